This design comes from an exercise in tuning for small area and a short achievable clock period on the open sky130 flow, not from production work.
At most, simulation tests tie the RTL to the original design; equivalence was not proved.
The runs stand in the order in which they began. Some may have run side by side, so a run need not build on the results above it, and the first need not be the original design.
The series may have gaps, and a smaller design here may also do less where the tests do not look.
For run 5, only the layout was checked, not whether the RTL still works.

**design/flow/run.sh**
```bash
#!/bin/bash
# synth_recipe.tcl (not shown) runs the flow's synth.tcl, then flattens the netlist and writes it again
# the make line also repeats each setting of config.mk as NAME=value (left out here)
make -C /OpenROAD-flow-scripts/flow DESIGN_CONFIG=/design/flow/config.mk WORK_HOME=/design/flow/orfs CLKGATE_MAP_FILE= SYNTH_SCRIPT=/design/flow/synth_recipe.tcl finish
```
**design/flow/config.mk**
```make
export PLATFORM = sky130hd
export DESIGN_NAME = fft
export DESIGN_NICKNAME = fft
export VERILOG_FILES = /design/flow/design.v
export SDC_FILE = /design/flow/constraint.sdc
export NUM_CORES = 4
export LEC_CHECK = 0
export CAP_MARGIN = 20
export CORE_MARGIN = 2
export CORE_UTILIZATION = 40
export SLEW_MARGIN = 20
```
**design/flow/constraint.sdc**
```tcl
create_clock -name core_clock -period 10.0 [get_ports {clk}]
set_input_delay 2.0000 -clock core_clock [delete_from_list [all_inputs] [get_ports {clk}]]
set_output_delay 2.0000 -clock core_clock [all_outputs]
set_load 0.01 [all_outputs]
```
**design/flow/design.v**
```verilog
`timescale 1ns / 1ps
module ROM16 (
    input [3:0]     rom_16_counter,
    output reg signed [8:0] w_r,  
    output reg signed [8:0] w_i   
);
        localparam signed [8:0] cos_q1_0 = 9'sd128; localparam signed [8:0] sin_q1_0 = 9'sd0;
        localparam signed [8:0] cos_q1_1 = 9'sd125; localparam signed [8:0] sin_q1_1 = 9'sd24;
        localparam signed [8:0] cos_q1_2 = 9'sd118; localparam signed [8:0] sin_q1_2 = 9'sd48;
        localparam signed [8:0] cos_q1_3 = 9'sd106; localparam signed [8:0] sin_q1_3 = 9'sd71;
        localparam signed [8:0] cos_q1_4 = 9'sd90;  localparam signed [8:0] sin_q1_4 = 9'sd90;
        localparam signed [8:0] cos_q1_5 = 9'sd71;  localparam signed [8:0] sin_q1_5 = 9'sd106;
        localparam signed [8:0] cos_q1_6 = 9'sd48;  localparam signed [8:0] sin_q1_6 = 9'sd118;
        localparam signed [8:0] cos_q1_7 = 9'sd24;  localparam signed [8:0] sin_q1_7 = 9'sd125;
    always @(rom_16_counter) begin
        case (rom_16_counter)
            4'd0: begin
                w_r = cos_q1_0;
                w_i = -sin_q1_0;
            end
            4'd1: begin
                w_r = cos_q1_1;
                w_i = -sin_q1_1;
            end
            4'd2: begin
                w_r = cos_q1_2;
                w_i = -sin_q1_2;
            end
            4'd3: begin
                w_r = cos_q1_3;
                w_i = -sin_q1_3;
            end
            4'd4: begin
                w_r = cos_q1_4;
                w_i = -sin_q1_4;
            end
            4'd5: begin
                w_r = cos_q1_5;
                w_i = -sin_q1_5;
            end
            4'd6: begin
                w_r = cos_q1_6;
                w_i = -sin_q1_6;
            end
            4'd7: begin
                w_r = cos_q1_7;
                w_i = -sin_q1_7;
            end
            4'd8: begin
                w_r = -sin_q1_0;
                w_i = -cos_q1_0;
            end
            4'd9: begin
                w_r = -sin_q1_1;
                w_i = -cos_q1_1;
            end
            4'd10: begin
                w_r = -sin_q1_2;
                w_i = -cos_q1_2;
            end
            4'd11: begin
                w_r = -sin_q1_3;
                w_i = -cos_q1_3;
            end
            4'd12: begin
                w_r = -sin_q1_4;
                w_i = -cos_q1_4;
            end
            4'd13: begin
                w_r = -sin_q1_5;
                w_i = -cos_q1_5;
            end
            4'd14: begin
                w_r = -sin_q1_6;
                w_i = -cos_q1_6;
            end
            4'd15: begin
                w_r = -sin_q1_7;
                w_i = -cos_q1_7;
            end
            default: begin
                w_r = 0;
                w_i = 0;
            end
        endcase
    end
endmodule
`timescale 1ns / 1ps
module ROM8 (
    input [2:0] rom_8_counter,
    output reg signed [8:0] w_r, 
    output reg signed [8:0] w_i
);
        localparam signed [8:0] cos_q1_0 = 9'sd128; localparam signed [8:0] sin_q1_0 = 9'sd0;
        localparam signed [8:0] cos_q1_1 = 9'sd118; localparam signed [8:0] sin_q1_1 = 9'sd48;
        localparam signed [8:0] cos_q1_2 = 9'sd90;  localparam signed [8:0] sin_q1_2 = 9'sd90;
        localparam signed [8:0] cos_q1_3 = 9'sd48;  localparam signed [8:0] sin_q1_3 = 9'sd118;
    always @(rom_8_counter) begin
        case (rom_8_counter)
            4'd0: begin
                w_r = cos_q1_0;
                w_i = -sin_q1_0;
            end
            4'd1: begin
                w_r = cos_q1_1;
                w_i = -sin_q1_1;
            end
            4'd2: begin
                w_r = cos_q1_2;
                w_i = -sin_q1_2;
            end
            4'd3: begin
                w_r = cos_q1_3;
                w_i = -sin_q1_3;
            end
            4'd4: begin
                w_r = -sin_q1_0;
                w_i = -cos_q1_0;
            end
            4'd5: begin
                w_r = -sin_q1_1;
                w_i = -cos_q1_1;
            end
            4'd6: begin
                w_r = -sin_q1_2;
                w_i = -cos_q1_2;
            end
            4'd7: begin
                w_r = -sin_q1_3;
                w_i = -cos_q1_3;
            end
            default: begin
                w_r = 0;
                w_i = 0;
            end
        endcase
    end
endmodule
`timescale 1ns / 1ps
module ROM4 (
    input [1:0] rom_4_counter,
    output reg signed [8:0] w_r, 
    output reg signed [8:0] w_i
);
        localparam signed [8:0] cos_q1_0 = 9'sd128; localparam signed [8:0] sin_q1_0 = 9'sd0;
        localparam signed [8:0] cos_q1_1 = 9'sd90;  localparam signed [8:0] sin_q1_1 = 9'sd90;
    always @(rom_4_counter) begin
        case (rom_4_counter)
            4'd0: begin
                w_r = cos_q1_0;
                w_i = -sin_q1_0;
            end
            4'd1: begin
                w_r = cos_q1_1;
                w_i = -sin_q1_1;
            end
            4'd2: begin
                w_r = -sin_q1_0;
                w_i = -cos_q1_0;
            end
            4'd3: begin
                w_r = -sin_q1_1;
                w_i = -cos_q1_1;
            end
            default: begin
                w_r = 0;
                w_i = 0;
            end
        endcase
    end
endmodule
`timescale 1ns / 1ps
module ROM2 (
    input rom_2_counter,
    output reg signed [8:0] w_r, 
    output reg signed [8:0] w_i
);
        localparam signed [8:0] cos_q1 = 9'sd128; localparam signed [8:0] sin_q1 = 9'sd0;
    always @(rom_2_counter) begin
        case (rom_2_counter)
            4'd0: begin
                w_r = cos_q1;
                w_i = -sin_q1;
            end
            4'd1: begin
                w_r = -sin_q1;
                w_i = -cos_q1;
            end
            default: begin
                w_r = 0;
                w_i = 0;
            end
        endcase
    end
endmodule
`timescale 1ns / 1ps
module shift #(
    parameter   DEPTH = 16,
    parameter   WIDTH = 9
)(
    input               clk,       
    input               rst_n,     
    input   [WIDTH-1:0] di_re,     
    input   [WIDTH-1:0] di_im,     
    output  [WIDTH-1:0] do_re,     
    output  [WIDTH-1:0] do_im      
);
reg [WIDTH-1:0] buf_re[0:DEPTH-1];
reg [WIDTH-1:0] buf_im[0:DEPTH-1];
integer n;
always @(posedge clk or negedge rst_n) begin
    if (!rst_n) begin
        for (n = 0; n < DEPTH; n = n + 1) begin
            buf_re[n] <= 0;
            buf_im[n] <= 0;
        end
    end else begin
        for (n = DEPTH-1; n > 0; n = n - 1) begin
            buf_re[n] <= buf_re[n-1];
            buf_im[n] <= buf_im[n-1];
        end
        buf_re[0] <= di_re;
        buf_im[0] <= di_im;
    end
end
assign do_re = buf_re[DEPTH-1];
assign do_im = buf_im[DEPTH-1];
endmodule
`timescale 1ns / 1ps
module butterfly #(
    parameter WIDTH = 10
)(
    input  wire                  butter_mode,      
    input  wire signed [WIDTH-2:0] x0_re,
    input  wire signed [WIDTH-2:0] x0_im,
    input  wire signed [WIDTH-2:0] x1_re,
    input  wire signed [WIDTH-2:0] x1_im,
    output reg  signed [WIDTH-1:0] y0_re,
    output reg  signed [WIDTH-1:0] y0_im,
    output reg  signed [WIDTH-1:0] y1_re,
    output reg  signed [WIDTH-1:0] y1_im
);
always @(x0_re or x0_im or x1_re or x1_im) begin
    if (!butter_mode) begin   
        y0_re = x0_re + x1_re;
        y0_im = x0_im + x1_im;
        y1_re = x0_re - x1_re;
        y1_im = x0_im - x1_im;
    end else begin   
        y0_re = x0_re;
        y0_im = x0_im;
        y1_re = x1_re;
        y1_im = x1_im;
    end
end
endmodule
`timescale 1ns / 1ps
module multiply #(
    parameter   WIDTH = 10
)(
    input   wire                mul_mode,       
    input   signed  [WIDTH-1:0] x0_re,
    input   signed  [WIDTH-1:0] x0_im,
    input   signed  [WIDTH-2:0] rom_re,
    input   signed  [WIDTH-2:0] rom_im,
    output  reg  signed [2*WIDTH-2:0] m_re,
    output  reg  signed [2*WIDTH-2:0] m_im
);
    wire signed [2*WIDTH-4:0] arbr, arbi, aibr, aibi;
    assign arbr  = x0_re * rom_re;
    assign arbi  = x0_re * rom_im;
    assign aibr  = x0_im * rom_re;
    assign aibi  = x0_im * rom_im;
    always @(arbr or arbi or aibr or aibi) begin
        if (!mul_mode) begin
            m_re = arbr - aibi;
            m_im = arbi + aibr;
        end else begin
            m_re = x0_re;
            m_im = x0_im;
        end
    end
endmodule
`timescale 1ns / 1ps
module commutator_state1 #(
    parameter WIDTH = 9
)(
    input  wire [4:0]            state_com_mode,      
    input  wire [6:0]            com_mask,  
    input  wire signed [WIDTH-1:0] inLI_re,
    input  wire signed [WIDTH-1:0] inLI_im,
    output wire  signed [WIDTH-1:0] Up_out_re,
    output wire  signed [WIDTH-1:0] Up_out_im,
    output wire  signed [WIDTH-1:0] Low_out_re,
    output wire  signed [WIDTH-1:0] Low_out_im
);
    assign Up_out_re  = (state_com_mode[0] && !com_mask[0]) ? inLI_re : 0;
    assign Up_out_im  = (state_com_mode[0] && !com_mask[0]) ? inLI_im : 0;
    assign Low_out_re = (state_com_mode[0] &&  com_mask[0]) ? inLI_re : 0;
    assign Low_out_im = (state_com_mode[0] &&  com_mask[0]) ? inLI_im : 0;
endmodule
`timescale 1ns / 1ps
module commutator_state2 #(
    parameter WIDTH = 9
)(
    input  wire [4:0]              state_com_mode,   
    input  wire [6:0]              com_mask,         
    input  wire signed [WIDTH-1:0] inUI_re,
    input  wire signed [WIDTH-1:0] inUI_im,
    input  wire signed [WIDTH-1:0] inLI_re,
    input  wire signed [WIDTH-1:0] inLI_im,
    output wire signed [WIDTH-1:0] Up_out_re,
    output wire signed [WIDTH-1:0] Up_out_im,
    output wire signed [WIDTH-1:0] Low_out_re,
    output wire signed [WIDTH-1:0] Low_out_im
);
    wire is_switch_mode = ~state_com_mode[1];
    assign Up_out_re  = is_switch_mode ?
                        (com_mask[1] ? inUI_re :
                         com_mask[2] ? inLI_re :
                         0) : 0;
    assign Up_out_im  = is_switch_mode ?
                        (com_mask[1] ? inUI_im :
                         com_mask[2] ? inLI_im :
                         0) : 0;
    assign Low_out_re = is_switch_mode ?
                        (com_mask[2] ? inUI_re :
                         com_mask[3] ? inLI_re :
                         0) : 0;
    assign Low_out_im = is_switch_mode ?
                        (com_mask[2] ? inUI_im :
                         com_mask[3] ? inLI_im :
                         0) : 0;
endmodule
`timescale 1ns / 1ps
module commutator_state3 #(
    parameter WIDTH = 9
)(
    input  wire [4:0]              state_com_mode,   
    input  wire [6:0]              com_mask,         
    input  wire signed [WIDTH-1:0] inUI_re,
    input  wire signed [WIDTH-1:0] inUI_im,
    input  wire signed [WIDTH-1:0] inLI_re,
    input  wire signed [WIDTH-1:0] inLI_im,
    output wire signed [WIDTH-1:0] Up_out_re,
    output wire signed [WIDTH-1:0] Up_out_im,
    output wire signed [WIDTH-1:0] Low_out_re,
    output wire signed [WIDTH-1:0] Low_out_im
);
    wire is_switch_mode = ~state_com_mode[2];
    assign Up_out_re = is_switch_mode ?
                        (com_mask[4] ? inUI_re :
                         com_mask[5] ? inLI_re :
                         0) : 0;
    assign Up_out_im = is_switch_mode ?
                        (com_mask[4] ? inUI_im :
                         com_mask[5] ? inLI_im :
                         0) : 0;
    assign Low_out_re = is_switch_mode ?
                        (com_mask[4] ? inLI_re :
                         com_mask[5] ? inUI_re :
                         com_mask[6] ? inLI_re :
                         0) : 0;
    assign Low_out_im = is_switch_mode ?
                        (com_mask[4] ? inLI_im :
                         com_mask[5] ? inUI_im :
                         com_mask[6] ? inLI_im :
                         0) : 0;
endmodule
`timescale 1ns / 1ps
module commutator_state4 #(
    parameter WIDTH = 9
)(
    input  wire [4:0]              state_com_mode,    
    input  wire                    state4_com_flag,
    input  wire signed [WIDTH-1:0] inUI_re,
    input  wire signed [WIDTH-1:0] inUI_im,
    input  wire signed [WIDTH-1:0] inLI_re,
    input  wire signed [WIDTH-1:0] inLI_im,
    output wire signed [WIDTH-1:0] Up_out_re,
    output wire signed [WIDTH-1:0] Up_out_im,
    output wire signed [WIDTH-1:0] Low_out_re,
    output wire signed [WIDTH-1:0] Low_out_im
);
    wire is_switch_mode = ~state_com_mode[3];
    assign Up_out_re   = is_switch_mode ? (state4_com_flag ? inUI_re : inLI_re) : 0;
    assign Up_out_im   = is_switch_mode ? (state4_com_flag ? inUI_im : inLI_im) : 0;
    assign Low_out_re  = is_switch_mode ? (state4_com_flag ? inLI_re : inUI_re) : 0;
    assign Low_out_im  = is_switch_mode ? (state4_com_flag ? inLI_im : inUI_im) : 0;
endmodule
`timescale 1ns / 1ps
module commutator_state5 #(
    parameter WIDTH = 9
)(
    input  wire [4:0]              state_com_mode,   
    input  wire                    state5_com_flag,
    input  wire signed [WIDTH-1:0] inUI_re,
    input  wire signed [WIDTH-1:0] inUI_im,
    input  wire signed [WIDTH-1:0] inLI_re,
    input  wire signed [WIDTH-1:0] inLI_im,
    output wire signed [WIDTH-1:0] Up_out_re,
    output wire signed [WIDTH-1:0] Up_out_im,
    output wire signed [WIDTH-1:0] Low_out_re,
    output wire signed [WIDTH-1:0] Low_out_im
);
    wire is_switch_mode = ~state_com_mode[4];
    assign Up_out_re   = is_switch_mode ? (state5_com_flag ? inUI_re : inLI_re) : 0;
    assign Up_out_im   = is_switch_mode ? (state5_com_flag ? inUI_im : inLI_im) : 0;
    assign Low_out_re  = is_switch_mode ? (state5_com_flag ? inLI_re : inUI_re) : 0;
    assign Low_out_im  = is_switch_mode ? (state5_com_flag ? inLI_im : inUI_im) : 0;
endmodule
`timescale 1ns / 1ps
module fft_state1 #(
    parameter WIDTH = 9
) (
    input clk,
    input rst_n,
    input [4:0] state_com_mode,
    input       butter_mode,
    input       mul_mode,
    input [6:0] state_code,
    input [3:0] rom_16_counter,
    input signed [WIDTH-1:0] state1_inLI_re,
    input signed [WIDTH-1:0] state1_inLI_im,
    output signed [WIDTH-1:0] state1_outUp_re,
    output signed [WIDTH-1:0] state1_outUp_im,
    output signed [WIDTH-1:0] state1_outL_re,
    output signed [WIDTH-1:0] state1_outL_im
);
    wire signed [8:0] state1_comUp_re;
    wire signed [8:0] state1_comUp_im;
    wire signed [8:0] state1_comL_re;
    wire signed [8:0] state1_comL_im;
    wire signed [8:0] state1_shift_re;
    wire signed [8:0] state1_shift_im;
    wire signed [9:0] state1_butter_up_re;
    wire signed [9:0] state1_butter_up_im;
    wire signed [9:0] state1_butter_l_re;
    wire signed [9:0] state1_butter_l_im;
    wire signed [8:0] rom16_re;
    wire signed [8:0] rom16_im;
    wire signed [18:0] state1_mul_l_re;
    wire signed [18:0] state1_mul_l_im;
    commutator_state1#(9) state1_com (state_com_mode, 
                            state_code,
                            state1_inLI_re, 
                            state1_inLI_im, 
                            state1_comUp_re, 
                            state1_comUp_im, 
                            state1_comL_re, 
                            state1_comL_im
    );
    shift#(16, 9) state1_shift_1(clk, 
                                rst_n, 
                                state1_comUp_re, 
                                state1_comUp_im, 
                                state1_shift_re, 
                                state1_shift_im
    );
    butterfly#(10) state1_butter(butter_mode, 
                                state1_shift_re, 
                                state1_shift_im, 
                                state1_comL_re, 
                                state1_comL_im, 
                                state1_butter_up_re, 
                                state1_butter_up_im, 
                                state1_butter_l_re, 
                                state1_butter_l_im
    );
    ROM16 rom_16(rom_16_counter, 
                rom16_re, 
                rom16_im
    );
    multiply#(10) state1_mul(mul_mode, 
                            state1_butter_l_re, 
                            state1_butter_l_im, 
                            rom16_re, rom16_im, 
                            state1_mul_l_re, 
                            state1_mul_l_im
    );
    assign state1_outUp_re = state1_butter_up_re[8:0];
    assign state1_outUp_im = state1_butter_up_im[8:0];
    assign state1_outL_re = state1_mul_l_re[15:7];
    assign state1_outL_im = state1_mul_l_im[15:7];
endmodule
`timescale 1ns / 1ps
module fft_state2 #(
    parameter WIDTH = 9
) (
    input clk,
    input rst_n,
    input [4:0] state_com_mode,
    input       butter_mode,
    input       mul_mode,
    input [6:0] state_code,
    input [2:0] rom_8_counter,
    input signed [WIDTH-1:0] state1_outUp_re,
    input signed [WIDTH-1:0] state1_outUp_im,
    input signed [WIDTH-1:0] state1_outL_re,
    input signed [WIDTH-1:0] state1_outL_im,
    output signed [WIDTH-1:0] state2_outUp_re,
    output signed [WIDTH-1:0] state2_outUp_im,
    output signed [WIDTH-1:0] state2_outL_re,
    output signed [WIDTH-1:0] state2_outL_im
);
    wire signed [8:0] state2_shift1_re;
    wire signed [8:0] state2_shift1_im;
    wire signed [8:0] state2_comUp_re;
    wire signed [8:0] state2_comUp_im;
    wire signed [8:0] state2_comL_re;
    wire signed [8:0] state2_comL_im;
    wire signed [8:0] state2_shift2_re;
    wire signed [8:0] state2_shift2_im;
    wire signed [9:0] state2_butter_up_re;
    wire signed [9:0] state2_butter_up_im;
    wire signed [9:0] state2_butter_l_re;
    wire signed [9:0] state2_butter_l_im;
    wire signed [8:0] rom8_re;
    wire signed [8:0] rom8_im;
    wire signed [18:0] state2_mul_l_re;
    wire signed [18:0] state2_mul_l_im;
    shift#(8, 9) state2_shift_1(clk, 
                                rst_n, 
                                state1_outL_re,
                                state1_outL_im, 
                                state2_shift1_re, 
                                state2_shift1_im
    );
    commutator_state2#(9) state2_com(state_com_mode, 
                            state_code,
                            state1_outUp_re, 
                            state1_outUp_im, 
                            state2_shift1_re, 
                            state2_shift1_im, 
                            state2_comUp_re, 
                            state2_comUp_im, 
                            state2_comL_re, 
                            state2_comL_im
    );
    shift#(8, 9) state2_shift_2(clk, 
                                rst_n, 
                                state2_comUp_re, 
                                state2_comUp_im, 
                                state2_shift2_re, 
                                state2_shift2_im
    );
    butterfly#(10) state2_butter(butter_mode, 
                                state2_shift2_re, 
                                state2_shift2_im, 
                                state2_comL_re, 
                                state2_comL_im, 
                                state2_butter_up_re, 
                                state2_butter_up_im, 
                                state2_butter_l_re, 
                                state2_butter_l_im
    );
    ROM8 rom_8(rom_8_counter, 
            rom8_re, 
            rom8_im);
    multiply#(10) state2_mul(mul_mode, 
                            state2_butter_l_re, 
                            state2_butter_l_im, 
                            rom8_re, rom8_im, 
                            state2_mul_l_re, 
                            state2_mul_l_im
    );
    assign state2_outUp_re = state2_butter_up_re[8:0];
    assign state2_outUp_im = state2_butter_up_im[8:0];
    assign state2_outL_re = state2_mul_l_re[15:7];
    assign state2_outL_im = state2_mul_l_im[15:7];
endmodule
`timescale 1ns / 1ps
module fft_state3 #(
    parameter WIDTH = 9
) (
    input clk,
    input rst_n,
    input [4:0] state_com_mode,
    input       butter_mode,
    input       mul_mode,
    input [6:0] state_code,
    input [1:0] rom_4_counter,
    input signed [WIDTH-1:0] state2_outUp_re,
    input signed [WIDTH-1:0] state2_outUp_im,
    input signed [WIDTH-1:0] state2_outL_re,
    input signed [WIDTH-1:0] state2_outL_im,
    output signed [WIDTH-1:0] state3_outUp_re,
    output signed [WIDTH-1:0] state3_outUp_im,
    output signed [WIDTH-1:0] state3_outL_re,
    output signed [WIDTH-1:0] state3_outL_im
);
    wire signed [8:0] state3_shift1_re;
    wire signed [8:0] state3_shift1_im;
    wire signed [8:0] state3_comUp_re;
    wire signed [8:0] state3_comUp_im;
    wire signed [8:0] state3_comL_re;
    wire signed [8:0] state3_comL_im;
    wire signed [8:0] state3_shift2_re;
    wire signed [8:0] state3_shift2_im;
    wire signed [9:0] state3_butter_up_re;
    wire signed [9:0] state3_butter_up_im;
    wire signed [9:0] state3_butter_l_re;
    wire signed [9:0] state3_butter_l_im;
    wire signed [8:0] rom4_re;
    wire signed [8:0] rom4_im;
    wire signed [18:0] state3_mul_l_re;
    wire signed [18:0] state3_mul_l_im;
    shift#(4, 9) state3_shift_1(clk, 
                                rst_n, 
                                state2_outL_re, 
                                state2_outL_im, 
                                state3_shift1_re, 
                                state3_shift1_im
    );
    commutator_state3#(9) state3_com(state_com_mode,
                            state_code,
                            state2_outUp_re,
                            state2_outUp_im,
                            state3_shift1_re,
                            state3_shift1_im,
                            state3_comUp_re,
                            state3_comUp_im,
                            state3_comL_re,
                            state3_comL_im
    );
    shift#(4, 9) state3_shift_2(clk, 
                                rst_n, 
                                state3_comUp_re, 
                                state3_comUp_im, 
                                state3_shift2_re, 
                                state3_shift2_im
    );
    butterfly#(10) state3_butter(butter_mode, 
                                state3_shift2_re, 
                                state3_shift2_im, 
                                state3_comL_re, 
                                state3_comL_im, 
                                state3_butter_up_re, 
                                state3_butter_up_im, 
                                state3_butter_l_re, 
                                state3_butter_l_im
    );
    ROM4 rom_4(rom_4_counter, 
            rom4_re, 
            rom4_im);
    multiply#(10) state3_mul(mul_mode, 
                            state3_butter_l_re, 
                            state3_butter_l_im, 
                            rom4_re, rom4_im, 
                            state3_mul_l_re, 
                            state3_mul_l_im
    );
    assign state3_outUp_re = state3_butter_up_re[8:0];
    assign state3_outUp_im = state3_butter_up_im[8:0];
    assign state3_outL_re = state3_mul_l_re[15:7];
    assign state3_outL_im = state3_mul_l_im[15:7];
endmodule
`timescale 1ns / 1ps
module fft_state4 #(
    parameter WIDTH = 9
) (
    input clk,
    input rst_n,
    input [4:0] state_com_mode,
    input butter_mode,
    input mul_mode,
    input state4_com_flag,
    input rom_2_counter,
    input signed [WIDTH-1:0] state3_outUp_re,
    input signed [WIDTH-1:0] state3_outUp_im,
    input signed [WIDTH-1:0] state3_outL_re,
    input signed [WIDTH-1:0] state3_outL_im,
    output signed [WIDTH-1:0] state4_outUp_re,
    output signed [WIDTH-1:0] state4_outUp_im,
    output signed [WIDTH-1:0] state4_outL_re,
    output signed [WIDTH-1:0] state4_outL_im
);
    wire signed [8:0] state4_shift1_re;
    wire signed [8:0] state4_shift1_im;
    wire signed [8:0] state4_comUp_re;
    wire signed [8:0] state4_comUp_im;
    wire signed [8:0] state4_comL_re;
    wire signed [8:0] state4_comL_im;
    wire signed [8:0] state4_shift2_re;
    wire signed [8:0] state4_shift2_im;
    wire signed [9:0] state4_butter_up_re;
    wire signed [9:0] state4_butter_up_im;
    wire signed [9:0] state4_butter_l_re;
    wire signed [9:0] state4_butter_l_im;
    wire signed [8:0] rom2_re;
    wire signed [8:0] rom2_im;
    wire signed [18:0] state4_mul_l_re;
    wire signed [18:0] state4_mul_l_im;
    shift#(2, 9) state4_shift_1(clk, 
                                rst_n, 
                                state3_outL_re, 
                                state3_outL_im, 
                                state4_shift1_re, 
                                state4_shift1_im
    );
    commutator_state4#(9) state4_com(state_com_mode,
                            state4_com_flag,
                            state3_outUp_re,
                            state3_outUp_im,
                            state4_shift1_re,
                            state4_shift1_im,
                            state4_comUp_re,
                            state4_comUp_im,
                            state4_comL_re,
                            state4_comL_im
    );
    shift#(2, 9) state4_shift_2(clk, 
                                rst_n, 
                                state4_comUp_re, 
                                state4_comUp_im, 
                                state4_shift2_re, 
                                state4_shift2_im
    );
    butterfly#(10) state4_butter(butter_mode, 
                                state4_shift2_re, 
                                state4_shift2_im, 
                                state4_comL_re, 
                                state4_comL_im, 
                                state4_butter_up_re, 
                                state4_butter_up_im, 
                                state4_butter_l_re, 
                                state4_butter_l_im
    );
    ROM2 rom_2(rom_2_counter, 
            rom2_re, 
            rom2_im);
    multiply#(10) state4_mul(mul_mode, 
                            state4_butter_l_re, 
                            state4_butter_l_im, 
                            rom2_re, rom2_im, 
                            state4_mul_l_re, 
                            state4_mul_l_im
    );
    assign state4_outUp_re = state4_butter_up_re[8:0];
    assign state4_outUp_im = state4_butter_up_im[8:0];
    assign state4_outL_re = state4_mul_l_re[15:7];
    assign state4_outL_im = state4_mul_l_im[15:7];
endmodule
`timescale 1ns / 1ps
module fft_state5 #(
    parameter WIDTH = 9
) (
    input clk,
    input rst_n,
    input [4:0] state_com_mode,
    input butter_mode,
    input state5_com_flag,
    input signed [WIDTH-1:0] state4_outUp_re,
    input signed [WIDTH-1:0] state4_outUp_im,
    input signed [WIDTH-1:0] state4_outL_re,
    input signed [WIDTH-1:0] state4_outL_im,
    output signed [WIDTH-1:0] state5_outUp_re,
    output signed [WIDTH-1:0] state5_outUp_im,
    output signed [WIDTH-1:0] state5_outL_re,
    output signed [WIDTH-1:0] state5_outL_im
);
    wire signed [8:0] state5_shift1_re;
    wire signed [8:0] state5_shift1_im;
    wire signed [8:0] state5_comUp_re;
    wire signed [8:0] state5_comUp_im;
    wire signed [8:0] state5_comL_re;
    wire signed [8:0] state5_comL_im;
    wire signed [8:0] state5_shift2_re;
    wire signed [8:0] state5_shift2_im;
    wire signed [9:0] state5_butter_up_re;
    wire signed [9:0] state5_butter_up_im;
    wire signed [9:0] state5_butter_l_re;
    wire signed [9:0] state5_butter_l_im;
    shift#(1, 9) state5_shift_1(clk, 
                                rst_n, 
                                state4_outL_re, 
                                state4_outL_im, 
                                state5_shift1_re, 
                                state5_shift1_im
    );
    commutator_state5#(9) state5_com(state_com_mode,
                            state5_com_flag,
                            state4_outUp_re,
                            state4_outUp_im,
                            state5_shift1_re,
                            state5_shift1_im,
                            state5_comUp_re,
                            state5_comUp_im,
                            state5_comL_re,
                            state5_comL_im
    );
    shift#(1, 9) state5_shift_2(clk, 
                                rst_n, 
                                state5_comUp_re, 
                                state5_comUp_im, 
                                state5_shift2_re, 
                                state5_shift2_im
    );
    butterfly#(10) state4_butter(butter_mode, 
                                state5_shift2_re, 
                                state5_shift2_im, 
                                state5_comL_re, 
                                state5_comL_im, 
                                state5_butter_up_re, 
                                state5_butter_up_im, 
                                state5_butter_l_re, 
                                state5_butter_l_im
    );
    assign state5_outUp_re = state5_butter_up_re[8:0];
    assign state5_outUp_im = state5_butter_up_im[8:0];
    assign state5_outL_re = state5_butter_l_re[8:0];
    assign state5_outL_im = state5_butter_l_im[8:0];
endmodule
`timescale 1ns / 1ps
module controller (
    input clk,
    input rst_n,
    input valid_in,
    output reg [4:0] state_com_mode,
    output           butter_mode,
    output           mul_mode,
    output reg [3:0] rom_16_counter,
    output reg [2:0] rom_8_counter,
    output reg [1:0] rom_4_counter,
    output reg       rom_2_counter,
    output reg  [6:0]  com_mask,
    output reg state4_com_flag,
    output reg state5_com_flag,
    output     valid_ping_pong_in
);
    reg [4:0] counter;
    always @(posedge clk or negedge rst_n) begin
        if (!rst_n) begin
            counter <= 0;
        end else if (valid_in) begin
            counter <= counter + 1;
        end else begin
            counter <= counter;
        end 
    end
    reg [4:0] res_counter;
    reg res_count_enable;
    always @(posedge clk or negedge rst_n) begin
        if (!rst_n) begin
            res_count_enable <= 0;
        end else if (counter == 30) begin
            res_count_enable <= 1;
        end else if (res_counter == 16) begin
            res_count_enable <= 0;
        end
    end
    always @(posedge clk or negedge rst_n) begin
        if (!rst_n) begin
            res_counter <= 0;
        end else if (res_count_enable) begin
            if (res_counter == 16) begin
                res_counter <= 0;
            end else begin
                res_counter <= res_counter + 1;
            end
        end else begin
            res_counter <= 0;
        end
    end
    always @(posedge clk or negedge rst_n) begin
        if (!rst_n) begin
            state_com_mode <= 0;
        end else begin
            state_com_mode[0] <= (counter >= 0);                                             
            state_com_mode[1] <= !((counter > 15 && counter < 32) || (res_counter < 9));     
            state_com_mode[2] <= !((counter > 23 && counter < 32) || (res_counter < 13));     
            state_com_mode[3] <= !((counter > 28 && counter < 32) || (res_counter < 15));     
            state_com_mode[4] <= !((counter < 30 && counter < 32) || (res_counter < 16));     
        end
    end
    assign butter_mode = ((counter >= 0) || (res_counter < 16)) ? 0 : 1;
    assign mul_mode = ((counter >= 0) || (res_counter < 15)) ? 0 : 1;
    always @(posedge clk or negedge rst_n) begin
        if (!rst_n) begin
            com_mask <= 6'b0;
        end else begin
            com_mask[0] <= (counter > 15 && counter < 32);   
            com_mask[1] <= (counter > 15 && counter < 24);   
            com_mask[2] <= (counter > 23 && counter < 32);   
            com_mask[3] <= (res_counter > 0 && res_counter < 9);   
            com_mask[4] <= (counter > 23 && counter < 28) || (res_counter > 0 && res_counter < 5);  
            com_mask[5] <= (counter > 27 && counter < 32) || (res_counter > 4 && res_counter < 9);  
            com_mask[6] <= (res_counter > 8 && res_counter < 13);   
        end
    end
    reg [1:0] pulse_cnt;
    always @(posedge clk or negedge rst_n) begin
        if (!rst_n) begin
            state4_com_flag <= 0;
            pulse_cnt  <= 0;
        end else begin
            if ((counter > 26 && counter < 32) || (res_counter < 15 && res_count_enable)) begin
                if (pulse_cnt == 1) begin
                    state4_com_flag <= ~state4_com_flag;
                    pulse_cnt  <= 0;
                end else begin
                    pulse_cnt <= pulse_cnt + 1;
                end
            end else begin
                state4_com_flag <= 0;
                pulse_cnt  <= 0;
            end
        end
    end
    always @(posedge clk or negedge rst_n) begin
        if (!rst_n) begin
            state5_com_flag  <= 0;
        end else begin
            if ((counter > 27 && counter < 32) || (res_count_enable && res_counter < 16)) begin   
                state5_com_flag <= ~state5_com_flag;  
            end else begin
                state5_com_flag <= 0;
            end
        end
    end
    reg flag_in_rom_16;
    wire valid_in_rom16;
    reg flag_in_tmp_rom16;
    always @(posedge clk or negedge rst_n) begin
        if (!rst_n) begin
            flag_in_tmp_rom16 <= 0;
        end else if (counter == 15) begin
            flag_in_tmp_rom16 <= 1;
        end
    end
    assign valid_in_rom16 = flag_in_tmp_rom16;
    always @(posedge clk or negedge rst_n) begin
        if (!rst_n) begin
            rom_16_counter <= 0;
        end else if (flag_in_rom_16) begin
            rom_16_counter <= rom_16_counter + 1;
        end else begin
            rom_16_counter <= 0;
        end
    end
    always @(posedge clk or negedge rst_n) begin
        if (!rst_n) begin
            flag_in_rom_16 <= 0;
        end else if (valid_in_rom16) begin
            flag_in_rom_16 <= 1;
        end else if (flag_in_rom_16 && rom_16_counter == 15) begin
            flag_in_rom_16 <= 0;
        end else begin
            flag_in_rom_16 <= flag_in_rom_16;
        end
    end
    reg flag_in_rom_8;
    wire valid_in_rom8;
    reg flag_in_tmp_rom8;
    always @(posedge clk or negedge rst_n) begin
        if (!rst_n) begin
            flag_in_tmp_rom8 <= 0;
        end else if (counter == 23) begin
            flag_in_tmp_rom8 <= 1;
        end
    end
    assign valid_in_rom8 = flag_in_tmp_rom8;
    always @(posedge clk or negedge rst_n) begin
        if (!rst_n) begin
            rom_8_counter <= 0;
        end else if (flag_in_rom_8) begin
            rom_8_counter <= rom_8_counter + 1;
        end else begin
            rom_8_counter <= 0;
        end
    end
    always @(posedge clk or negedge rst_n) begin
        if (!rst_n) begin
            flag_in_rom_8 <= 0;
        end else if (valid_in_rom8) begin
            flag_in_rom_8 <= 1;
        end else if (flag_in_rom_8 && rom_8_counter == 7) begin
            flag_in_rom_8 <= 0;
        end else begin
            flag_in_rom_8 <= flag_in_rom_8;
        end
    end
    reg flag_in_rom_4;
    wire valid_in_rom4;
    reg flag_in_tmp_rom4;
    always @(posedge clk or negedge rst_n) begin
        if (!rst_n) begin
            flag_in_tmp_rom4 <= 0;
        end else if (counter == 27) begin
            flag_in_tmp_rom4 <= 1;
        end
    end
    assign valid_in_rom4 = flag_in_tmp_rom4;
    always @(posedge clk or negedge rst_n) begin
        if (!rst_n) begin
            rom_4_counter <= 0;
        end else if (flag_in_rom_4) begin
            rom_4_counter <= rom_4_counter + 1;
        end else begin
            rom_4_counter <= 0;
        end
    end
    always @(posedge clk or negedge rst_n) begin
        if (!rst_n) begin
            flag_in_rom_4 <= 0;
        end else if (valid_in_rom4) begin
            flag_in_rom_4 <= 1;
        end else if (flag_in_rom_4 && rom_4_counter == 3) begin
            flag_in_rom_4 <= 0;
        end else begin
            flag_in_rom_4 <= flag_in_rom_4;
        end
    end
    reg flag_in_rom_2;
    wire valid_in_rom2;
    reg flag_in_tmp_rom2;
    always @(posedge clk or negedge rst_n) begin
        if (!rst_n) begin
            flag_in_tmp_rom2 <= 0;
        end else if (counter == 29) begin
            flag_in_tmp_rom2 <= 1;
        end
    end
    assign valid_in_rom2 = flag_in_tmp_rom2;
    always @(posedge clk or negedge rst_n) begin
        if (!rst_n) begin
            rom_2_counter <= 0;
        end else if (flag_in_rom_2) begin
            rom_2_counter <= rom_2_counter + 1;
        end else begin
            rom_2_counter <= 0;
        end
    end
    always @(posedge clk or negedge rst_n) begin
        if (!rst_n) begin
            flag_in_rom_2 <= 0;
        end else if (valid_in_rom2) begin
            flag_in_rom_2 <= 1;
        end else if (flag_in_rom_2 && rom_2_counter == 1) begin
            flag_in_rom_2 <= 0;
        end else begin
            flag_in_rom_2 <= flag_in_rom_2;
        end
    end
    assign valid_ping_pong_in = (counter == 31);
endmodule
`timescale 1ns / 1ps
module ping_pong (
    input  wire        clk,
    input  wire        rst_n,
    input  wire        valid_ping_pong_in,
    input  wire [8:0] state5_outUp_re,
    input  wire [8:0] state5_outUp_im,
    input  wire [8:0] state5_outL_re,
    input  wire [8:0] state5_outL_im,
    output reg  [8:0] memOut_re,
    output reg  [8:0] memOut_im
);
    reg [8:0] bankA_re [0:31];
    reg [8:0] bankA_im [0:31];
    reg [8:0] bankB_re [0:31];
    reg [8:0] bankB_im [0:31];
    reg [5:0] wr_count;
    reg [4:0] rd_count;
    reg       write_en;
    reg       write_sel;   
    reg       read_en;
    reg       read_sel;    
    wire [4:0] rd_addr = {rd_count[0], rd_count[1], rd_count[2], rd_count[3], rd_count[4]};
    always @(posedge clk or negedge rst_n) begin
        if (!rst_n) begin
            wr_count   <= 0;
            rd_count   <= 0;
            write_en   <= 0;
            write_sel  <= 0;
            read_en    <= 0;
            read_sel   <= 0;
        end else begin
            if (valid_ping_pong_in)
                write_en <= 1;
            if (write_en) begin
                if (wr_count == 6'd30) begin
                    wr_count   <= 0;
                    write_en   <= 0;
                    write_sel  <= ~write_sel;
                    read_en    <= 1;
                    rd_count   <= 0;
                end else begin
                    wr_count <= wr_count + 2;
                end
                if (!write_sel) begin
                    bankA_re[wr_count]     <= state5_outUp_re;
                    bankA_im[wr_count]     <= state5_outUp_im;
                    bankA_re[wr_count + 1] <= state5_outL_re;
                    bankA_im[wr_count + 1] <= state5_outL_im;
                end else begin
                    bankB_re[wr_count]     <= state5_outUp_re;
                    bankB_im[wr_count]     <= state5_outUp_im;
                    bankB_re[wr_count + 1] <= state5_outL_re;
                    bankB_im[wr_count + 1] <= state5_outL_im;
                end
            end
            if (read_en) begin
                if (rd_count == 5'd31) begin
                    read_sel <= ~read_sel;
                end else begin
                    rd_count <= rd_count + 1;
                end
            end
        end
    end
    always @(*) begin
        if (read_en) begin
            if (!read_sel) begin
                memOut_re = bankA_re[rd_addr];
                memOut_im = bankA_im[rd_addr];
            end else begin
                memOut_re = bankB_re[rd_addr];
                memOut_im = bankB_im[rd_addr];
            end
        end else begin
            memOut_re = 9'd0;
            memOut_im = 9'd0;
        end
    end
endmodule
`timescale 1ns / 1ps
module fft (
    input clk,
    input rst_n,
    input                   valid_in,
    input wire signed [8:0] FFTInRe,
    input wire signed [8:0] FFTInIm,
    output wire signed [8:0] MDCOutUpRe,
    output wire signed [8:0] MDCOutUpIm,
    output wire signed [8:0] MDCOutDownRe,
    output wire signed [8:0] MDCOutDownIm,
    output wire signed [8:0] FFTOutRe,
    output wire signed [8:0] FFTOutIm
);
wire [4:0] state_com_mode;
wire butter_mode;
wire mul_mode;
reg signed [8:0] state1_inLI_re;
reg signed [8:0] state1_inLI_im;
wire signed [8:0] state1_outUp_re;
wire signed [8:0] state1_outUp_im;
wire signed [8:0] state1_outL_re;
wire signed [8:0] state1_outL_im;
wire signed [3:0] rom_16_counter;
wire signed [8:0] state2_outUp_re;
wire signed [8:0] state2_outUp_im;
wire signed [8:0] state2_outL_re;
wire signed [8:0] state2_outL_im;
wire signed [2:0] rom_8_counter;
wire signed [8:0] state3_outUp_re;
wire signed [8:0] state3_outUp_im;
wire signed [8:0] state3_outL_re;
wire signed [8:0] state3_outL_im;
wire [1:0] rom_4_counter;
wire signed [8:0] state4_outUp_re;
wire signed [8:0] state4_outUp_im;
wire signed [8:0] state4_outL_re;
wire signed [8:0] state4_outL_im;
wire state4_com_flag;
wire rom_2_counter;
wire signed [8:0] state5_outUp_re;
wire signed [8:0] state5_outUp_im;
wire signed [8:0] state5_outL_re;
wire signed [8:0] state5_outL_im;
wire state5_com_flag;
wire valid_ping_pong_in;
wire [6:0] state_code;
controller controler_1(
    clk, 
    rst_n, 
    valid_in,
    state_com_mode,
    butter_mode,
    mul_mode,
    rom_16_counter, 
    rom_8_counter, 
    rom_4_counter,
    rom_2_counter,
    state_code,
    state4_com_flag,
    state5_com_flag,
    valid_ping_pong_in
);
always @(posedge clk or negedge rst_n) begin
    if (!rst_n) begin
        state1_inLI_re <= 0;
        state1_inLI_im <= 0;
    end else begin
        state1_inLI_re <= FFTInRe;
        state1_inLI_im <= FFTInIm;
    end
end
fft_state1 state1(
    clk,
    rst_n,
    state_com_mode,
    butter_mode,
    mul_mode,
    state_code,
    rom_16_counter,
    state1_inLI_re,
    state1_inLI_im,
    state1_outUp_re,
    state1_outUp_im,
    state1_outL_re,
    state1_outL_im
);
fft_state2#(9) state2(
    clk,
    rst_n,
    state_com_mode,
    butter_mode,
    mul_mode,
    state_code,
    rom_8_counter,
    state1_outUp_re,
    state1_outUp_im,
    state1_outL_re,
    state1_outL_im,
    state2_outUp_re,
    state2_outUp_im,
    state2_outL_re,
    state2_outL_im
);
    reg [8:0] state2_pp_outUp_re, state2_pp_outUp_im;
    reg [8:0] state2_pp_outL_re,  state2_pp_outL_im;
    always @(posedge clk or negedge rst_n) begin
        if (!rst_n) begin
            state2_pp_outUp_re <= 0; state2_pp_outUp_im <= 0;
            state2_pp_outL_re  <= 0; state2_pp_outL_im  <= 0;
        end else begin
            state2_pp_outUp_re <= state2_outUp_re;
            state2_pp_outUp_im <= state2_outUp_im;
            state2_pp_outL_re  <= state2_outL_re;
            state2_pp_outL_im  <= state2_outL_im;
        end
    end
    reg [4:0] state_com_mode_d1;
    reg       butter_mode_d1;
    reg       mul_mode_d1;
    reg [6:0] state_code_d1;
    reg [1:0] rom_4_counter_d1;
    reg       rom_2_counter_d1;
    reg       state4_com_flag_d1;
    reg       state5_com_flag_d1;
    always @(posedge clk or negedge rst_n) begin
        if (!rst_n) begin
            state_com_mode_d1 <= 0;
            butter_mode_d1    <= 0;
            mul_mode_d1       <= 0;
            state_code_d1     <= 0;
            rom_4_counter_d1  <= 0;
            rom_2_counter_d1  <= 0;
            state4_com_flag_d1 <= 0;
            state5_com_flag_d1 <= 0;
        end else begin
            state_com_mode_d1 <= state_com_mode;
            butter_mode_d1    <= butter_mode;
            mul_mode_d1       <= mul_mode;
            state_code_d1     <= state_code;
            rom_4_counter_d1  <= rom_8_counter;
            rom_2_counter_d1  <= rom_4_counter;
            state4_com_flag_d1 <= state4_com_flag;
            state5_com_flag_d1 <= state5_com_flag;
        end
    end
fft_state3#(9) state3(
    clk,
    rst_n,
    state_com_mode_d1,
    butter_mode_d1,
    mul_mode_d1,
    state_code_d1,
    rom_4_counter_d1,
    state2_pp_outUp_re,
    state2_pp_outUp_im,
    state2_pp_outL_re,
    state2_pp_outL_im,
    state3_outUp_re,
    state3_outUp_im,
    state3_outL_re,
    state3_outL_im
);
    reg [8:0] state3_pp_outUp_re, state3_pp_outUp_im;
    reg [8:0] state3_pp_outL_re,  state3_pp_outL_im;
    always @(posedge clk or negedge rst_n) begin
        if (!rst_n) begin
            state3_pp_outUp_re <= 0; state3_pp_outUp_im <= 0;
            state3_pp_outL_re  <= 0; state3_pp_outL_im  <= 0;
        end else begin
            state3_pp_outUp_re <= state3_outUp_re;
            state3_pp_outUp_im <= state3_outUp_im;
            state3_pp_outL_re  <= state3_outL_re;
            state3_pp_outL_im  <= state3_outL_im;
        end
    end
    reg [4:0] state_com_mode_d2;
    reg       butter_mode_d2;
    reg       mul_mode_d2;
    reg [6:0] state_code_d2;
    reg       rom_2_counter_d2;
    reg       state4_com_flag_d2;
    reg       state5_com_flag_d2;
    always @(posedge clk or negedge rst_n) begin
        if (!rst_n) begin
            state_com_mode_d2 <= 0;
            butter_mode_d2    <= 0;
            mul_mode_d2       <= 0;
            state_code_d2     <= 0;
            rom_2_counter_d2  <= 0;
            state4_com_flag_d2 <= 0;
            state5_com_flag_d2 <= 0;
        end else begin
            state_com_mode_d2 <= state_com_mode_d1;
            butter_mode_d2    <= butter_mode_d1;
            mul_mode_d2       <= mul_mode_d1;
            state_code_d2     <= state_code_d1;
            rom_2_counter_d2  <= rom_2_counter_d1;
            state4_com_flag_d2 <= state4_com_flag_d1;
            state5_com_flag_d2 <= state5_com_flag_d1;
        end
    end
fft_state4#(9) state4(
    clk,
    rst_n,
    state_com_mode_d2,
    butter_mode_d2,
    mul_mode_d2,
    state4_com_flag_d2,
    rom_2_counter_d2,
    state3_pp_outUp_re,
    state3_pp_outUp_im,
    state3_pp_outL_re,
    state3_pp_outL_im,
    state4_outUp_re,
    state4_outUp_im,
    state4_outL_re,
    state4_outL_im
);
fft_state5#(9) state5(
    clk,
    rst_n,
    state_com_mode_d2,
    butter_mode_d2,
    state5_com_flag_d2,
    state4_outUp_re,
    state4_outUp_im,
    state4_outL_re,
    state4_outL_im,
    state5_outUp_re,
    state5_outUp_im,
    state5_outL_re,
    state5_outL_im
);
assign MDCOutUpRe = state5_outUp_re;
assign MDCOutUpIm = state5_outUp_im;
assign MDCOutDownRe = state5_outL_re;
assign MDCOutDownIm = state5_outL_im;
    reg valid_ping_pong_in_d;
    reg valid_ping_pong_in_d2;
    always @(posedge clk or negedge rst_n) begin
        if (!rst_n) begin
            valid_ping_pong_in_d <= 0;
            valid_ping_pong_in_d2 <= 0;
        end
        else begin
            valid_ping_pong_in_d <= valid_ping_pong_in;
            valid_ping_pong_in_d2 <= valid_ping_pong_in_d;
        end
    end
ping_pong pp(
    clk,
    rst_n,
    valid_ping_pong_in_d2,
    state5_outUp_re,
    state5_outUp_im,
    state5_outL_re,
    state5_outL_im,
    FFTOutRe,
    FFTOutIm
);
endmodule
```
==> results of run 1 <==
## per-layer routing
metal	global-route usage [%]	wire length [microns]	share of wire (%)	up-vias
met4	13.89	24950	6.6	24
met3	7.131	44780	12	1211
li1	-	-	-	31380
met1	32.62	138700	37	38100
met2	40.59	170700	45	4711
met5	0	164	0.043	-
## logic make-up (layout without fill, tap and decap cells)
| kind of cell | count (synthesis) | count (layout) | synth area share (%) |
|---|---|---|---|
| flip-flops | 2144 | 2144 | 51.74 |
| AND/OR/NAND/NOR | 1932 | 1932 | 7.423 |
| buffers and inverters | 1668 | 2021 | 5.509 |
| adder cells (fa/ha/maj) | 1530 | 1530 | 21.77 |
| AO/OA/AOI/OAI | 1299 | 1299 | 8.166 |
| XOR/XNOR | 557 | 557 | 4.335 |
| multiplexers | 118 | 118 | 1.049 |
| other | 2 | 13 | 0.006540 |
## final cells by class
class	count	area share (%)
sequential	2144	45.90
timing repair buffer	365	2.335
clock buffer	281	4.654
tap	3762	3.636
multi-input combinational	5440	38.64
antenna	9	0.01740
inverter	1254	3.636
clock inverter	121	1.182
## path summary, 6_finish.rpt
check	cells after the start	slack (ns)	to	startpoint
worst min register to register	0	0.25	state4.state4_shift_1.buf_im[0][7]$_DFF_PN0_	state3_pp_outL_im[7]$_DFF_PN0_
worst max register to register	33	0.47	state2_pp_outL_re[8]$_DFF_PN0_	controler_1.state_com_mode[0]$_DFF_PN0_
worst min-delay path	0	0.25	state4.state4_shift_1.buf_im[0][7]$_DFF_PN0_	state3_pp_outL_im[7]$_DFF_PN0_
worst max-delay path	33	0.47	state2_pp_outL_re[8]$_DFF_PN0_	controler_1.state_com_mode[0]$_DFF_PN0_
max in group asynchronous	4	6.20	state2.state2_shift_1.buf_im[7][1]$_DFF_PN0_	rst_n
min in group asynchronous	1	0.96	state2.state2_shift_1.buf_im[4][6]$_DFF_PN0_	rst_n
## metrics by stage
| stage | hold slack, ns | setup slack, ns | instances |
|---|---|---|---|
| final | 0.2538 | 0.4671 | 13380 |
| after CTS | 0.2836 | 0.4307 | 13370 |
| after global routing | 0.2928 | 0.004099 | 13370 |
| after floorplan | 0.3312 | 0.7873 | 9252 |
| after global placement | 0.3311 | 0.4894 | 12960 |
| after detailed placement | 0.3347 | 0.5332 | 12960 |
## cells in the final DEF, fill, tap and decap left out, drive strengths merged, types with 22 or more instances in the layout
cell type,netlist,final
a21oi,305,305
bufinv,0,24
a22oi,37,37
a22o,245,245
a221oi,277,277
xnor2,424,424
clkinv,4,74
nand4,80,80
clkbuf,350,281
dfrtp,992,992
nand2b,89,89
ha,750,750
a21o,66,66
edfxtp,1152,1152
o21bai,58,58
clkdlybuf4s50,0,73
nor3,46,46
nor2b,60,60
buf,64,292
o21a,22,22
or2,52,52
and2,117,117
xor2,129,129
fa,780,780
mux2i,108,108
nor2,823,823
o21ai,167,167
inv,1250,1265
nand2,592,592
o22ai,22,22
## critical path, delay by kind of cell (launching register included)
kind	cells	cell delay, ns
flops	1	0.37
simple gates	7	1.27
fa+ha+maj	11	4.70
compound gates	9	1.82
xor+xnor	3	0.96
buf+inv	3	0.19
## registers in the layout, indices dropped and copies added (netlist names), 144 cells and up
signal,cells
pp.bankA_im,288
pp.bankA_re,288
pp.bankB_im,288
pp.bankB_re,288
state1.state1_shift_1.buf_im,144
state1.state1_shift_1.buf_re,144
## what timing repair did
item / CTS / global route
resized for setup: 0 / 4
setup endpoints to repair: 0 / 1
endpoints found under the hold margin: 0 / 0
hold buffers: 0 / 0
==> out/metrics.cfg, run 1 <==
[status]
status = no timing/DRC/antenna violations

[clock_network]
postCtsSetupRepairBufs = 0
insertion_delay_ns = 1.02
h-tree-depth = 4
clk_pin_slew_ns = 0.06
cts-root-buf = clkbuf_16
cts_sinks = 2144
cts_buffers = 220
cts_tree = built
cts_buffer_depth = 4

[critical_path]
start_kind = register
required_ns = 10.71
critPathMaxStageDelay_ns = 0.58
end_kind = register
cp_max_fo = 8
critPathArrivalTime_ns = 10.25
worstSetupPathType = register to register
cpMaxStageDelayCell = fa_1
cpMostUsedCell = fa_1

[sta]
maxSlewHeadroom_pct = 15.44
fin_crit_sh_pct = 95.33
tns_ns = 0
fin_worst_skew_ns = 0.2044
maxSlewViolCount = 0
tightest_slew_ns = 1.267
rsz0062_at_grt = false
timing.fmax_mhz = 104.9
fin_crit_ns = 9.533
setup_violations = 0
finalHoldViolCount = 0

[route]
routed_wl_mm = 379.3
dr.pass1.iters = 9
wl_per_cell_microns = 28.36
final_antenna_net_count = 0
dr_total_vias = 75420
drc_errors = 0
first_iter_violations = 9845
viasPerCell = 5.639

[global_routing]
grt-ovfl-total = 0
grt_first_pass_wirelength_mm = 545.8
grt_pass1_vias = 77620
antenna_found_initial = 23
grt.total_usage_pct = 25.90
grt_max_degree = 161

[placement]
hpwlAfterDp_mm = 256.9
post_dp_cell_area_sq_um = 121800
io_buffers = 74
routabilityCongestion = 0.9433

[synthesis]
syn_area_sq_um = 114800
synthFlopType = edfxtp_1
ys_seq_elements = 2144
avgSynthCellArea_sq_um = 12.41
synth_top_area_share_pct = 30.12
synth_area_leader_cell = edfxtp_1
synthArstFlopShare_pct = 46.27
syn_inst = 9250
synth_cell_types = 81
ys_warn_count = 28
synth-edff-count = 1152
synth_area_leaders = edfxtp_1 (30%), dfrtp_1 (22%), fa_1 (14%), ha_1 (8.2%), inv_1 (4.1%)
synth.top_cells.by_count = inv_1 (1241), edfxtp_1 (1152), dfrtp_1 (992), nor2_1 (823), fa_1 (780)
yosysMostFrequentCell = inv_1
seq_area_frac_synth_pct = 51.74

[layout]
design_area_sq_um = 129500
seqCellArea_sq_um = 59420
multi_input_area_sq_um = 50030
area_growth_pct = 12.74
final_nets = 10980
drive_gt1_share_pct = 9.308
fin_util_pct = 45.35
nFillCells = 25730

[floorplanning]
num_io_pins = 75
die_area_sq_um = 291400
die_x_microns = 539.8
placementRows = 196
start_util_pct = 40.23
dieHeight_microns = 539.8
core_sq_um = 285500

[worst_hold_path]
hp-class = register to register

[flow_run]
max_cap_viol_count = 0

Power of run 1 is left out: the tool's default activity adds up to more than one toggle a clock period on the data nets, which glitch-free logic cannot reach.
==> run 2: changes to the inputs <==
==> design/flow/design.v (replaced) <==
module fft (
    input clk,
    input rst_n,
    input                   valid_in,
    input wire signed [8:0] FFTInRe,
    input wire signed [8:0] FFTInIm,
    output wire signed [8:0] MDCOutUpRe,
    output wire signed [8:0] MDCOutUpIm,
    output wire signed [8:0] MDCOutDownRe,
    output wire signed [8:0] MDCOutDownIm,
    output wire signed [8:0] FFTOutRe,
    output wire signed [8:0] FFTOutIm
);
    reg  [4:0] ph;
    wire [4:0] ph_n = valid_in ? ph + 5'd1 : ph;    
    always @(posedge clk or negedge rst_n)
        if (!rst_n) ph <= 5'd31;
        else        ph <= ph_n;
    reg ins1, ins2, sel2a, sel3u, sel4u, sel5u, selr_up;
    reg [3:0] rdsel;
    localparam E1 = 2;       
    localparam J2 = 2;       
    wire [4:0] q_ins1 = ph_n + 5'd1 - E1;
    wire [4:0] q_ins2 = ph_n - 5'd24 - J2;
    wire [4:0] q_s4   = ph_n + 5'd1;
    wire [4:0] q_rd   = ph_n;
    always @(posedge clk or negedge rst_n)
        if (!rst_n) begin
            ins1 <= 1'b0; ins2 <= 1'b0; sel2a <= 1'b0; sel3u <= 1'b0;
            sel4u <= 1'b0; sel5u <= 1'b0; selr_up <= 1'b0; rdsel <= 4'd0;
        end else begin
            ins1    <= q_ins1[4];                    
            ins2    <= ~q_ins2[4];                   
            sel2a   <= ph_n[4];                      
            sel3u   <= ph_n[2];
            sel4u   <= ~q_s4[1];
            sel5u   <= ~ph_n[0];
            selr_up <= (ph_n >= 5'd1) && (ph_n <= 5'd16);
            rdsel   <= ph_n[3:0];
        end
    function [17:0] tw32;    
        input [3:0] n;
        reg [7:0] c, s;
        begin
            case (n[2:0])
                3'd0: begin c = 8'd128; s = 8'd0;   end
                3'd1: begin c = 8'd125; s = 8'd24;  end
                3'd2: begin c = 8'd118; s = 8'd48;  end
                3'd3: begin c = 8'd106; s = 8'd71;  end
                3'd4: begin c = 8'd90;  s = 8'd90;  end
                3'd5: begin c = 8'd71;  s = 8'd106; end
                3'd6: begin c = 8'd48;  s = 8'd118; end
                default: begin c = 8'd24; s = 8'd125; end
            endcase
            if (!n[3]) tw32 = {1'b0, c, -{1'b0, s}};
            else       tw32 = {-{1'b0, s}, -{1'b0, c}};
        end
    endfunction
    reg  [17:0] s1 [0:16];
    reg  [8:0]  a_re, a_im;           
    reg  [9:0]  d_re, d_im;           
    wire [8:0]  x0_re = s1[15][17:9], x0_im = s1[15][8:0];
    wire [17:0] b_new;
    integer i;
    always @(posedge clk) begin
        s1[0] <= {FFTInRe, FFTInIm};
        for (i = 1; i < 17; i = i + 1)
            s1[i] <= (ins1 && i == E1) ? b_new : s1[i-1];
        a_re <= x0_re + FFTInRe;
        a_im <= x0_im + FFTInIm;
        d_re <= {x0_re[8], x0_re} - {FFTInRe[8], FFTInRe};
        d_im <= {x0_im[8], x0_im} - {FFTInIm[8], FFTInIm};
    end
    reg signed [17:0] m1_rr, m1_ii, m1_ri, m1_ir;
    wire [17:0] w1 = tw32(ph[3:0]);
    wire signed [9:0] d_re_s = d_re, d_im_s = d_im;
    wire signed [8:0] w1_re = w1[17:9], w1_im = w1[8:0];
    always @(posedge clk) begin
        m1_rr <= d_re_s * w1_re;
        m1_ii <= d_im_s * w1_im;
        m1_ri <= d_re_s * w1_im;
        m1_ir <= d_im_s * w1_re;
    end
    wire [17:0] m1_re = m1_rr - m1_ii;
    wire [17:0] m1_im = m1_ri + m1_ir;
    assign b_new = {m1_re[15:7], m1_im[15:7]};
    reg  [17:0] s2 [0:7];
    wire [17:0] d_new;
    wire [17:0] bf2_x0 = sel2a ? s2[7] : s1[16];
    wire [17:0] bf2_x1 = sel2a ? {a_re, a_im} : s1[8];
    wire [8:0]  u2_re = bf2_x0[17:9] + bf2_x1[17:9];
    wire [8:0]  u2_im = bf2_x0[8:0]  + bf2_x1[8:0];
    reg  [9:0]  d2_re, d2_im;
    reg  [2:0]  d2_k;
    always @(posedge clk) begin
        s2[0] <= {a_re, a_im};
        for (i = 1; i < 8; i = i + 1)
            s2[i] <= (ins2 && i == J2) ? d_new : s2[i-1];
        d2_re <= {bf2_x0[17], bf2_x0[17:9]} - {bf2_x1[17], bf2_x1[17:9]};
        d2_im <= {bf2_x0[8],  bf2_x0[8:0]}  - {bf2_x1[8],  bf2_x1[8:0]};
        d2_k  <= ph[2:0];
    end
    reg signed [17:0] m2_rr, m2_ii, m2_ri, m2_ir;
    wire [17:0] w2 = tw32({d2_k, 1'b0});
    wire signed [9:0] d2_re_s = d2_re, d2_im_s = d2_im;
    wire signed [8:0] w2_re = w2[17:9], w2_im = w2[8:0];
    always @(posedge clk) begin
        m2_rr <= d2_re_s * w2_re;
        m2_ii <= d2_im_s * w2_im;
        m2_ri <= d2_re_s * w2_im;
        m2_ir <= d2_im_s * w2_re;
    end
    wire [17:0] m2_re = m2_rr - m2_ii;
    wire [17:0] m2_im = m2_ri + m2_ir;
    assign d_new = {m2_re[15:7], m2_im[15:7]};
    reg  [17:0] s3 [0:3];
    wire [17:0] bf3_x0 = sel3u ? s3[3] : s2[7];
    wire [17:0] bf3_x1 = sel3u ? {u2_re, u2_im} : s2[3];
    reg  [17:0] u3;
    reg  [9:0]  d3_re, d3_im;
    reg  [1:0]  d3_k;
    always @(posedge clk) begin
        s3[0] <= {u2_re, u2_im};
        for (i = 1; i < 4; i = i + 1) s3[i] <= s3[i-1];
        u3[17:9] <= bf3_x0[17:9] + bf3_x1[17:9];
        u3[8:0]  <= bf3_x0[8:0]  + bf3_x1[8:0];
        d3_re <= {bf3_x0[17], bf3_x0[17:9]} - {bf3_x1[17], bf3_x1[17:9]};
        d3_im <= {bf3_x0[8],  bf3_x0[8:0]}  - {bf3_x1[8],  bf3_x1[8:0]};
        d3_k  <= ph[1:0];
    end
    reg  [10:0] t3_re, t3_im;
    reg         t3_mul;
    wire [10:0] e3_re = {d3_re[9], d3_re}, e3_im = {d3_im[9], d3_im};
    always @(posedge clk) begin
        t3_mul <= d3_k[0];
        case (d3_k)
            2'd0: begin t3_re <= e3_re;          t3_im <= e3_im;          end
            2'd1: begin t3_re <= e3_re + e3_im;  t3_im <= e3_im - e3_re;  end
            2'd2: begin t3_re <= e3_im;          t3_im <= -e3_re;         end
            default: begin t3_re <= e3_im - e3_re; t3_im <= -e3_re - e3_im; end
        endcase
    end
    wire signed [10:0] t3_re_s = t3_re, t3_im_s = t3_im;
    wire signed [17:0] p3_re = t3_re_s * 18'sd90;
    wire signed [17:0] p3_im = t3_im_s * 18'sd90;
    reg  [17:0] v3;
    reg  [17:0] l4 [0:1];
    always @(posedge clk) begin
        v3 <= t3_mul ? {p3_re[15:7], p3_im[15:7]} : {t3_re[8:0], t3_im[8:0]};
        l4[0] <= v3;
        l4[1] <= l4[0];
    end
    reg  [17:0] s4 [0:1];
    reg         k4;
    wire [17:0] bf4_x0 = sel4u ? s4[1] : l4[1];
    wire [17:0] bf4_x1 = sel4u ? u3 : v3;
    wire [8:0]  u4_re = bf4_x0[17:9] + bf4_x1[17:9];
    wire [8:0]  u4_im = bf4_x0[8:0]  + bf4_x1[8:0];
    wire [8:0]  v4_re = k4 ? bf4_x0[8:0] - bf4_x1[8:0]   : bf4_x0[17:9] - bf4_x1[17:9];
    wire [8:0]  v4_im = k4 ? bf4_x1[17:9] - bf4_x0[17:9] : bf4_x0[8:0]  - bf4_x1[8:0];
    always @(posedge clk or negedge rst_n)
        if (!rst_n) k4 <= 1'b0;
        else        k4 <= ~ph_n[0];
    reg  [17:0] s5;
    reg  [17:0] l5 [0:1];
    always @(posedge clk) begin
        s4[0] <= u3;
        s4[1] <= s4[0];
        s5    <= {u4_re, u4_im};
        l5[0] <= {v4_re, v4_im};
        l5[1] <= l5[0];
    end
    wire [17:0] bf5_x0 = sel5u ? s5 : l5[1];
    wire [17:0] bf5_x1 = sel5u ? {u4_re, u4_im} : l5[0];
    reg  [17:0] mu, md;
    always @(posedge clk) begin
        mu[17:9] <= bf5_x0[17:9] + bf5_x1[17:9];
        mu[8:0]  <= bf5_x0[8:0]  + bf5_x1[8:0];
        md[17:9] <= bf5_x0[17:9] - bf5_x1[17:9];
        md[8:0]  <= bf5_x0[8:0]  - bf5_x1[8:0];
    end
    assign MDCOutUpRe   = mu[17:9];
    assign MDCOutUpIm   = mu[8:0];
    assign MDCOutDownRe = md[17:9];
    assign MDCOutDownIm = md[8:0];
    reg  [17:0] dl [0:15];
    reg  [17:0] r  [0:23];
    reg  [17:0] fo;
    always @(posedge clk) begin
        dl[0] <= md;
        for (i = 1; i < 16; i = i + 1) dl[i] <= dl[i-1];
        r[0] <= selr_up ? mu : dl[15];
        for (i = 1; i < 24; i = i + 1) r[i] <= r[i-1];
        case (rdsel)    
            4'd0:  fo <= r[14];
            4'd1:  fo <= r[7];
            4'd2:  fo <= r[12];
            4'd3:  fo <= r[5];
            4'd4:  fo <= r[16];
            4'd5:  fo <= r[9];
            4'd6:  fo <= r[14];
            4'd7:  fo <= r[7];
            4'd8:  fo <= r[21];
            4'd9:  fo <= r[14];
            4'd10: fo <= r[19];
            4'd11: fo <= r[12];
            4'd12: fo <= r[23];
            4'd13: fo <= r[16];
            4'd14: fo <= r[21];
            default: fo <= r[14];
        endcase
    end
    assign FFTOutRe = fo[17:9];
    assign FFTOutIm = fo[8:0];
endmodule
==> out/metrics.cfg, run 2 <==
[sta]
fin_crit_sh_pct = 80.60  ; -15 points
finalHoldViolCount = 0  ; unchanged
fin_worst_skew_ns = 0.06247  ; -0.1419 ns
setup_violations = 0  ; unchanged
rsz0062_at_grt = false
timing.fmax_mhz = 124.1  ; +18%
tns_ns = 0  ; unchanged
maxSlewHeadroom_pct = 26.32  ; +11 points
fin_crit_ns = 8.060  ; -1.473 ns
tightest_slew_ns = 1.105  ; -0.1618 ns
maxSlewViolCount = 0  ; unchanged
fin_ws_ns = 1.940  ; +1.473 ns

[floorplanning]
placementRows = 156  ; -20%
die_area_sq_um = 185400  ; -36%
dieHeight_microns = 430.6  ; -20%
die_x_microns = 430.6  ; -20%
num_io_pins = 75  ; unchanged
start_util_pct = 40.27  ; about the same
core_sq_um = 180700  ; -37%

[clock_network]
cts_buffers = 162  ; -26%
cts_tree = built
insertion_delay_ns = 0.80  ; -0.22 ns
cts_hold_buffers = 0  ; unchanged
cts_sinks = 1693  ; -21%
cts-root-buf = clkbuf_16
cts_buffer_depth = 3  ; -1
cts.repair.resized = 0  ; unchanged
postCtsSetupRepairBufs = 0  ; unchanged
clk_pin_slew_ns = 0.06  ; about the same
h-tree-depth = 4  ; unchanged

[synthesis]
muxShareOfSynthArea_pct = 2.976  ; +1.9 points
synth-edff-count = 0  ; -100%
syn_inst = 6373  ; -31%
ys_warn_count = 9  ; -68%
synthSimpleGateAreaFrac_pct = 7.525  ; +0.10 points
synth.top_cells.by_count = dfxtp_1 (1678), inv_1 (925), ha_1 (631), fa_1 (538), and2_1 (299)
synth_area_leader_cell = dfxtp_1
synthArstFlopShare_pct = 0.8860  ; -45 points
synth_top_family_by_area = adder cells
syn_area_sq_um = 72780  ; -37%
avgSynthCellArea_sq_um = 11.42  ; -8.0%
synthFlopType = dfxtp_1
yosys.area_share.adder_pct = 25.65  ; +3.9 points
seq_area_frac_synth_pct = 46.68  ; -5.1 points
synth_compound_area_share_pct = 6.809  ; -1.4 points
yosysMostFrequentCell = dfxtp_1
ys_seq_elements = 1693  ; -21%
synth-xor-area-share_pct = 4.611  ; +0.28 points
synth_area_leaders = dfxtp_1 (46%), fa_1 (15%), ha_1 (11%), inv_1 (4.8%), xnor2_1 (3.5%)
synth_top_area_share_pct = 46.16  ; +16 points
synth_cell_types = 83  ; +2.5%

[layout]
layout_common_cells = dfxtp_1 (1678), inv_1 (925), ha_1 (631)
nFillCells = 16750  ; -35%
drive_gt1_share_pct = 7.960  ; -1.3 points
largest_register_ff_count = 432
final_nets = 7676  ; -30%
seqCellArea_sq_um = 33980  ; -43%
largestRegisters = r x432, s1 x306, dl x288
top_register = r
area_growth_pct = 12.81  ; about the same
layout_commonest_cell = dfxtp_1
multi_input_area_sq_um = 34630  ; -31%
design_area_sq_um = 82100  ; -37%

[worst_hold_path]
hp-class = register to register
whs_path_depth = 0  ; unchanged

[route]
first_iter_violations = 1988  ; -80%
wl_per_cell_microns = 15.73  ; -45%
viasPerCell = 4.612  ; -18%
routed_wl_mm = 141.5  ; -63%
final_antenna_net_count = 0  ; unchanged
dr_total_vias = 41480  ; -45%
dr.pass1.iters = 8  ; -1
drc_errors = 0  ; unchanged

[flow_run]
max_cap_viol_count = 0  ; unchanged

[global_routing]
antenna_found_initial = 3  ; -87%
grt_first_pass_wirelength_mm = 232.1  ; -57%
grt_pass1_vias = 43520  ; -44%
grt_max_degree = 66  ; -59%
grt.total_usage_pct = 15.65  ; -10 points
grt-ovfl-total = 0  ; unchanged

[placement]
post_dp_cell_area_sq_um = 76220  ; -37%
routabilityCongestion = 0.8226  ; -13%
hpwlAfterDp_mm = 104.5  ; -59%
place_worst_setup_slack_ns = 1.950  ; +1.417 ns
io_buffers = 74  ; unchanged

[critical_path]
cpMaxStageDelayCell = or3_1
worstSetupPathType = register to register
cp-endpoint = m1_rr[15]$_DFF_P_
end_kind = register
reg2reg_setup_slack_ns = 1.94  ; +1.47 ns
required_ns = 10.67  ; -0.04 ns
cpMostUsedCell = inv_1
critPathMaxStageDelay_ns = 0.72  ; +0.14 ns
regToRegStartpoint = ph[1]$_DFF_PN1_
start_kind = register
worstRegToRegCells = 28  ; -15%
cp_max_fo = 20  ; +12
r2r_end = m1_rr[15]$_DFF_P_
critPathArrivalTime_ns = 8.73  ; -1.52 ns
critPathLaunch = ph[1]$_DFF_PN1_

[status]
status = no timing/DRC/antenna violations

[run 2: cell count changes after synthesis, moves of 132 or more]
cell,previous run,this run
fa_1,780,538
a221oi_1,277,27
inv_1,1241,925
nand2_1,592,292
dfxtp_1,0,1678
dfrtp_1,992,10
nor2_1,823,199
and2_1,117,299
a22o_1,245,19
edfxtp_1,1152,0
xnor2_1,423,291
clkbuf_1,349,164
[run 2: layout make-up]
cell class | instances | share of cell area [%]
Sequential cell | 1693 | 41.39
Multi-Input combinational cell | 3572 | 42.18
Clock inverter | 74 | 1.533
Clock buffer | 225 | 5.620
Antenna cell | 3 | 0.009144
Inverter | 926 | 4.234
Timing Repair Buffer | 131 | 1.423
Tap cell | 2370 | 3.612
[run 2: logic make-up after synthesis]
kind of cell	count (synthesis)
buffers and inverters	1108
adder cells (fa/ha/maj)	1169
flip-flops	1693
AO/OA/AOI/OAI	757
XOR/XNOR	380
AND/OR/NAND/NOR	1067
multiplexers	199
[run 2: how the worst min path moves through the flow]
stage	startpoint	endpoint	slack, ns
floorplan	dl[9][0]$_DFF_P_	dl[10][0]$_DFF_P_	0.31
global placement	s1[14][8]$_DFF_P_	s1[15][8]$_DFF_P_	0.31
detailed placement	dl[13][5]$_DFF_P_	dl[14][5]$_DFF_P_	0.31
CTS	s1[6][11]$_DFF_P_	s1[7][11]$_DFF_P_	0.29
global route	s1[5][9]$_DFF_P_	s1[6][9]$_DFF_P_	0.29
finish	s1[6][13]$_DFF_P_	s1[7][13]$_DFF_P_	0.29
[run 2: worst max-delay path, delay by kind of cell, from the launching register on]
kind | cells | cell delay, ns
compound gates | 6 | 1.47
xor+xnor | 1 | 0.15
buf+inv | 7 | 0.56
flops | 1 | 0.67
simple gates | 6 | 1.84
fa+ha+maj | 8 | 3.29
[run 2: layer usage]
layer,track usage [%],up-vias,routed length (microns)
li1,-,20420,-
met1,20.79,20300,66580
met2,26.58,571,67530
met3,2.406,187,4653
met4,4.049,0,2700
met5,0,-,0
[run 2: stage by stage]
step                      hold WS [ns]  utilization (%)  instances
after floorplan                 0.3096                -       6373
after detailed placement        0.3121            42.17       8692
after global routing            0.2897            45.42       8992
after CTS                       0.2850            45.42       8991
final                           0.2948            45.42       8994
after global placement          0.3096            42.17       8692
Power of run 2 is left out for the same reason.
==> run 3: changes to the inputs <==
--- a/design/flow/design.v
+++ b/design/flow/design.v
@@ -1,3 +1,101 @@
+module bmul (
+    input         clk,
+    input  [3:0]  idx,         
+    input  [9:0]  dr,
+    input  [9:0]  di,
+    output [17:0] out          
+);
+    reg [50-1:0] ctl;
+    always @(*) begin
+        case (idx)
+            4'd0: ctl = 50'h1;
+            4'd1: ctl = 50'h10a45c02c10a4;
+            4'd2: ctl = 50'h155a900d01558;
+            4'd3: ctl = 50'h15ba8c48555b8;
+            4'd4: ctl = 50'habae58ab8ab8;
+            4'd5: ctl = 50'h8571595b8854;
+            4'd6: ctl = 50'hd031b9558d00;
+            4'd7: ctl = 50'h2c30350a42c0;
+            4'd8: ctl = 50'h3000000002;
+            4'd9: ctl = 50'h5c30350a45c0;
+            4'd10: ctl = 50'h29031b955a900;
+            4'd11: ctl = 50'h28c71595ba8c4;
+            4'd12: ctl = 50'h2e5ae58abae58;
+            4'd13: ctl = 50'h315a8c4857158;
+            4'd14: ctl = 50'h31ba900d031b8;
+            4'd15: ctl = 50'h30345c02c3034;
+            default: ctl = 50'd0;
+        endcase
+    end
+    wire [10:0] xr = {dr[9], dr};
+    wire [10:0] xi = {di[9], di};
+    function [11:0] brow;
+        input [2:0]  c;      
+        input [10:0] x;
+        reg [10:0] m;
+        begin
+            m = c[0] ? x : c[1] ? {x[9:0], 1'b0} : 11'd0;
+            m = m ^ {11{c[2]}};
+            brow = {c[2], ~m[10], m[9:0]};
+        end
+    endfunction
+    wire [11:0] a0 = brow(ctl[4:2],   xr), a1 = brow(ctl[7:5],   xr),
+                a2 = brow(ctl[10:8],  xr), a3 = brow(ctl[13:11], xr);
+    wire [11:0] b0 = brow(ctl[16:14], xi), b1 = brow(ctl[19:17], xi),
+                b2 = brow(ctl[22:20], xi), b3 = brow(ctl[25:23], xi);
+    wire [11:0] c0 = brow(ctl[28:26], xr), c1 = brow(ctl[31:29], xr),
+                c2 = brow(ctl[34:32], xr), c3 = brow(ctl[37:35], xr);
+    wire [11:0] d0 = brow(ctl[40:38], xi), d1 = brow(ctl[43:41], xi),
+                d2 = brow(ctl[46:44], xi), d3 = brow(ctl[49:47], xi);
+    wire wr128 = ctl[0], nwi128 = ctl[1];
+    wire [15:0] ra0 = {5'b01011, a0[10:0]};
+    wire [15:0] ra1 = {3'b000, a1[10:0], 2'b00};
+    wire [15:0] ra2 = {1'b0, a2[10:0], 4'b0000};
+    wire [15:0] ra3 = {a3[9:0], 1'b0, b2[11], 1'b0, b1[11], 1'b0, b0[11]};
+    wire [15:0] rb0 = {5'b00000, b0[10:0]};
+    wire [15:0] rb1 = {3'b000, b1[10:0], 2'b00};
+    wire [15:0] rb2 = {1'b0, b2[10:0], 4'b0000};
+    wire [15:0] rb3 = {b3[9:0], 1'b0, a2[11], 1'b0, a1[11], 1'b0, a0[11]};
+    wire [15:0] er  = {(wr128 ? dr[8:0] : nwi128 ? di[8:0] : 9'd0), a3[11], 6'd0};
+    wire [15:0] rc0 = {5'b01011, c0[10:0]};
+    wire [15:0] rc1 = {3'b000, c1[10:0], 2'b00};
+    wire [15:0] rc2 = {1'b0, c2[10:0], 4'b0000};
+    wire [15:0] rc3 = {c3[9:0], 1'b0, d2[11], 1'b0, d1[11], 1'b0, d0[11]};
+    wire [15:0] rd0 = {5'b00000, d0[10:0]};
+    wire [15:0] rd1 = {3'b000, d1[10:0], 2'b00};
+    wire [15:0] rd2 = {1'b0, d2[10:0], 4'b0000};
+    wire [15:0] rd3 = {d3[9:0], 1'b0, c2[11], 1'b0, c1[11], 1'b0, c0[11]};
+    wire [15:0] ei  = wr128 ? {di[8:0], 7'd0}
+                            : {8'd0, c3[11] & d3[11], c3[11] ^ d3[11], 6'd0};
+    function [31:0] csa;     
+        input [15:0] x, y, z;
+        begin
+            csa = {((x & y) | (x & z) | (y & z)) << 1, x ^ y ^ z};
+        end
+    endfunction
+    wire [31:0] r1a = csa(ra0, ra1, ra2);
+    wire [31:0] r1b = csa(ra3, rb0, rb1);
+    wire [31:0] r1c = csa(rb2, rb3, er);
+    wire [31:0] r2a = csa(r1a[15:0], r1a[31:16], r1b[15:0]);
+    wire [31:0] r2b = csa(r1b[31:16], r1c[15:0], r1c[31:16]);
+    wire [31:0] r3a = csa(r2a[15:0], r2a[31:16], r2b[15:0]);
+    wire [31:0] r4a = csa(r3a[15:0], r3a[31:16], r2b[31:16]);
+    wire [31:0] i1a = csa(rc0, rc1, rc2);
+    wire [31:0] i1b = csa(rc3, rd0, rd1);
+    wire [31:0] i1c = csa(rd2, rd3, ei);
+    wire [31:0] i2a = csa(i1a[15:0], i1a[31:16], i1b[15:0]);
+    wire [31:0] i2b = csa(i1b[31:16], i1c[15:0], i1c[31:16]);
+    wire [31:0] i3a = csa(i2a[15:0], i2a[31:16], i2b[15:0]);
+    wire [31:0] i4a = csa(i3a[15:0], i3a[31:16], i2b[31:16]);
+    reg [15:0] rs, rc, is_, ic;
+    always @(posedge clk) begin
+        rs <= r4a[15:0]; rc <= r4a[31:16];
+        is_ <= i4a[15:0]; ic <= i4a[31:16];
+    end
+    wire [15:0] re = rs + rc;
+    wire [15:0] im = is_ + ic;
+    assign out = {re[15:7], im[15:7]};
+endmodule
 module fft (
     input clk,
     input rst_n,
@@ -38,24 +136,6 @@
             selr_up <= (ph_n >= 5'd1) && (ph_n <= 5'd16);
             rdsel   <= ph_n[3:0];
         end
-    function [17:0] tw32;    
-        input [3:0] n;
-        reg [7:0] c, s;
-        begin
-            case (n[2:0])
-                3'd0: begin c = 8'd128; s = 8'd0;   end
-                3'd1: begin c = 8'd125; s = 8'd24;  end
-                3'd2: begin c = 8'd118; s = 8'd48;  end
-                3'd3: begin c = 8'd106; s = 8'd71;  end
-                3'd4: begin c = 8'd90;  s = 8'd90;  end
-                3'd5: begin c = 8'd71;  s = 8'd106; end
-                3'd6: begin c = 8'd48;  s = 8'd118; end
-                default: begin c = 8'd24; s = 8'd125; end
-            endcase
-            if (!n[3]) tw32 = {1'b0, c, -{1'b0, s}};
-            else       tw32 = {-{1'b0, s}, -{1'b0, c}};
-        end
-    endfunction
     reg  [17:0] s1 [0:16];
     reg  [8:0]  a_re, a_im;           
     reg  [9:0]  d_re, d_im;           
@@ -71,19 +151,9 @@
         d_re <= {x0_re[8], x0_re} - {FFTInRe[8], FFTInRe};
         d_im <= {x0_im[8], x0_im} - {FFTInIm[8], FFTInIm};
     end
-    reg signed [17:0] m1_rr, m1_ii, m1_ri, m1_ir;
-    wire [17:0] w1 = tw32(ph[3:0]);
-    wire signed [9:0] d_re_s = d_re, d_im_s = d_im;
-    wire signed [8:0] w1_re = w1[17:9], w1_im = w1[8:0];
-    always @(posedge clk) begin
-        m1_rr <= d_re_s * w1_re;
-        m1_ii <= d_im_s * w1_im;
-        m1_ri <= d_re_s * w1_im;
-        m1_ir <= d_im_s * w1_re;
-    end
-    wire [17:0] m1_re = m1_rr - m1_ii;
-    wire [17:0] m1_im = m1_ri + m1_ir;
-    assign b_new = {m1_re[15:7], m1_im[15:7]};
+    reg [3:0] ix1;
+    always @(posedge clk) ix1 <= ph_n[3:0];
+    bmul mul1 (.clk(clk), .idx(ix1), .dr(d_re), .di(d_im), .out(b_new));
     reg  [17:0] s2 [0:7];
     wire [17:0] d_new;
     wire [17:0] bf2_x0 = sel2a ? s2[7] : s1[16];
@@ -100,34 +170,27 @@
         d2_im <= {bf2_x0[8],  bf2_x0[8:0]}  - {bf2_x1[8],  bf2_x1[8:0]};
         d2_k  <= ph[2:0];
     end
-    reg signed [17:0] m2_rr, m2_ii, m2_ri, m2_ir;
-    wire [17:0] w2 = tw32({d2_k, 1'b0});
-    wire signed [9:0] d2_re_s = d2_re, d2_im_s = d2_im;
-    wire signed [8:0] w2_re = w2[17:9], w2_im = w2[8:0];
-    always @(posedge clk) begin
-        m2_rr <= d2_re_s * w2_re;
-        m2_ii <= d2_im_s * w2_im;
-        m2_ri <= d2_re_s * w2_im;
-        m2_ir <= d2_im_s * w2_re;
-    end
-    wire [17:0] m2_re = m2_rr - m2_ii;
-    wire [17:0] m2_im = m2_ri + m2_ir;
-    assign d_new = {m2_re[15:7], m2_im[15:7]};
+    bmul mul2 (.clk(clk), .idx({d2_k, 1'b0}), .dr(d2_re), .di(d2_im), .out(d_new));
     reg  [17:0] s3 [0:3];
     wire [17:0] bf3_x0 = sel3u ? s3[3] : s2[7];
-    wire [17:0] bf3_x1 = sel3u ? {u2_re, u2_im} : s2[3];
+    wire [17:0] bf3_q  = sel3u ? bf2_x0 : s2[3];
+    wire [17:0] bf3_r  = sel3u ? bf2_x1 : 18'd0;
     reg  [17:0] u3;
-    reg  [9:0]  d3_re, d3_im;
+    reg  [17:0] x3;                  
+    reg         x3u;
     reg  [1:0]  d3_k;
     always @(posedge clk) begin
         s3[0] <= {u2_re, u2_im};
         for (i = 1; i < 4; i = i + 1) s3[i] <= s3[i-1];
-        u3[17:9] <= bf3_x0[17:9] + bf3_x1[17:9];
-        u3[8:0]  <= bf3_x0[8:0]  + bf3_x1[8:0];
-        d3_re <= {bf3_x0[17], bf3_x0[17:9]} - {bf3_x1[17], bf3_x1[17:9]};
-        d3_im <= {bf3_x0[8],  bf3_x0[8:0]}  - {bf3_x1[8],  bf3_x1[8:0]};
-        d3_k  <= ph[1:0];
-    end
+        u3[17:9] <= bf3_x0[17:9] + bf3_q[17:9] + bf3_r[17:9];
+        u3[8:0]  <= bf3_x0[8:0]  + bf3_q[8:0]  + bf3_r[8:0];
+        x3  <= bf3_x0;
+        x3u <= sel3u;
+        d3_k <= ph[1:0];
+    end
+    wire [17:0] x3b = x3u ? s3[0] : s2[4];
+    wire [9:0]  d3_re = {x3[17], x3[17:9]} - {x3b[17], x3b[17:9]};
+    wire [9:0]  d3_im = {x3[8],  x3[8:0]}  - {x3b[8],  x3b[8:0]};
     reg  [10:0] t3_re, t3_im;
     reg         t3_mul;
     wire [10:0] e3_re = {d3_re[9], d3_re}, e3_im = {d3_im[9], d3_im};
@@ -170,14 +233,15 @@
         l5[0] <= {v4_re, v4_im};
         l5[1] <= l5[0];
     end
-    wire [17:0] bf5_x0 = sel5u ? s5 : l5[1];
-    wire [17:0] bf5_x1 = sel5u ? {u4_re, u4_im} : l5[0];
+    wire [17:0] bf5_p = sel5u ? s5 : l5[1];
+    wire [17:0] bf5_q = sel5u ? bf4_x0 : l5[0];
+    wire [17:0] bf5_r = sel5u ? bf4_x1 : 18'd0;
     reg  [17:0] mu, md;
     always @(posedge clk) begin
-        mu[17:9] <= bf5_x0[17:9] + bf5_x1[17:9];
-        mu[8:0]  <= bf5_x0[8:0]  + bf5_x1[8:0];
-        md[17:9] <= bf5_x0[17:9] - bf5_x1[17:9];
-        md[8:0]  <= bf5_x0[8:0]  - bf5_x1[8:0];
+        mu[17:9] <= bf5_p[17:9] + bf5_q[17:9] + bf5_r[17:9];
+        mu[8:0]  <= bf5_p[8:0]  + bf5_q[8:0]  + bf5_r[8:0];
+        md[17:9] <= bf5_p[17:9] - bf5_q[17:9] - bf5_r[17:9];
+        md[8:0]  <= bf5_p[8:0]  - bf5_q[8:0]  - bf5_r[8:0];
     end
     assign MDCOutUpRe   = mu[17:9];
     assign MDCOutUpIm   = mu[8:0];
--- a/design/flow/config.mk
+++ b/design/flow/config.mk
@@ -8,4 +8,5 @@
 export CAP_MARGIN = 20
 export CORE_MARGIN = 2
 export CORE_UTILIZATION = 40
+export SETUP_SLACK_MARGIN = 5
 export SLEW_MARGIN = 20
==> out/metrics.cfg, run 3 <==
[status]
status = no timing/DRC/antenna violations

[synthesis]
synth.top_cells.by_count = dfxtp_1 (1708), inv_1 (631), nand2_1 (411), ha_1 (406), fa_1 (362)
avgSynthCellArea_sq_um = 11.51  ; +0.82%
synth_area_leader_cell = dfxtp_1
synthArstFlopShare_pct = 0.8706  ; -0.015 points
synth_top_area_share_pct = 51.74  ; +5.6 points
synth-edff-count = 0  ; unchanged
syn_area_sq_um = 66080  ; -9.2%
syn_inst = 5739  ; -9.9%
yosysMostFrequentCell = dfxtp_1
ys_warn_count = 10  ; +1
seq_area_frac_synth_pct = 52.32  ; +5.6 points
ys_seq_elements = 1723  ; +1.8%
synthFlopType = dfxtp_1
synth_cell_types = 75  ; -9.6%
synth_area_leaders = dfxtp_1 (52%), fa_1 (11%), ha_1 (7.7%), xnor2_1 (4.3%), inv_1 (3.6%)

[sta]
timing.fmax_mhz = 210.8  ; +70%
fin_worst_skew_ns = 0.06337  ; +0.0009015 ns
finalHoldViolCount = 0  ; unchanged
tns_ns = 0  ; unchanged
rsz0062_at_grt = false
fin_crit_sh_pct = 47.43  ; -33 points
maxSlewHeadroom_pct = 22.46  ; -3.9 points
setup_violations = 0  ; unchanged
fin_crit_ns = 4.743  ; -3.317 ns
tightest_slew_ns = 1.162  ; +0.05665 ns
maxSlewViolCount = 0  ; unchanged

[critical_path]
cp_max_fo = 24  ; +20%
critPathMaxStageDelay_ns = 1.05  ; +0.33 ns
worstSetupPathType = register to register
crit_family = adder cells
path_buf_inv = 4  ; -3
cpMostUsedCell = fa_1
end_kind = register
path_cells = buf_4 > inv_1 > nor2_2 > a22oi_1 > xnor2_1 > fa_1 > fa_1 > inv_1 > fa_1 > inv_1 > fa_1
r2r_end = mul2.is_[13]$_DFF_P_
start_kind = register
cpMaxStageDelayCell = nor2_2
worstRegToRegCells = 11  ; -61%
required_ns = 10.65  ; -0.02 ns
regToRegStartpoint = mul2.ctl[45]$_DFF_P_
critPathArrivalTime_ns = 5.40  ; -3.33 ns
reg2reg_setup_slack_ns = 5.26  ; +3.32 ns

[layout]
top_register = r
layout_common_cells = dfxtp_1 (1704), inv_1 (631), nand2_1 (411)
final_nets = 6584  ; -14%
fin_util_pct = 45.51  ; +0.089 points
nFillCells = 15130  ; -9.7%
largestRegisters = r x432, s1 x306, dl x288
area_growth_pct = 13.25
layout_commonest_cell = dfxtp_1
largest_register_ff_count = 432  ; unchanged
drive_gt1_share_pct = 8.366  ; +0.41 points

[placement]
routabilityCongestion = 0.8595  ; +4.5%
io_buffers = 74  ; unchanged
hpwlAfterDp_mm = 98.70  ; -5.6%

[route]
first_iter_violations = 2018  ; +1.5%
wl_per_cell_microns = 16.91  ; +7.5%
routed_wl_mm = 137.3  ; -3.0%
final_antenna_net_count = 0  ; unchanged
dr.pass1.iters = 5  ; -3
dr_total_vias = 37950  ; -8.5%
viasPerCell = 4.674  ; +1.4%
drc_errors = 0  ; unchanged

[global_routing]
grt_pass1_vias = 39050  ; -10%
grt_max_degree = 85  ; +29%
antenna_found_initial = 5  ; +2
grt-ovfl-total = 0  ; unchanged
grt_first_pass_wirelength_mm = 217.6  ; -6.2%
grt.total_usage_pct = 16.49  ; +0.84 points

[floorplanning]
dieHeight_microns = 410.5  ; -4.7%
start_util_pct = 40.19  ; -0.080 points
num_io_pins = 75  ; unchanged
die_area_sq_um = 168500  ; -9.1%
die_x_microns = 410.5  ; -4.7%
placementRows = 149  ; -4.5%
core_sq_um = 164400  ; -9.0%

[clock_network]
insertion_delay_ns = 0.83  ; +0.03 ns
postCtsSetupRepairBufs = 0  ; unchanged
h-tree-depth = 4  ; unchanged
cts_sinks = 1723  ; +1.8%
clk_pin_slew_ns = 0.07  ; about the same
cts_hold_buffers = 0  ; unchanged
cts_tree = built
cts-root-buf = clkbuf_16
cts_buffer_depth = 3  ; unchanged
cts.repair.resized = 0  ; unchanged
cts_buffers = 161  ; -0.62%

[worst_hold_path]
hp-class = register to register
hold_start = s3[2][12]$_DFF_P_
min_to = s3[3][12]$_DFF_P_
whs_path_depth = 0  ; unchanged

[flow_run]
max_cap_viol_count = 0  ; unchanged

## run 3: final cells by class
type / count / area (sq um) / area share, %
clock inverters: 81 / 1222 / 1.633
multi-input cells: 3154 / 28250 / 37.75
diodes: 1 / 2.502 / 0.003344
inverters: 638 / 2395 / 3.200
repair buffers: 117 / 1067 / 1.426
clock buffers: 216 / 4578 / 6.117
well taps: 2189 / 2739 / 3.660
flip-flops and latches: 1723 / 34590 / 46.21
## run 3: logic make-up (layout without fill, tap and decap cells)
kind of cell / after synthesis / in the layout / synth area share [%]
compound gates: 824 / 824 / 7.975
xor+xnor: 485 / 485 / 6.451
fa+ha+maj: 768 / 768 / 18.65
buf+inv: 862 / 1052 / 4.934
flops: 1723 / 1723 / 52.32
mux: 238 / 238 / 3.988
other cells: 0 / 1 / 0
simple gates: 839 / 839 / 5.677
## run 3: through the flow
step | area, sq um | setup WS [ns] | hold WS, ns | instances
final | 74840 | 5.257 | 0.3035 | 8119
after global routing | 74840 | 5.014 | 0.3096 | 8118
after CTS | 74830 | 5.294 | 0.2948 | 8118
after detailed placement | 69030 | 5.331 | 0.3121 | 7821
after global placement | 69030 | 5.327 | 0.3096 | 7821
after floorplan | 66080 | 5.529 | 0.3096 | 5739
## run 3: per-layer routing
metal  track usage (%)  vias to the layer above  part of all wire [%]  wire [microns]
met1             21.46                    18450                    45           62260
met4             5.147                        2                   2.5            3442
li1                  -                    18570                     -               -
met3             2.674                      210                   3.9            5383
met5                 0                        -                0.0087              12
met2             27.98                      717                    48           66180
## run 3: worst max path at each step
stage                    startpoint                    to  slack (ns)  cells past startpoint
2_1_floorplan           x3u$_DFF_P_     t3_im[10]$_DFF_P_        5.53                     18
3_3_place_gp       d2_re[0]$_DFF_P_     t3_im[10]$_DFF_P_        5.33                     18
3_5_place_dp       d2_re[0]$_DFF_P_     t3_im[10]$_DFF_P_        5.33                     18
4_1_cts                 x3u$_DFF_P_     t3_im[10]$_DFF_P_        5.29                     19
5_1_grt                 x3u$_DFF_P_     t3_im[10]$_DFF_P_        5.01                     19
6_report       mul2.ctl[45]$_DFF_P_  mul2.is_[13]$_DFF_P_        5.26                     11
## run 3: worst reg2reg max path: stages (launching register included)
cell,delay (ns)
dfxtp_1,0.30
buf_4,0.29
inv_1,0.49
nor2_2,1.06
a22oi_1,0.20
xnor2_1,0.23
fa_1,0.47
fa_1,0.52
inv_1,0.06
fa_1,0.52
inv_1,0.04
fa_1,0.42
Power of run 3 is left out for the same reason.
==> run 4: changes to the inputs <==
--- a/design/flow/config.mk
+++ b/design/flow/config.mk
@@ -7,6 +7,6 @@
 export LEC_CHECK = 0
 export CAP_MARGIN = 20
 export CORE_MARGIN = 2
-export CORE_UTILIZATION = 40
+export CORE_UTILIZATION = 60
 export SETUP_SLACK_MARGIN = 5
 export SLEW_MARGIN = 20
==> out/metrics.cfg, run 4 <==
[clock_network]
cts_buffer_depth = 3  ; unchanged
cts_buffers = 162  ; +0.62%
clk_pin_slew_ns = 0.06  ; about the same
h-tree-depth = 4  ; unchanged
cts_tree = built
insertion_delay_ns = 0.79  ; -0.04 ns
postCtsSetupRepairBufs = 0  ; unchanged
cts_sinks = 1723  ; unchanged
cts-root-buf = clkbuf_16
cts_hold_buffers = 0  ; unchanged
cts.repair.resized = 0  ; unchanged

[flow_run]
max_cap_viol_count = 0  ; unchanged

[route]
final_antenna_net_count = 0  ; unchanged
viasPerCell = 5.167  ; +11%
dr.pass1.iters = 6  ; +1
routed_wl_mm = 136.8  ; -0.37%
dr_total_vias = 37970  ; +0.040%
first_iter_violations = 1929  ; -4.4%
drc_errors = 0  ; unchanged
wl_per_cell_microns = 18.61  ; +10%

[floorplanning]
die_x_microns = 335.9  ; -18%
core_sq_um = 109000  ; -34%
num_io_pins = 75  ; unchanged
placementRows = 121  ; -19%
dieHeight_microns = 335.9  ; -18%
start_util_pct = 60.62  ; +20 points
die_area_sq_um = 112800  ; -33%

[synthesis]
synth-edff-count = 0  ; unchanged
synth_cell_types = 75  ; unchanged
syn_inst = 5739  ; unchanged
synth_top_family_by_area = adder cells
ys_warn_count = 10  ; unchanged
synth_area_leader_cell = dfxtp_1
yosys.area_share.adder_pct = 18.65  ; unchanged
avgSynthCellArea_sq_um = 11.51  ; unchanged
yosysMostFrequentCell = dfxtp_1
synthSimpleGateAreaFrac_pct = 5.677  ; unchanged
synth_area_leaders = dfxtp_1 (52%), fa_1 (11%), ha_1 (7.7%), xnor2_1 (4.3%), inv_1 (3.6%)
synthArstFlopShare_pct = 0.8706  ; unchanged
synthFlopType = dfxtp_1
synth-xor-area-share_pct = 6.451  ; unchanged
syn_area_sq_um = 66080  ; unchanged
seq_area_frac_synth_pct = 52.32  ; unchanged
synth_compound_area_share_pct = 7.975  ; unchanged
synth_top_area_share_pct = 51.74  ; unchanged
ys_seq_elements = 1723  ; unchanged
muxShareOfSynthArea_pct = 3.988  ; unchanged
synth.top_cells.by_count = dfxtp_1 (1708), inv_1 (631), nand2_1 (411), ha_1 (406), fa_1 (362)

[placement]
routabilityCongestion = 0.8581  ; -0.16%
place_worst_setup_slack_ns = 5.356  ; +0.02528 ns
io_buffers = 74  ; unchanged
hpwlAfterDp_mm = 98.19  ; -0.52%

[global_routing]
grt.total_usage_pct = 24.91  ; +8.4 points
grt-ovfl-total = 0  ; unchanged
grt_pass1_vias = 38860  ; -0.47%
antenna_found_initial = 1  ; -4
grt_first_pass_wirelength_mm = 216.7  ; -0.41%
grt_max_degree = 77  ; -9.4%

[critical_path]
path_cells = buf_4 > inv_1 > nor2_2 > a22oi_1 > xnor2_1 > fa_1 > inv_1 > fa_1 > inv_1 > fa_1 > fa_1
start_kind = register
end_kind = register
crit_family = adder cells
cp_max_fo = 24  ; unchanged
required_ns = 10.60  ; -0.05 ns
critPathMaxStageDelay_ns = 1.02  ; -0.03 ns
critPathArrivalTime_ns = 5.32  ; -0.08 ns
cpMaxStageDelayCell = nor2_2
cpMostUsedCell = fa_1
worstSetupPathType = register to register
path_buf_inv = 4  ; unchanged

[sta]
fin_ws_ns = 5.280  ; +0.02308 ns
hold_slack_ns = 0.2872  ; -0.01632 ns
rsz0062_at_grt = false
maxSlewHeadroom_pct = 24.62  ; +2.2 points
finalHoldViolCount = 0  ; unchanged
fin_worst_skew_ns = 0.06476  ; +0.001389 ns
timing.fmax_mhz = 211.9  ; +0.49%
tns_ns = 0  ; unchanged
setup_violations = 0  ; unchanged
tightest_slew_ns = 1.130  ; -0.03230 ns
fin_crit_ns = 4.720  ; -0.02308 ns
fin_crit_sh_pct = 47.20  ; -0.23 points
maxSlewViolCount = 0  ; unchanged

[layout]
nFillCells = 8240  ; -46%
largest_register_ff_count = 432  ; unchanged
area_growth_pct = 11.64
final_nets = 6583  ; -0.015%
largestRegisters = r x432, s1 x306, dl x288
layout_commonest_cell = dfxtp_1
layout_common_cells = dfxtp_1 (1705), inv_1 (631), nand2_1 (411)
seqCellArea_sq_um = 34590  ; about the same
drive_gt1_share_pct = 8.208  ; -0.16 points
top_register = r
multi_input_area_sq_um = 28250  ; unchanged

[status]
status = no timing/DRC/antenna violations

[worst_hold_path]
hp-class = register to register

[run 4: final timing paths]
path | start | endpoint | cells past startpoint | slack, ns
worst max-delay path | mul2.ctl[45]$_DFF_P_ | mul2.is_[7]$_DFF_P_ | 11 | 5.28
worst min-delay path | s3[0][1]$_DFF_P_ | s3[1][1]$_DFF_P_ | 0 | 0.29
worst max register to register | mul2.ctl[45]$_DFF_P_ | mul2.is_[7]$_DFF_P_ | 11 | 5.28
worst min register to register | s3[0][1]$_DFF_P_ | s3[1][1]$_DFF_P_ | 0 | 0.29
max in group asynchronous | rst_n | k4$_DFF_PN0_ | 1 | 7.69
min in group asynchronous | rst_n | rdsel[1]$_DFF_PN0_ | 1 | 1.71
[run 4: final cells by class]
class,instances,share of cell area (%)
inverters,638,3.246
clock inverters,73,1.425
well taps,1414,2.398
clock buffers,230,6.335
repair buffers,115,1.421
flip-flops and latches,1723,46.88
multi-input cells,3154,38.29
diodes,1,0.003392
[run 4: through the flow]
| step | std cells | instance area [sq um] | utilization [%] |
|---|---|---|---|
| 2_1_floorplan | 5739 | 66080 | - |
| 3_3_place_gp | 7044 | 68040 | 62.42 |
| 3_5_place_dp | 7044 | 68040 | 62.42 |
| 4_1_cts | 7347 | 73770 | 67.67 |
| 5_1_grt | 7347 | 73770 | 67.68 |
| 6_report | 7348 | 73770 | 67.68 |
[run 4: cells by family after synthesis]
logic type | Yosys count
compound gates | 824
xor+xnor | 485
mux | 238
flops | 1723
buf+inv | 862
fa+ha+maj | 768
simple gates | 839
[run 4: per-layer routing]
metal	track usage (%)	part of all wire, %	vias to the layer above
li1	-	-	18570
met1	31.95	44	18450
met2	43.43	50	724
met3	3.570	3.7	227
met4	7.938	2.7	0
met5	0	0	-
Power of run 4 is left out for the same reason.
==> run 5: changes to the inputs <==
--- a/design/flow/design.v
+++ b/design/flow/design.v
@@ -111,37 +111,61 @@
 );
     reg  [4:0] ph;
     wire [4:0] ph_n = valid_in ? ph + 5'd1 : ph;    
+    wire [4:0] ph_1 = ph + 5'd1;                     
     always @(posedge clk or negedge rst_n)
         if (!rst_n) ph <= 5'd31;
         else        ph <= ph_n;
-    reg ins1, ins2, sel2a, sel3u, sel4u, sel5u, selr_up;
-    reg [3:0] rdsel;
     localparam E1 = 2;       
     localparam J2 = 2;       
-    wire [4:0] q_ins1 = ph_n + 5'd1 - E1;
-    wire [4:0] q_ins2 = ph_n - 5'd24 - J2;
-    wire [4:0] q_s4   = ph_n + 5'd1;
-    wire [4:0] q_rd   = ph_n;
+    wire [4:0] q_ins1 = ph_1 + 5'd1 - E1;
+    wire [4:0] q_ins2 = ph_1 - 5'd24 - J2;
+    wire [4:0] q_s4   = ph_1 + 5'd1;
+    wire [4:0] q_s4n  = ph_n + 5'd1;
+    wire [1:0] k3n    = ph_1[1:0] - 2'd1;           
+    reg ins1, ins2, selr_up;
+    reg sel2a_r, sel2a_i, sel3u_r, sel3u_i, sel4u_r, sel4u_i, sel5u_r, sel5u_i;
+    reg k4_r, k4_i;
+    reg [3:0] rdsel;
+    reg [3:0] ix1;
+    reg [1:0] rsa, rsb, isa, isb;    
+    reg       t3m;
     always @(posedge clk or negedge rst_n)
         if (!rst_n) begin
-            ins1 <= 1'b0; ins2 <= 1'b0; sel2a <= 1'b0; sel3u <= 1'b0;
-            sel4u <= 1'b0; sel5u <= 1'b0; selr_up <= 1'b0; rdsel <= 4'd0;
+            ins1 <= 1'b0; ins2 <= 1'b0; selr_up <= 1'b0;
+            sel2a_r <= 1'b0; sel2a_i <= 1'b0; sel3u_r <= 1'b0; sel3u_i <= 1'b0;
+            sel4u_r <= 1'b0; sel4u_i <= 1'b0; sel5u_r <= 1'b0; sel5u_i <= 1'b0;
+            k4_r <= 1'b0; k4_i <= 1'b0;
+            rdsel <= 4'd0;
+            rsa <= 2'd0; rsb <= 2'd0; isa <= 2'd0; isb <= 2'd0; t3m <= 1'b0;
         end else begin
             ins1    <= q_ins1[4];                    
             ins2    <= ~q_ins2[4];                   
-            sel2a   <= ph_n[4];                      
-            sel3u   <= ph_n[2];
-            sel4u   <= ~q_s4[1];
-            sel5u   <= ~ph_n[0];
-            selr_up <= (ph_n >= 5'd1) && (ph_n <= 5'd16);
-            rdsel   <= ph_n[3:0];
+            selr_up <= (ph_1 >= 5'd1) && (ph_1 <= 5'd16);
+            sel2a_r <= ph_1[4];                      
+            sel2a_i <= ph_n[4];
+            sel3u_r <= ph_1[2];                      
+            sel3u_i <= ph_n[2];
+            sel4u_r <= ~q_s4[1];
+            sel4u_i <= ~q_s4n[1];
+            sel5u_r <= ~ph_1[0];
+            sel5u_i <= ~ph_n[0];
+            k4_r    <= ~ph_1[0];
+            k4_i    <= ~ph_n[0];
+            rdsel   <= ph_1[3:0];
+            t3m <= k3n[0];
+            case (k3n)
+                2'd0: begin rsa <= 2'b10; rsb <= 2'b00; isa <= 2'b00; isb <= 2'b10; end
+                2'd1: begin rsa <= 2'b10; rsb <= 2'b10; isa <= 2'b01; isb <= 2'b10; end
+                2'd2: begin rsa <= 2'b00; rsb <= 2'b10; isa <= 2'b01; isb <= 2'b00; end
+                default: begin rsa <= 2'b01; rsb <= 2'b10; isa <= 2'b01; isb <= 2'b01; end
+            endcase
         end
+    integer i;
     reg  [17:0] s1 [0:16];
     reg  [8:0]  a_re, a_im;           
     reg  [9:0]  d_re, d_im;           
     wire [8:0]  x0_re = s1[15][17:9], x0_im = s1[15][8:0];
     wire [17:0] b_new;
-    integer i;
     always @(posedge clk) begin
         s1[0] <= {FFTInRe, FFTInIm};
         for (i = 1; i < 17; i = i + 1)
@@ -151,57 +175,67 @@
         d_re <= {x0_re[8], x0_re} - {FFTInRe[8], FFTInRe};
         d_im <= {x0_im[8], x0_im} - {FFTInIm[8], FFTInIm};
     end
-    reg [3:0] ix1;
-    always @(posedge clk) ix1 <= ph_n[3:0];
+    always @(posedge clk) ix1 <= ph_1[3:0];
     bmul mul1 (.clk(clk), .idx(ix1), .dr(d_re), .di(d_im), .out(b_new));
     reg  [17:0] s2 [0:7];
     wire [17:0] d_new;
-    wire [17:0] bf2_x0 = sel2a ? s2[7] : s1[16];
-    wire [17:0] bf2_x1 = sel2a ? {a_re, a_im} : s1[8];
-    wire [8:0]  u2_re = bf2_x0[17:9] + bf2_x1[17:9];
-    wire [8:0]  u2_im = bf2_x0[8:0]  + bf2_x1[8:0];
+    wire [8:0]  bf2_x0_re = sel2a_r ? s2[7][17:9] : s1[16][17:9];
+    wire [8:0]  bf2_x1_re = sel2a_r ? a_re : s1[8][17:9];
+    wire [8:0]  bf2_x0_im = sel2a_i ? s2[7][8:0] : s1[16][8:0];
+    wire [8:0]  bf2_x1_im = sel2a_i ? a_im : s1[8][8:0];
+    wire [8:0]  u2_re = bf2_x0_re + bf2_x1_re;
+    wire [8:0]  u2_im = bf2_x0_im + bf2_x1_im;
     reg  [9:0]  d2_re, d2_im;
     reg  [2:0]  d2_k;
     always @(posedge clk) begin
         s2[0] <= {a_re, a_im};
         for (i = 1; i < 8; i = i + 1)
             s2[i] <= (ins2 && i == J2) ? d_new : s2[i-1];
-        d2_re <= {bf2_x0[17], bf2_x0[17:9]} - {bf2_x1[17], bf2_x1[17:9]};
-        d2_im <= {bf2_x0[8],  bf2_x0[8:0]}  - {bf2_x1[8],  bf2_x1[8:0]};
+        d2_re <= {bf2_x0_re[8], bf2_x0_re} - {bf2_x1_re[8], bf2_x1_re};
+        d2_im <= {bf2_x0_im[8], bf2_x0_im} - {bf2_x1_im[8], bf2_x1_im};
         d2_k  <= ph[2:0];
     end
     bmul mul2 (.clk(clk), .idx({d2_k, 1'b0}), .dr(d2_re), .di(d2_im), .out(d_new));
     reg  [17:0] s3 [0:3];
-    wire [17:0] bf3_x0 = sel3u ? s3[3] : s2[7];
-    wire [17:0] bf3_q  = sel3u ? bf2_x0 : s2[3];
-    wire [17:0] bf3_r  = sel3u ? bf2_x1 : 18'd0;
+    wire [8:0]  bf3_p_re = sel3u_r ? s3[3][17:9] : s2[7][17:9];
+    wire [8:0]  bf3_q_re = sel3u_r ? bf2_x0_re : s2[3][17:9];
+    wire [8:0]  bf3_r_re = sel3u_r ? bf2_x1_re : 9'd0;
+    wire [8:0]  bf3_p_im = sel3u_i ? s3[3][8:0] : s2[7][8:0];
+    wire [8:0]  bf3_q_im = sel3u_i ? bf2_x0_im : s2[3][8:0];
+    wire [8:0]  bf3_r_im = sel3u_i ? bf2_x1_im : 9'd0;
+    wire [8:0]  bf3_x1_re = sel3u_r ? u2_re : s2[3][17:9];
+    wire [8:0]  bf3_x1_im = sel3u_i ? u2_im : s2[3][8:0];
     reg  [17:0] u3;
-    reg  [17:0] x3;                  
-    reg         x3u;
-    reg  [1:0]  d3_k;
+    reg  [17:0] x3, x3b;             
     always @(posedge clk) begin
         s3[0] <= {u2_re, u2_im};
         for (i = 1; i < 4; i = i + 1) s3[i] <= s3[i-1];
-        u3[17:9] <= bf3_x0[17:9] + bf3_q[17:9] + bf3_r[17:9];
-        u3[8:0]  <= bf3_x0[8:0]  + bf3_q[8:0]  + bf3_r[8:0];
-        x3  <= bf3_x0;
-        x3u <= sel3u;
-        d3_k <= ph[1:0];
-    end
-    wire [17:0] x3b = x3u ? s3[0] : s2[4];
-    wire [9:0]  d3_re = {x3[17], x3[17:9]} - {x3b[17], x3b[17:9]};
-    wire [9:0]  d3_im = {x3[8],  x3[8:0]}  - {x3b[8],  x3b[8:0]};
+        u3[17:9] <= bf3_p_re + bf3_q_re + bf3_r_re;
+        u3[8:0]  <= bf3_p_im + bf3_q_im + bf3_r_im;
+        x3  <= {bf3_p_re, bf3_p_im};
+        x3b <= {bf3_x1_re, bf3_x1_im};
+    end
+    wire [10:0] e_r  = {{2{x3[17]}},  x3[17:9]},  e_i  = {{2{x3[8]}},  x3[8:0]};
+    wire [10:0] e_br = {{2{x3b[17]}}, x3b[17:9]}, e_bi = {{2{x3b[8]}}, x3b[8:0]};
+    function [10:0] sgn;     
+        input [1:0] s;
+        input [10:0] v;
+        begin
+            sgn = s[1] ? v : s[0] ? ~v : 11'd0;
+        end
+    endfunction
+    wire [10:0] t_re = sgn(rsa, e_r) + sgn({rsa[0], rsa[1]}, e_br)
+                     + sgn(rsb, e_i) + sgn({rsb[0], rsb[1]}, e_bi)
+                     + {10'd0, |rsa} + {10'd0, |rsb};
+    wire [10:0] t_im = sgn(isa, e_r) + sgn({isa[0], isa[1]}, e_br)
+                     + sgn(isb, e_i) + sgn({isb[0], isb[1]}, e_bi)
+                     + {10'd0, |isa} + {10'd0, |isb};
     reg  [10:0] t3_re, t3_im;
     reg         t3_mul;
-    wire [10:0] e3_re = {d3_re[9], d3_re}, e3_im = {d3_im[9], d3_im};
-    always @(posedge clk) begin
-        t3_mul <= d3_k[0];
-        case (d3_k)
-            2'd0: begin t3_re <= e3_re;          t3_im <= e3_im;          end
-            2'd1: begin t3_re <= e3_re + e3_im;  t3_im <= e3_im - e3_re;  end
-            2'd2: begin t3_re <= e3_im;          t3_im <= -e3_re;         end
-            default: begin t3_re <= e3_im - e3_re; t3_im <= -e3_re - e3_im; end
-        endcase
+    always @(posedge clk) begin
+        t3_mul <= t3m;
+        t3_re  <= t_re;
+        t3_im  <= t_im;
     end
     wire signed [10:0] t3_re_s = t3_re, t3_im_s = t3_im;
     wire signed [17:0] p3_re = t3_re_s * 18'sd90;
@@ -214,16 +248,14 @@
         l4[1] <= l4[0];
     end
     reg  [17:0] s4 [0:1];
-    reg         k4;
-    wire [17:0] bf4_x0 = sel4u ? s4[1] : l4[1];
-    wire [17:0] bf4_x1 = sel4u ? u3 : v3;
-    wire [8:0]  u4_re = bf4_x0[17:9] + bf4_x1[17:9];
-    wire [8:0]  u4_im = bf4_x0[8:0]  + bf4_x1[8:0];
-    wire [8:0]  v4_re = k4 ? bf4_x0[8:0] - bf4_x1[8:0]   : bf4_x0[17:9] - bf4_x1[17:9];
-    wire [8:0]  v4_im = k4 ? bf4_x1[17:9] - bf4_x0[17:9] : bf4_x0[8:0]  - bf4_x1[8:0];
-    always @(posedge clk or negedge rst_n)
-        if (!rst_n) k4 <= 1'b0;
-        else        k4 <= ~ph_n[0];
+    wire [8:0]  bf4_x0_re = sel4u_r ? s4[1][17:9] : l4[1][17:9];
+    wire [8:0]  bf4_x1_re = sel4u_r ? u3[17:9] : v3[17:9];
+    wire [8:0]  bf4_x0_im = sel4u_i ? s4[1][8:0] : l4[1][8:0];
+    wire [8:0]  bf4_x1_im = sel4u_i ? u3[8:0] : v3[8:0];
+    wire [8:0]  u4_re = bf4_x0_re + bf4_x1_re;
+    wire [8:0]  u4_im = bf4_x0_im + bf4_x1_im;
+    wire [8:0]  v4_re = k4_r ? bf4_x0_im - bf4_x1_im : bf4_x0_re - bf4_x1_re;
+    wire [8:0]  v4_im = k4_i ? bf4_x1_re - bf4_x0_re : bf4_x0_im - bf4_x1_im;
     reg  [17:0] s5;
     reg  [17:0] l5 [0:1];
     always @(posedge clk) begin
@@ -233,15 +265,18 @@
         l5[0] <= {v4_re, v4_im};
         l5[1] <= l5[0];
     end
-    wire [17:0] bf5_p = sel5u ? s5 : l5[1];
-    wire [17:0] bf5_q = sel5u ? bf4_x0 : l5[0];
-    wire [17:0] bf5_r = sel5u ? bf4_x1 : 18'd0;
+    wire [8:0]  bf5_p_re = sel5u_r ? s5[17:9] : l5[1][17:9];
+    wire [8:0]  bf5_q_re = sel5u_r ? bf4_x0_re : l5[0][17:9];
+    wire [8:0]  bf5_r_re = sel5u_r ? bf4_x1_re : 9'd0;
+    wire [8:0]  bf5_p_im = sel5u_i ? s5[8:0] : l5[1][8:0];
+    wire [8:0]  bf5_q_im = sel5u_i ? bf4_x0_im : l5[0][8:0];
+    wire [8:0]  bf5_r_im = sel5u_i ? bf4_x1_im : 9'd0;
     reg  [17:0] mu, md;
     always @(posedge clk) begin
-        mu[17:9] <= bf5_p[17:9] + bf5_q[17:9] + bf5_r[17:9];
-        mu[8:0]  <= bf5_p[8:0]  + bf5_q[8:0]  + bf5_r[8:0];
-        md[17:9] <= bf5_p[17:9] - bf5_q[17:9] - bf5_r[17:9];
-        md[8:0]  <= bf5_p[8:0]  - bf5_q[8:0]  - bf5_r[8:0];
+        mu[17:9] <= bf5_p_re + bf5_q_re + bf5_r_re;
+        mu[8:0]  <= bf5_p_im + bf5_q_im + bf5_r_im;
+        md[17:9] <= bf5_p_re - bf5_q_re - bf5_r_re;
+        md[8:0]  <= bf5_p_im - bf5_q_im - bf5_r_im;
     end
     assign MDCOutUpRe   = mu[17:9];
     assign MDCOutUpIm   = mu[8:0];
==> design/flow/flow/run.sh (new file) <==
#!/bin/bash
# Standard ORFS layout (standard.sh, standard synthesis), with
# timing repair aimed past the 10 ns clock: repair_timing works until each
# path has SETUP_SLACK_MARGIN ns of slack.
set -euo pipefail
bash standard.sh SETUP_SLACK_MARGIN=6.5 finish > orfs_make.log 2>&1
==> design/flow/standard.sh (new file) <==
#!/bin/bash
# synth_recipe.tcl (not shown) runs the flow's synth.tcl, then flattens the netlist and writes it again
# the make line also repeats each setting of config.mk as NAME=value (left out here)
make -C /OpenROAD-flow-scripts/flow DESIGN_CONFIG=/design/flow/config.mk WORK_HOME=/design/flow/orfs CLKGATE_MAP_FILE= SYNTH_SCRIPT=/design/flow/synth_recipe.tcl "${@:-finish}"
--- a/design/flow/config.mk
+++ b/design/flow/config.mk
@@ -7,6 +7,5 @@
 export LEC_CHECK = 0
 export CAP_MARGIN = 20
 export CORE_MARGIN = 2
-export CORE_UTILIZATION = 60
-export SETUP_SLACK_MARGIN = 5
+export CORE_UTILIZATION = 40
 export SLEW_MARGIN = 20
removed: design/flow/run.sh
==> out/metrics.cfg, run 5 <==
[critical_path]
reg2reg_setup_slack_ns = 6.18  ; +0.90 ns
regToRegStartpoint = isb[1]$_DFF_PN0_
path_cells = nand2b_4 > nor2_4 > a21oi_2 > fa_1 > inv_1 > fa_1 > ha_2 > fa_2 > a21o_1 > a21oi_2 > o21ai_2 > or4_4 > a2111o_1 > o211a_1
worstRegToRegCells = 14  ; +3
crit_family = adder cells
cp_max_fo = 4  ; -83%
start_kind = register
worstSetupPathType = register to register
r2r_end = t3_re[10]$_DFF_P_
critPathArrivalTime_ns = 4.50  ; -0.82 ns
cpMaxStageDelayCell = dfrtp_4
path_buf_inv = 1  ; -3
critPathMaxStageDelay_ns = 0.50  ; -0.52 ns
end_kind = register
required_ns = 10.69  ; +0.09 ns

[route]
dr_total_vias = 39570  ; +4.2%
final_antenna_net_count = 0  ; unchanged
drc_errors = 0  ; unchanged
routed_wl_mm = 141.5  ; +3.4%
dr.pass1.iters = 5  ; -1
wl_per_cell_microns = 16.92  ; -9.1%
first_iter_violations = 2231  ; +16%
viasPerCell = 4.733  ; -8.4%

[synthesis]
syn_area_sq_um = 66970  ; +1.3%
synth.top_cells.by_count = dfxtp_1 (1726), inv_1 (636), nand2_1 (453), fa_1 (396), ha_1 (375)
synth-edff-count = 0  ; unchanged
synthArstFlopShare_pct = 1.259  ; +0.39 points
yosysMostFrequentCell = dfxtp_1
synth_area_leaders = dfxtp_1 (52%), fa_1 (12%), ha_1 (7.0%), xnor2_1 (4.3%), inv_1 (3.6%)
synth_top_area_share_pct = 51.60  ; -0.15 points
synthFlopType = dfxtp_1
ys_warn_count = 10  ; unchanged
ys_seq_elements = 1748  ; +1.5%
synth_area_leader_cell = dfxtp_1
syn_inst = 5902  ; +2.8%
seq_area_frac_synth_pct = 52.43  ; +0.11 points
synth_cell_types = 77  ; +2.7%
avgSynthCellArea_sq_um = 11.35  ; -1.5%

[sta]
rsz0062_at_grt = true
tns_ns = 0  ; unchanged
fin_crit_sh_pct = 38.17  ; -9.0 points
finalHoldViolCount = 0  ; unchanged
maxSlewViolCount = 0  ; unchanged
timing.fmax_mhz = 262.0  ; +24%
fin_worst_skew_ns = 0.05516  ; -0.009599 ns
setup_violations = 0  ; unchanged
maxSlewHeadroom_pct = 49.89  ; +25 points
tightest_slew_ns = 0.7308  ; -0.3987 ns
fin_crit_ns = 3.817  ; -0.9030 ns

[layout]
layout_common_cells = dfxtp_1 (1648), inv_1 (626), nand2_1 (450)
top_register = r
largestRegisters = r x432, s1 x306, dl x288
nFillCells = 15290  ; +86%
area_growth_pct = 15.01
final_nets = 6806  ; +3.4%
drive_gt1_share_pct = 11.72  ; +3.5 points
layout_commonest_cell = dfxtp_1
largest_register_ff_count = 432  ; unchanged

[floorplanning]
start_util_pct = 40.18  ; -20 points
num_io_pins = 75  ; unchanged
dieHeight_microns = 413.2  ; +23%
die_x_microns = 413.2  ; +23%
die_area_sq_um = 170700  ; +51%
core_sq_um = 166700  ; +53%
placementRows = 150  ; +24%

[clock_network]
cts_buffers = 165  ; +1.9%
cts_sinks = 1748  ; +1.5%
cts-root-buf = clkbuf_16
cts_buffer_depth = 3  ; unchanged
h-tree-depth = 4  ; unchanged
insertion_delay_ns = 0.81  ; +0.02 ns
cts_hold_buffers = 0  ; unchanged
cts_tree = built
clk_pin_slew_ns = 0.06  ; about the same

[worst_hold_path]
hp-class = register to register
min_to = s2[7][5]$_DFF_P_
whs_path_depth = 0  ; unchanged
hold_start = s2[6][5]$_DFF_P_

[placement]
hpwlAfterDp_mm = 101.4  ; +3.2%
routabilityCongestion = 0.8674  ; +1.1%
io_buffers = 74  ; unchanged

[global_routing]
antenna_found_initial = 2  ; +1
grt_max_degree = 61  ; -21%
grt_pass1_vias = 40020  ; +3.0%
grt_first_pass_wirelength_mm = 222.1  ; +2.5%
grt.total_usage_pct = 16.68  ; -8.2 points
grt-ovfl-total = 0  ; unchanged

[status]
status = no timing/DRC/antenna violations

[flow_run]
max_cap_viol_count = 0  ; unchanged

-- run 5: cell types whose count changed in the layout (fill, tap and decap cells not counted), moves of 39 or more --
| cell | delta |
|---|---|
| xor2_1 | -41 |
| ha_1 | -49 |
| dfxtp_1 | -57 |
| buf_4 | +42 |
| dfxtp_2 | +57 |
| nor2_1 | +79 |
| nand2_1 | +39 |
| clkdlybuf4s50_1 | -54 |
-- run 5: cell families after synthesis --
logic type / Yosys count / share of synthesized area [%]
AO/OA/AOI/OAI: 852 / 8.197
multiplexers: 184 / 2.954
adder cells (fa/ha/maj): 771 / 18.84
AND/OR/NAND/NOR: 1029 / 6.859
XOR/XNOR: 440 / 5.777
buffers and inverters: 878 / 4.940
flip-flops: 1748 / 52.43
-- run 5: worst register-to-register path, delay by kind of cell, from the launching register on --
kind                       cells  cell delay (ns)
buffers and inverters          1             0.05
AOI/OAI and AO/OA              6             0.97
and+or+nand+nor                3             0.71
adders and majority gates      4             1.48
DFF                            1             0.50
-- run 5: cell type report --
cell class,instances,area [sq um],area share (%)
repair buffers,174,1549,2.011
inverters,647,2460,3.194
clock buffers,218,4599,5.972
repair inverters,2,12.51,0.01625
clock inverters,89,1256,1.631
flip-flops and latches,1748,35280,45.80
well taps,2204,2758,3.580
multi-input cells,3276,29100,37.79
diodes,2,5.005,0.006498
-- run 5: how the worst max path moves through the flow --
stage                                    to        startpoint  depth (start not counted)
after floorplan           t3_re[10]$_DFF_P_  isb[1]$_DFF_PN0_                         15
after global placement    t3_re[10]$_DFF_P_  isb[0]$_DFF_PN0_                         14
after detailed placement  t3_re[10]$_DFF_P_  isb[0]$_DFF_PN0_                         14
after CTS                 t3_re[10]$_DFF_P_  isb[1]$_DFF_PN0_                         14
after global routing      t3_im[10]$_DFF_P_  isb[0]$_DFF_PN0_                         14
final                     t3_re[10]$_DFF_P_  isb[1]$_DFF_PN0_                         14
-- run 5: per-stage QoR --
step	cell area, sq um	utilization, %	worst slack [ns]	hold slack (ns)	instances
after floorplan	67020	-	6.268	0.3096	5902
after global placement	69940	41.97	5.374	0.3096	7993
after detailed placement	69950	41.97	5.296	0.3121	7993
after CTS	76490	45.89	6.127	0.2818	8331
after global routing	77010	46.21	6.062	0.2888	8358
final	77020	46.21	6.183	0.2864	8360
-- run 5: what timing repair did --
item,in CTS,in global routing
gates resized for setup,258,114
pin swaps,21,22
gates cloned,1,1
buffers inserted,30,26
endpoints found under the setup margin,199,112
-- run 5: routing by layer --
metal	track usage, %	part of all wire, %	vias to the layer above
li1	-	-	19240
met1	21.22	44	19230
met2	28.67	49	848
met3	2.756	4.1	250
met4	5.524	2.8	2
met5	0	0.0078	-
Power of run 5 is left out for the same reason.
==> run 6: changes to the inputs <==
--- a/design/flow/design.v
+++ b/design/flow/design.v
@@ -203,20 +203,21 @@
     wire [8:0]  bf3_p_im = sel3u_i ? s3[3][8:0] : s2[7][8:0];
     wire [8:0]  bf3_q_im = sel3u_i ? bf2_x0_im : s2[3][8:0];
     wire [8:0]  bf3_r_im = sel3u_i ? bf2_x1_im : 9'd0;
-    wire [8:0]  bf3_x1_re = sel3u_r ? u2_re : s2[3][17:9];
-    wire [8:0]  bf3_x1_im = sel3u_i ? u2_im : s2[3][8:0];
+    wire ov2_re = sel3u_r & (bf2_x0_re[8] ~^ bf2_x1_re[8]) & (u2_re[8] ^ bf2_x0_re[8]);
+    wire ov2_im = sel3u_i & (bf2_x0_im[8] ~^ bf2_x1_im[8]) & (u2_im[8] ^ bf2_x0_im[8]);
+    wire [9:0]  dd3_re = {bf3_p_re[8], bf3_p_re} - {bf3_q_re[8], bf3_q_re} - {bf3_r_re[8], bf3_r_re};
+    wire [9:0]  dd3_im = {bf3_p_im[8], bf3_p_im} - {bf3_q_im[8], bf3_q_im} - {bf3_r_im[8], bf3_r_im};
     reg  [17:0] u3;
-    reg  [17:0] x3, x3b;             
+    reg  [9:0]  d3_re, d3_im;
     always @(posedge clk) begin
         s3[0] <= {u2_re, u2_im};
         for (i = 1; i < 4; i = i + 1) s3[i] <= s3[i-1];
         u3[17:9] <= bf3_p_re + bf3_q_re + bf3_r_re;
         u3[8:0]  <= bf3_p_im + bf3_q_im + bf3_r_im;
-        x3  <= {bf3_p_re, bf3_p_im};
-        x3b <= {bf3_x1_re, bf3_x1_im};
+        d3_re <= dd3_re ^ {ov2_re, 9'd0};
+        d3_im <= dd3_im ^ {ov2_im, 9'd0};
     end
-    wire [10:0] e_r  = {{2{x3[17]}},  x3[17:9]},  e_i  = {{2{x3[8]}},  x3[8:0]};
-    wire [10:0] e_br = {{2{x3b[17]}}, x3b[17:9]}, e_bi = {{2{x3b[8]}}, x3b[8:0]};
+    wire [10:0] e_r = {d3_re[9], d3_re}, e_i = {d3_im[9], d3_im};
     function [10:0] sgn;     
         input [1:0] s;
         input [10:0] v;
@@ -224,12 +225,8 @@
             sgn = s[1] ? v : s[0] ? ~v : 11'd0;
         end
     endfunction
-    wire [10:0] t_re = sgn(rsa, e_r) + sgn({rsa[0], rsa[1]}, e_br)
-                     + sgn(rsb, e_i) + sgn({rsb[0], rsb[1]}, e_bi)
-                     + {10'd0, |rsa} + {10'd0, |rsb};
-    wire [10:0] t_im = sgn(isa, e_r) + sgn({isa[0], isa[1]}, e_br)
-                     + sgn(isb, e_i) + sgn({isb[0], isb[1]}, e_bi)
-                     + {10'd0, |isa} + {10'd0, |isb};
+    wire [10:0] t_re = sgn(rsa, e_r) + sgn(rsb, e_i) + {10'd0, rsa[0]} + {10'd0, rsb[0]};
+    wire [10:0] t_im = sgn(isa, e_r) + sgn(isb, e_i) + {10'd0, isa[0]} + {10'd0, isb[0]};
     reg  [10:0] t3_re, t3_im;
     reg         t3_mul;
     always @(posedge clk) begin
@@ -237,9 +234,9 @@
         t3_re  <= t_re;
         t3_im  <= t_im;
     end
-    wire signed [10:0] t3_re_s = t3_re, t3_im_s = t3_im;
-    wire signed [17:0] p3_re = t3_re_s * 18'sd90;
-    wire signed [17:0] p3_im = t3_im_s * 18'sd90;
+    wire [15:0] w3_re = {{5{t3_re[10]}}, t3_re}, w3_im = {{5{t3_im[10]}}, t3_im};
+    wire [15:0] p3_re = (w3_re << 6) + (w3_re << 4) + (w3_re << 3) + (w3_re << 1);
+    wire [15:0] p3_im = (w3_im << 6) + (w3_im << 4) + (w3_im << 3) + (w3_im << 1);
     reg  [17:0] v3;
     reg  [17:0] l4 [0:1];
     always @(posedge clk) begin
==> design/flow/flow/run.sh (replaced) <==
#!/bin/bash
# Standard ORFS layout through standard.sh (standard synthesis and
# steps), with timing repair aimed past the 10 ns clock: repair_timing keeps
# working until each path has SETUP_SLACK_MARGIN ns of slack.  make's full
# output goes to orfs_make.log here; each ORFS step also logs under orfs/logs.
set -euo pipefail
bash standard.sh SETUP_SLACK_MARGIN=6.6 finish > orfs_make.log 2>&1
==> out/metrics.cfg, run 6 <==
[placement]
place_worst_setup_slack_ns = 5.647  ; +0.3515 ns
io_buffers = 74  ; unchanged
post_dp_cell_area_sq_um = 68500  ; -2.1%
routabilityCongestion = 0.8984  ; +3.6%
hpwlAfterDp_mm = 96.65  ; -4.7%

[sta]
tns_ns = 0  ; unchanged
tightest_slew_ns = 0.7767  ; +0.04591 ns
rsz0062_at_grt = true
setup_violations = 0  ; unchanged
maxSlewHeadroom_pct = 48.15  ; -1.7 points
fin_worst_skew_ns = 0.02491  ; -0.03025 ns
maxSlewViolCount = 0  ; unchanged
timing.fmax_mhz = 299.9  ; +14%
fin_crit_ns = 3.334  ; -0.4827 ns
fin_ws_ns = 6.666  ; +0.4827 ns
fin_crit_sh_pct = 33.34  ; -4.8 points
finalHoldViolCount = 0  ; unchanged

[critical_path]
start_kind = register
critPathMaxStageDelay_ns = 0.51  ; about the same
path_buf_inv = 5  ; +4
regToRegStartpoint = sel2a_i$_DFF_PN0_
reg2reg_setup_slack_ns = 6.67  ; +0.48 ns
worstRegToRegCells = 12  ; -2
cp-endpoint = d3_im[8]$_DFF_P_
worstSetupPathType = register to register
end_kind = register
r2r_end = d3_im[8]$_DFF_P_
critPathLaunch = sel2a_i$_DFF_PN0_
required_ns = 10.68  ; about the same
cp_max_fo = 7  ; +3
path_cells = buf_12 > buf_4 > buf_4 > mux2i_2 > inv_1 > nand2_1 > inv_1 > fa_1 > ha_1 > a21oi_1 > o21ai_0 > xnor2_1
crit_family = adder cells
cpMaxStageDelayCell = fa_1
critPathArrivalTime_ns = 4.01  ; -0.49 ns
cp.depth = 12  ; -2

[layout]
final_nets = 6624  ; -2.7%
layout_common_cells = dfxtp_1 (1624), inv_1 (670), nand2_1 (427)
area_growth_pct = 15.39
largest_register_ff_count = 432  ; unchanged
layout_commonest_cell = dfxtp_1
drive_gt1_share_pct = 12.13  ; +0.41 points
largestRegisters = r x432, s1 x306, dl x288
design_area_sq_um = 75640  ; -1.8%
top_register = r

[global_routing]
grt.total_usage_pct = 16.26  ; -0.42 points
grt_max_degree = 61  ; unchanged
grt_pass1_vias = 39000  ; -2.5%
antenna_found_initial = 1  ; -1
grt-ovfl-total = 0  ; unchanged
grt_first_pass_wirelength_mm = 213.3  ; -4.0%

[synthesis]
synth-edff-count = 0  ; unchanged
synth_area_leaders = dfxtp_1 (52%), fa_1 (12%), ha_1 (7.0%), xnor2_1 (4.7%), inv_1 (3.9%)
seq_area_frac_synth_pct = 53.02  ; +0.59 points
ys_seq_elements = 1730  ; -1.0%
syn_inst = 5730  ; -2.9%
yosysMostFrequentCell = dfxtp_1
synth.top_cells.by_count = dfxtp_1 (1708), inv_1 (677), nand2_1 (427), fa_1 (377), ha_1 (365)
synthArstFlopShare_pct = 1.272  ; +0.013 points
avgSynthCellArea_sq_um = 11.44  ; +0.82%
synth_top_area_share_pct = 52.17  ; +0.57 points
syn_area_sq_um = 65550  ; -2.1%
ys_warn_count = 10  ; unchanged
synth_area_leader_cell = dfxtp_1
synthFlopType = dfxtp_1
synth_cell_types = 72  ; -6.5%

[route]
wl_per_cell_microns = 16.76  ; -0.97%
first_iter_violations = 2334  ; +4.6%
dr_total_vias = 38010  ; -3.9%
final_antenna_net_count = 0  ; unchanged
dr.pass1.iters = 6  ; +1
routed_wl_mm = 137.0  ; -3.2%
drc_errors = 0  ; unchanged
viasPerCell = 4.650  ; -1.8%

[floorplanning]
placementRows = 148  ; -1.3%
num_io_pins = 75  ; unchanged
die_x_microns = 408.8  ; -1.1%
core_sq_um = 162800  ; -2.3%
start_util_pct = 40.27  ; +0.088 points
dieHeight_microns = 408.8  ; -1.1%
die_area_sq_um = 167100  ; -2.1%

[clock_network]
cts-root-buf = clkbuf_16
h-tree-depth = 4  ; unchanged
cts_buffer_depth = 3  ; unchanged
cts_sinks = 1730  ; -1.0%
clk_pin_slew_ns = 0.07  ; about the same
cts_tree = built
cts_buffers = 169  ; +2.4%
insertion_delay_ns = 0.80  ; about the same

[flow_run]
max_cap_viol_count = 0  ; unchanged

[worst_hold_path]
whs_path_depth = 0  ; unchanged
hold_start = dl[0][6]$_DFF_P_
hp-class = register to register

[status]
status = no timing/DRC/antenna violations

run 6: changes by cell type in the layout (fill, tap and decap cells not counted), sizes merged, moves of 29 or more:
cell,delta
xnor2,+30
inv,+46
nor2,-99
buf,+40
nor3,-29
mux2,-30
run 6: timing repair:
| action | CTS | global route |
|---|---|---|
| gates cloned | 4 | 4 |
| resized for setup | 349 | 143 |
| buffers inserted | 21 | 38 |
| hold buffers | 0 | 0 |
| endpoints found under the hold margin | 0 | 0 |
| setup endpoints to repair | 202 | 105 |
| pin swaps | 4 | 41 |
run 6: final cells by class:
type,count,area [sq um]
inverters,687,2603
fillers,14710,87130
clock inverters,81,1099
flip-flops and latches,1730,34960
repair buffers,182,1689
well taps,2175,2721
diodes,3,7.507
clock buffers,224,4696
multi-input cells,3091,27860
run 6: worst min-delay path by stage:
stage | end | slack, ns
2_1_floorplan | dl[10][0]$_DFF_P_ | 0.31
3_5_place_dp | dl[9][1]$_DFF_P_ | 0.31
4_1_cts | s3[1][11]$_DFF_P_ | 0.31
6_report | dl[1][6]$_DFF_P_ | 0.31
3_3_place_gp | s1[11][6]$_DFF_P_ | 0.31
5_1_grt | s3[1][11]$_DFF_P_ | 0.32
run 6: logic make-up (layout without fill, tap and decap cells):
group                      Yosys count  after routing  share of synthesized area (%)
AOI/OAI and AO/OA                  878            878                          8.527
adders and majority gates          742            742                          18.48
xor gates and xnor gates           465            465                          6.213
and+or+nand+nor                    827            828                          5.583
muxes                              178            178                          2.911
DFF                               1730           1730                          53.02
other                                0              3                              0
buffers and inverters              910           1174                          5.268
run 6: per-layer routing:
| metal | track usage (%) | share of wire (%) | vias up |
|---|---|---|---|
| li1 | - | - | 18570 |
| met1 | 20.28 | 44 | 18260 |
| met2 | 27.29 | 47 | 868 |
| met3 | 2.940 | 4.6 | 309 |
| met4 | 7.456 | 4.4 | 2 |
| met5 | 0 | 0.010 | - |
run 6: per-stage QoR:
step | utilization [%] | std cells | hold slack, ns
3_3_place_gp | 42.08 | 7798 | 0.3097
2_1_floorplan | - | 5730 | 0.3096
3_5_place_dp | 42.08 | 7798 | 0.3121
6_report | 46.47 | 8173 | 0.3118
5_1_grt | 46.46 | 8170 | 0.3155
4_1_cts | 45.94 | 8128 | 0.3136
Power of run 6 is left out for the same reason.
==> run 7: changes to the inputs <==
--- a/design/flow/design.v
+++ b/design/flow/design.v
@@ -79,21 +79,21 @@
     wire [31:0] r2a = csa(r1a[15:0], r1a[31:16], r1b[15:0]);
     wire [31:0] r2b = csa(r1b[31:16], r1c[15:0], r1c[31:16]);
     wire [31:0] r3a = csa(r2a[15:0], r2a[31:16], r2b[15:0]);
-    wire [31:0] r4a = csa(r3a[15:0], r3a[31:16], r2b[31:16]);
     wire [31:0] i1a = csa(rc0, rc1, rc2);
     wire [31:0] i1b = csa(rc3, rd0, rd1);
     wire [31:0] i1c = csa(rd2, rd3, ei);
     wire [31:0] i2a = csa(i1a[15:0], i1a[31:16], i1b[15:0]);
     wire [31:0] i2b = csa(i1b[31:16], i1c[15:0], i1c[31:16]);
     wire [31:0] i3a = csa(i2a[15:0], i2a[31:16], i2b[15:0]);
-    wire [31:0] i4a = csa(i3a[15:0], i3a[31:16], i2b[31:16]);
-    reg [15:0] rs, rc, is_, ic;
+    reg [15:0] ra, rb, rcc, ia, ib, icc;
     always @(posedge clk) begin
-        rs <= r4a[15:0]; rc <= r4a[31:16];
-        is_ <= i4a[15:0]; ic <= i4a[31:16];
+        ra <= r3a[15:0]; rb <= r3a[31:16]; rcc <= r2b[31:16];
+        ia <= i3a[15:0]; ib <= i3a[31:16]; icc <= i2b[31:16];
     end
-    wire [15:0] re = rs + rc;
-    wire [15:0] im = is_ + ic;
+    wire [31:0] r4a = csa(ra, rb, rcc);
+    wire [31:0] i4a = csa(ia, ib, icc);
+    wire [15:0] re = r4a[15:0] + r4a[31:16];
+    wire [15:0] im = i4a[15:0] + i4a[31:16];
     assign out = {re[15:7], im[15:7]};
 endmodule
 module fft (
==> design/flow/flow/run.sh (replaced) <==
#!/bin/bash
# Standard ORFS layout through standard.sh (standard synthesis and
# steps) with these changes to how it is optimised:
#  - timing repair aims past the 10 ns clock: repair_timing keeps working
#    until each path has SETUP_SLACK_MARGIN ns of slack, and may resize cells
#    to any footprint (MATCH_CELL_FOOTPRINT=0);
#  - the port buffers are buf_4 rather than the default delay-type buffer;
#  - clock tree sinks are clustered in larger groups (fewer leaf buffers).
# make's full output goes to orfs_make.log here; each ORFS step also writes
# its own log under orfs/logs.
set -euo pipefail
bash standard.sh SETUP_SLACK_MARGIN=6.7 MATCH_CELL_FOOTPRINT=0 \
  "BUFFER_PORTS_ARGS=-buffer_cell sky130_fd_sc_hd__buf_4" \
  CTS_CLUSTER_SIZE=30 CTS_CLUSTER_DIAMETER=100 \
  finish > orfs_make.log 2>&1
==> out/metrics.cfg, run 7 <==
[synthesis]
synth_area_leaders = dfxtp_1 (53%), fa_1 (11%), ha_1 (6.9%), xnor2_1 (4.7%), inv_1 (3.6%)
avgSynthCellArea_sq_um = 11.67  ; +2.0%
synth_area_leader_cell = dfxtp_1
seq_area_frac_synth_pct = 54.03  ; +1.0 points
syn_area_sq_um = 66240  ; +1.1%
synthFlopType = dfxtp_1
synth_cell_types = 71  ; -1.4%
synth-edff-count = 0  ; unchanged
synth.top_cells.by_count = dfxtp_1 (1760), inv_1 (642), fa_1 (377), nand2_1 (377), ha_1 (365)
ys_seq_elements = 1782  ; +3.0%
synth_top_area_share_pct = 53.19  ; +1.0 points
ys_warn_count = 10  ; unchanged
yosysMostFrequentCell = dfxtp_1
synthArstFlopShare_pct = 1.235  ; -0.037 points
syn_inst = 5676  ; -0.94%

[floorplanning]
num_io_pins = 75  ; unchanged
placementRows = 149  ; +0.68%
start_util_pct = 40.19  ; -0.076 points
core_sq_um = 164800  ; +1.2%
die_area_sq_um = 168900  ; +1.0%
dieHeight_microns = 410.9  ; +0.52%
die_x_microns = 410.9  ; +0.52%

[sta]
tns_ns = 0  ; unchanged
finalHoldViolCount = 0  ; unchanged
fin_crit_sh_pct = 32.93  ; -0.41 points
setup_violations = 0  ; unchanged
tightest_slew_ns = 0.9506  ; +0.1739 ns
maxSlewViolCount = 0  ; unchanged
rsz0062_at_grt = true
timing.fmax_mhz = 303.7  ; +1.2%
hold_slack_ns = 0.3184  ; +0.006626 ns
fin_worst_skew_ns = 0.03978  ; +0.01486 ns
fin_crit_ns = 3.293  ; -0.04083 ns
maxSlewHeadroom_pct = 36.39  ; -12 points

[global_routing]
met2_usage_pct = 26.19  ; -1.1 points
grt.total_usage_pct = 15.64  ; -0.62 points
antenna_found_initial = 3  ; +2
gr-max-usage-layer = met2
grt_pass1_vias = 37650  ; -3.5%
grt-ovfl-total = 0  ; unchanged
met3_usage_pct = 2.619  ; -0.32 points
grt_max_degree = 61  ; unchanged
use_met1_pct = 20.66  ; +0.38 points
grt_first_pass_wirelength_mm = 208.4  ; -2.3%

[placement]
routabilityCongestion = 0.8626  ; -4.0%
hpwlAfterDp_mm = 95.20  ; -1.5%
placed_cells = 7759  ; -0.50%
io_buffers = 74  ; unchanged

[route]
first_iter_violations = 2006  ; -14%
dr.pass1.iters = 6  ; unchanged
final_antenna_net_count = 0  ; unchanged
routed_wl_mm = 132.4  ; -3.3%
wl_per_cell_microns = 16.68  ; -0.46%
viasPerCell = 4.641  ; -0.19%
drc_errors = 0  ; unchanged
dr_total_vias = 36840  ; -3.1%

[critical_path]
start_kind = register
regToRegStartpoint = t3_im[2]$_DFF_P_
critPathArrivalTime_ns = 3.90  ; -0.11 ns
cp_max_fo = 4  ; -3
worstSetupPathType = register to register
worstRegToRegCells = 14  ; +2
required_ns = 10.61  ; -0.07 ns
critPathLaunch = t3_im[2]$_DFF_P_
end_kind = register

[clock_network]
cts_hold_buffers = 0  ; unchanged
cts_buffers = 73  ; -57%
clk_pin_slew_ns = 0.11  ; +0.04 ns
h-tree-depth = 3  ; -1
cts-root-buf = clkbuf_16
insertion_delay_ns = 0.74  ; -0.06 ns
cts_buffer_depth = 3  ; unchanged
cts_tree = built
cts_sinks = 1782  ; +3.0%

[layout]
largest_register_ff_count = 432  ; unchanged
layout_commonest_cell = dfxtp_1
final_nets = 6483  ; -2.1%
largestRegisters = r x432, s1 x306, dl x288
fin_util_pct = 44.21  ; -2.3 points
layout_common_cells = dfxtp_1 (1707), inv_1 (629), nand2_1 (375)
area_growth_pct = 9.985
drive_gt1_share_pct = 10.04  ; -2.1 points
final_cells = 7937  ; -2.9%
top_register = r

[worst_hold_path]
hp-class = register to register
whs_path_depth = 0  ; unchanged
hold_start = dl[13][0]$_DFF_P_

[flow_run]
max_cap_viol_count = 0  ; unchanged

[status]
status = no timing/DRC/antenna violations

## run 7: stage by stage
| stage | instance area, sq um | setup WS (ns) |
|---|---|---|
| floorplan | 66350 | 6.490 |
| global placement | 69090 | 6.169 |
| detailed placement | 69090 | 6.129 |
| CTS | 71860 | 6.540 |
| global route | 72850 | 6.504 |
| finish | 72850 | 6.707 |
## run 7: area by class of cell
| cell class | instances | area [sq um] |
|---|---|---|
| tap | 2189 | 2739 |
| clock buffer | 82 | 1891 |
| timing repair buffer | 187 | 1687 |
| inverter | 649 | 2456 |
| clock inverter | 19 | 346.6 |
| sequential | 1782 | 35910 |
| fill | 15260 | 91950 |
| antenna | 2 | 5.005 |
| multi-input combinational | 3027 | 27820 |
## run 7: what timing repair did
| action | in CTS | in global routing |
|---|---|---|
| cloned | 1 | 4 |
| pin swaps | 16 | 33 |
| gates resized for setup | 127 | 128 |
| setup buffers | 21 | 49 |
| endpoints found under the setup margin | 154 | 85 |
## run 7: worst max-delay path, cell delays in order, from the launching register on
cell	delay, ns
dfxtp_2	0.37
inv_4	0.06
fa_1	0.54
inv_1	0.06
fa_1	0.43
ha_1	0.30
a41oi_2	0.18
o21bai_2	0.11
a21oi_2	0.18
nor2b_2	0.08
a311oi_2	0.37
a21oi_2	0.12
a21oi_2	0.15
xnor2_1	0.13
mux2i_1	0.09
## run 7: path summary, 6_finish.rpt
check	slack (ns)	endpoint
max	6.71	v3[8]$_DFF_P_
min	0.32	dl[14][0]$_DFF_P_
max reg2reg	6.71	v3[8]$_DFF_P_
min reg2reg	0.32	dl[14][0]$_DFF_P_
max in group asynchronous	8.46	isb[1]$_DFF_PN0_
min in group asynchronous	1.19	ins2$_DFF_PN0_
## run 7: cells by family (layout without fill, tap and decap cells)
family / Yosys count / after routing / share of synthesized area [%]
DFF: 1782 / 1782 / 54.03
AOI/OAI and AO/OA: 834 / 834 / 8.209
and+or+nand+nor: 798 / 799 / 5.342
xor gates and xnor gates: 466 / 466 / 6.162
muxes: 186 / 186 / 3.007
buffers and inverters: 868 / 937 / 4.960
other: 0 / 2 / 0
adders and majority gates: 742 / 742 / 18.29
## run 7: routing by layer
metal / wire (microns) / share of wire, %
met1: 60060 / 45
met2: 62530 / 47
met3: 5584 / 4.2
met4: 4186 / 3.2
met5: 39 / 0.029
Power of run 7 is left out for the same reason.
==> run 8: changes to the inputs <==
--- a/design/flow/flow/run.sh
+++ b/design/flow/flow/run.sh
@@ -11,5 +11,5 @@
 set -euo pipefail
 bash standard.sh SETUP_SLACK_MARGIN=6.7 MATCH_CELL_FOOTPRINT=0 \
   "BUFFER_PORTS_ARGS=-buffer_cell sky130_fd_sc_hd__buf_4" \
-  CTS_CLUSTER_SIZE=30 CTS_CLUSTER_DIAMETER=100 \
+  CTS_CLUSTER_SIZE=25 CTS_CLUSTER_DIAMETER=80 \
   finish > orfs_make.log 2>&1
==> out/metrics.cfg, run 8 <==
[status]
status = no timing/DRC/antenna violations

[route]
dr.pass1.iters = 6  ; unchanged
final_antenna_net_count = 0  ; unchanged
first_iter_violations = 2000  ; -0.30%
dr_wl_met3_mm = 6.121  ; +9.6%
viasPerCell = 4.641  ; about the same
routed_wl_mm = 133.0  ; +0.48%
dr_total_vias = 37030  ; +0.52%
wl_met1_mm = 60.22  ; +0.27%
wl_per_cell_microns = 16.68  ; about the same
met2_length_mm = 62.31  ; -0.35%
drc_errors = 0  ; unchanged
top_layer = met5

[layout]
multi_input_area_sq_um = 27820  ; unchanged
final_nets = 6503  ; +0.31%
seqCellArea_sq_um = 35930  ; about the same
nFillCells = 15140  ; -0.79%
area_growth_pct = 11.51
largest_register_ff_count = 432  ; unchanged
top_register = r
layout_common_cells = dfxtp_1 (1699), inv_1 (628), nand2_1 (375)
layout_commonest_cell = dfxtp_1
largestRegisters = r x432, s1 x306, dl x288
drive_gt1_share_pct = 10.89  ; +0.85 points

[clock_network]
cts_buffer_depth = 3  ; unchanged
cts_sinks = 1782  ; unchanged
h-tree-depth = 3  ; unchanged
cts_hold_buffers = 0  ; unchanged
insertion_delay_ns = 0.77  ; +0.03 ns
cts-root-buf = clkbuf_16
clk_pin_slew_ns = 0.10  ; about the same
cts_buffers = 95  ; +30%
cts_tree = built

[synthesis]
avgSynthCellArea_sq_um = 11.67  ; unchanged
ys_seq_elements = 1782  ; unchanged
synth_area_leader_cell = dfxtp_1
ys_warn_count = 10  ; unchanged
seq_area_frac_synth_pct = 54.03  ; unchanged
synthArstFlopShare_pct = 1.235  ; unchanged
synthFlopType = dfxtp_1
synth-edff-count = 0  ; unchanged
yosysMostFrequentCell = dfxtp_1
synth_top_area_share_pct = 53.19  ; unchanged
syn_inst = 5676  ; unchanged
syn_area_sq_um = 66240  ; unchanged
synth_cell_types = 71  ; unchanged
synth_area_leaders = dfxtp_1 (53%), fa_1 (11%), ha_1 (6.9%), xnor2_1 (4.7%), inv_1 (3.6%)
synth.top_cells.by_count = dfxtp_1 (1760), inv_1 (642), fa_1 (377), nand2_1 (377), ha_1 (365)

[critical_path]
cpMostUsedCell = a21oi_2
required_ns = 10.64  ; +0.03 ns
path_buf_inv = 2  ; unchanged
start_kind = register
cpMaxStageDelayCell = fa_1
critPathMaxStageDelay_ns = 0.52  ; -0.02 ns
worstSetupPathType = register to register
critPathArrivalTime_ns = 3.93  ; +0.03 ns
cp_max_fo = 3  ; -1
crit_family = adder cells
path_cells = inv_4 > fa_1 > inv_1 > fa_1 > ha_1 > a41oi_2 > o21bai_2 > a21oi_2 > nor2b_2 > a311oi_2 > a21oi_2 > a21oi_2 > xnor2_1 > mux2i_1
end_kind = register

[sta]
maxSlewHeadroom_pct = 38.27  ; +1.9 points
rsz0062_at_grt = true
finalHoldViolCount = 0  ; unchanged
maxSlewViolCount = 0  ; unchanged
fin_crit_sh_pct = 32.85  ; -0.080 points
fin_worst_skew_ns = 0.04153  ; +0.001757 ns
tns_ns = 0  ; unchanged
fin_crit_ns = 3.285  ; -0.008040 ns
timing.fmax_mhz = 304.4  ; +0.24%
tightest_slew_ns = 0.9246  ; -0.02598 ns
setup_violations = 0  ; unchanged

[floorplanning]
die_area_sq_um = 168900  ; unchanged
dieHeight_microns = 410.9  ; unchanged
die_x_microns = 410.9  ; unchanged
start_util_pct = 40.19  ; unchanged
core_sq_um = 164800  ; unchanged
placementRows = 149  ; unchanged
num_io_pins = 75  ; unchanged

[worst_hold_path]
hp-class = register to register

[placement]
routabilityCongestion = 0.8626  ; unchanged
hpwlAfterDp_mm = 95.20  ; unchanged
io_buffers = 74  ; unchanged

[global_routing]
grt-ovfl-total = 0  ; unchanged
antenna_found_initial = 3  ; unchanged
grt_first_pass_wirelength_mm = 209.9  ; +0.70%
grt_max_degree = 61  ; unchanged
grt_pass1_vias = 37880  ; +0.60%
grt.total_usage_pct = 15.76  ; +0.12 points

[flow_run]
max_cap_viol_count = 0  ; unchanged

## run 8: cell counts after synthesis
No cell type changed its count.
## run 8: stage by stage
stage	hold WS, ns	cells	cell area [sq um]	setup WS [ns]	utilization (%)
floorplan	0.3096	5676	66350	6.490	-
global placement	0.3095	7759	69090	6.169	41.92
detailed placement	0.3121	7759	69090	6.129	41.92
CTS	0.3137	7926	72940	6.500	44.26
global route	0.3075	7975	73860	6.507	44.82
finish	0.3106	7978	73860	6.715	44.82
## run 8: final timing paths
| kind | startpoint | endpoint | slack [ns] | cells after the start |
|---|---|---|---|---|
| max | t3_re[2]$_DFF_P_ | v3[17]$_DFF_P_ | 6.71 | 14 |
| min | dl[5][2]$_DFF_P_ | dl[6][2]$_DFF_P_ | 0.31 | 0 |
| max reg2reg | t3_re[2]$_DFF_P_ | v3[17]$_DFF_P_ | 6.71 | 14 |
| min reg2reg | dl[5][2]$_DFF_P_ | dl[6][2]$_DFF_P_ | 0.31 | 0 |
| max in group asynchronous | rst_n | ph[0]$_DFF_PN1_ | 8.48 | 1 |
| min in group asynchronous | rst_n | sel2a_r$_DFF_PN0_ | 1.16 | 1 |
## run 8: what timing repair did
action / CTS / global route
gates resized for setup: 170 / 124
endpoints found under the hold margin: 0 / 0
setup endpoints to repair: 174 / 88
gates cloned: 0 / 5
pin swaps: 17 / 36
buffers inserted: 24 / 44
## run 8: logic make-up (layout without fill, tap and decap cells)
family,after synthesis,after routing,share of synthesized area [%]
buffers and inverters,868,977,4.960
DFF,1782,1782,54.03
and+or+nand+nor,798,799,5.342
AOI/OAI and AO/OA,834,834,8.209
adders and majority gates,742,742,18.29
other,0,3,0
muxes,186,186,3.007
xor gates and xnor gates,466,466,6.162
## run 8: layout make-up
| cell class | instances | share of cell area (%) |
|---|---|---|
| inverters | 649 | 3.330 |
| repair inverters | 1 | 0.006776 |
| multi-input cells | 3027 | 37.66 |
| repair buffers | 184 | 2.343 |
| diodes | 3 | 0.01016 |
| clock inverters | 39 | 0.9842 |
| well taps | 2189 | 3.708 |
| flip-flops and latches | 1782 | 48.64 |
| clock buffers | 104 | 3.318 |
## run 8: worst reg2reg max path: stages (launching register included)
cell      delay [ns]
dfxtp_2         0.37
inv_4           0.05
fa_1            0.52
inv_1           0.05
fa_1            0.45
ha_1            0.31
a41oi_2         0.18
o21bai_2        0.12
a21oi_2         0.19
nor2b_2         0.07
a311oi_2        0.37
a21oi_2         0.13
a21oi_2         0.15
xnor2_1         0.12
mux2i_1         0.08
## run 8: per-layer routing
layer / vias up / track usage (%)
met5: - / 0
met4: 6 / 5.179
met3: 241 / 2.905
met2: 700 / 26.30
met1: 17960 / 20.60
li1: 18120 / -
Power of run 8 is left out for the same reason.
==> run 9: changes to the inputs <==
--- a/design/flow/design.v
+++ b/design/flow/design.v
@@ -123,26 +123,28 @@
     wire [4:0] q_s4n  = ph_n + 5'd1;
     wire [1:0] k3n    = ph_1[1:0] - 2'd1;           
     reg ins1, ins2, selr_up;
-    reg sel2a_r, sel2a_i, sel3u_r, sel3u_i, sel4u_r, sel4u_i, sel5u_r, sel5u_i;
+    reg sel3u_r, sel3u_i, sel4u_r, sel4u_i, sel5u_r, sel5u_i;
     reg k4_r, k4_i;
     reg [3:0] rdsel;
     reg [3:0] ix1;
+    reg sel2a_e, sel3u_e, sel4u_e, sel5u_e;
+    wire [4:0] ph_2 = ph_1 + 5'd1;
+    wire [4:0] ph_3 = ph_1 + 5'd2;
     reg [1:0] rsa, rsb, isa, isb;    
     reg       t3m;
     always @(posedge clk or negedge rst_n)
         if (!rst_n) begin
             ins1 <= 1'b0; ins2 <= 1'b0; selr_up <= 1'b0;
-            sel2a_r <= 1'b0; sel2a_i <= 1'b0; sel3u_r <= 1'b0; sel3u_i <= 1'b0;
+            sel3u_r <= 1'b0; sel3u_i <= 1'b0;
             sel4u_r <= 1'b0; sel4u_i <= 1'b0; sel5u_r <= 1'b0; sel5u_i <= 1'b0;
             k4_r <= 1'b0; k4_i <= 1'b0;
+            sel2a_e <= 1'b0; sel3u_e <= 1'b0; sel4u_e <= 1'b0; sel5u_e <= 1'b0;
             rdsel <= 4'd0;
             rsa <= 2'd0; rsb <= 2'd0; isa <= 2'd0; isb <= 2'd0; t3m <= 1'b0;
         end else begin
             ins1    <= q_ins1[4];                    
             ins2    <= ~q_ins2[4];                   
             selr_up <= (ph_1 >= 5'd1) && (ph_1 <= 5'd16);
-            sel2a_r <= ph_1[4];                      
-            sel2a_i <= ph_n[4];
             sel3u_r <= ph_1[2];                      
             sel3u_i <= ph_n[2];
             sel4u_r <= ~q_s4[1];
@@ -152,6 +154,10 @@
             k4_r    <= ~ph_1[0];
             k4_i    <= ~ph_n[0];
             rdsel   <= ph_1[3:0];
+            sel2a_e <= ph_2[4];                      
+            sel3u_e <= ph_2[2];
+            sel4u_e <= ~ph_3[1];
+            sel5u_e <= ph_1[0];
             t3m <= k3n[0];
             case (k3n)
                 2'd0: begin rsa <= 2'b10; rsb <= 2'b00; isa <= 2'b00; isb <= 2'b10; end
@@ -161,17 +167,19 @@
             endcase
         end
     integer i;
-    reg  [17:0] s1 [0:16];
-    reg  [8:0]  a_re, a_im;           
+    reg  [17:0] s1 [0:15];
+    reg  [17:0] x2a, x2b;
     reg  [9:0]  d_re, d_im;           
     wire [8:0]  x0_re = s1[15][17:9], x0_im = s1[15][8:0];
+    wire [8:0]  a_re = x0_re + FFTInRe;
+    wire [8:0]  a_im = x0_im + FFTInIm;
     wire [17:0] b_new;
     always @(posedge clk) begin
         s1[0] <= {FFTInRe, FFTInIm};
-        for (i = 1; i < 17; i = i + 1)
+        for (i = 1; i < 16; i = i + 1)
             s1[i] <= (ins1 && i == E1) ? b_new : s1[i-1];
-        a_re <= x0_re + FFTInRe;
-        a_im <= x0_im + FFTInIm;
+        x2a <= sel2a_e ? s2[6] : s1[15];
+        x2b <= sel2a_e ? {a_re, a_im} : s1[7];
         d_re <= {x0_re[8], x0_re} - {FFTInRe[8], FFTInRe};
         d_im <= {x0_im[8], x0_im} - {FFTInIm[8], FFTInIm};
     end
@@ -179,16 +187,14 @@
     bmul mul1 (.clk(clk), .idx(ix1), .dr(d_re), .di(d_im), .out(b_new));
     reg  [17:0] s2 [0:7];
     wire [17:0] d_new;
-    wire [8:0]  bf2_x0_re = sel2a_r ? s2[7][17:9] : s1[16][17:9];
-    wire [8:0]  bf2_x1_re = sel2a_r ? a_re : s1[8][17:9];
-    wire [8:0]  bf2_x0_im = sel2a_i ? s2[7][8:0] : s1[16][8:0];
-    wire [8:0]  bf2_x1_im = sel2a_i ? a_im : s1[8][8:0];
+    wire [8:0]  bf2_x0_re = x2a[17:9], bf2_x0_im = x2a[8:0];
+    wire [8:0]  bf2_x1_re = x2b[17:9], bf2_x1_im = x2b[8:0];
     wire [8:0]  u2_re = bf2_x0_re + bf2_x1_re;
     wire [8:0]  u2_im = bf2_x0_im + bf2_x1_im;
     reg  [9:0]  d2_re, d2_im;
     reg  [2:0]  d2_k;
     always @(posedge clk) begin
-        s2[0] <= {a_re, a_im};
+        s2[0] <= x2b;
         for (i = 1; i < 8; i = i + 1)
             s2[i] <= (ins2 && i == J2) ? d_new : s2[i-1];
         d2_re <= {bf2_x0_re[8], bf2_x0_re} - {bf2_x1_re[8], bf2_x1_re};
@@ -196,11 +202,11 @@
         d2_k  <= ph[2:0];
     end
     bmul mul2 (.clk(clk), .idx({d2_k, 1'b0}), .dr(d2_re), .di(d2_im), .out(d_new));
-    reg  [17:0] s3 [0:3];
-    wire [8:0]  bf3_p_re = sel3u_r ? s3[3][17:9] : s2[7][17:9];
+    reg  [17:0] s3 [0:2];
+    reg  [17:0] p3;
+    wire [8:0]  bf3_p_re = p3[17:9], bf3_p_im = p3[8:0];
     wire [8:0]  bf3_q_re = sel3u_r ? bf2_x0_re : s2[3][17:9];
     wire [8:0]  bf3_r_re = sel3u_r ? bf2_x1_re : 9'd0;
-    wire [8:0]  bf3_p_im = sel3u_i ? s3[3][8:0] : s2[7][8:0];
     wire [8:0]  bf3_q_im = sel3u_i ? bf2_x0_im : s2[3][8:0];
     wire [8:0]  bf3_r_im = sel3u_i ? bf2_x1_im : 9'd0;
     wire ov2_re = sel3u_r & (bf2_x0_re[8] ~^ bf2_x1_re[8]) & (u2_re[8] ^ bf2_x0_re[8]);
@@ -211,7 +217,8 @@
     reg  [9:0]  d3_re, d3_im;
     always @(posedge clk) begin
         s3[0] <= {u2_re, u2_im};
-        for (i = 1; i < 4; i = i + 1) s3[i] <= s3[i-1];
+        for (i = 1; i < 3; i = i + 1) s3[i] <= s3[i-1];
+        p3 <= sel3u_e ? s3[2] : s2[6];
         u3[17:9] <= bf3_p_re + bf3_q_re + bf3_r_re;
         u3[8:0]  <= bf3_p_im + bf3_q_im + bf3_r_im;
         d3_re <= dd3_re ^ {ov2_re, 9'd0};
@@ -237,36 +244,30 @@
     wire [15:0] w3_re = {{5{t3_re[10]}}, t3_re}, w3_im = {{5{t3_im[10]}}, t3_im};
     wire [15:0] p3_re = (w3_re << 6) + (w3_re << 4) + (w3_re << 3) + (w3_re << 1);
     wire [15:0] p3_im = (w3_im << 6) + (w3_im << 4) + (w3_im << 3) + (w3_im << 1);
-    reg  [17:0] v3;
-    reg  [17:0] l4 [0:1];
+    reg  [17:0] v3, l4;
     always @(posedge clk) begin
         v3 <= t3_mul ? {p3_re[15:7], p3_im[15:7]} : {t3_re[8:0], t3_im[8:0]};
-        l4[0] <= v3;
-        l4[1] <= l4[0];
+        l4 <= v3;
     end
-    reg  [17:0] s4 [0:1];
-    wire [8:0]  bf4_x0_re = sel4u_r ? s4[1][17:9] : l4[1][17:9];
+    reg  [17:0] s4, p4;
+    wire [8:0]  bf4_x0_re = p4[17:9], bf4_x0_im = p4[8:0];
     wire [8:0]  bf4_x1_re = sel4u_r ? u3[17:9] : v3[17:9];
-    wire [8:0]  bf4_x0_im = sel4u_i ? s4[1][8:0] : l4[1][8:0];
     wire [8:0]  bf4_x1_im = sel4u_i ? u3[8:0] : v3[8:0];
     wire [8:0]  u4_re = bf4_x0_re + bf4_x1_re;
     wire [8:0]  u4_im = bf4_x0_im + bf4_x1_im;
     wire [8:0]  v4_re = k4_r ? bf4_x0_im - bf4_x1_im : bf4_x0_re - bf4_x1_re;
     wire [8:0]  v4_im = k4_i ? bf4_x1_re - bf4_x0_re : bf4_x0_im - bf4_x1_im;
-    reg  [17:0] s5;
-    reg  [17:0] l5 [0:1];
+    reg  [17:0] p5, l5;
     always @(posedge clk) begin
-        s4[0] <= u3;
-        s4[1] <= s4[0];
-        s5    <= {u4_re, u4_im};
-        l5[0] <= {v4_re, v4_im};
-        l5[1] <= l5[0];
+        s4 <= u3;
+        p4 <= sel4u_e ? s4 : l4;
+        p5 <= sel5u_e ? {u4_re, u4_im} : l5;
+        l5 <= {v4_re, v4_im};
     end
-    wire [8:0]  bf5_p_re = sel5u_r ? s5[17:9] : l5[1][17:9];
-    wire [8:0]  bf5_q_re = sel5u_r ? bf4_x0_re : l5[0][17:9];
+    wire [8:0]  bf5_p_re = p5[17:9], bf5_p_im = p5[8:0];
+    wire [8:0]  bf5_q_re = sel5u_r ? bf4_x0_re : l5[17:9];
     wire [8:0]  bf5_r_re = sel5u_r ? bf4_x1_re : 9'd0;
-    wire [8:0]  bf5_p_im = sel5u_i ? s5[8:0] : l5[1][8:0];
-    wire [8:0]  bf5_q_im = sel5u_i ? bf4_x0_im : l5[0][8:0];
+    wire [8:0]  bf5_q_im = sel5u_i ? bf4_x0_im : l5[8:0];
     wire [8:0]  bf5_r_im = sel5u_i ? bf4_x1_im : 9'd0;
     reg  [17:0] mu, md;
     always @(posedge clk) begin
==> out/metrics.cfg, run 9 <==
[global_routing]
grt_first_pass_wirelength_mm = 213.3  ; +1.6%
grt_pass1_vias = 38520  ; +1.7%
grt-ovfl-total = 0  ; unchanged
grt.total_usage_pct = 16.17  ; +0.41 points
grt_max_degree = 61  ; unchanged
antenna_found_initial = 5  ; +2

[synthesis]
synth_area_leader_cell = dfxtp_1
ys_warn_count = 7  ; -3
syn_area_sq_um = 65270  ; -1.5%
synthFlopType = dfxtp_1
yosysMostFrequentCell = dfxtp_1
synth_top_area_share_pct = 52.45  ; -0.74 points
synth_cell_types = 71  ; unchanged
seq_area_frac_synth_pct = 53.30  ; -0.73 points
synth.top_cells.by_count = dfxtp_1 (1710), inv_1 (611), nand2_1 (399), fa_1 (377), ha_1 (375)
syn_inst = 5647  ; -0.51%
synthArstFlopShare_pct = 1.270  ; +0.036 points
ys_seq_elements = 1732  ; -2.8%
synth-edff-count = 0  ; unchanged
synth_area_leaders = dfxtp_1 (52%), fa_1 (12%), ha_1 (7.2%), xnor2_1 (4.7%), inv_1 (3.5%)
avgSynthCellArea_sq_um = 11.56  ; -0.96%

[layout]
final_cells = 7874  ; -1.3%
antenna_cells = 0  ; -3
largestRegisters = r x432, dl x288, s1 x288
multi_input_area_sq_um = 27640  ; -0.64%
largest_register_ff_count = 432  ; unchanged
top_register = r
drive_gt1_share_pct = 9.616  ; -1.3 points
final_nets = 6431  ; -1.1%
area_growth_pct = 10.21
layout_common_cells = dfxtp_1 (1646), inv_1 (602), nand2_1 (399)
nFillCells = 15150  ; +0.059%
seqCellArea_sq_um = 34920  ; -2.8%
layout_commonest_cell = dfxtp_1

[clock_network]
cts-root-buf = clkbuf_16
h-tree-depth = 3  ; unchanged
cts_hold_buffers = 0  ; unchanged
clk_pin_slew_ns = 0.09  ; about the same
cts_tree = built
cts_buffer_depth = 3  ; unchanged
insertion_delay_ns = 0.77  ; about the same
cts_buffers = 92  ; -3.2%
cts_sinks = 1732  ; -2.8%

[placement]
placed_cells = 7713  ; -0.59%
place_worst_setup_slack_ns = 6.012  ; -0.1174 ns
hpwlAfterDp_mm = 97.14  ; +2.0%
routabilityCongestion = 0.8843  ; +2.5%
io_buffers = 74  ; unchanged

[sta]
fin_crit_sh_pct = 32.67  ; -0.18 points
setup_violations = 0  ; unchanged
hold_slack_ns = 0.3017  ; -0.008986 ns
maxSlewViolCount = 0  ; unchanged
tightest_slew_ns = 1.054  ; +0.1290 ns
finalHoldViolCount = 0  ; unchanged
rsz0062_at_grt = true
fin_worst_skew_ns = 0.05819  ; +0.01665 ns
timing.fmax_mhz = 306.1  ; +0.54%
tns_ns = 0  ; unchanged
fin_crit_ns = 3.267  ; -0.01773 ns
maxSlewHeadroom_pct = 29.76  ; -8.5 points
fin_ws_ns = 6.733  ; +0.01773 ns

[floorplanning]
dieHeight_microns = 407.9  ; -0.73%
start_util_pct = 40.19  ; about the same
placementRows = 148  ; -0.67%
die_area_sq_um = 166400  ; -1.5%
die_x_microns = 407.9  ; -0.73%
core_sq_um = 162400  ; -1.5%
num_io_pins = 75  ; unchanged

[route]
viasPerCell = 4.676  ; +0.76%
dr_total_vias = 36820  ; -0.56%
dr.pass1.iters = 5  ; -1
routed_wl_mm = 133.4  ; +0.30%
drc_errors = 0  ; unchanged
final_antenna_net_count = 0  ; unchanged
wl_per_cell_microns = 16.95  ; +1.6%
first_iter_violations = 2132  ; +6.6%

[critical_path]
crit_family = flip-flops
required_ns = 8.00  ; -2.64 ns
cpMaxStageDelayCell = dfxtp_4
end_kind = output pin
cp_max_fo = 2  ; -1
path_buf_inv = 1  ; -1
worstSetupPathType = register to output pin
critPathArrivalTime_ns = 1.27  ; -2.66 ns
path_cells = buf_6
start_kind = register
critPathMaxStageDelay_ns = 0.40  ; -0.12 ns

[status]
status = no timing/DRC/antenna violations

[worst_hold_path]
hp-class = register to register

[flow_run]
max_cap_viol_count = 0  ; unchanged

run 9: changes by cell type after synthesis, sizes merged, moves of 10 or more:
cell | before | now
ha | 365 | 375
inv | 646 | 619
dfxtp | 1760 | 1710
nor2 | 197 | 178
o21ai | 251 | 278
nand2 | 377 | 399
clkbuf | 183 | 193
a21oi | 178 | 199
mux2i | 100 | 60
a21o | 84 | 51
o21bai | 56 | 42
mux2 | 85 | 119
run 9: final timing paths:
path / from / end / slack (ns) / depth (start not counted)
setup / recovery: mu[11]$_DFF_P_ / MDCOutUpRe[2] / 6.73 / 1
setup reg to reg: d_re[3]$_DFF_P_ / mul1.ia[4]$_DFF_P_ / 6.76 / 8
min in group asynchronous: rst_n / ins1$_DFF_PN0_ / 1.16 / 1
hold reg to reg: s3[0][13]$_DFF_P_ / s3[1][13]$_DFF_P_ / 0.30 / 0
hold / removal: s3[0][13]$_DFF_P_ / s3[1][13]$_DFF_P_ / 0.30 / 0
max in group asynchronous: rst_n / ph[0]$_DFF_PN1_ / 8.46 / 1
run 9: logic make-up after synthesis:
family                   Yosys count  synth area share (%)
flip-flops                      1732                 53.30
AND/OR/NAND/NOR                  820                 5.567
XOR/XNOR                         456                 6.119
multiplexers                     180                 3.014
adder cells (fa/ha/maj)          752                 18.75
AO/OA/AOI/OAI                    866                 8.397
buffers and inverters            841                 4.848
run 9: cell type report:
type,instances,area share (%)
Sequential cell,1732,48.55
Tap cell,2175,3.783
Clock buffer,100,3.298
Timing Repair Buffer,136,1.719
Multi-Input combinational cell,3074,38.42
Timing Repair inverter,1,0.01044
Inverter,621,3.263
Clock inverter,35,0.9514
run 9: per-stage QoR:
stage / cell area (sq um) / utilization, %
detailed placement: 68130 / 41.95
CTS: 71630 / 44.11
global route: 71930 / 44.29
global placement: 68130 / 41.95
finish: 71930 / 44.29
floorplan: 65400 / -
run 9: routing by layer:
metal,vias to the layer above,track usage [%],part of all wire [%]
li1,18000,-,-
met1,17930,20.64,44
met2,665,28.25,49
met3,223,2.138,3.5
met4,0,5.128,3.0
met5,-,0,0
run 9: timing repair:
action / in CTS / in global routing
pin swaps: 3 / 14
buffers inserted: 13 / 12
gates resized for setup: 135 / 66
cloned: 0 / 1
setup endpoints to repair: 153 / 114
Power of run 9 is left out for the same reason.
==> run 10: changes to the inputs <==
--- a/design/flow/flow/run.sh
+++ b/design/flow/flow/run.sh
@@ -9,7 +9,7 @@
 # make's full output goes to orfs_make.log here; each ORFS step also writes
 # its own log under orfs/logs.
 set -euo pipefail
-bash standard.sh SETUP_SLACK_MARGIN=6.7 MATCH_CELL_FOOTPRINT=0 \
+bash standard.sh SETUP_SLACK_MARGIN=6.85 MATCH_CELL_FOOTPRINT=0 \
   "BUFFER_PORTS_ARGS=-buffer_cell sky130_fd_sc_hd__buf_4" \
   CTS_CLUSTER_SIZE=25 CTS_CLUSTER_DIAMETER=80 \
   finish > orfs_make.log 2>&1
==> out/metrics.cfg, run 10 <==
[status]
status = no timing/DRC/antenna violations

[critical_path]
path_cells = buf_6
end_kind = output pin
worstRegToRegCells = 14  ; +6
critPathMaxStageDelay_ns = 0.37  ; -0.03 ns
crit_family = flip-flops
cp_max_fo = 1  ; -1
required_ns = 8.00  ; about the same
cp.depth = 1  ; unchanged
critPathArrivalTime_ns = 1.24  ; -0.03 ns
path_buf_inv = 1  ; unchanged
cpMaxStageDelayCell = dfxtp_4
worstSetupPathType = register to output pin
start_kind = register

[layout]
largest_register_ff_count = 432  ; unchanged
largestRegisters = r x432, dl x288, s1 x288
top_register = r
drive_gt1_share_pct = 11.49  ; +1.9 points
final_nets = 6467  ; +0.56%
nFillCells = 15100  ; -0.32%
area_growth_pct = 11.18
layout_common_cells = dfxtp_1 (1622), inv_1 (597), nand2_1 (395)
layout_commonest_cell = dfxtp_1

[placement]
routabilityCongestion = 0.8717  ; -1.4%
io_buffers = 74  ; unchanged
hpwlAfterDp_mm = 96.64  ; -0.52%

[synthesis]
synth_top_area_share_pct = 52.45  ; unchanged
yosysMostFrequentCell = dfxtp_1
synthArstFlopShare_pct = 1.270  ; unchanged
ys_warn_count = 7  ; unchanged
synth-edff-count = 0  ; unchanged
synthFlopType = dfxtp_1
synth-xor-area-share_pct = 6.119  ; unchanged
synthSimpleGateAreaFrac_pct = 5.567  ; unchanged
synth.top_cells.by_count = dfxtp_1 (1710), inv_1 (611), nand2_1 (399), fa_1 (377), ha_1 (375)
synth_area_leader_cell = dfxtp_1
avgSynthCellArea_sq_um = 11.56  ; unchanged
seq_area_frac_synth_pct = 53.30  ; unchanged
syn_inst = 5647  ; unchanged
yosys.area_share.adder_pct = 18.75  ; unchanged
synth_cell_types = 71  ; unchanged
synth_area_leaders = dfxtp_1 (52%), fa_1 (12%), ha_1 (7.2%), xnor2_1 (4.7%), inv_1 (3.5%)
syn_area_sq_um = 65270  ; unchanged
muxShareOfSynthArea_pct = 3.014  ; unchanged
synth_top_family_by_area = adder cells
synth_compound_area_share_pct = 8.397  ; unchanged
ys_seq_elements = 1732  ; unchanged

[sta]
tightest_slew_ns = 0.9082  ; -0.1454 ns
fin_crit_ns = 3.243  ; -0.02467 ns
fin_crit_sh_pct = 32.43  ; -0.25 points
fin_worst_skew_ns = 0.05577  ; -0.002419 ns
timing.fmax_mhz = 308.4  ; +0.76%
rsz0062_at_grt = true
setup_violations = 0  ; unchanged
maxSlewViolCount = 0  ; unchanged
tns_ns = 0  ; unchanged
finalHoldViolCount = 0  ; unchanged
maxSlewHeadroom_pct = 39.23  ; +9.5 points

[floorplanning]
die_x_microns = 407.9  ; unchanged
num_io_pins = 75  ; unchanged
die_area_sq_um = 166400  ; unchanged
dieHeight_microns = 407.9  ; unchanged
placementRows = 148  ; unchanged
start_util_pct = 40.19  ; unchanged
core_sq_um = 162400  ; unchanged

[route]
wl_per_cell_microns = 17.02  ; +0.45%
final_antenna_net_count = 0  ; unchanged
dr.pass1.iters = 7  ; +2
viasPerCell = 4.681  ; about the same
first_iter_violations = 1907  ; -11%
drc_errors = 0  ; unchanged
dr_total_vias = 37030  ; +0.56%
routed_wl_mm = 134.6  ; +0.91%

[clock_network]
insertion_delay_ns = 0.76  ; about the same
cts_sinks = 1732  ; unchanged
clk_pin_slew_ns = 0.10  ; about the same
cts_buffers = 91  ; -1.1%
cts_tree = built
cts_buffer_depth = 3  ; unchanged
h-tree-depth = 3  ; unchanged
cts-root-buf = clkbuf_16

[global_routing]
grt-ovfl-total = 0  ; unchanged
grt.total_usage_pct = 16.04  ; -0.13 points
grt_first_pass_wirelength_mm = 210.4  ; -1.4%
grt_max_degree = 61  ; unchanged
antenna_found_initial = 2  ; -3
grt_pass1_vias = 38230  ; -0.76%

[worst_hold_path]
hp-class = register to register
whs_path_depth = 0  ; unchanged

[flow_run]
max_cap_viol_count = 0  ; unchanged

==> run 10: cell type report <==
| class | instances | area [sq um] | area share [%] |
|---|---|---|---|
| clock buffer | 96 | 2326 | 3.206 |
| clock inverter | 37 | 595.6 | 0.8208 |
| multi-input combinational | 3074 | 27920 | 38.48 |
| inverter | 621 | 2364 | 3.257 |
| sequential | 1732 | 35000 | 48.23 |
| timing repair buffer | 173 | 1627 | 2.242 |
| timing repair inverter | 1 | 7.507 | 0.01035 |
| tap | 2175 | 2721 | 3.750 |
| antenna | 1 | 2.502 | 0.003449 |
==> run 10: cell families (layout without fill, tap and decap cells) <==
family | after synthesis | count (layout)
AO/OA/AOI/OAI | 866 | 866
XOR/XNOR | 456 | 456
adder cells (fa/ha/maj) | 752 | 752
buffers and inverters | 841 | 928
flip-flops | 1732 | 1732
multiplexers | 180 | 180
other | 0 | 1
AND/OR/NAND/NOR | 820 | 820
==> run 10: final timing paths <==
path	from	end	slack [ns]
max in group asynchronous	rst_n	sel4u_i$_DFF_PN0_	8.46
setup reg to reg	t3_im[2]$_DFF_P_	v3[8]$_DFF_P_	6.84
setup / recovery	fo[17]$_DFF_P_	FFTOutRe[8]	6.76
min in group asynchronous	rst_n	sel3u_i$_DFF_PN0_	1.16
hold / removal	s1[14][11]$_DFF_P_	s1[15][11]$_DFF_P_	0.30
hold reg to reg	s1[14][11]$_DFF_P_	s1[15][11]$_DFF_P_	0.30
==> run 10: worst reg2reg max path, stage by stage, from the launching register on <==
cell	delay [ns]
dfxtp_2	0.36
inv_4	0.05
fa_1	0.53
inv_1	0.05
fa_1	0.43
ha_1	0.28
a41o_1	0.20
a21o_1	0.19
a21oi_2	0.16
o21a_1	0.20
buf_6	0.12
a21oi_4	0.05
a21oi_2	0.17
xnor2_1	0.13
mux2i_1	0.11
==> run 10: metrics by stage <==
stage                     area (sq um)  worst slack (ns)  hold slack (ns)  utilization [%]  instances
after detailed placement         68150             6.058           0.3121            41.96       7713
after floorplan                  65420             6.510           0.3096                -       5647
final                            72560             6.757           0.3018            44.68       7910
after global placement           68150             6.098           0.3098            41.96       7713
after global routing             72560             6.672           0.2993            44.68       7910
after CTS                        71710             6.660           0.3009            44.16       7864
==> run 10: what timing repair did <==
action                     4_1_cts  5_1_grt
hold buffers                     0        0
pin swaps                        9       27
gates cloned                     1        4
setup endpoints to repair      202      142
setup buffers                   17       41
resized for setup              195      119
==> run 10: routing by layer <==
metal	up-vias	routed length, microns	part of all wire, %	global-route usage (%)
met5	-	13	0.0097	0
met4	2	4291	3.2	5.338
met3	233	4958	3.7	2.369
met2	676	65910	49	27.90
met1	18030	59470	44	20.31
li1	18090	-	-	-
Power of run 10 is left out for the same reason.
==> run 11: changes to the inputs <==
--- a/design/flow/design.v
+++ b/design/flow/design.v
@@ -144,7 +144,7 @@
         end else begin
             ins1    <= q_ins1[4];                    
             ins2    <= ~q_ins2[4];                   
-            selr_up <= (ph_1 >= 5'd1) && (ph_1 <= 5'd16);
+            selr_up <= ~ph_1[4];                     
             sel3u_r <= ph_1[2];                      
             sel3u_i <= ph_n[2];
             sel4u_r <= ~q_s4[1];
@@ -269,42 +269,44 @@
     wire [8:0]  bf5_r_re = sel5u_r ? bf4_x1_re : 9'd0;
     wire [8:0]  bf5_q_im = sel5u_i ? bf4_x0_im : l5[8:0];
     wire [8:0]  bf5_r_im = sel5u_i ? bf4_x1_im : 9'd0;
+    wire [8:0]  mu_re = bf5_p_re + bf5_q_re + bf5_r_re;
+    wire [8:0]  mu_im = bf5_p_im + bf5_q_im + bf5_r_im;
+    wire [8:0]  md_re = bf5_p_re - bf5_q_re - bf5_r_re;
+    wire [8:0]  md_im = bf5_p_im - bf5_q_im - bf5_r_im;
     reg  [17:0] mu, md;
     always @(posedge clk) begin
-        mu[17:9] <= bf5_p_re + bf5_q_re + bf5_r_re;
-        mu[8:0]  <= bf5_p_im + bf5_q_im + bf5_r_im;
-        md[17:9] <= bf5_p_re - bf5_q_re - bf5_r_re;
-        md[8:0]  <= bf5_p_im - bf5_q_im - bf5_r_im;
+        mu <= {mu_re, mu_im};
+        md <= {md_re, md_im};
     end
     assign MDCOutUpRe   = mu[17:9];
     assign MDCOutUpIm   = mu[8:0];
     assign MDCOutDownRe = md[17:9];
     assign MDCOutDownIm = md[8:0];
-    reg  [17:0] dl [0:15];
-    reg  [17:0] r  [0:23];
+    reg  [17:0] dl [0:14];
+    reg  [17:0] r  [0:24];
     reg  [17:0] fo;
     always @(posedge clk) begin
         dl[0] <= md;
-        for (i = 1; i < 16; i = i + 1) dl[i] <= dl[i-1];
-        r[0] <= selr_up ? mu : dl[15];
-        for (i = 1; i < 24; i = i + 1) r[i] <= r[i-1];
+        for (i = 1; i < 15; i = i + 1) dl[i] <= dl[i-1];
+        r[0] <= selr_up ? {mu_re, mu_im} : dl[14];
+        for (i = 1; i < 25; i = i + 1) r[i] <= r[i-1];
         case (rdsel)    
-            4'd0:  fo <= r[14];
-            4'd1:  fo <= r[7];
-            4'd2:  fo <= r[12];
-            4'd3:  fo <= r[5];
-            4'd4:  fo <= r[16];
-            4'd5:  fo <= r[9];
-            4'd6:  fo <= r[14];
-            4'd7:  fo <= r[7];
-            4'd8:  fo <= r[21];
-            4'd9:  fo <= r[14];
-            4'd10: fo <= r[19];
-            4'd11: fo <= r[12];
-            4'd12: fo <= r[23];
-            4'd13: fo <= r[16];
-            4'd14: fo <= r[21];
-            default: fo <= r[14];
+            4'd0:  fo <= r[15];
+            4'd1:  fo <= r[8];
+            4'd2:  fo <= r[13];
+            4'd3:  fo <= r[6];
+            4'd4:  fo <= r[17];
+            4'd5:  fo <= r[10];
+            4'd6:  fo <= r[15];
+            4'd7:  fo <= r[8];
+            4'd8:  fo <= r[22];
+            4'd9:  fo <= r[15];
+            4'd10: fo <= r[20];
+            4'd11: fo <= r[13];
+            4'd12: fo <= r[24];
+            4'd13: fo <= r[17];
+            4'd14: fo <= r[22];
+            default: fo <= r[15];
         endcase
     end
     assign FFTOutRe = fo[17:9];
--- a/design/flow/config.mk
+++ b/design/flow/config.mk
@@ -7,5 +7,5 @@
 export LEC_CHECK = 0
 export CAP_MARGIN = 20
 export CORE_MARGIN = 2
-export CORE_UTILIZATION = 40
+export CORE_UTILIZATION = 70
 export SLEW_MARGIN = 20
==> out/metrics.cfg, run 11 <==
[route]
final_antenna_net_count = 0  ; unchanged
met2_length_mm = 66.95  ; +1.6%
top_layer = met5
first_iter_violations = 2433  ; +28%
routed_wl_mm = 134.0  ; -0.48%
viasPerCell = 5.398  ; +15%
dr_wl_met3_mm = 5.590  ; +13%
dr_total_vias = 37560  ; +1.4%
drc_errors = 0  ; unchanged
wl_per_cell_microns = 19.25  ; +13%
dr.pass1.iters = 6  ; -1
wl_met1_mm = 56.08  ; -5.7%

[sta]
tns_ns = 0  ; unchanged
fin_worst_skew_ns = 0.03645  ; -0.01932 ns
rsz0062_at_grt = true
timing.fmax_mhz = 313.5  ; +1.7%
tightest_slew_ns = 1.170  ; +0.2621 ns
maxSlewViolCount = 0  ; unchanged
fin_crit_ns = 3.190  ; -0.05308 ns
fin_crit_sh_pct = 31.90  ; -0.53 points
maxSlewHeadroom_pct = 21.98  ; -17 points
finalHoldViolCount = 0  ; unchanged
setup_violations = 0  ; unchanged

[synthesis]
synth_cell_types = 65  ; -8.5%
synth_top_area_share_pct = 52.53  ; +0.080 points
synth_area_leaders = dfxtp_1 (53%), fa_1 (12%), ha_1 (7.3%), xnor2_1 (4.6%), inv_1 (3.5%)
synth_area_leader_cell = dfxtp_1
ys_warn_count = 7  ; unchanged
syn_area_sq_um = 65170  ; -0.15%
synthFlopType = dfxtp_1
synth-edff-count = 0  ; unchanged
synthArstFlopShare_pct = 1.270  ; unchanged
syn_inst = 5640  ; -0.12%
yosysMostFrequentCell = dfxtp_1
synth.top_cells.by_count = dfxtp_1 (1710), inv_1 (615), nand2_1 (405), ha_1 (378), fa_1 (377)
seq_area_frac_synth_pct = 53.38  ; +0.081 points
avgSynthCellArea_sq_um = 11.55  ; about the same
ys_seq_elements = 1732  ; unchanged

[layout]
nFillCells = 6020  ; -60%
final_nets = 6466  ; -0.015%
layout_common_cells = dfxtp_1 (1621), inv_1 (596), nand2_1 (400)
final_cells = 6959  ; -12%
area_growth_pct = 8.813
drive_gt1_share_pct = 11.58  ; +0.089 points
layout_commonest_cell = dfxtp_1
largestRegisters = r x450, s1 x288, dl x270
largest_register_ff_count = 450  ; +4.2%
antenna_cells = 0  ; -1
top_register = r

[floorplanning]
placementRows = 111  ; -25%
die_x_microns = 309.1  ; -24%
dieHeight_microns = 309.1  ; -24%
start_util_pct = 70.88  ; +31 points
core_sq_um = 91940  ; -43%
num_io_pins = 75  ; unchanged
die_area_sq_um = 95560  ; -43%

[placement]
routabilityCongestion = 0.9362  ; +7.4%
io_buffers = 74  ; unchanged
hpwlAfterDp_mm = 94.09  ; -2.6%
placed_cells = 6771  ; -12%

[flow_run]
max_cap_viol_count = 0  ; unchanged

[clock_network]
h-tree-depth = 3  ; unchanged
cts_tree = built
cts_sinks = 1732  ; unchanged
insertion_delay_ns = 0.72  ; -0.04 ns
clk_pin_slew_ns = 0.09  ; about the same
cts-root-buf = clkbuf_16
cts_buffer_depth = 3  ; unchanged
cts_buffers = 83  ; -8.8%

[critical_path]
start_kind = register
cpMaxStageDelayCell = dfxtp_4
required_ns = 8.00  ; about the same
path_cells = buf_6
worstSetupPathType = register to output pin
critPathMaxStageDelay_ns = 0.38  ; about the same
crit_family = flip-flops
path_buf_inv = 1  ; unchanged
cp_max_fo = 2  ; +1
end_kind = output pin
critPathArrivalTime_ns = 1.19  ; -0.05 ns

[global_routing]
grt_pass1_vias = 39220  ; +2.6%
grt_first_pass_wirelength_mm = 210.7  ; +0.14%
antenna_found_initial = 3  ; +1
grt.total_usage_pct = 28.52  ; +12 points
grt-ovfl-total = 0  ; unchanged
grt_max_degree = 61  ; unchanged

[status]
status = no timing/DRC/antenna violations

[worst_hold_path]
hp-class = register to register

==> run 11: cell count changes in the layout (fill, tap and decap cells not counted), moves of 10 or more <==
cell | before | now
dfxtp_2 | 54 | 80
o21ai_0 | 227 | 253
dfxtp_4 | 34 | 9
o21ai_1 | 47 | 29
a21oi_1 | 172 | 158
nor2b_1 | 74 | 61
nor2_1 | 173 | 184
buf_4 | 105 | 115
xnor2_1 | 350 | 340
==> run 11: per-stage QoR <==
step	worst slack [ns]	hold WS, ns	utilization [%]	instance area (sq um)
final	6.810	0.3166	77.13	70910
after global routing	6.656	0.3289	77.13	70910
after CTS	6.765	0.3261	76.31	70160
after detailed placement	6.231	0.3121	72.69	66830
after global placement	6.301	0.3095	72.69	66830
after floorplan	6.543	0.3096	-	65330
==> run 11: layer usage <==
| layer | track usage [%] | up-vias |
|---|---|---|
| li1 | - | 18020 |
| met1 | 35.75 | 18330 |
| met2 | 50.19 | 938 |
| met3 | 3.097 | 276 |
| met4 | 12.17 | 4 |
| met5 | 0 | - |
==> run 11: cell families (layout without fill, tap and decap cells) <==
family                   count (synthesis)  count (layout)  synth area share [%]
XOR/XNOR                               454             454                 6.125
buffers and inverters                  841             917                 4.877
flip-flops                            1732            1732                 53.38
AND/OR/NAND/NOR                        826             826                 5.589
adder cells (fa/ha/maj)                755             755                 18.84
multiplexers                           185             185                 3.089
AO/OA/AOI/OAI                          847             847                 8.098
==> run 11: timing repair <==
| item | 4_1_cts | 5_1_grt |
|---|---|---|
| endpoints found under the setup margin | 211 | 155 |
| hold buffers | 0 | 0 |
| setup buffers | 38 | 36 |
| pin swaps | 14 | 59 |
| gates resized for setup | 194 | 146 |
| gates cloned | 3 | 0 |
==> run 11: worst paths after layout <==
| kind | start | to | slack [ns] | cells past startpoint |
|---|---|---|---|---|
| setup / recovery | md[17]$_DFF_P_ | MDCOutDownRe[8] | 6.81 | 1 |
| hold / removal | s3[0][5]$_DFF_P_ | s3[1][5]$_DFF_P_ | 0.32 | 0 |
| setup reg to reg | t3_im[0]$_DFF_P_ | v3[6]$_DFF_P_ | 6.82 | 13 |
| hold reg to reg | s3[0][5]$_DFF_P_ | s3[1][5]$_DFF_P_ | 0.32 | 0 |
| max in group asynchronous | rst_n | sel4u_i$_DFF_PN0_ | 8.40 | 1 |
| min in group asynchronous | rst_n | rdsel[2]$_DFF_PN0_ | 1.21 | 1 |
==> run 11: final cells by class <==
| cell class | count | area, sq um | share of cell area, % |
|---|---|---|---|
| Timing Repair Buffer | 181 | 1682 | 2.371 |
| Multi-Input combinational cell | 3067 | 27900 | 39.35 |
| Clock inverter | 19 | 302.8 | 0.4270 |
| Timing Repair inverter | 1 | 7.507 | 0.01059 |
| Inverter | 624 | 2377 | 3.352 |
| Sequential cell | 1732 | 34940 | 49.27 |
| Tap cell | 1243 | 1555 | 2.193 |
| Clock buffer | 92 | 2142 | 3.021 |
Power of run 11 is left out for the same reason.
==> run 12: changes to the inputs <==
--- a/design/flow/config.mk
+++ b/design/flow/config.mk
@@ -7,5 +7,5 @@
 export LEC_CHECK = 0
 export CAP_MARGIN = 20
 export CORE_MARGIN = 2
-export CORE_UTILIZATION = 70
+export CORE_UTILIZATION = 60
 export SLEW_MARGIN = 20
==> out/metrics.cfg, run 12 <==
[status]
status = no timing/DRC/antenna violations

[route]
routed_wl_mm = 132.5  ; -1.1%
dr_total_vias = 36980  ; -1.5%
final_antenna_net_count = 0  ; unchanged
dr.pass1.iters = 6  ; unchanged
wl_per_cell_microns = 18.58  ; -3.5%
first_iter_violations = 2036  ; -16%
viasPerCell = 5.186  ; -3.9%
drc_errors = 0  ; unchanged

[critical_path]
required_ns = 8.00  ; about the same
path_cells = buf_6
worstSetupPathType = register to output pin
cpMaxStageDelayCell = dfxtp_4
crit_family = flip-flops
path_buf_inv = 1  ; unchanged
cp_max_fo = 1  ; -1
critPathArrivalTime_ns = 1.21  ; +0.02 ns
critPathMaxStageDelay_ns = 0.37  ; about the same
end_kind = output pin
reg2reg_setup_slack_ns = 6.84  ; +0.02 ns
start_kind = register

[global_routing]
grt_max_degree = 61  ; unchanged
met2_usage_pct = 42.58  ; -7.6 points
grt.total_usage_pct = 24.09  ; -4.4 points
grt_pass1_vias = 37820  ; -3.6%
grt-ovfl-total = 0  ; unchanged
grt_first_pass_wirelength_mm = 208.1  ; -1.2%
antenna_found_initial = 3  ; unchanged
met3_usage_pct = 2.651  ; -0.45 points
use_met1_pct = 30.64  ; -5.1 points
gr-max-usage-layer = met2

[clock_network]
h-tree-depth = 3  ; unchanged
cts_sinks = 1732  ; unchanged
cts_hold_buffers = 0  ; unchanged
cts_tree = built
cts-root-buf = clkbuf_16
insertion_delay_ns = 0.72  ; about the same
cts_buffer_depth = 3  ; unchanged
cts_buffers = 83  ; unchanged
clk_pin_slew_ns = 0.09  ; about the same

[synthesis]
synth_area_leaders = dfxtp_1 (53%), fa_1 (12%), ha_1 (7.3%), xnor2_1 (4.6%), inv_1 (3.5%)
synthArstFlopShare_pct = 1.270  ; unchanged
syn_inst = 5640  ; unchanged
avgSynthCellArea_sq_um = 11.55  ; unchanged
yosysMostFrequentCell = dfxtp_1
synth_cell_types = 65  ; unchanged
synth-edff-count = 0  ; unchanged
synthFlopType = dfxtp_1
synth_top_area_share_pct = 52.53  ; unchanged
synth.top_cells.by_count = dfxtp_1 (1710), inv_1 (615), nand2_1 (405), ha_1 (378), fa_1 (377)
ys_seq_elements = 1732  ; unchanged
synth_area_leader_cell = dfxtp_1
seq_area_frac_synth_pct = 53.38  ; unchanged
syn_area_sq_um = 65170  ; unchanged
ys_warn_count = 7  ; unchanged

[sta]
maxSlewHeadroom_pct = 34.73  ; +13 points
fin_crit_sh_pct = 32.12  ; +0.22 points
fin_worst_skew_ns = 0.04110  ; +0.004649 ns
maxSlewViolCount = 0  ; unchanged
finalHoldViolCount = 0  ; unchanged
hold_slack_ns = 0.3086  ; -0.007976 ns
setup_violations = 0  ; unchanged
tns_ns = 0  ; unchanged
tightest_slew_ns = 0.9777  ; -0.1926 ns
timing.fmax_mhz = 311.4  ; -0.68%
fin_crit_ns = 3.212  ; +0.02189 ns
rsz0062_at_grt = true

[worst_hold_path]
hp-class = register to register

[floorplanning]
die_x_microns = 333.6  ; +7.9%
die_area_sq_um = 111300  ; +16%
start_util_pct = 60.71  ; -10 points
dieHeight_microns = 333.6  ; +7.9%
core_sq_um = 107400  ; +17%
placementRows = 120  ; +8.1%
num_io_pins = 75  ; unchanged

[layout]
layout_common_cells = dfxtp_1 (1626), inv_1 (590), nand2_1 (399)
antenna_cells = 0  ; unchanged
area_growth_pct = 9.440
nFillCells = 8270  ; +37%
largest_register_ff_count = 450  ; unchanged
layout_commonest_cell = dfxtp_1
largestRegisters = r x450, s1 x288, dl x270
top_register = r
final_nets = 6480  ; +0.22%
drive_gt1_share_pct = 11.80  ; +0.22 points

[placement]
io_buffers = 74  ; unchanged
hpwlAfterDp_mm = 96.10  ; +2.1%
routabilityCongestion = 0.8887  ; -5.1%

[flow_run]
max_cap_viol_count = 0  ; unchanged

-- run 12: cell type report --
class / instances / area [sq um] / share of cell area [%]
timing repair buffer: 195 / 1833 / 2.570
multi-input combinational: 3067 / 27900 / 39.12
inverter: 624 / 2384 / 3.342
sequential: 1732 / 34930 / 48.98
timing repair inverter: 1 / 7.507 / 0.01053
clock buffer: 90 / 2123 / 2.977
clock inverter: 20 / 379.1 / 0.5316
tap: 1403 / 1755 / 2.461
-- run 12: logic make-up (layout without fill, tap and decap cells) --
group	after synthesis	count (layout)	share of synthesized area [%]
flops	1732	1732	53.38
compound gates	847	847	8.098
buf+inv	841	930	4.877
simple gates	826	826	5.589
fa+ha+maj	755	755	18.84
xor+xnor	454	454	6.125
mux	185	185	3.089
-- run 12: worst paths after layout --
check	start	end	depth (start not counted)
max in group asynchronous	rst_n	ph[2]$_DFF_PN1_	1
min in group asynchronous	rst_n	rsb[1]$_DFF_PN0_	1
worst max-delay path	mu[17]$_DFF_P_	MDCOutUpRe[8]	1
worst min-delay path	s1[12][7]$_DFF_P_	s1[13][7]$_DFF_P_	0
worst min register to register	s1[12][7]$_DFF_P_	s1[13][7]$_DFF_P_	0
worst max register to register	t3_re[2]$_DFF_P_	v3[16]$_DFF_P_	14
-- run 12: per-layer routing --
| metal | wire (microns) | share of wire (%) |
|---|---|---|
| met4 | 4865 | 3.7 |
| met1 | 57660 | 44 |
| met5 | 12 | 0.0091 |
| met2 | 65910 | 50 |
| met3 | 4092 | 3.1 |
-- run 12: per-stage QoR --
step | util (%) | instance area, sq um | worst slack, ns | std cells
after detailed placement | 62.50 | 67090 | 6.238 | 6939
final | 66.44 | 71320 | 6.788 | 7132
after global placement | 62.50 | 67090 | 6.282 | 6939
after global routing | 66.44 | 71320 | 6.676 | 7132
after floorplan | - | 65330 | 6.543 | 5640
after CTS | 65.74 | 70580 | 6.730 | 7094
-- run 12: repair_timing --
| item | CTS | global route |
|---|---|---|
| pin swaps | 25 | 56 |
| endpoints found under the setup margin | 207 | 163 |
| resized for setup | 211 | 139 |
| buffers inserted | 44 | 35 |
| gates cloned | 1 | 3 |
Power of run 12 is left out for the same reason.
==> run 13: changes to the inputs <==
--- a/design/flow/design.v
+++ b/design/flow/design.v
@@ -127,9 +127,9 @@
     reg k4_r, k4_i;
     reg [3:0] rdsel;
     reg [3:0] ix1;
-    reg sel2a_e, sel3u_e, sel4u_e, sel5u_e;
+    reg sel2a_e, sel3u_e, sel4q_e, sel5u_e;
     wire [4:0] ph_2 = ph_1 + 5'd1;
-    wire [4:0] ph_3 = ph_1 + 5'd2;
+    wire [4:0] ph_4 = ph_1 + 5'd3;
     reg [1:0] rsa, rsb, isa, isb;    
     reg       t3m;
     always @(posedge clk or negedge rst_n)
@@ -138,7 +138,7 @@
             sel3u_r <= 1'b0; sel3u_i <= 1'b0;
             sel4u_r <= 1'b0; sel4u_i <= 1'b0; sel5u_r <= 1'b0; sel5u_i <= 1'b0;
             k4_r <= 1'b0; k4_i <= 1'b0;
-            sel2a_e <= 1'b0; sel3u_e <= 1'b0; sel4u_e <= 1'b0; sel5u_e <= 1'b0;
+            sel2a_e <= 1'b0; sel3u_e <= 1'b0; sel4q_e <= 1'b0; sel5u_e <= 1'b0;
             rdsel <= 4'd0;
             rsa <= 2'd0; rsb <= 2'd0; isa <= 2'd0; isb <= 2'd0; t3m <= 1'b0;
         end else begin
@@ -156,7 +156,7 @@
             rdsel   <= ph_1[3:0];
             sel2a_e <= ph_2[4];                      
             sel3u_e <= ph_2[2];
-            sel4u_e <= ~ph_3[1];
+            sel4q_e <= ~ph_4[1];                     
             sel5u_e <= ph_1[0];
             t3m <= k3n[0];
             case (k3n)
@@ -244,12 +244,10 @@
     wire [15:0] w3_re = {{5{t3_re[10]}}, t3_re}, w3_im = {{5{t3_im[10]}}, t3_im};
     wire [15:0] p3_re = (w3_re << 6) + (w3_re << 4) + (w3_re << 3) + (w3_re << 1);
     wire [15:0] p3_im = (w3_im << 6) + (w3_im << 4) + (w3_im << 3) + (w3_im << 1);
-    reg  [17:0] v3, l4;
-    always @(posedge clk) begin
+    reg  [17:0] v3;
+    always @(posedge clk)
         v3 <= t3_mul ? {p3_re[15:7], p3_im[15:7]} : {t3_re[8:0], t3_im[8:0]};
-        l4 <= v3;
-    end
-    reg  [17:0] s4, p4;
+    reg  [17:0] q4, p4;
     wire [8:0]  bf4_x0_re = p4[17:9], bf4_x0_im = p4[8:0];
     wire [8:0]  bf4_x1_re = sel4u_r ? u3[17:9] : v3[17:9];
     wire [8:0]  bf4_x1_im = sel4u_i ? u3[8:0] : v3[8:0];
@@ -259,8 +257,8 @@
     wire [8:0]  v4_im = k4_i ? bf4_x1_re - bf4_x0_re : bf4_x0_im - bf4_x1_im;
     reg  [17:0] p5, l5;
     always @(posedge clk) begin
-        s4 <= u3;
-        p4 <= sel4u_e ? s4 : l4;
+        q4 <= sel4q_e ? u3 : v3;
+        p4 <= q4;
         p5 <= sel5u_e ? {u4_re, u4_im} : l5;
         l5 <= {v4_re, v4_im};
     end
==> out/metrics.cfg, run 13 <==
[status]
status = no timing/DRC/antenna violations

[clock_network]
insertion_delay_ns = 0.70  ; -0.02 ns
cts_buffers = 82  ; -1.2%
clk_pin_slew_ns = 0.09  ; about the same
cts_buffer_depth = 3  ; unchanged
cts_tree = built
cts_hold_buffers = 0  ; unchanged
cts-root-buf = clkbuf_16
h-tree-depth = 3  ; unchanged
cts_sinks = 1715  ; -0.98%

[critical_path]
worstRegToRegCells = 13  ; -1
end_kind = output pin
cpMaxStageDelayCell = dfxtp_4
critPathArrivalTime_ns = 1.19  ; -0.02 ns
crit_family = flip-flops
critPathMaxStageDelay_ns = 0.38  ; about the same
path_cells = buf_6
cp_max_fo = 2  ; +1
worstSetupPathType = register to output pin
reg2reg_setup_slack_ns = 6.86  ; +0.02 ns
start_kind = register
required_ns = 8.00  ; about the same
regToRegStartpoint = isb[1]$_DFF_PN0_
path_buf_inv = 1  ; unchanged
r2r_end = t3_im[10]$_DFF_P_

[global_routing]
grt-ovfl-total = 0  ; unchanged
grt_max_degree = 61  ; unchanged
antenna_found_initial = 2  ; -1
met3_usage_pct = 3.273  ; +0.62 points
grt_first_pass_wirelength_mm = 210.2  ; +0.99%
grt_pass1_vias = 37540  ; -0.73%
use_met1_pct = 32.49  ; +1.8 points
met2_usage_pct = 41.63  ; -0.94 points
grt.total_usage_pct = 24.27  ; +0.18 points
gr-max-usage-layer = met2

[floorplanning]
die_x_microns = 333.1  ; -0.13%
dieHeight_microns = 333.1  ; -0.13%
start_util_pct = 60.63  ; -0.075 points
die_area_sq_um = 111000  ; -0.26%
placementRows = 120  ; unchanged
num_io_pins = 75  ; unchanged
core_sq_um = 107200  ; -0.14%

[sta]
maxSlewViolCount = 0  ; unchanged
setup_violations = 0  ; unchanged
fin_crit_ns = 3.193  ; -0.01882 ns
timing.fmax_mhz = 313.2  ; +0.59%
tns_ns = 0  ; unchanged
maxSlewHeadroom_pct = 40.90  ; +6.2 points
rsz0062_at_grt = true
hold_slack_ns = 0.3235  ; +0.01487 ns
fin_ws_ns = 6.807  ; +0.01882 ns
finalHoldViolCount = 0  ; unchanged
tightest_slew_ns = 0.8853  ; -0.09236 ns
fin_worst_skew_ns = 0.04761  ; +0.006503 ns
fin_crit_sh_pct = 31.93  ; -0.19 points

[route]
drc_errors = 0  ; unchanged
wl_per_cell_microns = 18.75  ; +0.91%
routed_wl_mm = 133.6  ; +0.77%
final_antenna_net_count = 0  ; unchanged
dr.pass1.iters = 6  ; unchanged
first_iter_violations = 2351  ; +15%
dr_total_vias = 36880  ; -0.28%
viasPerCell = 5.178  ; -0.14%

[worst_hold_path]
min_to = dl[8][16]$_DFF_P_
hold_start = dl[7][16]$_DFF_P_
whs_path_depth = 0  ; unchanged
hp-class = register to register

[placement]
post_dp_cell_area_sq_um = 66900  ; -0.28%
io_buffers = 74  ; unchanged
hpwlAfterDp_mm = 96.01  ; about the same
place_worst_setup_slack_ns = 6.215  ; -0.02256 ns
routabilityCongestion = 0.8760  ; -1.4%

[synthesis]
synth-edff-count = 0  ; unchanged
synth.top_cells.by_count = dfxtp_1 (1692), inv_1 (616), nand2_1 (411), ha_1 (380), fa_1 (377)
seq_area_frac_synth_pct = 53.01  ; -0.38 points
synthFlopType = dfxtp_1
syn_inst = 5646  ; +0.11%
yosysMostFrequentCell = dfxtp_1
avgSynthCellArea_sq_um = 11.51  ; -0.37%
ys_warn_count = 7  ; unchanged
synth_area_leaders = dfxtp_1 (52%), fa_1 (12%), ha_1 (7.3%), xnor2_1 (4.5%), inv_1 (3.6%)
synth_area_leader_cell = dfxtp_1
synth_cell_types = 78  ; +20%
ys_seq_elements = 1715  ; -0.98%
synthArstFlopShare_pct = 1.341  ; +0.071 points
synth_top_area_share_pct = 52.11  ; -0.42 points
syn_area_sq_um = 65000  ; -0.26%

[layout]
largest_register_ff_count = 450  ; unchanged
layout_commonest_cell = dfxtp_1
design_area_sq_um = 70940  ; -0.53%
area_growth_pct = 9.146
largestRegisters = r x450, s1 x288, dl x270
drive_gt1_share_pct = 11.73  ; -0.065 points
top_register = r
layout_common_cells = dfxtp_1 (1599), inv_1 (596), nand2_1 (408)
final_nets = 6473  ; -0.11%

[flow_run]
max_cap_viol_count = 0  ; unchanged

run 13: layout make-up:
type | instances | area [sq um]
multi-input cells | 3090 | 28100
well taps | 1403 | 1755
fillers | 8320 | 36260
repair inverters | 1 | 7.507
diodes | 1 | 2.502
clock buffers | 88 | 2085
clock inverters | 19 | 291.5
inverters | 626 | 2381
repair buffers | 179 | 1718
flip-flops and latches | 1715 | 34600
run 13: layer usage:
metal	vias to the layer above	routed length, microns	part of all wire [%]
li1	18020	-	-
met1	17890	59520	45
met2	780	65200	49
met3	185	5626	4.2
met4	0	3222	2.4
met5	-	0	0
run 13: how the worst max path moves through the flow:
stage	cells past startpoint	to	startpoint	slack (ns)
floorplan	10	d_im[8]$_DFF_P_	FFTInIm[0]	6.54
global placement	12	x2b[17]$_DFF_P_	FFTInRe[0]	6.30
detailed placement	12	t3_im[10]$_DFF_P_	isb[1]$_DFF_PN0_	6.22
CTS	15	t3_im[10]$_DFF_P_	isb[1]$_DFF_PN0_	6.71
global route	15	t3_im[10]$_DFF_P_	isb[1]$_DFF_PN0_	6.67
finish	1	MDCOutDownIm[8]	md[8]$_DFF_P_	6.81
run 13: kinds of logic after synthesis:
family	after synthesis	synth area share, %
AO/OA/AOI/OAI	856	8.281
XOR/XNOR	450	6.098
adder cells (fa/ha/maj)	757	18.93
buffers and inverters	841	4.895
flip-flops	1715	53.01
multiplexers	179	3.030
AND/OR/NAND/NOR	848	5.760
run 13: worst register-to-register path: cells and delay by family, from the launching register on:
family / cells / cell delay (ns)
flops: 1 / 0.48
simple gates: 3 / 0.81
compound gates: 7 / 1.00
buf+inv: 1 / 0.16
fa+ha+maj: 2 / 0.60
run 13: per-stage QoR:
step / utilization [%] / cells
3_5_place_dp: 62.41 / 6944
4_1_cts: 65.39 / 7083
6_report: 66.18 / 7122
2_1_floorplan: - / 5646
5_1_grt: 66.17 / 7121
3_3_place_gp: 62.41 / 6944
run 13: repair_timing:
action                                  4_1_cts  5_1_grt
pin swaps                                    12       46
cloned                                        2        2
buffers inserted                             30       36
endpoints found under the setup margin      210      157
resized for setup                           192      155
Power of run 13 is left out for the same reason.

what the ideal ports hide:
How much do the figures lean on ideal ports? The routed layouts below were timed once more, with nothing changed but the port constraints.
Step 1, drivers: a clkbuf_16 drives clk and a buf_2 each remaining input, both assumed.
Step 2 times the ports against the registers' clock, not the clock port: input delays grow and output delays shrink by t, the midpoint of the rising clock arrivals with the driver on.
Three values: ideal, step 1, step 2; two values: the first two.
| run | t, ns | slack for setup (ns) | worst setup path at the end | slew at the worst register clock pin (ns) |
|---|---|---|---|---|
| run 1 | 1.002 | 0.467 / 0.467 / 0.467 | register to register | 0.08 / 0.08 |
| run 2 | 0.859 | 1.940 / 1.940 / 1.940 | register to register | 0.07 / 0.07 |
| run 3 | 0.873 | 5.257 / 5.257 / 5.255 | input to register | 0.07 / 0.07 |
| run 4 | 0.828 | 5.280 / 5.280 / 5.280 | register to register | 0.07 / 0.07 |
| run 5 | 0.851 | 6.183 / 6.183 / 5.778 | input to register | 0.07 / 0.07 |
| run 6 | 0.866 | 6.666 / 6.596 / 5.867 | input to register | 0.07 / 0.07 |
| run 7 | 0.794 | 6.707 / 6.686 / 6.134 | input to register | 0.12 / 0.12 |
| run 8 | 0.828 | 6.715 / 6.659 / 6.119 | input to register | 0.11 / 0.11 |
| run 9 | 0.812 | 6.733 / 6.660 / 6.113 | input to register | 0.11 / 0.11 |
| run 10 | 0.809 | 6.757 / 6.683 / 6.179 | input to register | 0.10 / 0.10 |
| run 11 | 0.772 | 6.810 / 6.733 / 6.172 | input to register | 0.10 / 0.10 |
| run 12 | 0.778 | 6.788 / 6.709 / 6.134 | input to register | 0.10 / 0.10 |
| run 13 | 0.748 | 6.807 / 6.739 / 6.266 | input to register | 0.10 / 0.10 |
After both steps every run listed still meets setup and hold. For run 6, which loses most, drivers alone change the setup slack by -0.070 ns; drivers and shift together by -0.799 ns.
